Background: an optimization exercise with open tools, aiming at small area, a short achievable clock period and few clock cycles per item. Do not read the settings as production practice.
At most, simulation tests tie the RTL to the original design; equivalence was not proved.
Runs are listed by start time; runs that overlapped did not see each other's results, and the first one shown may already differ from the original design.
The series may have gaps, and a smaller design here may also do less where the tests do not look.
The RTL of runs 11, 16, 17, 24, 25, 28, 29 and 31 to 33 was laid out without a check of its function.
No driver is modelled on the clock port, so clocking that relies on it looks cheaper here than on a real chip.
Power and IR drop assume default switching activity.

--- design/flow/constraint.sdc ---
create_clock -name core_clock -period 12.5 [get_ports {clk}]
set_input_delay 2.5000 -clock core_clock [delete_from_list [all_inputs] [get_ports {clk}]]
set_output_delay 2.5000 -clock core_clock [all_outputs]
set_load 0.01 [all_outputs]
--- design/flow/config.mk ---
export PLATFORM = sky130hd
export DESIGN_NAME = fastInvSqrt
export DESIGN_NICKNAME = fastInvSqrt
export VERILOG_FILES = /design/flow/design.v
export SDC_FILE = /design/flow/constraint.sdc
export NUM_CORES = 4
export LEC_CHECK = 0
export CAP_MARGIN = 20
export CORE_AREA = 2.5 2.5 61.5 61.5
export DIE_AREA = 0 0 64 64
export SLEW_MARGIN = 20
--- design/flow/run.sh ---
#!/bin/bash
# synth_recipe.tcl (not shown) runs the flow's synth.tcl, then flattens the netlist and writes it again
# the make line also repeats each setting of config.mk as NAME=value (left out here)
make -C /OpenROAD-flow-scripts/flow DESIGN_CONFIG=/design/flow/config.mk WORK_HOME=/design/flow/orfs CLKGATE_MAP_FILE= SYNTH_SCRIPT=/design/flow/synth_recipe.tcl finish
--- design/flow/design.v ---
module fastInvSqrt #(
    parameter INT_WIDTH = 12,       
    parameter FRACT_WIDTH = 4        
    )
    (
    input wire clk,
    input wire rst_n,
    input wire [INT_WIDTH+FRACT_WIDTH-1:0] data_in,
    input wire valid_in,
    output reg ready_in,
    output wire [INT_WIDTH+FRACT_WIDTH-1:0] data_out,
    output reg valid_out,
    input wire ready_out
    );
    localparam WORD_WIDTH = INT_WIDTH + FRACT_WIDTH;
    function automatic [6:0] rsqrt_q4(input [15:0] x);
        begin
            if      (x == 16'd0)     rsqrt_q4 = 7'd0;
            else if (x <  16'd2)     rsqrt_q4 = 7'd93;
            else if (x <  16'd3)     rsqrt_q4 = 7'd45;
            else if (x <  16'd4)     rsqrt_q4 = 7'd44;
            else if (x <  16'd6)     rsqrt_q4 = 7'd32;
            else if (x <  16'd8)     rsqrt_q4 = 7'd26;
            else if (x <  16'd10)    rsqrt_q4 = 7'd23;
            else if (x <  16'd12)    rsqrt_q4 = 7'd20;
            else if (x <  16'd14)    rsqrt_q4 = 7'd18;
            else if (x <  16'd16)    rsqrt_q4 = 7'd17;
            else if (x <  16'd18)    rsqrt_q4 = 7'd16;
            else if (x <  16'd20)    rsqrt_q4 = 7'd15;
            else if (x <  16'd24)    rsqrt_q4 = 7'd14;
            else if (x <  16'd28)    rsqrt_q4 = 7'd13;
            else if (x <  16'd32)    rsqrt_q4 = 7'd12;
            else if (x <  16'd38)    rsqrt_q4 = 7'd11;
            else if (x <  16'd46)    rsqrt_q4 = 7'd10;
            else if (x <  16'd58)    rsqrt_q4 = 7'd9;
            else if (x <  16'd72)    rsqrt_q4 = 7'd8;
            else if (x <  16'd96)    rsqrt_q4 = 7'd7;
            else if (x <  16'd134)   rsqrt_q4 = 7'd6;
            else if (x <  16'd198)   rsqrt_q4 = 7'd5;
            else if (x <  16'd322)   rsqrt_q4 = 7'd4;
            else if (x <  16'd608)   rsqrt_q4 = 7'd3;
            else if (x <  16'd1538)  rsqrt_q4 = 7'd2;
            else if (x <  16'd8194)  rsqrt_q4 = 7'd1;
            else                     rsqrt_q4 = 7'd0;
        end
    endfunction
    reg [6:0] result;    
    wire full_next = valid_in | ~ready_in;   
    always @(posedge clk) begin
        if (!rst_n) begin
            valid_out <= 1'b0;
            ready_in <= 1'b1;
        end else begin
            valid_out <= ready_out & full_next;
            ready_in <= ready_out | ~full_next;
        end
    end
    always @(posedge clk) begin
        if (ready_in) result <= rsqrt_q4(data_in);
    end
    assign data_out = {{(WORD_WIDTH-7){1'b0}}, result};
endmodule
==> run_results.csv, run 1 <==
group,metric,value,unit
sta,hold_viol,0,
cts,clock-sinks,9,
cts,h-tree-depth,1,
logic_synthesis,yosysTopAreaCell,"edfxtp_1",
critical_path,required,12.49,ns
power,pwr-share-seq,44.4,%
sta,tns,0,ns
global_routing,grt_overflow_total,0,
power,p_comb_share,28.3,%
placement,place_ws,7.79,ns
sta,fin_crit_sh,36.2,%
placement,placed_area,1140,um2
logic_synthesis,netlist_instances,107,
power,p_clk_share,27.3,%
sta,fin_ws,7.98,ns
die,die_y,64,um
sta,clock_skew,0.000245,ns
detailed_routing,ant_nets,0,
critical_path,cp.arrival,4.51,ns
cells_and_area,area_delta_synth_final,31.0,%
logic_synthesis,async_flop_share,0,%
detailed_routing,drt-initial-drc-count,22,
cells_and_area,fin_util,34.8,%
power,p_sw,20.5,uW
logic_synthesis,dominantRegCellSynth,"edfxtp_1",
cts,postCtsHoldBufs,0,
placement,place_congestion,0.891,
cts,numCtsBuffers,3,
cts,post_cts_buffers,0,
logic_synthesis,synth_top_cells_by_area,"edfxtp_1, buf_4, o21ai_0, dfxtp_1, nor3_1",
sta,timing.final.crit_period,4.52,ns
cts,cts_tree,"yes",
logic_synthesis,syn-cell-area,887,um2
cells_and_area,nNetsFinal,154,
logic_synthesis,ys_warn_count,1,
global_routing,grt_pass1_wl,3.27,mm
die,die_w,64,um
die,start_util,26.6,%
global_routing,antenna_found_initial,0,
critical_path,start_kind,"input port",
cells_and_area,drive_gt1_share,9.77,%
sta,rsz0062_at_grt,"false",
critical_path,cp_max_fo,11,
power,p_leak,0.000427,uW
die,dieArea,4100,um2
power,vdd_drop_max,0.0000235,V
global_routing,grt_start_max_net_pins,14,
logic_synthesis,synth-seq-cells,9,
power,netSwitchingFraction,26.6,%
sta,maxSlewViolCount,0,
power,p_int,56.8,uW
cells_and_area,final_area,1160,um2
worst_hold_path,hp-class,"reg2reg",
cts,cts_buffer_depth,2,
die,num_rows,21,
logic_synthesis,synth-edff-count,7,
cts,clkSlewWorstSetupHoldPaths,0.06,ns
global_routing,track_usage,9.74,%
detailed_routing,drt-total-wl,1.98,mm
outcome,status,"timing/DRC/antenna clean",
logic_synthesis,synth_top_area_share,23.7,%
cells_and_area,n_antenna_cell,0,
detailed_routing,wire_per_inst,11.1,um
placement,dp_hpwl,1.63,mm
logic_synthesis,seq_area_frac_synth,28.2,%
logic_synthesis,synth.avg_cell_area,8.29,um2
cts,ctsRootBufferMaster,"clkbuf_4",
placement,port_buffers,28,
global_routing,grt_pass1_vias,740,
detailed_routing,vias,864,
detailed_routing,drc,0,
cts,insertion_delay,0.25,ns
sta,finalSetupViolCount,0,
critical_path,critPathKind,"in2reg",
critical_path,crit_path_end_kind,"flip-flop",
detailed_routing,viasPerCell,4.83,
power,pwr_density_cell,66.5,nW/um2
logic_synthesis,synth_cell_types,40,
die,io_pins,38,
job,drv_cap,0,
detailed_routing,dr.pass1.iters,4,
sta,max_freq,221,MHz
cts,ctsResizeCount,0,
die,core-area,3340,um2
flip-flops by register name, summed over array words and instances, names as in the netlist:
| name | count |
|---|---|
| ready_in | 1 |
| result | 7 |
| valid_out | 1 |
layer usage:
metal | vias up | track usage, % | routed length [um]
li1 | 428 | - | -
met1 | 395 | 11.9 | 802
met2 | 39 | 15.9 | 975
met3 | 2 | 2.46 | 187
met4 | 0 | 4.62 | 17
met5 | - | 0 | 0
synthesized netlist by cell type, types with 2 or more instances:
| cell | count |
|---|---|
| a31oi_1 | 4 |
| xnor2_1 | 2 |
| nor3_1 | 8 |
| o31ai_1 | 2 |
| nand2b_1 | 2 |
| nand2_1 | 5 |
| nor2_1 | 9 |
| buf_4 | 11 |
| o21ai_0 | 11 |
| nor3_4 | 2 |
| inv_1 | 5 |
| nor2b_1 | 5 |
| edfxtp_1 | 7 |
| o22ai_1 | 2 |
| a21oi_1 | 3 |
| buf_6 | 2 |
| o21ai_1 | 2 |
| dfxtp_1 | 2 |
| nand3_1 | 2 |
cells by family (layout without fill, tap and decap cells):
family          Yosys count  in the layout  synth area share, %
simple gates             46             46                 32.6
flops                     9              9                 28.2
other cells               1              9                0.423
compound gates           30             30                 21.3
buf+inv                  19             37                 15.5
xor+xnor                  2              2                 1.97
worst paths after layout:
check,startpoint,depth (start not counted),slack [ns],to
max,data_in[2],7,7.98,result[0]$_SDFFCE_PP0P_
min,ready_in$_SDFF_PN1_,0,0.63,result[0]$_SDFFCE_PP0P_
max reg2reg,ready_in$_SDFF_PN1_,3,11.49,ready_in$_SDFF_PN1_
min reg2reg,ready_in$_SDFF_PN1_,0,0.63,result[0]$_SDFFCE_PP0P_
area by class of cell:
cell class                      instances  area, um2
Multi-Input combinational cell         87        529
Timing Repair Buffer                   28        280
Inverter                                5       18.8
Tap cell                               46       57.6
Fill cell                             350       2170
Sequential cell                         9        250
Clock buffer                            4       26.3
power by group through the flow:
stage	registers, uW	logic (uW)	clock network, uW
2_1_floorplan	35.6	12.5	0
3_3_place_gp	34.9	21.6	0
3_5_place_dp	35.1	21.8	0
4_1_cts	34.4	21.8	22.2
5_1_grt	34.6	23.9	23.6
6_report	34.3	21.9	21.1
metrics by stage:
step	power, uW	hold slack, ns	instances
final	77.3	0.633	179
after global routing	82.1	0.674	179
after CTS	78.4	0.638	179
after detailed placement	56.8	0.628	175
after global placement	56.5	0.609	175
after floorplan	48.1	0.604	115
cells in the final DEF (no fill, tap or decap), drive strengths merged, types with 4 or more instances in the layout:
cell type,instances
a31oi,4
clkbuf,4
clkdlybuf4s50,28
conb,9
edfxtp,7
inv,5
nand2,5
nor2,9
nor2b,5
nor3,11
o21ai,13
critical path, cell delays in order:
cell and delay [ns]:
clkdlybuf4s50_1 0.60, nor3_2 0.45, a31oi_1 0.14, nor3_1 0.37, o31ai_1 0.13, a31oi_1 0.26, a2111oi_2 0.06
Testbench counts, summed over its fixed seeds: cycles 1,028, items 1,024.
==> run 2, diff against run 1 <==
==> design/flow/flow/run.sh (new file) <==
#!/bin/bash
# Standard layout, with the port buffers made of buf_2 cells instead of the
# cell buffer_ports picks by default.
set -euo pipefail
bash standard.sh "BUFFER_PORTS_ARGS=-buffer_cell sky130_fd_sc_hd__buf_2" SETUP_SLACK_MARGIN=9.3 finish > standard.log 2>&1
==> design/flow/standard.sh (new file) <==
#!/bin/bash
# synth_recipe.tcl (not shown) runs the flow's synth.tcl, then flattens the netlist and writes it again
# the make line also repeats each setting of config.mk as NAME=value (left out here)
make -C /OpenROAD-flow-scripts/flow DESIGN_CONFIG=/design/flow/config.mk WORK_HOME=/design/flow/orfs CLKGATE_MAP_FILE= SYNTH_SCRIPT=/design/flow/synth_recipe.tcl "${@:-finish}"
removed: design/flow/run.sh
==> run_results.csv, run 2 <==
group,metric,value,unit
worst_hold_path,hp-class,"reg2reg",
sta,max_freq,268,MHz
die,io_pins,38,
cts,clock-sinks,9,
detailed_routing,wire_per_inst,13.1,um
die,die_w,64,um
sta,maxSlewViolCount,0,
die,num_rows,21,
sta,rsz0062_at_grt,"true",
critical_path,start_kind,"input port",
critical_path,critPathKind,"in2reg",
detailed_routing,dr_wl_met3,175,um
cells_and_area,drive_gt1_share,52.3,%
logic_synthesis,ys_warn_count,1,
cts,cts_buffer_depth,2,
cells_and_area,multi_input_area,654,um2
logic_synthesis,synth.avg_cell_area,8.29,um2
critical_path,crit_path_end_kind,"flip-flop",
sta,hold_viol,0,
detailed_routing,wl_met2,1.39,mm
power,pwr_density_cell,59.7,nW/um2
detailed_routing,vias,958,
cells_and_area,area_delta_synth_final,53.7,%
logic_synthesis,synth-seq-cells,9,
critical_path,worstPathCellList,"buf_2 > nor2_2 > and4_4 > buf_4 > or2_2 > a311oi_2 > a2111oi_2",
cells_and_area,layout_common_cells,"buf_2, buf_4, conb_1",
critical_path,cp.arrival,3.73,ns
cells_and_area,final.fill_count,341,
logic_synthesis,synthTopCellsByCount,"buf_4, o21ai_0, nor2_1",
logic_synthesis,seq_area_frac_synth,28.2,%
logic_synthesis,synth-edff-count,7,
critical_path,cp_max_fo,9,
logic_synthesis,yosysTopAreaCell,"edfxtp_1",
die,core-area,3340,um2
sta,finalSetupViolCount,0,
critical_path,crit_family,"simple AND/OR/NAND/NOR gates",
detailed_routing,drt-initial-drc-count,22,
detailed_routing,dr.pass1.iters,4,
global_routing,grt_pass1_wl,4.35,mm
global_routing,grt_pass1_vias,1002,
detailed_routing,highest_layer,"met4",
cells_and_area,largest_reg_flops,7,
sta,timing.final.crit_period,3.73,ns
cts,insertion_delay,0.25,ns
global_routing,track_usage,13.1,%
placement,dp_cells,175,
power,vdd_drop_max,0.0000214,V
sta,fin_crit_sh,29.9,%
critical_path,critical_path_buf_inv_count,2,
cells_and_area,nNetsFinal,172,
cts,h-tree-depth,1,
logic_synthesis,netlist_instances,107,
placement,dp_hpwl,1.72,mm
logic_synthesis,synth_top_area_share,23.7,%
detailed_routing,viasPerCell,4.86,
cells_and_area,regArea,251,um2
power,power,81.4,uW
die,dieArea,4100,um2
detailed_routing,drt-total-wl,2.58,mm
detailed_routing,ant_nets,0,
logic_synthesis,synth_cell_types,40,
cells_and_area,n_antenna_cell,0,
placement,place_congestion,0.865,
logic_synthesis,syn-cell-area,887,um2
critical_path,required,12.50,ns
placement,port_buffers,28,
outcome,status,"timing/DRC/antenna clean",
cells_and_area,top_register,"result",
global_routing,antenna_found_initial,0,
cts,clkSlewWorstSetupHoldPaths,0.06,ns
global_routing,grt_start_max_net_pins,12,
cts,numCtsBuffers,3,
placement,place_ws,8.25,ns
sta,fin_ws,8.77,ns
detailed_routing,met1_length,999,um
power,p_leak,0.000580,uW
die,start_util,26.6,%
critical_path,crit_slowest_cell,"or2_2",
sta,clock_skew,0.00245,ns
detailed_routing,drc,0,
cts,cts_tree,"yes",
global_routing,grt_overflow_total,0,
cts,postCtsHoldBufs,0,
sta,tns,0,ns
cells_and_area,largest_registers,"result x7, ready_in x1, valid_out x1",
job,drv_cap,0,
cts,ctsRootBufferMaster,"clkbuf_4",
cells_and_area,mostFrequentLayoutCell,"buf_2",
die,die_y,64,um
logic_synthesis,dominantRegCellSynth,"edfxtp_1",
logic_synthesis,synth_top_cells_by_area,"edfxtp_1, buf_4, o21ai_0, dfxtp_1, nor3_1",
logic_synthesis,async_flop_share,0,%
critical_path,critPathMaxStageDelay,0.27,ns
cells_and_area,finalNonFillerCells,197,
## run 2: cell counts after synthesis
Identical to the previous run, type by type.
## run 2: worst paths after layout
| kind | from | to | slack, ns | depth (start not counted) |
|---|---|---|---|---|
| min | ready_in$_SDFF_PN1_ | result[5]$_SDFFCE_PP0P_ | 0.56 | 0 |
| max | data_in[5] | result[0]$_SDFFCE_PP0P_ | 8.77 | 7 |
| min reg2reg | ready_in$_SDFF_PN1_ | result[5]$_SDFFCE_PP0P_ | 0.56 | 0 |
| max reg2reg | ready_in$_SDFF_PN1_ | ready_in$_SDFF_PN1_ | 11.58 | 3 |
## run 2: what timing repair did
action | in CTS | in global routing
pin swaps | 18 | 8
buffers inserted | 17 | 1
resized for setup | 40 | 5
endpoints found under the setup margin | 15 | 16
## run 2: layout make-up
class | instances | area share [%]
clock buffer | 4 | 1.93
sequential | 9 | 18.4
timing repair buffer | 46 | 26.1
inverter | 5 | 1.38
multi-input combinational | 87 | 48.0
tap | 46 | 4.22
## run 2: power by group
group	internal, uW	total [uW]	switching (uW)
sequential	33.6	34.3	0.720
combinational	11.7	25.9	14.1
clock	12.2	21.3	9.03
## run 2: cells by family after synthesis
family	after synthesis	synth area share [%]
buffers and inverters	19	15.5
other	1	0.423
DFF	9	28.2
xor gates and xnor gates	2	1.97
and+or+nand+nor	46	32.6
AOI/OAI and AO/OA	30	21.3
## run 2: routing by layer
metal | global-route usage, % | vias to the layer above
li1 | - | 467
met1 | 14.0 | 442
met2 | 25.9 | 47
met3 | 1.94 | 2
met4 | 4.35 | 0
met5 | 0 | -
## run 2: stage by stage
| stage | cell area (um2) | hold slack (ns) | util [%] |
|---|---|---|---|
| 2_1_floorplan | 938 | 0.604 | - |
| 3_3_place_gp | 1020 | 0.608 | 30.5 |
| 3_5_place_dp | 1020 | 0.629 | 30.5 |
| 4_1_cts | 1330 | 0.570 | 39.9 |
| 5_1_grt | 1360 | 0.572 | 40.9 |
| 6_report | 1360 | 0.564 | 40.9 |
==> run 3, diff against run 2 <==
==> design/flow/flow/run.sh (replaced) <==
#!/bin/bash
# Standard layout, with the port buffers made of buf_2 cells instead of the
# cell buffer_ports picks by default.
set -euo pipefail
bash standard.sh "BUFFER_PORTS_ARGS=-buffer_cell sky130_fd_sc_hd__buf_2" finish > standard.log 2>&1
--- a/design/flow/config.mk
+++ b/design/flow/config.mk
@@ -5,6 +5,7 @@
 export SDC_FILE = /design/flow/constraint.sdc
 export NUM_CORES = 4
 export LEC_CHECK = 0
+export ABC_CLOCK_PERIOD_IN_PS = 1000
 export CAP_MARGIN = 20
 export CORE_AREA = 2.5 2.5 61.5 61.5
 export DIE_AREA = 0 0 64 64
==> run_results.csv, run 3 <==
group,metric,value,unit
detailed_routing,ant_nets,0,
cells_and_area,n_antenna_cell,0,
logic_synthesis,synth.avg_cell_area,8.29,um2
logic_synthesis,synth_top_cells_by_area,"edfxtp_1, buf_4, o21ai_0, dfxtp_1, nor3_1",
sta,tns,0,ns
die,num_rows,21,
logic_synthesis,synth-edff-count,7,
power,power,72.8,uW
sta,finalSetupViolCount,0,
detailed_routing,viasPerCell,4.72,
die,die_w,64,um
logic_synthesis,seq_area_frac_synth,28.2,%
cts,insertion_delay,0.25,ns
cts,clkSlewWorstSetupHoldPaths,0.05,ns
detailed_routing,drt-total-wl,2.03,mm
global_routing,antenna_found_initial,0,
placement,placed_area,996,um2
cts,clock-sinks,9,
cells_and_area,mostFrequentLayoutCell,"buf_2",
placement,place_congestion,0.878,
cts,h-tree-depth,1,
critical_path,crit_start,"data_in[12]",
worst_hold_path,hp-class,"reg2reg",
critical_path,required,12.55,ns
job,drv_cap,0,
logic_synthesis,yosysTopAreaCell,"edfxtp_1",
cells_and_area,largest_registers,"result x7, ready_in x1, valid_out x1",
detailed_routing,wire_per_inst,11.3,um
cells_and_area,top_register,"result",
critical_path,start_kind,"input port",
outcome,status,"timing/DRC/antenna clean",
die,die_y,64,um
cells_and_area,drive_gt1_share,30.8,%
logic_synthesis,netlist_instances,107,
critical_path,crit_path_end,"result[0]$_SDFFCE_PP0P_",
logic_synthesis,synth_top_area_share,23.7,%
global_routing,grt_overflow_total,0,
cells_and_area,final.fill_count,360,
critical_path,r2r_setup_slack,11.53,ns
sta,max_freq,256,MHz
placement,port_buffers,28,
cts,postCtsHoldBufs,0,
sta,rsz0062_at_grt,"false",
sta,maxSlewViolCount,0,
critical_path,reg2reg_depth,3,
critical_path,cp_max_fo,6,
power,vdd_drop_max,0.0000213,V
die,dieArea,4100,um2
global_routing,grt_start_max_net_pins,14,
cts,ctsRootBufferMaster,"clkbuf_4",
critical_path,crit_path_end_kind,"flip-flop",
global_routing,grt_pass1_wl,3.33,mm
die,core-area,3340,um2
sta,hold_viol,0,
die,io_pins,38,
sta,timing.final.crit_period,3.90,ns
detailed_routing,dr.pass1.iters,4,
global_routing,grt_pass1_vias,766,
logic_synthesis,ys_warn_count,1,
cells_and_area,area_delta_synth_final,15.2,%
cells_and_area,layout_common_cells,"buf_2, o21ai_0, nor2_1, conb_1, nor3_1",
sta,clock_skew,0.000561,ns
detailed_routing,drc,0,
global_routing,track_usage,10.2,%
logic_synthesis,synth_cell_types,40,
critical_path,critPathMaxStageDelay,0.34,ns
cells_and_area,fin_util,30.6,%
critical_path,worstPathCellList,"buf_2 > nor3_4 > and4_2 > nor3b_1 > o21ai_0 > a311oi_1 > a2111oi_2",
critical_path,rr_startpoint,"ready_in$_SDFF_PN1_",
cells_and_area,largest_reg_flops,7,
placement,dp_hpwl,1.68,mm
cells_and_area,final_area,1020,um2
logic_synthesis,async_flop_share,0,%
power,pwr_density_cell,71.2,nW/um2
logic_synthesis,dominantRegCellSynth,"edfxtp_1",
cts,numCtsBuffers,3,
sta,fin_crit_sh,31.2,%
logic_synthesis,synthTopCellsByCount,"buf_4, o21ai_0, nor2_1",
cells_and_area,nNetsFinal,154,
critical_path,cp.arrival,3.95,ns
critical_path,crit_slowest_cell,"and4_2",
power,p_leak,0.000439,uW
die,start_util,26.6,%
cts,post_cts_buffers,0,
detailed_routing,drt-initial-drc-count,23,
logic_synthesis,synth-seq-cells,9,
cts,ctsResizeCount,0,
cts,cts_tree,"yes",
sta,whs,0.610,ns
logic_synthesis,syn-cell-area,887,um2
detailed_routing,vias,845,
critical_path,r2r-end,"ready_in$_SDFF_PN1_",
cts,cts_buffer_depth,2,
critical_path,critPathKind,"in2reg",
run 3: kinds of logic (layout without fill, tap and decap cells):
| kind of cell | after synthesis | after routing | share of synthesized area (%) |
|---|---|---|---|
| and+or+nand+nor | 46 | 46 | 32.6 |
| AOI/OAI and AO/OA | 30 | 30 | 21.3 |
| buffers and inverters | 19 | 37 | 15.5 |
| DFF | 9 | 9 | 28.2 |
| xor gates and xnor gates | 2 | 2 | 1.97 |
| other | 1 | 9 | 0.423 |
run 3: worst min path at each step:
| stage | cells past startpoint | endpoint | startpoint | slack (ns) |
|---|---|---|---|---|
| after floorplan | 0 | result[0]$_SDFFCE_PP0P_ | ready_in$_SDFF_PN1_ | 0.60 |
| after global placement | 0 | result[5]$_SDFFCE_PP0P_ | ready_in$_SDFF_PN1_ | 0.60 |
| after detailed placement | 0 | result[5]$_SDFFCE_PP0P_ | ready_in$_SDFF_PN1_ | 0.61 |
| after CTS | 0 | result[5]$_SDFFCE_PP0P_ | ready_in$_SDFF_PN1_ | 0.62 |
| after global routing | 0 | result[5]$_SDFFCE_PP0P_ | ready_in$_SDFF_PN1_ | 0.65 |
| final | 0 | result[6]$_SDFFCE_PP0P_ | ready_in$_SDFF_PN1_ | 0.61 |
run 3: final cells by class:
cell class                 instances  area, um2  share of cell area [%]
inverter                           5       18.8                    1.84
clock buffer                       4       26.3                    2.57
multi-input combinational         87        529                    51.8
sequential                         9        250                    24.5
tap                               46       57.6                    5.63
timing repair buffer              28        140                    13.7
run 3: routing by layer:
layer / share of wire (%) / GRT usage [%] / vias up
met4: 0.84 / 5.43 / 0
met5: 0 / 0 / -
met1: 42 / 12.2 / 387
met2: 51 / 17.8 / 26
met3: 5.9 / 1.23 / 2
li1: - / - / 430
run 3: worst max-delay path: cells and delay by family:
family | cells | cell delay, ns
simple gates | 3 | 0.69
buf+inv | 1 | 0.12
compound gates | 3 | 0.64
run 3: report_power, final:
group	switching (uW)	internal [uW]
logic	11.0	6.64
clock network	8.71	12.2
registers	0.660	33.6
total	20.4	52.4
run 3: through the flow:
stage,instances,worst slack [ns]
after floorplan,115,8.66
after global placement,175,8.40
after detailed placement,175,8.31
after CTS,179,8.59
after global routing,179,8.39
final,179,8.60
==> run 4, diff against run 3 <==
--- a/design/flow/config.mk
+++ b/design/flow/config.mk
@@ -5,7 +5,6 @@
 export SDC_FILE = /design/flow/constraint.sdc
 export NUM_CORES = 4
 export LEC_CHECK = 0
-export ABC_CLOCK_PERIOD_IN_PS = 1000
 export CAP_MARGIN = 20
 export CORE_AREA = 2.5 2.5 61.5 61.5
 export DIE_AREA = 0 0 64 64
==> run_results.csv, run 4 <==
group,metric,value,unit
critical_path,crit_family,"simple AND/OR/NAND/NOR gates",
global_routing,grt_overflow_total,0,
die,num_rows,21,
logic_synthesis,netlist_instances,107,
die,dieArea,4100,um2
critical_path,cp_max_fo,6,
die,io_pins,38,
global_routing,track_usage,10.2,%
detailed_routing,drc,0,
placement,placed_area,996,um2
logic_synthesis,dominantRegCellSynth,"edfxtp_1",
sta,timing.final.crit_period,3.90,ns
cells_and_area,layout_common_cells,"buf_2, o21ai_0, nor2_1, conb_1, nor3_1",
detailed_routing,vias,845,
cells_and_area,regArea,250,um2
cts,cts_tree,"yes",
cells_and_area,multi_input_area,529,um2
sta,hold_viol,0,
cells_and_area,n_antenna_cell,0,
logic_synthesis,synthTopCellsByCount,"buf_4, o21ai_0, nor2_1",
cts,ctsResizeCount,0,
cells_and_area,top_register,"result",
cts,clkSlewWorstSetupHoldPaths,0.05,ns
die,start_util,26.6,%
detailed_routing,drt-total-wl,2.03,mm
cts,cts_buffer_depth,2,
critical_path,critPathMaxStageDelay,0.34,ns
detailed_routing,dr.pass1.iters,4,
detailed_routing,drt-initial-drc-count,23,
detailed_routing,ant_nets,0,
logic_synthesis,seq_area_frac_synth,28.2,%
sta,max_freq,256,MHz
sta,finalSetupViolCount,0,
placement,place_congestion,0.878,
cells_and_area,final_area,1020,um2
sta,fin_crit_sh,31.2,%
critical_path,start_kind,"input port",
cells_and_area,drive_gt1_share,30.8,%
die,core-area,3340,um2
critical_path,critPathKind,"in2reg",
detailed_routing,viasPerCell,4.72,
sta,tns,0,ns
critical_path,required,12.55,ns
cts,post_cts_buffers,0,
global_routing,grt_start_max_net_pins,14,
power,pwr_density_cell,71.2,nW/um2
sta,maxSlewViolCount,0,
critical_path,cp.arrival,3.95,ns
sta,clock_skew,0.000561,ns
cts,h-tree-depth,1,
cells_and_area,final.fill_count,360,
cells_and_area,nNetsFinal,154,
placement,place_ws,8.31,ns
power,p_leak,0.000439,uW
logic_synthesis,async_flop_share,0,%
logic_synthesis,synth_top_cells_by_area,"edfxtp_1, buf_4, o21ai_0, dfxtp_1, nor3_1",
cts,postCtsHoldBufs,0,
logic_synthesis,yosysTopAreaCell,"edfxtp_1",
sta,rsz0062_at_grt,"false",
logic_synthesis,syn-cell-area,887,um2
global_routing,grt_pass1_vias,766,
logic_synthesis,synth-seq-cells,9,
cells_and_area,largest_registers,"result x7, ready_in x1, valid_out x1",
critical_path,crit_slowest_cell,"and4_2",
cells_and_area,largest_reg_flops,7,
worst_hold_path,hp-class,"reg2reg",
die,die_w,64,um
logic_synthesis,ys_warn_count,1,
cts,ctsRootBufferMaster,"clkbuf_4",
sta,fin_ws,8.60,ns
global_routing,antenna_found_initial,0,
outcome,status,"timing/DRC/antenna clean",
cts,clock-sinks,9,
logic_synthesis,synth-edff-count,7,
cts,insertion_delay,0.25,ns
detailed_routing,wire_per_inst,11.3,um
cts,numCtsBuffers,3,
power,vdd_drop_max,0.0000213,V
placement,port_buffers,28,
critical_path,crit_path_end_kind,"flip-flop",
logic_synthesis,synth.avg_cell_area,8.29,um2
die,die_y,64,um
logic_synthesis,synth_cell_types,40,
job,drv_cap,0,
cells_and_area,area_delta_synth_final,15.2,%
global_routing,grt_pass1_wl,3.33,mm
critical_path,worstPathCellList,"buf_2 > nor3_4 > and4_2 > nor3b_1 > o21ai_0 > a311oi_1 > a2111oi_2",
placement,dp_hpwl,1.68,mm
cells_and_area,mostFrequentLayoutCell,"buf_2",
logic_synthesis,synth_top_area_share,23.7,%
critical_path,critical_path_buf_inv_count,1,
[run 4: cell counts after synthesis]
No cell type changed its count.
[run 4: cell type report]
cell class,instances,share of cell area (%)
flip-flops and latches,9,24.5
inverters,5,1.84
well taps,46,5.63
repair buffers,28,13.7
clock buffers,4,2.57
multi-input cells,87,51.8
[run 4: final timing paths]
check	startpoint	end	slack, ns	cells after the start
max	data_in[12]	result[0]$_SDFFCE_PP0P_	8.60	7
min	ready_in$_SDFF_PN1_	result[6]$_SDFFCE_PP0P_	0.61	0
max reg2reg	ready_in$_SDFF_PN1_	ready_in$_SDFF_PN1_	11.53	3
min reg2reg	ready_in$_SDFF_PN1_	result[6]$_SDFFCE_PP0P_	0.61	0
[run 4: cells by family after synthesis]
kind of cell / after synthesis / synth area share (%)
and+or+nand+nor: 46 / 32.6
AOI/OAI and AO/OA: 30 / 21.3
buffers and inverters: 19 / 15.5
DFF: 9 / 28.2
xor gates and xnor gates: 2 / 1.97
other: 1 / 0.423
[run 4: per-stage QoR]
stage	util [%]	power [uW]	instances	hold slack, ns
after floorplan	-	48.1	115	0.604
after global placement	29.8	52.1	175	0.605
after global routing	30.6	77.6	179	0.649
after CTS	30.6	74.1	179	0.620
final	30.6	72.8	179	0.610
after detailed placement	29.8	52.4	175	0.607
[run 4: where the power goes]
part           leakage [uW]  switching, uW  internal, uW
registers         0.0000975          0.660          33.6
clock network     0.0000150           8.71          12.2
logic              0.000326           11.0          6.64
[run 4: metal layers]
| layer | share of wire, % | vias to the layer above | track usage [%] | wire (um) |
|---|---|---|---|---|
| met5 | 0 | - | 0 | 0 |
| met4 | 0.84 | 0 | 5.43 | 17 |
| met3 | 5.9 | 2 | 1.23 | 119 |
| met2 | 51 | 26 | 17.8 | 1030 |
| met1 | 42 | 387 | 12.2 | 861 |
| li1 | - | 430 | - | - |
==> run 5, diff against run 4 <==
==> design/flow/flow/run.sh (replaced) <==
#!/bin/bash
# The standard layout, except:
#  - synthesis maps the logic with flow/abc_custom.script instead of ORFS's
#    abc_speed.script (the rest of the synthesis script is the standard flow's own);
#  - port buffers are buf_2 cells;
#  - the constant outputs share one tie cell.
set -euo pipefail
here=$PWD
# A scripts folder that is ORFS's, with abc_speed.script replaced.
mkdir -p scripts_custom
for f in "$FLOW_HOME"/scripts/*; do ln -sf "$f" scripts_custom/; done
rm -f scripts_custom/abc_speed.script
cp flow/abc_custom.script scripts_custom/abc_speed.script
cat > synth_custom.tcl <<EOT
set ::env(SCRIPTS_DIR) $here/scripts_custom
source $here/synth_recipe.tcl
EOT
bash standard.sh SYNTH_SCRIPT=$here/synth_custom.tcl synth > synth.log 2>&1
bash standard.sh "BUFFER_PORTS_ARGS=-buffer_cell sky130_fd_sc_hd__buf_2" SKIP_REPAIR_TIE_FANOUT=1 finish > standard.log 2>&1
==> design/flow/flow/abc_custom.script (new file) <==
strash
dc2
collapse
strash
dc2
dc2
dch
map -B 0.3
topo
stime -c
==> run_results.csv, run 5 <==
group,metric,value,unit
detailed_routing,wire_per_inst,11.3,um
logic_synthesis,yosysTopAreaCell,"edfxtp_1",
sta,tns,0,ns
cts,cts_buffer_depth,2,
critical_path,critPathKind,"in2reg",
cells_and_area,drive_gt1_share,21.2,%
critical_path,required,12.61,ns
sta,maxSlewViolCount,0,
critical_path,critPathMaxStageDelay,0.30,ns
detailed_routing,drc,0,
detailed_routing,drt-initial-drc-count,77,
logic_synthesis,synthTopCellsByCount,"nand2_1, nor2_1, clkinv_1",
critical_path,crit_path_end_kind,"flip-flop",
cells_and_area,top_register,"result",
critical_path,reg2reg_depth,0,
die,start_util,24.7,%
logic_synthesis,dominantRegCellSynth,"edfxtp_1",
die,die_w,64,um
critical_path,r2r-end,"result[3]$_SDFFCE_PP0P_",
logic_synthesis,synth.avg_cell_area,6.45,um2
detailed_routing,dr.pass1.iters,4,
cells_and_area,largest_registers,"result x7, ready_in x1, valid_out x1",
global_routing,track_usage,10.9,%
cells_and_area,nNetsFinal,172,
logic_synthesis,synth-seq-cells,9,
worst_hold_path,min_path_cells,0,
critical_path,start_kind,"input port",
detailed_routing,ant_nets,0,
placement,dp_cells,193,
die,dieArea,4100,um2
logic_synthesis,ys_warn_count,1,
global_routing,grt_pass1_wl,3.58,mm
cells_and_area,layout_common_cells,"buf_2, nand2_1, nor2_1",
cts,post_cts_buffers,0,
cts,cts_tree,"yes",
global_routing,antenna_found_initial,0,
sta,rsz0062_at_grt,"false",
placement,place_congestion,0.945,
critical_path,critical_path_buf_inv_count,1,
job,drv_cap,0,
outcome,status,"timing/DRC/antenna clean",
cts,ctsRootBufferMaster,"clkbuf_4",
worst_hold_path,hp-class,"reg2reg",
critical_path,rr_startpoint,"ready_in$_SDFF_PN1_",
sta,finalSetupViolCount,0,
cts,postCtsHoldBufs,0,
cells_and_area,mostFrequentLayoutCell,"buf_2",
sta,clock_skew,0.00501,ns
detailed_routing,vias,959,
die,die_y,64,um
cells_and_area,fin_util,29.4,%
logic_synthesis,netlist_instances,128,
logic_synthesis,synth_top_cells_by_area,"edfxtp_1, nand2_1, nor2_1, buf_4, clkinv_1",
sta,whs,0.611,ns
critical_path,cp_max_fo,9,
sta,hold_viol,0,
logic_synthesis,synth_cell_types,21,
placement,dp_hpwl,1.75,mm
critical_path,crit_slowest_cell,"a211o_2",
critical_path,crit_family,"simple AND/OR/NAND/NOR gates",
cts,clkSlewWorstSetupHoldPaths,0.06,ns
power,pwr_density_cell,77.7,nW/um2
sta,max_freq,271,MHz
logic_synthesis,seq_area_frac_synth,30.3,%
cells_and_area,final.fill_count,370,
die,core-area,3340,um2
logic_synthesis,async_flop_share,0,%
placement,port_buffers,28,
detailed_routing,viasPerCell,4.87,
cells_and_area,area_delta_synth_final,18.9,%
cells_and_area,finalNonFillerCells,197,
power,p_leak,0.000416,uW
cts,clock-sinks,9,
logic_synthesis,yosysMostFrequentCell,"nand2_1",
cts,h-tree-depth,1,
global_routing,grt_overflow_total,0,
cts,numCtsBuffers,3,
critical_path,r2r_setup_slack,11.65,ns
worst_hold_path,min-delay-start,"ready_in$_SDFF_PN1_",
die,num_rows,21,
cells_and_area,largest_reg_flops,7,
worst_hold_path,hold_end,"result[0]$_SDFFCE_PP0P_",
sta,fin_crit_sh,29.5,%
cts,ctsResizeCount,0,
detailed_routing,drt-total-wl,2.23,mm
power,vdd_drop_max,0.0000194,V
sta,timing.final.crit_period,3.69,ns
cts,insertion_delay,0.25,ns
logic_synthesis,synth_top_area_share,25.5,%
global_routing,grt_pass1_vias,829,
critical_path,cp.arrival,3.79,ns
critical_path,worstPathCellList,"buf_2 > nor2_1 > nand3_1 > nor2_1 > nand3_1 > a211o_2 > a21oi_1",
die,io_pins,38,
logic_synthesis,syn-cell-area,826,um2
logic_synthesis,synth-edff-count,7,
cells_and_area,n_antenna_cell,0,
global_routing,grt_start_max_net_pins,11,
## run 5: cell count changes in the layout (fill, tap and decap cells not counted), moves of 5 or more
cell	delta
clkinv_1	+17
nand3_1	+10
conb_1	-8
nor3_1	-5
nor2b_1	-5
inv_1	-5
nor2_1	+12
nand2_1	+19
## run 5: worst max path at each step
stage          startpoint                 endpoint  slack (ns)  cells after the start
2_1_floorplan  data_in[2]  result[0]$_SDFFCE_PP0P_        8.94                      6
3_3_place_gp   data_in[2]  result[0]$_SDFFCE_PP0P_        8.56                      7
3_5_place_dp   data_in[2]  result[0]$_SDFFCE_PP0P_        8.57                      7
4_1_cts        data_in[2]  result[0]$_SDFFCE_PP0P_        8.84                      7
5_1_grt        data_in[2]  result[0]$_SDFFCE_PP0P_        8.65                      7
6_report       data_in[2]  result[0]$_SDFFCE_PP0P_        8.81                      7
## run 5: power breakdown
part | internal, uW | total, uW | switching [uW]
clock network | 12.2 | 20.8 | 8.56
registers | 33.5 | 34.2 | 0.628
logic | 7.26 | 21.4 | 14.1
## run 5: metal layers
layer	global-route usage (%)	vias to the layer above	wire length [um]
met5	0	-	0
met4	6.25	0	39
met3	1.76	6	196
met2	19.3	57	1130
met1	12.2	420	864
li1	-	476	-
## run 5: per-stage QoR
step,setup WS (ns),instance area (um2),power (uW)
finish,8.81,982,76.3
global route,8.65,982,81.9
CTS,8.84,982,77.1
detailed placement,8.57,956,55.6
global placement,8.56,956,56.5
floorplan,8.94,826,48.6
## run 5: logic make-up (layout without fill, tap and decap cells)
logic type | count (synthesis) | in the layout | share of synthesized area, %
and+or+nand+nor | 63 | 63 | 31.8
AOI/OAI and AO/OA | 29 | 29 | 21.5
buffers and inverters | 26 | 49 | 15.9
DFF | 9 | 9 | 30.3
other | 1 | 1 | 0.454
## run 5: layout make-up
type	instances	area (um2)	area share [%]
clock buffer	4	26.3	2.68
multi-input combinational	93	444	45.2
inverter	17	63.8	6.50
sequential	9	250	25.5
tap	46	57.6	5.86
timing repair buffer	28	140	14.3
==> run 6, diff against run 5 <==
--- a/design/flow/flow/run.sh
+++ b/design/flow/flow/run.sh
@@ -2,7 +2,7 @@
 # The standard layout, except:
 #  - synthesis maps the logic with flow/abc_custom.script instead of ORFS's
 #    abc_speed.script (the rest of the synthesis script is the standard flow's own);
-#  - port buffers are buf_2 cells;
+#  - port buffers are buf_1 cells;
 #  - the constant outputs share one tie cell.
 set -euo pipefail
 here=$PWD
@@ -16,4 +16,4 @@
 source $here/synth_recipe.tcl
 EOT
 bash standard.sh SYNTH_SCRIPT=$here/synth_custom.tcl synth > synth.log 2>&1
-bash standard.sh "BUFFER_PORTS_ARGS=-buffer_cell sky130_fd_sc_hd__buf_2" SKIP_REPAIR_TIE_FANOUT=1 finish > standard.log 2>&1
+bash standard.sh "BUFFER_PORTS_ARGS=-buffer_cell sky130_fd_sc_hd__buf_1" SKIP_REPAIR_TIE_FANOUT=1 finish > standard.log 2>&1
==> run_results.csv, run 6 <==
group,metric,value,unit
outcome,status,"timing/DRC/antenna clean",
critical_path,critPathMaxStageDelay,0.31,ns
cells_and_area,top_register,"result",
sta,fin_crit_sh,30.3,%
cells_and_area,layout_common_cells,"buf_1, nand2_1, nor2_1",
global_routing,track_usage,10.7,%
critical_path,critical_path_buf_inv_count,1,
sta,fin_ws,8.72,ns
sta,finalSetupViolCount,0,
global_routing,antenna_found_initial,0,
die,die_y,64,um
power,p_leak,0.000330,uW
critical_path,crit_family,"simple AND/OR/NAND/NOR gates",
cells_and_area,nNetsFinal,172,
critical_path,cp.depth,7,
logic_synthesis,syn-cell-area,826,um2
sta,clock_skew,0.00246,ns
cells_and_area,mostFrequentLayoutCell,"buf_1",
die,start_util,24.7,%
logic_synthesis,synth-seq-cells,9,
placement,place_ws,8.46,ns
detailed_routing,wire_per_inst,11.0,um
die,dieArea,4100,um2
worst_hold_path,min-delay-start,"ready_in$_SDFF_PN1_",
job,drv_cap,0,
sta,hold_viol,0,
critical_path,cp_max_fo,10,
placement,port_buffers,28,
power,power,75.0,uW
logic_synthesis,yosysMostFrequentCell,"nand2_1",
global_routing,grt_start_max_net_pins,11,
detailed_routing,viasPerCell,4.75,
power,netSwitchingFraction,31.0,%
critical_path,required,12.60,ns
critical_path,crit_slowest_cell,"nor2_1",
power,pwr_density_cell,79.2,nW/um2
power,p_sw,23.3,uW
logic_synthesis,async_flop_share,0,%
die,core-area,3340,um2
critical_path,rr_startpoint,"ready_in$_SDFF_PN1_",
cts,postCtsHoldBufs,0,
sta,max_freq,264,MHz
detailed_routing,ant_nets,0,
power,pwr-share-seq,45.6,%
sta,maxSlewViolCount,0,
cells_and_area,drive_gt1_share,2.65,%
power,vdd_drop_max,0.0000132,V
critical_path,r2r-end,"result[3]$_SDFFCE_PP0P_",
detailed_routing,vias,935,
cts,numCtsBuffers,3,
logic_synthesis,synthTopCellsByCount,"nand2_1, nor2_1, clkinv_1",
logic_synthesis,synth_cell_types,21,
worst_hold_path,min_path_cells,0,
cts,cts_tree,"yes",
cts,clkSlewWorstSetupHoldPaths,0.06,ns
detailed_routing,dr.pass1.iters,4,
critical_path,start_kind,"input port",
critical_path,r2r_setup_slack,11.64,ns
worst_hold_path,hold_end,"result[0]$_SDFFCE_PP0P_",
cts,cts_buffer_depth,2,
detailed_routing,drt-total-wl,2.16,mm
global_routing,grt_pass1_vias,839,
detailed_routing,drt-initial-drc-count,33,
die,die_w,64,um
logic_synthesis,dominantRegCellSynth,"edfxtp_1",
power,p_comb_share,26.6,%
placement,dp_hpwl,1.81,mm
die,num_rows,21,
logic_synthesis,synth-edff-count,7,
critical_path,critPathKind,"in2reg",
critical_path,cp.arrival,3.88,ns
cts,post_cts_buffers,0,
die,io_pins,38,
cells_and_area,largest_registers,"result x7, ready_in x1, valid_out x1",
cells_and_area,fin_util,28.4,%
logic_synthesis,ys_warn_count,1,
placement,place_congestion,0.948,
cts,insertion_delay,0.25,ns
critical_path,worstPathCellList,"buf_1 > nor2_1 > nand3_1 > nor2_1 > nand3_1 > a211o_2 > a21oi_1",
cts,h-tree-depth,1,
sta,rsz0062_at_grt,"false",
power,p_int,51.7,uW
cells_and_area,area_delta_synth_final,14.7,%
cells_and_area,largest_reg_flops,7,
power,p_clk_share,27.9,%
cts,ctsResizeCount,0,
global_routing,grt_pass1_wl,3.44,mm
critical_path,crit_path_end_kind,"flip-flop",
worst_hold_path,hp-class,"reg2reg",
sta,tns,0,ns
logic_synthesis,synth_top_cells_by_area,"edfxtp_1, nand2_1, nor2_1, buf_4, clkinv_1",
logic_synthesis,seq_area_frac_synth,30.3,%
logic_synthesis,synth.avg_cell_area,6.45,um2
detailed_routing,drc,0,
logic_synthesis,synth_top_area_share,25.5,%
cts,ctsRootBufferMaster,"clkbuf_4",
cts,clock-sinks,9,
critical_path,reg2reg_depth,0,
cells_and_area,n_antenna_cell,0,
global_routing,grt_overflow_total,0,
sta,timing.final.crit_period,3.78,ns
logic_synthesis,yosysTopAreaCell,"edfxtp_1",
logic_synthesis,netlist_instances,128,
## run 6: worst max path at each step
stage | startpoint | endpoint | slack (ns)
after detailed placement | data_in[3] | result[0]$_SDFFCE_PP0P_ | 8.46
after floorplan | data_in[2] | result[0]$_SDFFCE_PP0P_ | 8.94
after global placement | data_in[2] | result[0]$_SDFFCE_PP0P_ | 8.45
final | data_in[3] | result[0]$_SDFFCE_PP0P_ | 8.72
after global routing | data_in[3] | result[0]$_SDFFCE_PP0P_ | 8.66
after CTS | data_in[3] | result[0]$_SDFFCE_PP0P_ | 8.74
## run 6: cell families after synthesis
family,synth area share [%]
buffers and inverters,15.9
AND/OR/NAND/NOR,31.8
AO/OA/AOI/OAI,21.5
flip-flops,30.3
other,0.454
## run 6: routing by layer
metal	global-route usage [%]	wire length (um)
met5	0	0
met2	19.8	1120
met1	10.7	858
met3	1.94	124
met4	7.61	62
## run 6: final cells by class
| cell class | count | area, um2 |
|---|---|---|
| inverter | 17 | 63.8 |
| multi-input combinational | 93 | 444 |
| timing repair buffer | 28 | 105 |
| sequential | 9 | 250 |
| tap | 46 | 57.6 |
| fill | 404 | 2390 |
| clock buffer | 4 | 26.3 |
## run 6: per-stage QoR
stage / area, um2 / std cells / hold WS (ns)
2_1_floorplan: 826 / 128 / 0.604
3_3_place_gp: 921 / 193 / 0.621
3_5_place_dp: 921 / 193 / 0.627
4_1_cts: 947 / 197 / 0.640
5_1_grt: 947 / 197 / 0.662
6_report: 947 / 197 / 0.621
## run 6: power by group through the flow
stage	logic, uW	clock network, uW	registers [uW]
finish	19.9	20.9	34.2
global route	22.4	24.2	34.4
CTS	19.7	22.1	34.2
detailed placement	19.7	0	34.9
global placement	20.2	0	34.9
floorplan	13.0	0	35.6
==> run 7, diff against run 6 <==
--- a/design/flow/design.v
+++ b/design/flow/design.v
@@ -55,8 +55,9 @@
             ready_in <= ready_out | ~full_next;
         end
     end
+    wire [6:0] r = rsqrt_q4(data_in);
     always @(posedge clk) begin
-        if (ready_in) result <= rsqrt_q4(data_in);
+        if (ready_in) result <= {r[6:1], r[0] ^ r[1]};
     end
-    assign data_out = {{(WORD_WIDTH-7){1'b0}}, result};
+    assign data_out = {{(WORD_WIDTH-7){1'b0}}, result[6:1], result[0] ^ result[1]};
 endmodule
==> run_results.csv, run 7 <==
group,metric,value,unit
critical_path,required,12.50,ns
sta,finalSetupViolCount,0,
critical_path,cp.arrival,3.68,ns
sta,clock_skew,0.00191,ns
logic_synthesis,synthSimpleGateAreaFrac,27.5,%
logic_synthesis,yosysTopAreaCell,"edfxtp_1",
worst_hold_path,hp-class,"reg2reg",
logic_synthesis,synth_compound_area_share,20.0,%
cells_and_area,largest_registers,"result x7, ready_in x1, valid_out x1",
critical_path,r2r-end,"result[3]$_SDFFCE_PN0P_",
cts,clkSlewWorstSetupHoldPaths,0.05,ns
logic_synthesis,synth-xor-area-share,1.05,%
cells_and_area,drive_gt1_share,2.11,%
die,dieArea,4100,um2
power,power,73.9,uW
detailed_routing,drt-initial-drc-count,20,
logic_synthesis,ys_warn_count,1,
detailed_routing,dr.pass1.iters,4,
power,pwr-share-seq,46.6,%
logic_synthesis,synth-edff-count,7,
power,p_int,51.7,uW
logic_synthesis,synth_mux_area_share,0,%
die,start_util,25.1,%
logic_synthesis,synth_top_cells_by_area,"edfxtp_1, buf_4, nand2_1, clkinv_1, nor2_1",
logic_synthesis,synthTopCellsByCount,"nand2_1, clkinv_1, nor2_1",
logic_synthesis,synth-seq-cells,9,
global_routing,grt_overflow_total,0,
power,pwr_density_cell,80.9,nW/um2
critical_path,start_kind,"input port",
critical_path,crit_top_cell,"nor2_1",
cts,numCtsBuffers,3,
power,p_comb_share,26.0,%
cells_and_area,area_delta_synth_final,9.12,%
cells_and_area,layout_common_cells,"buf_1, nand2_1, clkinv_1",
worst_hold_path,min-delay-start,"ready_in$_SDFF_PN1_",
critical_path,r2r_setup_slack,11.65,ns
die,core-area,3340,um2
sta,max_freq,272,MHz
logic_synthesis,synth_cell_types,23,
logic_synthesis,yosysMostFrequentCell,"nand2_1",
die,die_w,64,um
critical_path,critPathKind,"in2reg",
global_routing,grt_pass1_vias,781,
cts,ctsRootBufferMaster,"clkbuf_4",
sta,maxSlewViolCount,0,
logic_synthesis,dominantRegCellSynth,"edfxtp_1",
cts,cts_buffer_depth,2,
placement,dp_hpwl,1.63,mm
power,p_sw,22.1,uW
critical_path,rr_startpoint,"ready_in$_SDFF_PN1_",
power,p_clk_share,27.4,%
detailed_routing,viasPerCell,4.65,
cells_and_area,top_register,"result",
worst_hold_path,min_path_cells,0,
global_routing,track_usage,10.2,%
logic_synthesis,seq_area_frac_synth,29.9,%
global_routing,grt_pass1_wl,3.35,mm
critical_path,cp_max_fo,9,
logic_synthesis,synth.avg_cell_area,6.70,um2
cts,cts_tree,"yes",
detailed_routing,wire_per_inst,10.6,um
global_routing,grt_start_max_net_pins,11,
detailed_routing,drc,0,
placement,port_buffers,28,
cells_and_area,fin_util,27.4,%
outcome,status,"timing/DRC/antenna clean",
cells_and_area,mostFrequentLayoutCell,"buf_1",
sta,fin_crit_sh,29.4,%
die,die_y,64,um
cts,insertion_delay,0.24,ns
logic_synthesis,synth_top_area_share,25.1,%
cts,h-tree-depth,1,
job,drv_cap,0,
critical_path,worstPathCellList,"buf_1 > nor2_1 > clkinv_1 > nor2_1 > o22ai_1 > nand2_1 > nand3_1 > a21oi_1 > nor3_1",
logic_synthesis,syn-cell-area,837,um2
critical_path,crit_slowest_cell,"nor2_1",
logic_synthesis,netlist_instances,125,
power,netSwitchingFraction,30.0,%
cts,clock-sinks,9,
placement,place_congestion,0.898,
power,p_leak,0.000313,uW
power,vdd_drop_max,0.0000159,V
sta,hold_viol,0,
logic_synthesis,async_flop_share,0,%
sta,rsz0062_at_grt,"false",
sta,timing.final.crit_period,3.68,ns
cts,postCtsHoldBufs,0,
detailed_routing,vias,874,
die,io_pins,38,
detailed_routing,ant_nets,0,
critical_path,reg2reg_depth,0,
cts,post_cts_buffers,0,
cts,ctsResizeCount,0,
sta,tns,0,ns
cells_and_area,largest_reg_flops,7,
cells_and_area,n_antenna_cell,0,
global_routing,antenna_found_initial,0,
cells_and_area,nNetsFinal,163,
logic_synthesis,synth_fa_ha_area_share,0,%
critical_path,critPathMaxStageDelay,0.26,ns
die,num_rows,21,
critical_path,crit_path_end_kind,"flip-flop",
worst_hold_path,hold_end,"result[5]$_SDFFCE_PP0P_",
logic_synthesis,synth_top_family_by_area,"simple AND/OR/NAND/NOR gates",
detailed_routing,drt-total-wl,1.98,mm
==> run 7: changes by cell type after synthesis, sizes merged, moves of 2 or more <==
cell and delta:
a21oi +3, a31oi -2, buf +6, nand3 -6, nor2 -5, nor3 +2, o21a +2, o21ai -4
o21bai -3
==> run 7: cell families (layout without fill, tap and decap cells) <==
family / after synthesis / in the layout
buffers and inverters: 32 / 49
and+or+nand+nor: 55 / 55
other: 1 / 1
xor gates and xnor gates: 1 / 1
DFF: 9 / 9
AOI/OAI and AO/OA: 27 / 27
==> run 7: power by group through the flow <==
stage	logic, uW	clock network [uW]	registers (uW)
after floorplan	14.1	0	35.1
after global placement	19.2	0	35.1
after detailed placement	19.0	0	35.1
after CTS	19.1	21.4	34.4
after global routing	21.9	23.5	34.6
final	19.2	20.2	34.4
==> run 7: final cells by class <==
| class | count | area [um2] |
|---|---|---|
| clock buffer | 4 | 26.3 |
| fill | 386 | 2420 |
| inverter | 17 | 63.8 |
| multi-input combinational | 84 | 410 |
| sequential | 9 | 250 |
| tap | 46 | 57.6 |
| timing repair buffer | 28 | 105 |
==> run 7: worst max path at each step <==
stage,start,to,slack [ns],cells after the start
detailed placement,data_in[4],result[1]$_DFFE_PP_,8.59,9
floorplan,data_in[8],result[1]$_DFFE_PP_,9.00,7
CTS,data_in[4],result[1]$_DFFE_PP_,8.84,9
finish,data_in[4],result[1]$_DFFE_PP_,8.82,9
global placement,data_in[4],result[1]$_DFFE_PP_,8.57,9
global route,data_in[7],result[1]$_DFFE_PP_,8.58,8
==> run 7: critical path: cells and delay by family <==
kind	cells	cell delay, ns
compound gates	2	0.23
simple gates	5	0.66
buf+inv	2	0.28
==> run 7: per-stage QoR <==
step                cells  setup WS, ns  instance area (um2)  hold slack (ns)
global route          188          8.58                  913            0.653
floorplan             125          9.00                  837            0.604
global placement      184          8.57                  887            0.617
finish                188          8.82                  913            0.613
detailed placement    184          8.59                  887            0.608
CTS                   188          8.84                  913            0.622
==> run 7: per-layer routing <==
layer | vias up | global-route usage (%) | share of wire [%]
li1 | 449 | - | -
met1 | 386 | 14.1 | 44
met2 | 37 | 15.4 | 47
met3 | 2 | 0.528 | 6.9
met4 | 0 | 6.52 | 1.4
met5 | - | 0 | 0
Testbench counts for the RTL of run 7, summed over its fixed seeds: cycles 1,028, items 1,024.
==> run 8, diff against run 7 <==
==> design/flow/design.v (replaced) <==
module fastInvSqrt #(
    parameter INT_WIDTH = 12,       
    parameter FRACT_WIDTH = 4        
    )
    (
    input wire clk,
    input wire rst_n,
    input wire [INT_WIDTH+FRACT_WIDTH-1:0] data_in,
    input wire valid_in,
    output reg ready_in,
    output wire [INT_WIDTH+FRACT_WIDTH-1:0] data_out,
    output reg valid_out,
    input wire ready_out
    );
    localparam WORD_WIDTH = INT_WIDTH + FRACT_WIDTH;
    wire [15:0] x = data_in;
    wire [6:0] s;
    wire n24, n25, n26, n27, n28, n29, n30, n31, n32, n33;
    wire n34, n35, n36, n37, n38, n39, n40, n41, n42, n43;
    wire n44, n45, n46, n47, n48, n49, n50, n51, n52, n53;
    wire n54, n55, n56, n57, n58, n59, n60, n61, n62, n63;
    wire n64, n65, n66, n67, n68, n69, n70, n71, n73, n74;
    wire n75, n76, n77, n78, n79, n80, n81, n82, n83, n84;
    wire n85, n86, n87, n88, n89, n90, n91, n92, n94, n95;
    wire n96, n98, n99, n100, n101, n102, n103, n104, n105, n107;
    wire n108, n109, n110, n111, n112, n115;
    assign n24 = x[3] & ~x[1];
    assign n25 = ~x[1] & ~x[0];
    assign n26 = ~x[5] & ~n25;
    assign n27 = ~n24 & ~n26;
    assign n28 = ~x[2] & ~n27;
    assign n29 = ~x[4] & x[3];
    assign n30 = x[2] & x[1];
    assign n31 = ~x[4] & ~n30;
    assign n32 = ~x[3] & ~n31;
    assign n33 = ~n29 & ~n32;
    assign n34 = ~n28 & n33;
    assign n35 = ~x[9] & ~n34;
    assign n36 = ~x[6] & ~n35;
    assign n37 = ~x[3] & ~x[2];
    assign n38 = x[1] & x[0];
    assign n39 = ~x[4] & ~n38;
    assign n40 = n37 & ~n39;
    assign n41 = ~x[2] & n29;
    assign n42 = ~x[6] & ~n41;
    assign n43 = ~n40 & n42;
    assign n44 = ~x[5] & ~n43;
    assign n45 = ~n36 & ~n44;
    assign n46 = ~x[12] & ~x[11];
    assign n47 = ~x[13] & n46;
    assign n48 = ~x[8] & ~x[7];
    assign n49 = ~x[10] & n48;
    assign n50 = n47 & n49;
    assign n51 = ~n45 & n50;
    assign n52 = ~x[6] & n48;
    assign n53 = ~x[5] & ~n24;
    assign n54 = ~x[2] & ~x[1];
    assign n55 = n53 & n54;
    assign n56 = ~x[4] & n55;
    assign n57 = n52 & n56;
    assign n58 = ~x[10] & ~x[9];
    assign n59 = n46 & n58;
    assign n60 = n57 & n59;
    assign n61 = ~x[5] & ~x[4];
    assign n62 = ~x[3] & n61;
    assign n63 = ~n30 & n62;
    assign n64 = x[7] & x[6];
    assign n65 = ~n63 & n64;
    assign n66 = ~x[8] & ~n65;
    assign n67 = n59 & ~n66;
    assign n68 = ~x[13] & ~n67;
    assign n69 = ~n60 & ~n68;
    assign n70 = ~x[15] & ~x[14];
    assign n71 = ~n69 & n70;
    assign s[0] = ~n51 & n71;
    assign n73 = x[6] & ~n56;
    assign n74 = ~x[7] & ~n73;
    assign n75 = x[8] & ~n74;
    assign n76 = x[6] & ~n62;
    assign n77 = x[7] & n63;
    assign n78 = ~n76 & ~n77;
    assign n79 = ~n64 & ~n78;
    assign n80 = n31 & ~n53;
    assign n81 = ~n32 & ~n80;
    assign n82 = x[5] & x[4];
    assign n83 = n52 & ~n82;
    assign n84 = ~n55 & n83;
    assign n85 = ~n81 & n84;
    assign n86 = n58 & ~n85;
    assign n87 = ~n79 & n86;
    assign n88 = ~n75 & n87;
    assign n89 = x[10] & x[9];
    assign n90 = ~n57 & n89;
    assign n91 = n47 & n70;
    assign n92 = ~n90 & n91;
    assign s[1] = ~n88 & n92;
    assign n94 = n58 & n91;
    assign n95 = n52 & n94;
    assign n96 = n35 & n95;
    assign s[6] = n56 & n96;
    assign n98 = ~x[6] & ~x[2];
    assign n99 = ~x[4] & ~n98;
    assign n100 = ~x[5] & ~n99;
    assign n101 = ~n55 & n100;
    assign n102 = n48 & ~n76;
    assign n103 = ~n101 & n102;
    assign n104 = ~s[6] & n103;
    assign n105 = ~n75 & n94;
    assign s[2] = ~n104 & n105;
    assign n107 = ~n36 & n62;
    assign n108 = ~n37 & n61;
    assign n109 = ~n55 & ~n108;
    assign n110 = ~x[6] & n109;
    assign n111 = ~n107 & ~n110;
    assign n112 = n48 & n94;
    assign s[3] = ~n111 & n112;
    assign s[4] = n96 & ~n109;
    assign n115 = ~n54 & n63;
    assign s[5] = n95 & n115;
    reg [6:0] result;    
    wire full_next = valid_in | ~ready_in;   
    always @(posedge clk) begin
        if (!rst_n) begin
            valid_out <= 1'b0;
            ready_in <= 1'b1;
        end else begin
            valid_out <= ready_out & full_next;
            ready_in <= ready_out | ~full_next;
        end
    end
    always @(posedge clk) begin
        if (ready_in) result <= s;
    end
    assign data_out = {{(WORD_WIDTH-7){1'b0}}, result[6:1], result[0] ^ result[1]};
endmodule
--- a/design/flow/flow/run.sh
+++ b/design/flow/flow/run.sh
@@ -1,6 +1,7 @@
 #!/bin/bash
 # The standard layout, except:
-#  - synthesis maps the logic with flow/abc_custom.script instead of ORFS's
+#  - synthesis maps the logic with flow/abc_custom.script, a light mapping
+#    that keeps the RTL's and-inverter graph, instead of ORFS's
 #    abc_speed.script (the rest of the synthesis script is the standard flow's own);
 #  - port buffers are buf_1 cells;
 #  - the constant outputs share one tie cell.
==> design/flow/flow/abc_custom.script (replaced) <==
strash
dch
map -B 0.3
topo
stime -c
==> run_results.csv, run 8 <==
group,metric,value,unit
outcome,status,"timing/DRC/antenna clean",
critical_path,cp_max_fo,5,
worst_hold_path,min-delay-start,"ready_in$_SDFF_PN1_",
sta,rsz0062_at_grt,"false",
cts,h-tree-depth,1,
die,die_w,64,um
logic_synthesis,dominantRegCellSynth,"edfxtp_1",
cts,insertion_delay,0.25,ns
logic_synthesis,synth_cell_types,21,
cells_and_area,layout_common_cells,"buf_1, nand2_1, clkinv_1",
global_routing,grt_pass1_wl,2.69,mm
global_routing,use_met2,13.0,%
critical_path,crit_slowest_cell,"or2_2",
critical_path,critPathMaxStageDelay,0.35,ns
placement,dp_hpwl,1.43,mm
logic_synthesis,yosysTopAreaCell,"edfxtp_1",
logic_synthesis,yosysMostFrequentCell,"nand2_1",
cts,numCtsBuffers,3,
sta,clock_skew,0.00363,ns
detailed_routing,dr.pass1.iters,4,
critical_path,start_kind,"input port",
critical_path,reg2reg_depth,3,
detailed_routing,wire_per_inst,9.74,um
die,io_pins,38,
logic_synthesis,synth-edff-count,7,
placement,placed_area,822,um2
global_routing,antenna_found_initial,0,
logic_synthesis,netlist_instances,113,
detailed_routing,ant_nets,0,
cells_and_area,n_antenna_cell,0,
cells_and_area,area_delta_synth_final,9.89,%
cts,cts_buffer_depth,2,
critical_path,worstPathCellList,"buf_1 > or2_2 > nor2_1 > clkinv_1 > nor2_1 > clkinv_1 > a211oi_1",
die,num_rows,21,
detailed_routing,drc,0,
cts,clock-sinks,9,
sta,tns,0,ns
cts,clkSlewWorstSetupHoldPaths,0.06,ns
logic_synthesis,seq_area_frac_synth,32.4,%
global_routing,grt_pass1_vias,632,
die,dieArea,4100,um2
power,p_leak,0.000300,uW
cells_and_area,largest_reg_flops,7,
critical_path,cp.arrival,3.77,ns
logic_synthesis,synth.avg_cell_area,6.83,um2
cells_and_area,mostFrequentLayoutCell,"buf_1",
sta,hold_viol,0,
critical_path,crit_path_end_kind,"flip-flop",
cts,ctsRootBufferMaster,"clkbuf_4",
logic_synthesis,synth_top_area_share,27.2,%
global_routing,grt_start_max_net_pins,10,
cts,ctsResizeCount,0,
sta,max_freq,271,MHz
critical_path,critPathKind,"in2reg",
placement,place_congestion,0.838,
logic_synthesis,synth_fa_ha_area_share,0,%
detailed_routing,drt-initial-drc-count,27,
detailed_routing,drt-total-wl,1.71,mm
cells_and_area,largest_registers,"result x7, ready_in x1, valid_out x1",
global_routing,track_usage,8.23,%
logic_synthesis,synth_top_cells_by_area,"edfxtp_1, buf_4, nand2_1, clkinv_1, nor2_1",
cells_and_area,finalNonFillerCells,176,
cells_and_area,drive_gt1_share,3.08,%
detailed_routing,viasPerCell,4.32,
critical_path,crit_start,"data_in[8]",
sta,whs,0.624,ns
placement,port_buffers,28,
global_routing,grt_busiest_layer,"met2",
cts,postCtsHoldBufs,0,
cts,post_cts_buffers,0,
worst_hold_path,hp-class,"reg2reg",
detailed_routing,vias,761,
global_routing,grtUsageMet1,10.7,%
logic_synthesis,async_flop_share,0,%
placement,dp_cells,172,
sta,fin_crit_sh,29.6,%
sta,timing.final.crit_period,3.69,ns
cts,cts_tree,"yes",
cells_and_area,nNetsFinal,151,
logic_synthesis,synthSimpleGateAreaFrac,28.2,%
power,pwr_density_cell,84.8,nW/um2
logic_synthesis,synth-seq-cells,9,
logic_synthesis,synthTopCellsByCount,"nand2_1, clkinv_1, buf_4",
global_routing,grtUsageMet3,1.94,%
cells_and_area,final_area,848,um2
logic_synthesis,synth-xor-area-share,1.13,%
logic_synthesis,synth_compound_area_share,15.4,%
die,die_y,64,um
die,core-area,3340,um2
cells_and_area,top_register,"result",
global_routing,grt_overflow_total,0,
worst_hold_path,min_path_cells,0,
sta,maxSlewViolCount,0,
critical_path,required,12.57,ns
logic_synthesis,ys_warn_count,1,
logic_synthesis,synth_mux_area_share,0,%
die,start_util,23.1,%
power,vdd_drop_max,0.0000212,V
job,drv_cap,0,
critical_path,rr_startpoint,"ready_in$_SDFF_PN1_",
logic_synthesis,syn-cell-area,772,um2
logic_synthesis,synth_top_family_by_area,"simple AND/OR/NAND/NOR gates",
sta,finalSetupViolCount,0,
run 8: stage by stage:
step / power [uW] / setup slack, ns / util [%]
floorplan: 47.5 / 8.88 / -
global placement: 50.8 / 8.54 / 24.6
detailed placement: 50.7 / 8.53 / 24.6
CTS: 73.1 / 8.80 / 25.4
global route: 76.7 / 8.67 / 25.4
finish: 71.9 / 8.81 / 25.4
run 8: routing by layer:
layer	vias to the layer above	wire [um]
li1	393	-
met1	325	772
met2	41	749
met3	2	178
met4	0	13
met5	-	0
run 8: path summary, 6_finish.rpt:
path                                to  slack (ns)
setup / recovery   result[5]$_DFFE_PP_        8.81
hold / removal     result[2]$_DFFE_PP_        0.62
setup reg to reg  valid_out$_SDFF_PN0_       11.55
hold reg to reg    result[2]$_DFFE_PP_        0.62
run 8: worst max-delay path: cells and delay by family:
family | cells | cell delay [ns]
AND/OR/NAND/NOR | 3 | 0.76
AO/OA/AOI/OAI | 1 | 0.20
buffers and inverters | 3 | 0.31
run 8: report_power, final:
group	total, uW	switching (uW)	leakage (uW)	internal (uW)
clock	21.8	9.50	0.0000150	12.3
combinational	15.8	10.8	0.000188	5.01
sequential	34.3	0.830	0.0000975	33.5
run 8: logic make-up (layout without fill, tap and decap cells):
group,count (synthesis),count (layout)
DFF,9,9
AOI/OAI and AO/OA,21,21
xor gates and xnor gates,1,1
and+or+nand+nor,50,50
buffers and inverters,31,48
other,1,1
run 8: final cells by class:
| type | count | area [um2] |
|---|---|---|
| repair buffers | 28 | 105 |
| clock buffers | 4 | 26.3 |
| well taps | 46 | 57.6 |
| inverters | 16 | 60.1 |
| multi-input cells | 73 | 349 |
| flip-flops and latches | 9 | 250 |
| fillers | 397 | 2490 |
Testbench counts for the RTL of run 8, summed over its fixed seeds: cycles 1,028, items 1,024.
==> run 9, diff against run 8 <==
--- a/design/flow/flow/run.sh
+++ b/design/flow/flow/run.sh
@@ -17,4 +17,4 @@
 source $here/synth_recipe.tcl
 EOT
 bash standard.sh SYNTH_SCRIPT=$here/synth_custom.tcl synth > synth.log 2>&1
-bash standard.sh "BUFFER_PORTS_ARGS=-buffer_cell sky130_fd_sc_hd__buf_1" SKIP_REPAIR_TIE_FANOUT=1 finish > standard.log 2>&1
+bash standard.sh "BUFFER_PORTS_ARGS=-buffer_cell sky130_fd_sc_hd__buf_1" SKIP_REPAIR_TIE_FANOUT=1 POST_CTS_TCL=$here/flow/post_cts.tcl finish > standard.log 2>&1
==> design/flow/flow/post_cts.tcl (new file) <==
# After clock tree synthesis: upsize and swap pins (no new buffers) on paths
# with less than 9.0 ns of setup slack.
repair_timing -setup -setup_margin 9.0 -sequence "sizeup,swap" -verbose
==> run_results.csv, run 9 <==
group,metric,value,unit
critical_path,rr_startpoint,"ready_in$_SDFF_PN1_",
logic_synthesis,yosysTopAreaCell,"edfxtp_1",
die,num_rows,21,
sta,fin_crit_sh,28.3,%
logic_synthesis,synthTopCellsByCount,"nand2_1, clkinv_1, buf_4",
logic_synthesis,ys_warn_count,1,
die,core-area,3340,um2
critical_path,start_kind,"input port",
critical_path,crit_path_end_kind,"flip-flop",
logic_synthesis,synth-seq-cells,9,
logic_synthesis,dominantRegCellSynth,"edfxtp_1",
critical_path,cp_max_fo,6,
die,dieArea,4100,um2
power,pwr_density_cell,83.4,nW/um2
sta,tns,0,ns
placement,dp_cells,172,
cells_and_area,mostFrequentLayoutCell,"buf_1",
detailed_routing,wire_per_inst,9.78,um
critical_path,crit_family,"compound AO/OA/AOI/OAI gates",
global_routing,track_usage,8.27,%
sta,finalSetupViolCount,0,
critical_path,crit_top_cell,"a21oi_1",
outcome,status,"timing/DRC/antenna clean",
logic_synthesis,synth.avg_cell_area,6.83,um2
cells_and_area,drive_gt1_share,8.46,%
detailed_routing,drt-total-wl,1.72,mm
logic_synthesis,synth_top_cells_by_area,"edfxtp_1, buf_4, nand2_1, clkinv_1, nor2_1",
placement,place_congestion,0.838,
sta,clock_skew,0.00366,ns
cells_and_area,final.fill_count,391,
sta,max_freq,283,MHz
die,die_w,64,um
power,vdd_drop_max,0.0000220,V
power,p_comb_share,22.8,%
detailed_routing,vias,764,
global_routing,antenna_found_initial,0,
detailed_routing,viasPerCell,4.34,
detailed_routing,highest_layer,"met4",
logic_synthesis,synth_cell_types,21,
logic_synthesis,seq_area_frac_synth,32.4,%
die,die_y,64,um
cts,insertion_delay,0.25,ns
detailed_routing,dr_wl_met3,157,um
global_routing,grt_start_max_net_pins,10,
cells_and_area,finalNonFillerCells,176,
detailed_routing,drt-initial-drc-count,30,
sta,rsz0062_at_grt,"false",
placement,dp_hpwl,1.43,mm
cells_and_area,area_delta_synth_final,13.0,%
detailed_routing,met1_length,778,um
logic_synthesis,syn-cell-area,772,um2
detailed_routing,dr.pass1.iters,4,
cells_and_area,top_register,"result",
critical_path,r2r_setup_slack,11.68,ns
cells_and_area,multi_input_area,370,um2
cells_and_area,largest_reg_flops,7,
power,netSwitchingFraction,29.6,%
sta,hold_viol,0,
critical_path,critPathKind,"in2reg",
critical_path,critPathMaxStageDelay,0.23,ns
critical_path,required,12.61,ns
power,p_int,51.2,uW
worst_hold_path,hold_end,"result[2]$_DFFE_PP_",
detailed_routing,wl_met2,772,um
cts,clock-sinks,9,
critical_path,reg2reg_depth,3,
detailed_routing,drc,0,
critical_path,crit_slowest_cell,"buf_1",
worst_hold_path,min_path_cells,0,
power,p_leak,0.000307,uW
cts,clkSlewWorstSetupHoldPaths,0.06,ns
cells_and_area,fin_util,26.1,%
power,p_sw,21.5,uW
global_routing,grt_pass1_wl,2.70,mm
sta,maxSlewViolCount,0,
cells_and_area,nNetsFinal,151,
worst_hold_path,min-delay-start,"ready_in$_SDFF_PN1_",
critical_path,critical_path_buf_inv_count,2,
power,pwr-share-seq,47.3,%
cts,cts_tree,"yes",
logic_synthesis,async_flop_share,0,%
cells_and_area,regArea,251,um2
cells_and_area,n_antenna_cell,0,
placement,port_buffers,28,
global_routing,grt_pass1_vias,639,
cells_and_area,largest_registers,"result x7, ready_in x1, valid_out x1",
logic_synthesis,synth_top_area_share,27.2,%
die,start_util,23.1,%
critical_path,r2r-end,"valid_out$_SDFF_PN0_",
job,drv_cap,0,
sta,timing.final.crit_period,3.54,ns
detailed_routing,ant_nets,0,
die,io_pins,38,
cells_and_area,layout_common_cells,"buf_1, nand2_1, clkinv_1",
critical_path,worstPathCellList,"buf_1 > clkinv_1 > nand2_1 > a21oi_1 > a21oi_2 > o21ai_0 > a21oi_1",
logic_synthesis,netlist_instances,113,
logic_synthesis,synth-edff-count,7,
critical_path,cp.arrival,3.65,ns
worst_hold_path,hp-class,"reg2reg",
global_routing,grt_overflow_total,0,
power,p_clk_share,29.9,%
logic_synthesis,yosysMostFrequentCell,"nand2_1",
==> run 9: cell families after synthesis <==
| family | count (synthesis) | share of synthesized area, % |
|---|---|---|
| AO/OA/AOI/OAI | 21 | 15.4 |
| AND/OR/NAND/NOR | 50 | 28.2 |
| flip-flops | 9 | 32.4 |
| XOR/XNOR | 1 | 1.13 |
| buffers and inverters | 31 | 22.4 |
| other | 1 | 0.486 |
==> run 9: routing by layer <==
layer  GRT usage (%)  up-vias
li1                -      395
met1            10.7      327
met2            13.2       40
met3            1.94        2
met4            3.26        0
met5               0        -
==> run 9: worst max-delay path by stage <==
stage / slack (ns) / end / start / depth (start not counted)
after global routing: 8.77 / result[3]$_DFFE_PP_ / data_in[13] / 7
after floorplan: 8.88 / result[5]$_DFFE_PP_ / data_in[8] / 6
final: 8.96 / result[0]$_DFFE_PP_ / data_in[4] / 7
after detailed placement: 8.53 / result[5]$_DFFE_PP_ / data_in[8] / 7
after global placement: 8.54 / result[5]$_DFFE_PP_ / data_in[8] / 7
==> run 9: per-stage QoR <==
stage	hold slack, ns	total power [uW]	area, um2	setup WS, ns
after global routing	0.576	77.6	872	8.77
after detailed placement	0.622	50.7	822	8.53
after global placement	0.627	50.8	822	8.54
after floorplan	0.607	47.5	772	8.88
final	0.559	72.7	872	8.96
==> run 9: cell type report <==
type | instances | share of cell area, %
Tap cell | 46 | 6.60
Clock buffer | 4 | 3.01
Inverter | 16 | 6.89
Sequential cell | 9 | 28.8
Multi-Input combinational cell | 73 | 42.5
Timing Repair Buffer | 28 | 12.2
==> run 9: power groups by stage <==
stage | Clock, uW | Combinational, uW | Sequential [uW]
finish | 21.8 | 16.6 | 34.4
floorplan | 0 | 12.5 | 35.0
detailed placement | 0 | 15.6 | 35.0
global placement | 0 | 15.8 | 35.1
global route | 24.3 | 18.8 | 34.5
==> run 10, diff against run 9 <==
==> design/flow/flow/post_cts.tcl (replaced) <==
# After clock tree synthesis: upsize and swap pins (no new buffers) on paths
# with less than 9.3 ns of setup slack.
repair_timing -setup -setup_margin 9.3 -sequence "sizeup,swap" -verbose
==> run_results.csv, run 10 <==
group,metric,value,unit
logic_synthesis,yosysTopAreaCell,"edfxtp_1",
global_routing,grt_busiest_layer,"met2",
logic_synthesis,ys_warn_count,1,
sta,timing.final.crit_period,3.44,ns
placement,dp_cells,172,
die,start_util,23.1,%
power,pwr_density_cell,77.3,nW/um2
logic_synthesis,seq_area_frac_synth,32.4,%
global_routing,grt_start_max_net_pins,10,
placement,port_buffers,28,
job,drv_cap,0,
die,core-area,3340,um2
critical_path,cp_max_fo,3,
detailed_routing,wire_per_inst,10.4,um
logic_synthesis,synth-edff-count,7,
die,die_y,64,um
critical_path,worstPathCellList,"buf_1 > nand3b_1 > nor3_2 > nand2_1 > nor2_4 > inv_2 > a211oi_2",
sta,finalSetupViolCount,0,
cts,cts_tree,"yes",
cells_and_area,area_delta_synth_final,28.4,%
placement,placed_area,822,um2
sta,maxSlewViolCount,0,
global_routing,grtUsageMet1,11.2,%
logic_synthesis,synth_top_area_share,27.2,%
placement,dp_hpwl,1.43,mm
sta,whs,0.547,ns
detailed_routing,viasPerCell,4.32,
detailed_routing,drc,0,
global_routing,grt_pass1_wl,2.77,mm
detailed_routing,drt-initial-drc-count,38,
logic_synthesis,dominantRegCellSynth,"edfxtp_1",
cells_and_area,largest_registers,"result x7, ready_in x1, valid_out x1",
logic_synthesis,syn-cell-area,772,um2
global_routing,use_met2,12.8,%
critical_path,crit_slowest_cell,"nor3_2",
sta,tns,0,ns
logic_synthesis,netlist_instances,113,
cts,insertion_delay,0.25,ns
detailed_routing,dr.pass1.iters,5,
global_routing,grtUsageMet3,2.11,%
die,dieArea,4100,um2
critical_path,start_kind,"input port",
critical_path,r2r_setup_slack,11.72,ns
die,die_w,64,um
cells_and_area,mostFrequentLayoutCell,"nand2_1",
sta,clock_skew,0.00329,ns
critical_path,critPathKind,"in2reg",
power,p_leak,0.000373,uW
critical_path,crit_path_end_kind,"flip-flop",
cells_and_area,nNetsFinal,151,
critical_path,required,12.59,ns
global_routing,grt_pass1_vias,650,
cells_and_area,final.fill_count,377,
logic_synthesis,synth_cell_types,21,
logic_synthesis,synth_top_cells_by_area,"edfxtp_1, buf_4, nand2_1, clkinv_1, nor2_1",
outcome,status,"timing/DRC/antenna clean",
logic_synthesis,yosysMostFrequentCell,"nand2_1",
cells_and_area,drive_gt1_share,27.7,%
sta,rsz0062_at_grt,"false",
cells_and_area,n_antenna_cell,0,
logic_synthesis,async_flop_share,0,%
cells_and_area,largest_reg_flops,7,
power,power,76.6,uW
logic_synthesis,synth.avg_cell_area,6.83,um2
die,io_pins,38,
detailed_routing,drt-total-wl,1.83,mm
die,num_rows,21,
power,vdd_drop_max,0.0000212,V
critical_path,critPathMaxStageDelay,0.23,ns
cells_and_area,regArea,254,um2
worst_hold_path,hp-class,"reg2reg",
sta,hold_viol,0,
detailed_routing,ant_nets,0,
critical_path,cp.arrival,3.53,ns
sta,max_freq,291,MHz
logic_synthesis,synthTopCellsByCount,"nand2_1, clkinv_1, buf_4",
cells_and_area,finalNonFillerCells,176,
global_routing,antenna_found_initial,0,
global_routing,grt_overflow_total,0,
cts,clkSlewWorstSetupHoldPaths,0.06,ns
detailed_routing,vias,761,
cells_and_area,top_register,"result",
cts,clock-sinks,9,
sta,fin_crit_sh,27.5,%
cells_and_area,final_area,991,um2
placement,place_congestion,0.838,
global_routing,track_usage,8.42,%
logic_synthesis,synth-seq-cells,9,
cells_and_area,multi_input_area,417,um2
cells_and_area,layout_common_cells,"nand2_1, buf_1, clkinv_1",
## run 10: cell counts after synthesis
Identical to the previous run, type by type.
## run 10: per-layer routing
layer  up-vias  wire length, um  part of all wire, %
li1        396                -                    -
met1       327              799                   44
met2        36              856                   47
met3         2              164                  8.9
met4         0               13                 0.71
met5         -                0                    0
## run 10: where the power goes
part / switching [uW] / internal (uW) / leakage, uW
Sequential: 0.849 / 33.4 / 0.0000975
Combinational: 12.7 / 7.71 / 0.000260
Clock: 9.66 / 12.3 / 0.0000150
Total: 23.3 / 53.4 / 0.000373
## run 10: worst max-delay path, delay by kind of cell
kind / cells / cell delay [ns]
AO/OA/AOI/OAI: 1 / 0.16
buffers and inverters: 2 / 0.14
AND/OR/NAND/NOR: 4 / 0.73
## run 10: final timing paths
check	start	end	cells past startpoint
worst min-delay path	ready_in$_SDFF_PN1_	result[2]$_DFFE_PP_	0
worst max register to register	ready_in$_SDFF_PN1_	valid_out$_SDFF_PN0_	3
worst max-delay path	data_in[13]	result[5]$_DFFE_PP_	7
worst min register to register	ready_in$_SDFF_PN1_	result[2]$_DFFE_PP_	0
## run 10: logic make-up after synthesis
kind of cell,Yosys count,synth area share [%]
DFF,9,32.4
other,1,0.486
AOI/OAI and AO/OA,21,15.4
xor gates and xnor gates,1,1.13
and+or+nand+nor,50,28.2
buffers and inverters,31,22.4
## run 10: area by class of cell
type | count | share of cell area, %
inverter | 16 | 7.83
tap | 46 | 5.81
clock buffer | 4 | 2.65
sequential | 9 | 25.6
multi-input combinational | 73 | 42.0
timing repair buffer | 28 | 16.0
## run 10: stage by stage
stage	setup slack, ns	util [%]
finish	9.06	29.7
global route	8.96	29.7
floorplan	8.88	-
detailed placement	8.53	24.6
global placement	8.54	24.6
==> run 11, diff against run 10 <==
==> design/flow/design.v (replaced) <==
module fastInvSqrt #(
    parameter INT_WIDTH = 12,       
    parameter FRACT_WIDTH = 4        
    )
    (
    input wire clk,
    input wire rst_n,
    input wire [INT_WIDTH+FRACT_WIDTH-1:0] data_in,
    input wire valid_in,
    output reg ready_in,
    output wire [INT_WIDTH+FRACT_WIDTH-1:0] data_out,
    output reg valid_out,
    input wire ready_out
    );
    localparam WORD_WIDTH = INT_WIDTH + FRACT_WIDTH;
    wire [15:0] x = data_in;
    wire [5:0] s;
    wire n23, n24, n25, n26, n27, n28, n29, n30, n31, n32;
    wire n33, n34, n35, n36, n37, n38, n39, n40, n41, n42;
    wire n43, n44, n45, n46, n47, n48, n49, n50, n51, n52;
    wire n53, n54, n55, n56, n57, n58, n59, n60, n61, n62;
    wire n63, n64, n65, n66, n67, n68, n69, n70, n71, n72;
    wire n73, n75, n76, n77, n78, n79, n80, n81, n82, n83;
    wire n84, n85, n86, n87, n88, n89, n90, n91, n92, n93;
    wire n94, n95, n96, n97, n98, n100, n101, n102, n104, n105;
    wire n106, n107, n108, n110, n112;
    assign n23 = ~x[4] & ~x[3];
    assign n24 = ~x[1] & n23;
    assign n25 = ~x[6] & ~n24;
    assign n26 = ~x[4] & x[0];
    assign n27 = ~x[3] & ~x[2];
    assign n28 = ~x[1] & n27;
    assign n29 = ~n26 & n28;
    assign n30 = ~x[4] & x[2];
    assign n31 = ~x[6] & ~x[5];
    assign n32 = ~n30 & n31;
    assign n33 = ~n29 & n32;
    assign n34 = ~n25 & ~n33;
    assign n35 = ~x[4] & ~n27;
    assign n36 = x[4] & ~x[3];
    assign n37 = ~n35 & ~n36;
    assign n38 = ~x[5] & ~n26;
    assign n39 = x[1] & ~n38;
    assign n40 = n37 & n39;
    assign n41 = ~n34 & ~n40;
    assign n42 = ~x[5] & ~x[2];
    assign n43 = ~n37 & n42;
    assign n44 = x[2] & n37;
    assign n45 = ~x[9] & ~n44;
    assign n46 = ~n43 & n45;
    assign n47 = n41 & n46;
    assign n48 = ~x[8] & ~x[7];
    assign n49 = ~x[5] & n23;
    assign n50 = x[2] & x[1];
    assign n51 = n49 & ~n50;
    assign n52 = ~x[9] & x[6];
    assign n53 = ~n51 & n52;
    assign n54 = ~n48 & ~n53;
    assign n55 = ~x[7] & x[6];
    assign n56 = x[5] & n55;
    assign n57 = ~x[12] & ~x[11];
    assign n58 = ~x[10] & n57;
    assign n59 = ~x[13] & n58;
    assign n60 = ~n56 & n59;
    assign n61 = ~n54 & n60;
    assign n62 = ~n47 & n61;
    assign n63 = ~x[15] & ~x[14];
    assign n64 = ~x[13] & n63;
    assign n65 = ~x[9] & n58;
    assign n66 = x[8] & n65;
    assign n67 = n64 & ~n66;
    assign n68 = ~x[6] & n48;
    assign n69 = n24 & n42;
    assign n70 = n68 & n69;
    assign n71 = n63 & n65;
    assign n72 = n70 & n71;
    assign n73 = ~n67 & ~n72;
    assign s[0] = ~n62 & ~n73;
    assign n75 = x[6] & ~n69;
    assign n76 = ~x[7] & ~n75;
    assign n77 = x[8] & ~n76;
    assign n78 = ~x[13] & n71;
    assign n79 = ~n77 & n78;
    assign n80 = x[6] & ~n49;
    assign n81 = ~x[5] & ~x[3];
    assign n82 = ~n28 & n81;
    assign n83 = x[4] & ~n82;
    assign n84 = x[5] & ~x[2];
    assign n85 = x[3] & x[1];
    assign n86 = ~n84 & n85;
    assign n87 = ~x[6] & ~n86;
    assign n88 = ~n83 & n87;
    assign n89 = ~n80 & ~n88;
    assign n90 = ~n48 & ~n51;
    assign n91 = ~x[7] & n51;
    assign n92 = ~n90 & ~n91;
    assign n93 = ~n89 & n92;
    assign n94 = n79 & ~n93;
    assign n95 = x[10] & x[9];
    assign n96 = ~n70 & n95;
    assign n97 = n57 & n64;
    assign n98 = ~n96 & n97;
    assign s[1] = ~n94 & n98;
    assign n100 = n48 & n78;
    assign n101 = ~n80 & n100;
    assign n102 = ~n33 & n101;
    assign s[2] = n79 & ~n102;
    assign n104 = n23 & n41;
    assign n105 = ~n28 & ~n35;
    assign n106 = ~x[5] & ~n105;
    assign n107 = ~x[6] & n106;
    assign n108 = ~n104 & n107;
    assign s[3] = n101 & ~n108;
    assign n110 = ~n34 & n106;
    assign s[4] = n100 & n110;
    assign n112 = n68 & n82;
    assign s[5] = n94 & n112;
    reg [5:0] result;    
    wire full_next = valid_in | ~ready_in;   
    always @(posedge clk) begin
        if (!rst_n) begin
            valid_out <= 1'b0;
            ready_in <= 1'b1;
        end else begin
            valid_out <= ready_out & full_next;
            ready_in <= ready_out | ~full_next;
        end
    end
    always @(posedge clk) begin
        if (ready_in) result <= s;
    end
    assign data_out = {{(WORD_WIDTH-7){1'b0}}, result[4] & result[3] & result[2],
                       result[5:1], result[0] ^ result[1]};
endmodule
--- a/design/flow/flow/run.sh
+++ b/design/flow/flow/run.sh
@@ -17,4 +17,4 @@
 source $here/synth_recipe.tcl
 EOT
 bash standard.sh SYNTH_SCRIPT=$here/synth_custom.tcl synth > synth.log 2>&1
-bash standard.sh "BUFFER_PORTS_ARGS=-buffer_cell sky130_fd_sc_hd__buf_1" SKIP_REPAIR_TIE_FANOUT=1 POST_CTS_TCL=$here/flow/post_cts.tcl finish > standard.log 2>&1
+bash standard.sh "BUFFER_PORTS_ARGS=-buffer_cell sky130_fd_sc_hd__buf_1" SKIP_REPAIR_TIE_FANOUT=1 finish > standard.log 2>&1
removed: design/flow/flow/post_cts.tcl
==> run_results.csv, run 11 <==
group,metric,value,unit
outcome,status,"timing/DRC/antenna clean",
global_routing,grt_start_max_net_pins,10,
critical_path,r2r-end,"valid_out$_SDFF_PN0_",
logic_synthesis,seq_area_frac_synth,29.3,%
sta,finalSetupViolCount,0,
sta,timing.final.crit_period,3.60,ns
logic_synthesis,ys_warn_count,1,
detailed_routing,drc,0,
critical_path,rr_startpoint,"ready_in$_SDFF_PN1_",
cells_and_area,n_antenna_cell,0,
detailed_routing,drt-initial-drc-count,17,
cts,clock-sinks,8,
detailed_routing,dr.pass1.iters,4,
logic_synthesis,synth-edff-count,6,
placement,dp_cells,174,
power,pwr-share-seq,45.5,%
cells_and_area,layout_common_cells,"buf_1, nand2_1, clkinv_1",
logic_synthesis,synth_cell_types,20,
logic_synthesis,yosysMostFrequentCell,"nand2_1",
critical_path,critPathMaxStageDelay,0.31,ns
cells_and_area,largest_registers,"result x6, ready_in x1, valid_out x1",
logic_synthesis,dominantRegCellSynth,"edfxtp_1",
die,die_w,64,um
global_routing,grt_pass1_vias,718,
critical_path,critical_path_buf_inv_count,2,
power,p_comb_share,23.8,%
detailed_routing,drt-total-wl,1.63,mm
critical_path,crit_start,"data_in[3]",
die,num_rows,21,
cells_and_area,largest_reg_flops,6,
power,p_int,47.0,uW
sta,hold_viol,0,
cts,cts_tree,"yes",
power,netSwitchingFraction,30.0,%
power,p_sw,20.2,uW
sta,tns,0,ns
critical_path,cp_max_fo,7,
cells_and_area,mostFrequentLayoutCell,"buf_1",
placement,dp_hpwl,1.36,mm
detailed_routing,ant_nets,0,
cells_and_area,nNetsFinal,153,
die,io_pins,38,
cts,ctsResizeCount,0,
sta,fin_crit_sh,28.8,%
job,drv_cap,0,
detailed_routing,wire_per_inst,9.17,um
cells_and_area,final.fill_count,394,
placement,port_buffers,28,
placement,place_congestion,0.852,
power,p_leak,0.000303,uW
critical_path,required,12.50,ns
die,die_y,64,um
logic_synthesis,yosysTopAreaCell,"edfxtp_1",
cells_and_area,drive_gt1_share,3.03,%
cts,post_cts_buffers,0,
logic_synthesis,synth_top_cells_by_area,"edfxtp_1, buf_4, nand2_1, nand3_1, clkinv_1",
logic_synthesis,syn-cell-area,752,um2
cts,ctsRootBufferMaster,"clkbuf_4",
logic_synthesis,synth-seq-cells,8,
global_routing,grt_pass1_wl,2.96,mm
cts,cts_buffer_depth,2,
power,pwr_density_cell,80.4,nW/um2
critical_path,crit_family,"simple AND/OR/NAND/NOR gates",
sta,rsz0062_at_grt,"false",
critical_path,r2r_setup_slack,11.60,ns
sta,clock_skew,0.00562,ns
power,vdd_drop_max,0.0000146,V
sta,maxSlewViolCount,0,
logic_synthesis,synth.avg_cell_area,6.60,um2
cts,numCtsBuffers,3,
cells_and_area,finalNonFillerCells,178,
die,start_util,22.5,%
cts,h-tree-depth,1,
critical_path,worstPathCellList,"buf_1 > nor2_1 > nand3_1 > o21ai_0 > clkinv_1 > nand2_1 > a21oi_1",
global_routing,grt_overflow_total,0,
logic_synthesis,synth_top_area_share,24.0,%
cts,postCtsHoldBufs,0,
die,dieArea,4100,um2
logic_synthesis,synthTopCellsByCount,"nand2_1, clkinv_1, nand3_1",
cells_and_area,top_register,"result",
detailed_routing,vias,743,
cells_and_area,area_delta_synth_final,11.1,%
power,p_clk_share,30.7,%
critical_path,critPathKind,"in2reg",
sta,max_freq,278,MHz
global_routing,track_usage,8.74,%
logic_synthesis,async_flop_share,0,%
critical_path,crit_path_end_kind,"flip-flop",
critical_path,crit_slowest_cell,"nor2_1",
global_routing,antenna_found_initial,0,
worst_hold_path,hp-class,"reg2reg",
critical_path,crit_path_end,"result[1]$_DFFE_PP_",
cts,clkSlewWorstSetupHoldPaths,0.06,ns
critical_path,reg2reg_depth,3,
critical_path,cp.depth,7,
cts,insertion_delay,0.25,ns
critical_path,cp.arrival,3.59,ns
logic_synthesis,netlist_instances,114,
detailed_routing,viasPerCell,4.17,
die,core-area,3340,um2
critical_path,start_kind,"input port",
## run 11: power groups by stage
| stage | logic [uW] | clock network (uW) | registers, uW |
|---|---|---|---|
| after CTS | 16.0 | 21.5 | 30.7 |
| after floorplan | 12.6 | 0 | 31.1 |
| after detailed placement | 15.9 | 0 | 31.2 |
| final | 16.0 | 20.6 | 30.6 |
| after global placement | 16.1 | 0 | 31.2 |
| after global routing | 18.4 | 23.3 | 30.8 |
## run 11: routing by layer
layer	part of all wire, %	up-vias	global-route usage (%)
li1	-	405	-
met5	0	-	0
met1	45	312	10.5
met3	5.9	0	0.528
met4	0	0	4.89
met2	49	26	15.4
## run 11: per-stage QoR
stage | hold WS, ns | power, uW | util, % | setup WS, ns | area, um2
4_1_cts | 0.615 | 68.2 | 25.0 | 8.91 | 836
3_3_place_gp | 0.604 | 47.3 | 24.3 | 8.68 | 810
6_report | 0.599 | 67.2 | 25.0 | 8.90 | 836
2_1_floorplan | 0.592 | 43.8 | - | 8.95 | 752
5_1_grt | 0.637 | 72.4 | 25.0 | 8.72 | 836
3_5_place_dp | 0.601 | 47.1 | 24.3 | 8.64 | 810
## run 11: worst min path at each step
stage	from	endpoint	slack, ns	depth (start not counted)
global route	ready_in$_SDFF_PN1_	result[3]$_DFFE_PP_	0.64	0
detailed placement	ready_in$_SDFF_PN1_	result[0]$_DFFE_PP_	0.60	0
finish	ready_in$_SDFF_PN1_	result[5]$_DFFE_PP_	0.60	0
floorplan	ready_in$_SDFF_PN1_	result[0]$_DFFE_PP_	0.59	0
CTS	ready_in$_SDFF_PN1_	result[4]$_DFFE_PP_	0.61	0
global placement	ready_in$_SDFF_PN1_	result[0]$_DFFE_PP_	0.60	0
## run 11: final cells by class
cell class / instances / area [um2] / share of cell area (%)
multi-input cells: 76 / 367 / 43.9
flip-flops and latches: 8 / 220 / 26.3
repair buffers: 28 / 105 / 12.6
inverters: 16 / 60.1 / 7.19
well taps: 46 / 57.6 / 6.89
clock buffers: 4 / 26.3 / 3.14
## run 11: cell families (layout without fill, tap and decap cells)
kind of cell              count (synthesis)  after routing  synth area share (%)
AOI/OAI and AO/OA                        18             18                  13.6
xor gates and xnor gates                  1              1                  1.16
buffers and inverters                    30             48                  22.0
DFF                                       8              8                  29.3
other                                     1              1                 0.499
and+or+nand+nor                          56             56                  33.4
==> run 12, diff against run 11 <==
==> design/flow/design.v (replaced) <==
module fastInvSqrt #(
    parameter INT_WIDTH = 12,       
    parameter FRACT_WIDTH = 4        
    )
    (
    input wire clk,
    input wire rst_n,
    input wire [INT_WIDTH+FRACT_WIDTH-1:0] data_in,
    input wire valid_in,
    output reg ready_in,
    output wire [INT_WIDTH+FRACT_WIDTH-1:0] data_out,
    output reg valid_out,
    input wire ready_out
    );
    localparam WORD_WIDTH = INT_WIDTH + FRACT_WIDTH;
    wire [15:0] x = data_in;
    wire [5:0] s;
    wire n23, n24, n25, n26, n27, n28, n29, n30, n31, n32;
    wire n33, n34, n35, n36, n37, n38, n39, n40, n41, n42;
    wire n43, n44, n45, n46, n47, n48, n49, n50, n51, n52;
    wire n53, n54, n55, n56, n57, n58, n59, n60, n61, n62;
    wire n63, n64, n65, n66, n67, n68, n70, n71, n72, n73;
    wire n74, n75, n76, n77, n78, n79, n80, n81, n82, n83;
    wire n84, n85, n86, n87, n88, n89, n90, n91, n92, n93;
    wire n95, n96, n97, n98, n99, n100, n101, n103, n104, n105;
    wire n106, n108, n109, n111, n112;
    assign n23 = ~x[15] & ~x[14];
    assign n24 = ~x[13] & n23;
    assign n25 = ~x[12] & ~x[11];
    assign n26 = ~x[10] & n25;
    assign n27 = ~x[9] & n26;
    assign n28 = x[8] & n27;
    assign n29 = n24 & ~n28;
    assign n30 = ~x[4] & ~x[3];
    assign n31 = ~x[5] & n30;
    assign n32 = ~x[2] & ~x[1];
    assign n33 = n31 & n32;
    assign n34 = ~x[8] & ~x[7];
    assign n35 = ~x[6] & n34;
    assign n36 = n33 & n35;
    assign n37 = n23 & n27;
    assign n38 = n36 & n37;
    assign n39 = ~n29 & ~n38;
    assign n40 = ~x[5] & ~x[2];
    assign n41 = ~n30 & ~n40;
    assign n42 = x[0] & n32;
    assign n43 = ~x[1] & ~n42;
    assign n44 = n30 & ~n43;
    assign n45 = ~x[6] & ~x[5];
    assign n46 = x[1] & x[0];
    assign n47 = n45 & ~n46;
    assign n48 = n44 & n47;
    assign n49 = ~n41 & ~n48;
    assign n50 = x[4] & x[3];
    assign n51 = ~n32 & n50;
    assign n52 = ~n49 & ~n51;
    assign n53 = x[2] & x[1];
    assign n54 = ~n50 & ~n53;
    assign n55 = n49 & ~n54;
    assign n56 = ~x[7] & ~n55;
    assign n57 = ~n52 & n56;
    assign n58 = n31 & ~n53;
    assign n59 = x[6] & ~n58;
    assign n60 = ~x[9] & ~n59;
    assign n61 = ~n57 & n60;
    assign n62 = ~x[13] & n26;
    assign n63 = ~x[7] & x[6];
    assign n64 = x[5] & n63;
    assign n65 = x[9] & ~n34;
    assign n66 = ~n64 & ~n65;
    assign n67 = n62 & n66;
    assign n68 = ~n61 & n67;
    assign s[0] = ~n39 & ~n68;
    assign n70 = x[6] & ~n33;
    assign n71 = ~x[7] & ~n70;
    assign n72 = x[8] & ~n71;
    assign n73 = n24 & n27;
    assign n74 = ~n72 & n73;
    assign n75 = ~n31 & n63;
    assign n76 = x[5] & ~x[2];
    assign n77 = x[1] & ~n76;
    assign n78 = ~x[4] & ~n77;
    assign n79 = x[3] & ~n78;
    assign n80 = ~n34 & ~n58;
    assign n81 = ~x[5] & ~n32;
    assign n82 = x[4] & ~n81;
    assign n83 = ~x[6] & ~n82;
    assign n84 = ~n80 & n83;
    assign n85 = ~n79 & n84;
    assign n86 = ~n75 & ~n85;
    assign n87 = ~x[7] & n58;
    assign n88 = ~n86 & ~n87;
    assign n89 = n74 & ~n88;
    assign n90 = x[10] & x[9];
    assign n91 = ~n36 & n90;
    assign n92 = n24 & n25;
    assign n93 = ~n91 & n92;
    assign s[1] = ~n89 & n93;
    assign n95 = n34 & ~n75;
    assign n96 = ~x[3] & n32;
    assign n97 = ~n44 & n96;
    assign n98 = ~x[4] & x[2];
    assign n99 = n45 & ~n98;
    assign n100 = ~n97 & n99;
    assign n101 = n95 & ~n100;
    assign s[2] = n74 & ~n101;
    assign n103 = n73 & n95;
    assign n104 = x[4] & ~n96;
    assign n105 = n45 & ~n104;
    assign n106 = ~n44 & n105;
    assign s[3] = n103 & ~n106;
    assign n108 = ~n42 & n58;
    assign n109 = n105 & ~n108;
    assign s[4] = n103 & n109;
    assign n111 = ~x[6] & ~n32;
    assign n112 = n58 & n111;
    assign s[5] = n103 & n112;
    reg [5:0] result;    
    wire full_next = valid_in | ~ready_in;   
    always @(posedge clk) begin
        if (!rst_n) begin
            valid_out <= 1'b0;
            ready_in <= 1'b1;
        end else begin
            valid_out <= ready_out & full_next;
            ready_in <= ready_out | ~full_next;
        end
    end
    always @(posedge clk) begin
        if (ready_in) result <= s;
    end
    assign data_out = {{(WORD_WIDTH-7){1'b0}}, result[4] & result[3] & result[2],
                       result[5:1], result[0] ^ result[1]};
endmodule
==> run_results.csv, run 12 <==
group,metric,value,unit
worst_hold_path,hp-class,"reg2reg",
logic_synthesis,synth-seq-cells,8,
sta,max_freq,269,MHz
detailed_routing,drt-total-wl,1.55,mm
die,start_util,21.3,%
global_routing,track_usage,8.14,%
die,die_y,64,um
sta,rsz0062_at_grt,"false",
placement,dp_hpwl,1.33,mm
cts,cts_buffer_depth,2,
cts,h-tree-depth,1,
power,p_int,46.7,uW
die,die_w,64,um
die,io_pins,38,
power,p_comb_share,22.4,%
detailed_routing,ant_nets,0,
cts,ctsResizeCount,0,
cts,numCtsBuffers,3,
power,p_clk_share,31.3,%
critical_path,cp.arrival,3.76,ns
logic_synthesis,synth_fa_ha_area_share,0,%
sta,clock_skew,0.00197,ns
power,p_sw,19.4,uW
logic_synthesis,syn-cell-area,709,um2
global_routing,grt_pass1_vias,688,
cts,post_cts_buffers,0,
logic_synthesis,synth-edff-count,6,
cts,clock-sinks,8,
power,vdd_drop_max,0.0000186,V
cts,postCtsHoldBufs,0,
detailed_routing,vias,713,
cells_and_area,largest_reg_flops,6,
sta,timing.final.crit_period,3.72,ns
logic_synthesis,synth_compound_area_share,16.2,%
logic_synthesis,ys_warn_count,1,
die,num_rows,21,
sta,finalSetupViolCount,0,
cells_and_area,finalNonFillerCells,166,
logic_synthesis,synth_top_cells_by_area,"edfxtp_1, buf_4, clkinv_1, nand3_1, nand2_1",
logic_synthesis,yosysTopAreaCell,"edfxtp_1",
cells_and_area,top_register,"result",
logic_synthesis,synth_top_area_share,25.4,%
sta,tns,0,ns
detailed_routing,viasPerCell,4.30,
critical_path,crit_path_end_kind,"flip-flop",
logic_synthesis,netlist_instances,102,
cells_and_area,mostFrequentLayoutCell,"buf_1",
logic_synthesis,synth_top_family_by_area,"simple AND/OR/NAND/NOR gates",
critical_path,cp_max_fo,4,
global_routing,grt_pass1_wl,2.68,mm
cells_and_area,n_antenna_cell,0,
logic_synthesis,async_flop_share,0,%
placement,place_congestion,0.914,
sta,maxSlewViolCount,0,
cells_and_area,drive_gt1_share,3.33,%
cells_and_area,area_delta_synth_final,11.8,%
sta,fin_crit_sh,29.8,%
cts,cts_tree,"yes",
power,pwr_density_cell,83.3,nW/um2
logic_synthesis,dominantRegCellSynth,"edfxtp_1",
detailed_routing,dr.pass1.iters,4,
logic_synthesis,synth-xor-area-share,1.23,%
cts,ctsRootBufferMaster,"clkbuf_4",
critical_path,required,12.54,ns
job,drv_cap,0,
cells_and_area,final.fill_count,388,
critical_path,critPathKind,"in2reg",
cts,insertion_delay,0.25,ns
cells_and_area,nNetsFinal,141,
critical_path,start_kind,"input port",
sta,hold_viol,0,
logic_synthesis,synth_mux_area_share,0,%
logic_synthesis,synth.avg_cell_area,6.96,um2
global_routing,antenna_found_initial,0,
power,netSwitchingFraction,29.3,%
placement,dp_cells,162,
die,core-area,3340,um2
placement,port_buffers,28,
cells_and_area,layout_common_cells,"buf_1, clkinv_1, nand2_1",
power,p_leak,0.000269,uW
cells_and_area,largest_registers,"result x6, ready_in x1, valid_out x1",
logic_synthesis,seq_area_frac_synth,31.0,%
die,dieArea,4100,um2
outcome,status,"timing/DRC/antenna clean",
detailed_routing,wire_per_inst,9.36,um
detailed_routing,drc,0,
power,pwr-share-seq,46.3,%
detailed_routing,drt-initial-drc-count,24,
logic_synthesis,synth_cell_types,22,
cts,clkSlewWorstSetupHoldPaths,0.05,ns
logic_synthesis,synthTopCellsByCount,"clkinv_1, buf_4, nand2_1",
global_routing,grt_start_max_net_pins,10,
logic_synthesis,yosysMostFrequentCell,"clkinv_1",
global_routing,grt_overflow_total,0,
logic_synthesis,synthSimpleGateAreaFrac,28.2,%
==> run 12: changes by cell type after synthesis, sizes merged, moves of 2 or more <==
cell   before  now
nand3      15    9
nor4        0    3
a21oi       9    7
o21ai       3    6
nor2        8   10
nand2      23   12
==> run 12: metrics by stage <==
| step | setup WS, ns | hold slack (ns) | utilization (%) | total power [uW] | area (um2) |
|---|---|---|---|---|---|
| after floorplan | 8.94 | 0.592 | - | 42.6 | 709 |
| after global placement | 8.48 | 0.600 | 23.0 | 46.0 | 767 |
| after detailed placement | 8.55 | 0.605 | 23.0 | 45.9 | 767 |
| after CTS | 8.81 | 0.620 | 23.8 | 67.3 | 793 |
| after global routing | 8.64 | 0.630 | 23.8 | 70.7 | 793 |
| final | 8.78 | 0.606 | 23.8 | 66.1 | 793 |
==> run 12: path summary, 6_finish.rpt <==
path                       start                   end  slack, ns  cells after the start
max                  data_in[11]   result[5]$_DFFE_PP_       8.78                      6
min          ready_in$_SDFF_PN1_   result[2]$_DFFE_PP_       0.61                      0
max reg2reg  ready_in$_SDFF_PN1_  valid_out$_SDFF_PN0_      11.52                      5
min reg2reg  ready_in$_SDFF_PN1_   result[2]$_DFFE_PP_       0.61                      0
==> run 12: cells by family after synthesis <==
kind of cell    count (synthesis)
other cells                     1
xor+xnor                        1
simple gates                   43
flops                           8
compound gates                 20
buf+inv                        29
==> run 12: area by class of cell <==
type / count / area (um2) / share of cell area [%]
Clock buffer: 4 / 26.3 / 3.31
Inverter: 15 / 56.3 / 7.10
Sequential cell: 8 / 220 / 27.8
Timing Repair Buffer: 28 / 105 / 13.2
Tap cell: 46 / 57.6 / 7.26
Multi-Input combinational cell: 65 / 328 / 41.3
==> run 12: critical path, cell delays in order <==
cell     delay (ns)
buf_1          0.07
nor2_1         0.21
nand3_1        0.13
nor4_1         0.35
nand3_1        0.21
nor4_1         0.29
==> run 12: per-layer routing <==
metal	track usage, %	vias up	share of wire [%]
li1	-	373	-
met1	9.17	315	40
met2	14.7	23	54
met3	1.06	2	5.1
met4	4.35	0	0.64
met5	0	-	0
==> run 12: power groups by stage <==
stage,Sequential [uW],Combinational (uW),Clock [uW]
floorplan,31.1,11.5,0
global placement,31.1,14.9,0
detailed placement,31.2,14.8,0
CTS,30.6,14.9,21.8
global route,30.8,17.0,23.0
finish,30.6,14.8,20.7
Testbench counts for the RTL of run 12, summed over its fixed seeds: cycles 1,028, items 1,024.
==> run 13, diff against run 12 <==
--- a/design/flow/flow/run.sh
+++ b/design/flow/flow/run.sh
@@ -4,7 +4,9 @@
 #    that keeps the RTL's and-inverter graph, instead of ORFS's
 #    abc_speed.script (the rest of the synthesis script is the standard flow's own);
 #  - port buffers are buf_1 cells;
-#  - the constant outputs share one tie cell.
+#  - the constant outputs share one tie cell;
+#  - after clock tree synthesis, cells on the slowest paths are upsized
+#    (flow/post_cts.tcl).
 set -euo pipefail
 here=$PWD
 # A scripts folder that is ORFS's, with abc_speed.script replaced.
@@ -17,4 +19,4 @@
 source $here/synth_recipe.tcl
 EOT
 bash standard.sh SYNTH_SCRIPT=$here/synth_custom.tcl synth > synth.log 2>&1
-bash standard.sh "BUFFER_PORTS_ARGS=-buffer_cell sky130_fd_sc_hd__buf_1" SKIP_REPAIR_TIE_FANOUT=1 finish > standard.log 2>&1
+bash standard.sh "BUFFER_PORTS_ARGS=-buffer_cell sky130_fd_sc_hd__buf_1" SKIP_REPAIR_TIE_FANOUT=1 POST_CTS_TCL=$here/flow/post_cts.tcl finish > standard.log 2>&1
==> design/flow/flow/post_cts.tcl (new file) <==
# After clock tree synthesis: upsize and swap pins (no new buffers) on paths
# with less than 9.0 ns of setup slack, then legalize the placement again.
repair_timing -setup -setup_margin 9.0 -sequence "sizeup,swap" -verbose
detailed_placement
check_placement -verbose
==> run_results.csv, run 13 <==
group,metric,value,unit
outcome,status,"timing/DRC/antenna clean",
cts,clkSlewWorstSetupHoldPaths,0.06,ns
power,p_leak,0.000270,uW
cells_and_area,drive_gt1_share,6.67,%
global_routing,grt_pass1_wl,2.67,mm
critical_path,crit_path_end_kind,"flip-flop",
sta,whs,0.605,ns
global_routing,grt_pass1_vias,687,
placement,dp_hpwl,1.33,mm
logic_synthesis,yosysMostFrequentCell,"clkinv_1",
critical_path,cp_max_fo,4,
logic_synthesis,syn-cell-area,709,um2
logic_synthesis,synthTopCellsByCount,"clkinv_1, buf_4, nand2_1",
sta,tns,0,ns
detailed_routing,drt-total-wl,1.56,mm
cells_and_area,layout_common_cells,"buf_1, clkinv_1, nand2_1",
logic_synthesis,async_flop_share,0,%
die,die_y,64,um
critical_path,cp.arrival,3.58,ns
logic_synthesis,netlist_instances,102,
logic_synthesis,synth_cell_types,22,
logic_synthesis,synth_top_cells_by_area,"edfxtp_1, buf_4, clkinv_1, nand3_1, nand2_1",
logic_synthesis,ys_warn_count,1,
logic_synthesis,synth_top_family_by_area,"simple AND/OR/NAND/NOR gates",
worst_hold_path,hp-class,"reg2reg",
cells_and_area,top_register,"result",
placement,placed_area,767,um2
sta,timing.final.crit_period,3.58,ns
sta,maxSlewViolCount,0,
placement,port_buffers,28,
critical_path,critPathKind,"in2reg",
critical_path,required,12.50,ns
power,vdd_drop_max,0.0000186,V
logic_synthesis,synth_mux_area_share,0,%
die,num_rows,21,
critical_path,crit_start,"data_in[11]",
cells_and_area,final.fill_count,385,
logic_synthesis,synth_top_area_share,25.4,%
detailed_routing,drt-initial-drc-count,20,
logic_synthesis,seq_area_frac_synth,31.0,%
detailed_routing,ant_nets,0,
cells_and_area,mostFrequentLayoutCell,"buf_1",
sta,fin_ws,8.92,ns
cts,cts_tree,"yes",
job,drv_cap,0,
cells_and_area,largest_registers,"result x6, ready_in x1, valid_out x1",
die,die_w,64,um
die,core-area,3340,um2
logic_synthesis,dominantRegCellSynth,"edfxtp_1",
critical_path,start_kind,"input port",
die,dieArea,4100,um2
sta,finalSetupViolCount,0,
global_routing,grtUsageMet3,1.06,%
global_routing,grtUsageMet1,9.17,%
detailed_routing,vias,716,
cells_and_area,nNetsFinal,141,
logic_synthesis,synth_compound_area_share,16.2,%
logic_synthesis,synth-xor-area-share,1.23,%
sta,clock_skew,0.00259,ns
detailed_routing,drc,0,
global_routing,use_met2,14.7,%
cells_and_area,area_delta_synth_final,14.6,%
die,start_util,21.3,%
logic_synthesis,synth_fa_ha_area_share,0,%
logic_synthesis,synthSimpleGateAreaFrac,28.2,%
cells_and_area,final_area,813,um2
global_routing,grt_overflow_total,0,
global_routing,grt_busiest_layer,"met2",
placement,place_ws,8.55,ns
cts,insertion_delay,0.25,ns
critical_path,rr_startpoint,"ready_in$_SDFF_PN1_",
logic_synthesis,yosysTopAreaCell,"edfxtp_1",
cells_and_area,multi_input_area,348,um2
sta,max_freq,280,MHz
cts,clock-sinks,8,
global_routing,antenna_found_initial,0,
placement,place_congestion,0.914,
sta,hold_viol,0,
logic_synthesis,synth-edff-count,6,
sta,fin_crit_sh,28.6,%
sta,rsz0062_at_grt,"false",
die,io_pins,38,
global_routing,track_usage,8.14,%
cells_and_area,largest_reg_flops,6,
power,pwr_density_cell,81.8,nW/um2
cells_and_area,regArea,220,um2
logic_synthesis,synth-seq-cells,8,
detailed_routing,viasPerCell,4.31,
worst_hold_path,min-delay-start,"ready_in$_SDFF_PN1_",
logic_synthesis,synth.avg_cell_area,6.96,um2
detailed_routing,dr.pass1.iters,4,
global_routing,grt_start_max_net_pins,10,
cells_and_area,n_antenna_cell,0,
detailed_routing,wire_per_inst,9.42,um
## run 13: cell counts after synthesis
No cell type changed its count.
## run 13: path summary, 6_finish.rpt
check / end / slack (ns) / depth (start not counted)
worst max-delay path: result[1]$_DFFE_PP_ / 8.92 / 7
worst max register to register: valid_out$_SDFF_PN0_ / 11.52 / 5
worst min register to register: result[2]$_DFFE_PP_ / 0.60 / 0
worst min-delay path: result[2]$_DFFE_PP_ / 0.60 / 0
## run 13: area by class of cell
class                      instances  area share, %
multi-input combinational         65           42.8
sequential                         8           27.1
timing repair buffer              28           12.9
tap                               46           7.08
inverter                          15           6.92
clock buffer                       4           3.23
## run 13: worst max-delay path, cell delays in order
cell	delay, ns
buf_1	0.07
nor2_1	0.21
nand3_1	0.15
nor4_2	0.24
o21ai_0	0.19
a21oi_1	0.16
nor2_1	0.06
## run 13: logic make-up after synthesis
group | count (synthesis)
buffers and inverters | 29
AO/OA/AOI/OAI | 20
XOR/XNOR | 1
other | 1
flip-flops | 8
AND/OR/NAND/NOR | 43
## run 13: where the power goes
part	internal (uW)	total (uW)	switching, uW	leakage [uW]
logic	4.85	15.2	10.4	0.000170
clock network	12.2	20.7	8.55	0.0000150
registers	29.8	30.6	0.823	0.0000859
## run 13: routing by layer
metal | vias up | routed length [um]
met4 | 0 | 10
met5 | - | 0
met3 | 2 | 84
met1 | 316 | 619
li1 | 375 | -
met2 | 23 | 850
## run 13: metrics by stage
stage               power, uW  utilization [%]  std cells
floorplan                42.6                -        102
global placement         46.0             23.0        162
detailed placement       45.9             23.0        162
global route             71.1             24.4        166
finish                   66.6             24.4        166
==> run 14, diff against run 13 <==
==> design/flow/flow/post_cts.tcl (replaced) <==
# After clock tree synthesis: upsize and swap pins (no new buffers) on paths
# with less than 9.15 ns of setup slack, then legalize the placement again.
repair_timing -setup -setup_margin 9.15 -sequence "sizeup,swap" -verbose
detailed_placement
check_placement -verbose
==> run_results.csv, run 14 <==
group,metric,value,unit
outcome,status,"timing/DRC/antenna clean",
critical_path,rr_startpoint,"ready_in$_SDFF_PN1_",
global_routing,grt_pass1_wl,2.79,mm
detailed_routing,wire_per_inst,9.57,um
logic_synthesis,yosysTopAreaCell,"edfxtp_1",
die,die_y,64,um
cts,cts_tree,"yes",
power,pwr_density_cell,77.1,nW/um2
logic_synthesis,async_flop_share,0,%
worst_hold_path,hold_end,"result[2]$_DFFE_PP_",
cells_and_area,mostFrequentLayoutCell,"buf_1",
cells_and_area,drive_gt1_share,19.2,%
critical_path,reg2reg_depth,5,
detailed_routing,drt-initial-drc-count,25,
critical_path,cp_max_fo,4,
critical_path,start_kind,"input port",
cts,clock-sinks,8,
die,die_w,64,um
global_routing,track_usage,8.44,%
critical_path,critPathKind,"in2reg",
cells_and_area,top_register,"result",
cts,insertion_delay,0.25,ns
sta,hold_viol,0,
detailed_routing,drc,0,
cells_and_area,nNetsFinal,141,
logic_synthesis,yosysMostFrequentCell,"clkinv_1",
cells_and_area,layout_common_cells,"buf_1, clkinv_1, nand2_1",
detailed_routing,vias,723,
sta,whs,0.550,ns
sta,clock_skew,0.00240,ns
detailed_routing,ant_nets,0,
sta,max_freq,282,MHz
detailed_routing,viasPerCell,4.36,
critical_path,r2r-end,"valid_out$_SDFF_PN0_",
cts,clkSlewWorstSetupHoldPaths,0.05,ns
logic_synthesis,synthTopCellsByCount,"clkinv_1, buf_4, nand2_1",
sta,rsz0062_at_grt,"false",
critical_path,crit_path_end_kind,"flip-flop",
global_routing,grt_overflow_total,0,
placement,place_congestion,0.914,
logic_synthesis,seq_area_frac_synth,31.0,%
cells_and_area,n_antenna_cell,0,
placement,port_buffers,28,
cells_and_area,largest_reg_flops,6,
worst_hold_path,hp-class,"reg2reg",
sta,fin_ws,8.95,ns
job,drv_cap,0,
die,num_rows,21,
global_routing,grt_pass1_vias,707,
logic_synthesis,synth_top_area_share,25.4,%
logic_synthesis,ys_warn_count,1,
sta,maxSlewViolCount,0,
critical_path,cp.arrival,3.55,ns
power,p_leak,0.000309,uW
critical_path,r2r_setup_slack,11.64,ns
critical_path,required,12.50,ns
global_routing,antenna_found_initial,0,
sta,finalSetupViolCount,0,
sta,fin_crit_sh,28.4,%
cells_and_area,area_delta_synth_final,26.5,%
logic_synthesis,synth-seq-cells,8,
worst_hold_path,min_path_cells,0,
logic_synthesis,synth_top_cells_by_area,"edfxtp_1, buf_4, clkinv_1, nand3_1, nand2_1",
logic_synthesis,synth.avg_cell_area,6.96,um2
logic_synthesis,syn-cell-area,709,um2
die,dieArea,4100,um2
sta,timing.final.crit_period,3.55,ns
logic_synthesis,netlist_instances,102,
placement,dp_hpwl,1.33,mm
global_routing,grt_start_max_net_pins,10,
placement,place_ws,8.55,ns
logic_synthesis,dominantRegCellSynth,"edfxtp_1",
cells_and_area,largest_registers,"result x6, ready_in x1, valid_out x1",
placement,dp_cells,162,
die,start_util,21.3,%
power,power,69.2,uW
detailed_routing,drt-total-wl,1.59,mm
logic_synthesis,synth-edff-count,6,
detailed_routing,dr.pass1.iters,4,
die,io_pins,38,
die,core-area,3340,um2
sta,tns,0,ns
power,vdd_drop_max,0.0000184,V
logic_synthesis,synth_cell_types,22,
cells_and_area,finalNonFillerCells,166,
worst_hold_path,min-delay-start,"ready_in$_SDFF_PN1_",
-- run 14: worst max path at each step --
stage | cells after the start | start | to
3_3_place_gp | 7 | data_in[11] | result[1]$_DFFE_PP_
5_1_grt | 7 | data_in[12] | result[1]$_DFFE_PP_
3_5_place_dp | 7 | data_in[11] | result[1]$_DFFE_PP_
2_1_floorplan | 6 | data_in[11] | result[1]$_DFFE_PP_
6_report | 7 | data_in[12] | result[1]$_DFFE_PP_
-- run 14: logic make-up after synthesis --
kind of cell	synth area share, %
AOI/OAI and AO/OA	16.2
xor gates and xnor gates	1.23
buffers and inverters	22.8
DFF	31.0
other	0.529
and+or+nand+nor	28.2
-- run 14: per-layer routing --
layer,track usage [%],up-vias,wire length [um]
met5,0,-,0
met2,15.4,27,862
li1,-,371,-
met1,9.40,323,629
met3,1.06,2,86
met4,4.62,0,10
-- run 14: final cells by class --
class,count,area (um2)
Multi-Input combinational cell,65,390
Timing Repair Buffer,28,145
Inverter,15,56.3
Fill cell,372,2440
Tap cell,46,57.6
Clock buffer,4,26.3
Sequential cell,8,221
-- run 14: per-stage QoR --
stage | util (%) | area [um2]
2_1_floorplan | - | 709
3_3_place_gp | 23.0 | 767
3_5_place_dp | 23.0 | 767
5_1_grt | 26.9 | 897
6_report | 26.9 | 897
-- run 14: power by group --
group	switching, uW	internal, uW
clock	8.54	12.2
combinational	11.3	6.50
sequential	0.864	29.8
total	20.7	48.5
-- run 14: critical path: stages --
cell     delay (ns)
buf_1          0.08
nor2_2         0.18
nand3_2        0.12
nor4_4         0.32
o21ai_1        0.14
a21oi_1        0.15
nor2_1         0.06
==> run 15, diff against run 14 <==
--- a/design/flow/flow/run.sh
+++ b/design/flow/flow/run.sh
@@ -5,8 +5,6 @@
 #    abc_speed.script (the rest of the synthesis script is the standard flow's own);
 #  - port buffers are buf_1 cells;
 #  - the constant outputs share one tie cell;
-#  - after clock tree synthesis, cells on the slowest paths are upsized
-#    (flow/post_cts.tcl).
 set -euo pipefail
 here=$PWD
 # A scripts folder that is ORFS's, with abc_speed.script replaced.
==> design/flow/flow/post_cts.tcl (replaced) <==
source [file join [file dirname [info script]] sizeopt.tcl]
size_for_area_period $::env(FLOW_PERIOD_NS)
detailed_placement
check_placement -verbose
==> design/flow/flow/sizeopt.tcl (new file) <==
proc so_eval {} {
  estimate_parasitics -placement
  set ends [find_timing_paths -path_delay max -group_path_count $::so_k -endpoint_path_count 1]
  set ws [get_property [lindex $ends 0] slack]
  set sum 0.0
  foreach e $ends { set sum [expr {$sum + [get_property $e slack]}] }
  return [list [expr {[rsz::design_area] * 1e12 * ($::so_period - $ws)}] $sum]
}
proc so_better {a b} {
  lassign $a m1 s1
  lassign $b m2 s2
  if {$m1 < $m2 - 1e-6} { return 1 }
  if {$m1 <= $m2 + 1e-9 && $s1 > $s2 + 1e-6} { return 1 }
  return 0
}
proc so_family {inst} {
  set m [get_name [get_property $inst liberty_cell]]
  if {![regexp {^(sky130_fd_sc_hd__[a-z0-9]+)_(\d+)$} $m -> base drive]} { return {} }
  set out {}
  foreach lc [get_lib_cells ${base}_*] {
    set n [get_name $lc]
    if {[regexp "^${base}_\\d+\$" $n] && $n ne $m} { lappend out $n }
  }
  return $out
}
proc so_skip {inst} {
  set lc [get_property $inst liberty_cell]
  if {$lc eq "" || $lc eq "NULL"} { return 1 }
  return [regexp {df|clkbuf_|conb|tap|fill} [get_name $lc]]
}
proc so_try {inst best} {
  set orig [get_name [get_property $inst liberty_cell]]
  set bestcell $orig
  foreach c [so_family $inst] {
    replace_cell $inst $c
    set v [so_eval]
    if {[so_better $v $best]} { set best $v; set bestcell $c }
  }
  replace_cell $inst $bestcell
  return [list $best [expr {$bestcell ne $orig}] $bestcell]
}
proc size_for_area_period {period {k 8}} {
  set ::so_period $period
  set ::so_k $k
  set best [so_eval]
  puts "sizeopt: start $best"
  for {set pass 0} {$pass < 40} {incr pass} {
    set changed 0
    set insts {}
    foreach e [find_timing_paths -path_delay max -group_path_count $k -endpoint_path_count 1] {
      foreach pt [get_property $e points] {
        if {[catch {set inst [get_cells -of_objects [get_property $pt pin]]}] || $inst eq ""} { continue }
        if {[lsearch -exact $insts [get_name $inst]] < 0} { lappend insts [get_name $inst] }
      }
    }
    foreach name $insts {
      set inst [get_cells $name]
      if {[so_skip $inst]} { continue }
      lassign [so_try $inst $best] best ch cell
      if {$ch} { incr changed; puts "sizeopt: $name -> $cell $best" }
    }
    if {!$changed} { break }
  }
  foreach inst [get_cells *] {
    if {[so_skip $inst]} { continue }
    lassign [so_try $inst $best] best ch cell
    if {$ch} { puts "sizeopt: [get_name $inst] -> $cell $best" }
  }
  puts "sizeopt: end $best"
}
==> run_results.csv, run 15 <==
group,metric,value,unit
sta,maxSlewViolCount,0,
critical_path,required,12.54,ns
power,p_leak,0.000270,uW
cells_and_area,area_delta_synth_final,12.7,%
critical_path,crit_slowest_cell,"nor4_1",
detailed_routing,drt-total-wl,1.56,mm
critical_path,critPathKind,"in2reg",
cells_and_area,top_register,"result",
job,drv_cap,0,
power,p_clk_share,31.2,%
critical_path,critPathMaxStageDelay,0.34,ns
die,dieArea,4100,um2
power,pwr_density_cell,83.0,nW/um2
sta,finalSetupViolCount,0,
cells_and_area,largest_reg_flops,6,
logic_synthesis,seq_area_frac_synth,31.0,%
cells_and_area,final.fill_count,385,
sta,rsz0062_at_grt,"false",
die,die_w,64,um
logic_synthesis,synthTopCellsByCount,"clkinv_1, buf_4, nand2_1",
critical_path,critical_path_buf_inv_count,1,
global_routing,track_usage,8.21,%
placement,place_ws,8.55,ns
detailed_routing,drc,0,
cts,cts_tree,"yes",
logic_synthesis,synth-edff-count,6,
logic_synthesis,syn-cell-area,709,um2
power,p_comb_share,22.8,%
sta,fin_ws,8.87,ns
cts,clkSlewWorstSetupHoldPaths,0.05,ns
logic_synthesis,ys_warn_count,1,
global_routing,grt_start_max_net_pins,10,
critical_path,crit_family,"simple AND/OR/NAND/NOR gates",
detailed_routing,dr.pass1.iters,4,
logic_synthesis,async_flop_share,0,%
global_routing,grtUsageMet3,1.06,%
worst_hold_path,hp-class,"reg2reg",
power,p_sw,19.6,uW
global_routing,grt_pass1_wl,2.70,mm
power,netSwitchingFraction,29.5,%
sta,clock_skew,0.00196,ns
logic_synthesis,synth_top_family_by_area,"simple AND/OR/NAND/NOR gates",
cells_and_area,n_antenna_cell,0,
critical_path,start_kind,"input port",
logic_synthesis,synth_fa_ha_area_share,0,%
global_routing,grtUsageMet1,9.28,%
sta,whs,0.606,ns
outcome,status,"timing/DRC/antenna clean",
global_routing,use_met2,14.8,%
placement,dp_hpwl,1.33,mm
cells_and_area,largest_registers,"result x6, ready_in x1, valid_out x1",
cells_and_area,layout_common_cells,"buf_1, clkinv_1, nand2_1",
detailed_routing,ant_nets,0,
cts,clock-sinks,8,
logic_synthesis,netlist_instances,102,
logic_synthesis,synth.avg_cell_area,6.96,um2
sta,tns,0,ns
logic_synthesis,synth_mux_area_share,0,%
logic_synthesis,synth_top_area_share,25.4,%
die,die_y,64,um
global_routing,grt_pass1_vias,687,
logic_synthesis,yosysTopAreaCell,"edfxtp_1",
detailed_routing,wire_per_inst,9.40,um
power,pwr-share-seq,46.0,%
cts,insertion_delay,0.25,ns
die,start_util,21.3,%
global_routing,grt_overflow_total,0,
placement,place_congestion,0.914,
cells_and_area,drive_gt1_share,3.33,%
placement,dp_cells,162,
cells_and_area,regArea,220,um2
detailed_routing,drt-initial-drc-count,21,
die,io_pins,38,
sta,max_freq,275,MHz
die,num_rows,21,
cells_and_area,multi_input_area,334,um2
logic_synthesis,synthSimpleGateAreaFrac,28.2,%
logic_synthesis,yosysMostFrequentCell,"clkinv_1",
logic_synthesis,dominantRegCellSynth,"edfxtp_1",
logic_synthesis,synth_compound_area_share,16.2,%
critical_path,worstPathCellList,"buf_1 > nor2_4 > nand3_1 > nor4_1 > nand3_1 > nor4_1",
critical_path,cp.arrival,3.67,ns
sta,fin_crit_sh,29.0,%
logic_synthesis,synth_cell_types,22,
cells_and_area,finalNonFillerCells,166,
critical_path,cp_max_fo,4,
power,vdd_drop_max,0.0000186,V
global_routing,antenna_found_initial,0,
cells_and_area,fin_util,24.0,%
logic_synthesis,synth_top_cells_by_area,"edfxtp_1, buf_4, clkinv_1, nand3_1, nand2_1",
sta,timing.final.crit_period,3.63,ns
die,core-area,3340,um2
sta,hold_viol,0,
placement,port_buffers,28,
cells_and_area,mostFrequentLayoutCell,"buf_1",
detailed_routing,viasPerCell,4.28,
global_routing,grt_busiest_layer,"met2",
critical_path,crit_path_end_kind,"flip-flop",
logic_synthesis,synth-seq-cells,8,
detailed_routing,vias,711,
cells_and_area,nNetsFinal,141,
power,p_int,46.8,uW
logic_synthesis,synth-xor-area-share,1.23,%
## run 15: cell counts after synthesis
No cell type changed its count.
## run 15: metrics by stage
| stage | power, uW | cell area [um2] |
|---|---|---|
| after global placement | 46.0 | 767 |
| final | 66.4 | 800 |
| after global routing | 71.1 | 800 |
| after detailed placement | 45.9 | 767 |
| after floorplan | 42.6 | 709 |
## run 15: power groups by stage
stage / sequential (uW) / combinational [uW] / clock, uW
6_report: 30.6 / 15.1 / 20.7
5_1_grt: 30.8 / 17.3 / 23.0
3_5_place_dp: 31.2 / 14.8 / 0
3_3_place_gp: 31.1 / 14.9 / 0
2_1_floorplan: 31.1 / 11.5 / 0
## run 15: final cells by class
| type | count | area share [%] |
|---|---|---|
| well taps | 46 | 7.20 |
| inverters | 15 | 7.04 |
| flip-flops and latches | 8 | 27.5 |
| multi-input cells | 65 | 41.8 |
| repair buffers | 28 | 13.1 |
| clock buffers | 4 | 3.29 |
## run 15: logic make-up after synthesis
group,after synthesis
other,1
flip-flops,8
AND/OR/NAND/NOR,43
AO/OA/AOI/OAI,20
buffers and inverters,29
XOR/XNOR,1
## run 15: per-layer routing
layer  up-vias  routed length [um]
li1        374                   -
met1       314                 629
met2        21                 844
met3         2                  76
met4         0                  10
met5         -                   0
## run 15: final timing paths
check	slack [ns]	to	cells after the start	start
worst max-delay path	8.87	result[5]$_DFFE_PP_	6	data_in[11]
worst min-delay path	0.61	result[2]$_DFFE_PP_	0	ready_in$_SDFF_PN1_
worst max register to register	11.52	valid_out$_SDFF_PN0_	5	ready_in$_SDFF_PN1_
worst min register to register	0.61	result[2]$_DFFE_PP_	0	ready_in$_SDFF_PN1_
==> run 16, diff against run 15 <==
==> design/flow/design.v (replaced) <==
module fastInvSqrt #(
    parameter INT_WIDTH = 12,       
    parameter FRACT_WIDTH = 4        
    )
    (
    input wire clk,
    input wire rst_n,
    input wire [INT_WIDTH+FRACT_WIDTH-1:0] data_in,
    input wire valid_in,
    output reg ready_in,
    output wire [INT_WIDTH+FRACT_WIDTH-1:0] data_out,
    output reg valid_out,
    input wire ready_out
    );
    localparam WORD_WIDTH = INT_WIDTH + FRACT_WIDTH;
    wire [15:0] x = data_in;
    wire [5:0] s;
    wire n23, n24, n25, n26, n27, n28, n29, n30, n31, n32;
    wire n33, n34, n35, n36, n37, n38, n39, n40, n41, n42;
    wire n43, n44, n45, n46, n47, n48, n49, n50, n51, n52;
    wire n53, n54, n55, n56, n57, n58, n59, n60, n61, n62;
    wire n63, n64, n65, n66, n67, n68, n69, n71, n72, n73;
    wire n74, n75, n76, n77, n78, n79, n80, n81, n82, n83;
    wire n84, n85, n86, n87, n88, n89, n90, n91, n92, n94;
    wire n95, n96, n97, n98, n99, n101, n102, n103, n104, n105;
    wire n106, n107, n109, n110, n112;
    assign n23 = ~x[15] & ~x[14];
    assign n24 = ~x[13] & n23;
    assign n25 = ~x[12] & ~x[11];
    assign n26 = ~x[10] & n25;
    assign n27 = ~x[9] & n26;
    assign n28 = x[8] & n27;
    assign n29 = n24 & ~n28;
    assign n30 = ~x[4] & ~x[3];
    assign n31 = x[2] & x[1];
    assign n32 = n30 & ~n31;
    assign n33 = ~x[5] & n32;
    assign n34 = ~x[2] & ~x[1];
    assign n35 = n33 & n34;
    assign n36 = ~x[8] & ~x[7];
    assign n37 = ~x[6] & n36;
    assign n38 = n35 & n37;
    assign n39 = n23 & n27;
    assign n40 = n38 & n39;
    assign n41 = ~n29 & ~n40;
    assign n42 = ~x[3] & n34;
    assign n43 = ~x[5] & ~x[2];
    assign n44 = ~x[5] & x[4];
    assign n45 = ~n43 & ~n44;
    assign n46 = ~n42 & ~n45;
    assign n47 = x[0] & n35;
    assign n48 = ~n46 & ~n47;
    assign n49 = n32 & n48;
    assign n50 = x[4] & x[3];
    assign n51 = ~n34 & ~n43;
    assign n52 = n50 & n51;
    assign n53 = ~x[9] & ~n52;
    assign n54 = ~n49 & n53;
    assign n55 = n37 & ~n54;
    assign n56 = ~x[5] & n36;
    assign n57 = x[7] & ~n33;
    assign n58 = ~x[9] & n57;
    assign n59 = ~n56 & ~n58;
    assign n60 = n36 & ~n50;
    assign n61 = x[1] & x[0];
    assign n62 = n30 & ~n61;
    assign n63 = ~x[2] & ~n62;
    assign n64 = n60 & n63;
    assign n65 = ~x[6] & ~n64;
    assign n66 = ~n59 & ~n65;
    assign n67 = ~n55 & ~n66;
    assign n68 = ~x[13] & n26;
    assign n69 = ~n67 & n68;
    assign s[0] = ~n41 & ~n69;
    assign n71 = x[6] & ~n35;
    assign n72 = ~x[7] & ~n71;
    assign n73 = x[6] & n30;
    assign n74 = ~n57 & ~n73;
    assign n75 = ~x[8] & ~n74;
    assign n76 = ~n72 & ~n75;
    assign n77 = x[5] & ~x[2];
    assign n78 = x[3] & x[1];
    assign n79 = ~n77 & n78;
    assign n80 = x[6] & ~x[5];
    assign n81 = n60 & ~n80;
    assign n82 = ~n79 & n81;
    assign n83 = ~x[5] & ~n34;
    assign n84 = x[4] & ~n83;
    assign n85 = ~n33 & ~n84;
    assign n86 = n82 & n85;
    assign n87 = n27 & ~n86;
    assign n88 = ~n76 & n87;
    assign n89 = x[10] & x[9];
    assign n90 = ~n38 & n89;
    assign n91 = n24 & n25;
    assign n92 = ~n90 & n91;
    assign s[1] = ~n88 & n92;
    assign n94 = x[8] & ~n72;
    assign n95 = n37 & n48;
    assign n96 = n56 & n73;
    assign n97 = n24 & n27;
    assign n98 = ~n96 & n97;
    assign n99 = ~n95 & n98;
    assign s[2] = ~n94 & n99;
    assign n101 = ~x[4] & x[3];
    assign n102 = n46 & ~n101;
    assign n103 = ~x[5] & ~n102;
    assign n104 = n30 & ~n49;
    assign n105 = n103 & ~n104;
    assign n106 = n37 & ~n105;
    assign n107 = ~n96 & ~n106;
    assign s[3] = n97 & ~n107;
    assign n109 = n37 & n97;
    assign n110 = n103 & n109;
    assign s[4] = n54 & n110;
    assign n112 = n33 & ~n34;
    assign s[5] = n109 & n112;
    reg [5:0] result;    
    wire full_next = valid_in | ~ready_in;   
    always @(posedge clk) begin
        if (!rst_n) begin
            valid_out <= 1'b0;
            ready_in <= 1'b1;
        end else begin
            valid_out <= ready_out & full_next;
            ready_in <= ready_out | ~full_next;
        end
    end
    always @(posedge clk) begin
        if (ready_in) result <= s;
    end
    assign data_out = {{(WORD_WIDTH-7){1'b0}}, result[4] & result[3] & result[2],
                       result[5:1], result[0] ^ result[1]};
endmodule
==> run_results.csv, run 16 <==
group,metric,value,unit
logic_synthesis,synthSimpleGateAreaFrac,23.9,%
cells_and_area,drive_gt1_share,5.83,%
global_routing,grt_pass1_wl,2.66,mm
cells_and_area,largest_registers,"result x6, ready_in x1, valid_out x1",
logic_synthesis,yosysTopAreaCell,"edfxtp_1",
cells_and_area,nNetsFinal,141,
sta,finalSetupViolCount,0,
sta,fin_ws,8.92,ns
critical_path,cp.arrival,3.64,ns
critical_path,crit_slowest_cell,"nor3b_1",
placement,place_congestion,0.854,
global_routing,grt_overflow_total,0,
cts,insertion_delay,0.25,ns
cts,clock-sinks,8,
critical_path,crit_path_end_kind,"flip-flop",
detailed_routing,drt-total-wl,1.62,mm
cells_and_area,n_antenna_cell,0,
sta,fin_crit_sh,28.7,%
logic_synthesis,synthTopCellsByCount,"nand2_1, clkinv_1, buf_4",
sta,maxSlewViolCount,0,
power,pwr_density_cell,82.2,nW/um2
critical_path,worstPathCellList,"buf_2 > nor2_2 > nand4_1 > o211ai_2 > nand2_1 > nor3b_1",
detailed_routing,wire_per_inst,9.78,um
critical_path,required,12.56,ns
power,p_sw,19.3,uW
placement,placed_area,771,um2
critical_path,cp_max_fo,5,
sta,hold_viol,0,
logic_synthesis,synth_fa_ha_area_share,0,%
power,p_int,46.9,uW
logic_synthesis,synth_top_cells_by_area,"edfxtp_1, buf_4, nand2_1, clkinv_1, dfxtp_1",
cells_and_area,layout_common_cells,"buf_1, nand2_1, clkinv_1",
logic_synthesis,ys_warn_count,1,
power,p_leak,0.000282,uW
power,pwr-share-seq,46.2,%
logic_synthesis,synth-seq-cells,8,
critical_path,critPathKind,"in2reg",
die,num_rows,21,
sta,clock_skew,0.00855,ns
detailed_routing,ant_nets,0,
logic_synthesis,netlist_instances,102,
logic_synthesis,synth_compound_area_share,20.4,%
placement,dp_hpwl,1.39,mm
logic_synthesis,synth-edff-count,6,
logic_synthesis,async_flop_share,0,%
logic_synthesis,synth_top_family_by_area,"simple AND/OR/NAND/NOR gates",
logic_synthesis,synth_top_area_share,25.3,%
cells_and_area,mostFrequentLayoutCell,"buf_1",
global_routing,grt_start_max_net_pins,10,
placement,place_ws,8.56,ns
sta,rsz0062_at_grt,"false",
cells_and_area,final_area,806,um2
global_routing,track_usage,8.36,%
cells_and_area,largest_reg_flops,6,
sta,timing.final.crit_period,3.58,ns
logic_synthesis,yosysMostFrequentCell,"nand2_1",
job,drv_cap,0,
critical_path,r2r_setup_slack,11.50,ns
die,core-area,3340,um2
die,start_util,21.4,%
detailed_routing,vias,726,
detailed_routing,drt-initial-drc-count,15,
logic_synthesis,dominantRegCellSynth,"edfxtp_1",
detailed_routing,drc,0,
die,die_y,64,um
detailed_routing,dr.pass1.iters,4,
outcome,status,"timing/DRC/antenna clean",
power,p_comb_share,23.1,%
logic_synthesis,synth.avg_cell_area,6.99,um2
sta,max_freq,279,MHz
logic_synthesis,synth-xor-area-share,1.23,%
logic_synthesis,seq_area_frac_synth,30.9,%
power,netSwitchingFraction,29.1,%
placement,port_buffers,28,
cts,clkSlewWorstSetupHoldPaths,0.06,ns
logic_synthesis,syn-cell-area,713,um2
die,die_w,64,um
sta,tns,0,ns
global_routing,grt_pass1_vias,647,
cts,cts_tree,"yes",
cells_and_area,top_register,"result",
power,p_clk_share,30.7,%
critical_path,start_kind,"input port",
detailed_routing,viasPerCell,4.37,
logic_synthesis,synth_mux_area_share,0,%
die,dieArea,4100,um2
global_routing,antenna_found_initial,0,
power,vdd_drop_max,0.0000192,V
critical_path,critPathMaxStageDelay,0.26,ns
worst_hold_path,hp-class,"reg2reg",
logic_synthesis,synth_cell_types,22,
die,io_pins,38,
cells_and_area,area_delta_synth_final,13.0,%
==> run 16: cell count changes after synthesis, moves of 2 or more <==
cell      change
a31oi_1       +2
nand2_1       +7
nand3_1       -6
nor2_1        -4
nor4_1        -2
o211ai_1      +4
==> run 16: cell families (layout without fill, tap and decap cells) <==
logic type      after synthesis  after routing
simple gates                 38             38
other cells                   1              1
buf+inv                      30             48
xor+xnor                      1              1
compound gates               24             24
flops                         8              8
==> run 16: metal layers <==
metal | track usage, % | up-vias | share of wire, %
li1 | - | 376 | -
met1 | 10.2 | 327 | 44
met2 | 13.8 | 21 | 48
met3 | 1.76 | 2 | 7.8
met4 | 4.08 | 0 | 0.68
met5 | 0 | - | 0
==> run 16: path summary, 6_finish.rpt <==
| check | start | end | cells after the start |
|---|---|---|---|
| max reg2reg | ready_in$_SDFF_PN1_ | valid_out$_SDFF_PN0_ | 5 |
| min | ready_in$_SDFF_PN1_ | result[3]$_DFFE_PP_ | 0 |
| min reg2reg | ready_in$_SDFF_PN1_ | result[3]$_DFFE_PP_ | 0 |
| max | data_in[4] | result[4]$_DFFE_PP_ | 6 |
==> run 16: metrics by stage <==
stage / total power (uW) / hold WS (ns) / std cells / util [%]
floorplan: 42.8 / 0.592 / 102 / -
detailed placement: 45.9 / 0.603 / 162 / 23.1
finish: 66.2 / 0.595 / 166 / 24.1
global route: 70.4 / 0.629 / 166 / 24.1
global placement: 45.9 / 0.605 / 162 / 23.1
==> run 16: final cells by class <==
cell class / count / area [um2]
flip-flops and latches: 8 / 220
inverters: 16 / 60.1
clock buffers: 4 / 26.3
multi-input cells: 64 / 334
fillers: 390 / 2530
repair buffers: 28 / 108
well taps: 46 / 57.6
==> run 16: power by group through the flow <==
stage	registers [uW]	logic [uW]	clock network, uW
2_1_floorplan	31.1	11.6	0
3_3_place_gp	31.2	14.8	0
3_5_place_dp	31.2	14.7	0
5_1_grt	30.8	17.4	22.2
6_report	30.6	15.3	20.4
==> run 16: critical path, delay by kind of cell <==
kind / cells / cell delay (ns)
and+or+nand+nor: 4 / 0.79
AOI/OAI and AO/OA: 1 / 0.22
buffers and inverters: 1 / 0.13
==> run 17, diff against run 16 <==
==> design/flow/design.v (replaced) <==
module fastInvSqrt #(
    parameter INT_WIDTH = 12,       
    parameter FRACT_WIDTH = 4        
    )
    (
    input wire clk,
    input wire rst_n,
    input wire [INT_WIDTH+FRACT_WIDTH-1:0] data_in,
    input wire valid_in,
    output reg ready_in,
    output wire [INT_WIDTH+FRACT_WIDTH-1:0] data_out,
    output reg valid_out,
    input wire ready_out
    );
    localparam WORD_WIDTH = INT_WIDTH + FRACT_WIDTH;
    wire [15:0] x = data_in;
    wire [5:0] s;
    wire n23, n24, n25, n26, n27, n28, n29, n30, n31, n32;
    wire n33, n34, n35, n36, n37, n38, n39, n40, n41, n42;
    wire n43, n44, n45, n46, n47, n48, n49, n50, n51, n52;
    wire n53, n54, n55, n56, n57, n58, n59, n60, n61, n62;
    wire n63, n64, n66, n67, n68, n69, n70, n71, n72, n73;
    wire n74, n75, n76, n77, n78, n79, n80, n81, n82, n83;
    wire n84, n85, n86, n87, n88, n89, n90, n92, n93, n94;
    wire n95, n96, n97, n99, n100, n101, n102, n103, n104, n106;
    wire n107, n108, n109, n111;
    assign n23 = ~x[12] & ~x[11];
    assign n24 = ~x[10] & n23;
    assign n25 = x[2] & x[1];
    assign n26 = ~x[4] & ~x[3];
    assign n27 = ~n25 & n26;
    assign n28 = ~x[5] & n27;
    assign n29 = ~x[7] & n28;
    assign n30 = x[7] & ~n28;
    assign n31 = ~n29 & ~n30;
    assign n32 = x[6] & ~n31;
    assign n33 = ~x[8] & ~n32;
    assign n34 = ~x[9] & ~n33;
    assign n35 = ~x[5] & ~x[2];
    assign n36 = x[4] & x[3];
    assign n37 = x[1] & x[0];
    assign n38 = n26 & ~n37;
    assign n39 = ~n36 & ~n38;
    assign n40 = n35 & ~n39;
    assign n41 = ~x[2] & ~x[1];
    assign n42 = n36 & ~n41;
    assign n43 = ~n27 & ~n35;
    assign n44 = ~n42 & n43;
    assign n45 = ~n40 & ~n44;
    assign n46 = ~x[1] & ~x[0];
    assign n47 = n26 & n46;
    assign n48 = ~x[6] & ~n47;
    assign n49 = ~x[9] & n48;
    assign n50 = ~n45 & n49;
    assign n51 = ~x[8] & ~x[7];
    assign n52 = x[6] & x[5];
    assign n53 = ~x[13] & ~n52;
    assign n54 = n51 & n53;
    assign n55 = ~n50 & n54;
    assign n56 = ~n34 & ~n55;
    assign n57 = n24 & ~n56;
    assign n58 = ~x[15] & ~x[14];
    assign n59 = ~x[13] & n58;
    assign n60 = n29 & n41;
    assign n61 = ~x[9] & n58;
    assign n62 = n24 & n61;
    assign n63 = n60 & n62;
    assign n64 = ~n59 & ~n63;
    assign s[0] = ~n57 & ~n64;
    assign n66 = ~x[5] & n26;
    assign n67 = ~x[8] & ~x[5];
    assign n68 = ~x[3] & ~n41;
    assign n69 = n67 & n68;
    assign n70 = ~x[6] & ~n69;
    assign n71 = ~n66 & ~n70;
    assign n72 = x[5] & ~x[2];
    assign n73 = x[3] & x[1];
    assign n74 = ~n72 & n73;
    assign n75 = ~x[8] & ~x[6];
    assign n76 = ~x[4] & n75;
    assign n77 = ~n74 & n76;
    assign n78 = ~n71 & ~n77;
    assign n79 = n31 & ~n78;
    assign n80 = ~x[13] & n62;
    assign n81 = ~x[7] & ~x[6];
    assign n82 = x[8] & ~n81;
    assign n83 = ~n60 & n82;
    assign n84 = n80 & ~n83;
    assign n85 = ~n79 & n84;
    assign n86 = n60 & n75;
    assign n87 = x[10] & x[9];
    assign n88 = ~n86 & n87;
    assign n89 = n23 & n59;
    assign n90 = ~n88 & n89;
    assign s[1] = ~n85 & n90;
    assign n92 = ~x[4] & ~x[2];
    assign n93 = ~n36 & ~n92;
    assign n94 = ~x[5] & ~n93;
    assign n95 = n48 & n94;
    assign n96 = n51 & ~n95;
    assign n97 = ~n71 & n96;
    assign s[2] = n84 & ~n97;
    assign n99 = x[3] & x[2];
    assign n100 = ~x[3] & ~n25;
    assign n101 = ~x[4] & ~n100;
    assign n102 = ~n99 & n101;
    assign n103 = n67 & n81;
    assign n104 = ~n102 & n103;
    assign s[3] = n84 & ~n104;
    assign n106 = n80 & n103;
    assign n107 = ~x[3] & n41;
    assign n108 = ~n47 & n107;
    assign n109 = ~n101 & ~n108;
    assign s[4] = n106 & ~n109;
    assign n111 = n27 & ~n41;
    assign s[5] = n106 & n111;
    reg [5:0] result;    
    wire full_next = valid_in | ~ready_in;   
    always @(posedge clk) begin
        if (!rst_n) begin
            valid_out <= 1'b0;
            ready_in <= 1'b1;
        end else begin
            valid_out <= ready_out & full_next;
            ready_in <= ready_out | ~full_next;
        end
    end
    always @(posedge clk) begin
        if (ready_in) result <= s;
    end
    assign data_out = {{(WORD_WIDTH-7){1'b0}}, result[4] & ~result[3] & result[2],
                       result[5:4], result[3] ^ result[2], result[2:1], result[0] ^ result[1]};
endmodule
==> run_results.csv, run 17 <==
group,metric,value,unit
outcome,status,"timing/DRC/antenna clean",
critical_path,start_kind,"input port",
critical_path,critPathKind,"in2reg",
detailed_routing,vias,699,
die,die_w,64,um
power,power,67.0,uW
cts,clkSlewWorstSetupHoldPaths,0.06,ns
global_routing,grt_pass1_vias,667,
sta,tns,0,ns
logic_synthesis,netlist_instances,102,
cells_and_area,top_register,"result",
detailed_routing,wire_per_inst,9.32,um
cells_and_area,drive_gt1_share,4.13,%
global_routing,track_usage,8.62,%
logic_synthesis,synth-edff-count,6,
cells_and_area,nNetsFinal,143,
placement,placed_area,777,um2
cells_and_area,final_area,805,um2
placement,place_congestion,0.823,
critical_path,cp_max_fo,7,
die,start_util,21.3,%
logic_synthesis,yosysMostFrequentCell,"nor2_1",
die,die_y,64,um
cts,insertion_delay,0.26,ns
detailed_routing,ant_nets,0,
logic_synthesis,synth-seq-cells,8,
critical_path,worstPathCellList,"buf_1 > nand2_1 > nand2_1 > clkinv_1 > ha_1 > clkinv_1 > a21oi_1 > o22ai_1 > a21oi_1",
global_routing,grt_overflow_total,0,
die,num_rows,21,
die,core-area,3340,um2
placement,port_buffers,28,
cells_and_area,layout_common_cells,"buf_1, nor2_1, clkinv_1",
sta,rsz0062_at_grt,"false",
cells_and_area,n_antenna_cell,0,
sta,hold_viol,0,
cells_and_area,area_delta_synth_final,13.0,%
global_routing,grt_pass1_wl,2.77,mm
logic_synthesis,synth.avg_cell_area,6.98,um2
cts,cts_tree,"yes",
power,p_leak,0.000280,uW
die,dieArea,4100,um2
logic_synthesis,dominantRegCellSynth,"edfxtp_1",
logic_synthesis,synth_top_cells_by_area,"edfxtp_1, buf_4, nor2_1, clkinv_1, nand2_1",
cells_and_area,fin_util,24.1,%
logic_synthesis,yosysTopAreaCell,"edfxtp_1",
worst_hold_path,hp-class,"reg2reg",
global_routing,antenna_found_initial,0,
logic_synthesis,synthTopCellsByCount,"nor2_1, clkinv_1, buf_4, nand2_1",
critical_path,crit_slowest_cell,"ha_1",
logic_synthesis,seq_area_frac_synth,30.9,%
sta,max_freq,273,MHz
cells_and_area,largest_registers,"result x6, ready_in x1, valid_out x1",
critical_path,cp.arrival,3.75,ns
power,vdd_drop_max,0.0000163,V
placement,dp_cells,163,
detailed_routing,drt-total-wl,1.56,mm
job,drv_cap,0,
logic_synthesis,synth_top_area_share,25.3,%
critical_path,crit_path_end_kind,"flip-flop",
cells_and_area,finalNonFillerCells,167,
logic_synthesis,synth_cell_types,22,
logic_synthesis,async_flop_share,0,%
die,io_pins,38,
cells_and_area,mostFrequentLayoutCell,"buf_1",
logic_synthesis,ys_warn_count,1,
detailed_routing,drt-initial-drc-count,21,
placement,dp_hpwl,1.35,mm
sta,clock_skew,0.00545,ns
detailed_routing,drc,0,
sta,fin_crit_sh,29.3,%
detailed_routing,viasPerCell,4.19,
global_routing,grt_start_max_net_pins,10,
cells_and_area,largest_reg_flops,6,
sta,maxSlewViolCount,0,
sta,timing.final.crit_period,3.66,ns
critical_path,critPathMaxStageDelay,0.27,ns
sta,finalSetupViolCount,0,
cts,clock-sinks,8,
critical_path,required,12.59,ns
logic_synthesis,syn-cell-area,712,um2
detailed_routing,dr.pass1.iters,4,
power,pwr_density_cell,83.3,nW/um2
[run 17: changes by cell type after synthesis, sizes merged, moves of 2 or more]
| cell | delta |
|---|---|
| clkinv | -2 |
| nand2 | -6 |
| nand3 | +2 |
| nor2 | +10 |
| nor3 | +2 |
| o211ai | -3 |
| o21ai | -2 |
[run 17: critical path, delay by kind of cell]
kind            cells  cell delay (ns)
compound gates      3             0.40
buf+inv             3             0.35
fa+ha+maj           1             0.27
simple gates        2             0.23
[run 17: cell type report]
| class | count | area (um2) |
|---|---|---|
| clock buffer | 4 | 26.3 |
| fill | 393 | 2530 |
| inverter | 14 | 52.6 |
| multi-input combinational | 67 | 342 |
| sequential | 8 | 220 |
| tap | 46 | 57.6 |
| timing repair buffer | 28 | 106 |
[run 17: logic make-up (layout without fill, tap and decap cells)]
logic type,Yosys count,in the layout,share of synthesized area (%)
AO/OA/AOI/OAI,19,19,16.3
AND/OR/NAND/NOR,44,44,26.9
flip-flops,8,8,30.9
other,1,1,0.527
buffers and inverters,27,46,21.1
adder cells (fa/ha/maj),1,1,1.76
XOR/XNOR,2,2,2.46
[run 17: worst paths after layout]
kind,slack (ns),cells after the start,startpoint,to
worst max register to register,11.49,5,ready_in$_SDFF_PN1_,valid_out$_SDFF_PN0_
worst max-delay path,8.84,9,data_in[2],result[0]$_DFFE_PP_
worst min register to register,0.61,0,ready_in$_SDFF_PN1_,result[2]$_DFFE_PP_
worst min-delay path,0.61,0,ready_in$_SDFF_PN1_,result[2]$_DFFE_PP_
[run 17: stage by stage]
step	hold WS, ns	setup WS [ns]
2_1_floorplan	0.592	8.85
5_1_grt	0.649	8.66
3_3_place_gp	0.609	8.60
3_5_place_dp	0.611	8.58
6_report	0.610	8.84
[run 17: routing by layer]
metal	vias up	global-route usage, %	wire, um
met5	-	0	0
met4	0	5.71	23
met3	4	2.82	161
met2	28	12.9	677
met1	296	10.5	695
li1	371	-	-
[run 17: power breakdown]
group | total (uW) | switching [uW] | internal [uW] | leakage [uW]
Sequential | 30.7 | 0.921 | 29.8 | 0.0000859
Clock | 21.1 | 8.87 | 12.2 | 0.0000150
Combinational | 15.3 | 10.2 | 5.07 | 0.000179
Total | 67.0 | 20.0 | 47.1 | 0.000280
==> run 18, diff against run 17 <==
==> design/flow/design.v: back to that of run 12 <==
==> design/flow/flow/abc_custom.script (replaced) <==
strash
map -B 0.3
topo
stime -c
==> run_results.csv, run 18 <==
group,metric,value,unit
outcome,status,"timing/DRC/antenna clean",
cells_and_area,drive_gt1_share,3.25,%
logic_synthesis,yosysMostFrequentCell,"nand2_1",
global_routing,grt_pass1_wl,2.44,mm
die,num_rows,21,
critical_path,critPathMaxStageDelay,0.38,ns
detailed_routing,drc,0,
logic_synthesis,synth-edff-count,6,
critical_path,cp_max_fo,5,
logic_synthesis,synth_top_area_share,24.9,%
placement,dp_hpwl,1.29,mm
global_routing,grt_overflow_total,0,
detailed_routing,ant_nets,0,
global_routing,grt_start_max_net_pins,10,
power,p_comb_share,22.9,%
power,p_int,47.0,uW
power,p_sw,19.2,uW
logic_synthesis,synthTopCellsByCount,"nand2_1, buf_4, clkinv_1",
power,netSwitchingFraction,29.0,%
logic_synthesis,netlist_instances,105,
logic_synthesis,yosysTopAreaCell,"edfxtp_1",
cells_and_area,area_delta_synth_final,11.6,%
cells_and_area,layout_common_cells,"buf_1, nand2_1, clkinv_1",
critical_path,critPathKind,"in2reg",
sta,finalSetupViolCount,0,
logic_synthesis,async_flop_share,0,%
power,p_leak,0.000287,uW
logic_synthesis,synthSimpleGateAreaFrac,27.9,%
detailed_routing,vias,710,
cells_and_area,largest_registers,"result x6, ready_in x1, valid_out x1",
logic_synthesis,synth-xor-area-share,1.21,%
sta,hold_viol,0,
logic_synthesis,synth_top_family_by_area,"simple AND/OR/NAND/NOR gates",
placement,place_congestion,0.817,
detailed_routing,wire_per_inst,8.97,um
cells_and_area,n_antenna_cell,0,
placement,port_buffers,28,
logic_synthesis,synth.avg_cell_area,6.89,um2
die,start_util,21.7,%
sta,maxSlewViolCount,0,
logic_synthesis,synth_compound_area_share,18.2,%
critical_path,critical_path_buf_inv_count,2,
cts,clkSlewWorstSetupHoldPaths,0.05,ns
power,vdd_drop_max,0.0000157,V
logic_synthesis,synth_top_cells_by_area,"edfxtp_1, buf_4, nand2_1, clkinv_1, nor2_1",
power,pwr_density_cell,82.1,nW/um2
placement,placed_area,781,um2
logic_synthesis,seq_area_frac_synth,30.4,%
die,die_w,64,um
sta,tns,0,ns
sta,max_freq,279,MHz
global_routing,antenna_found_initial,0,
critical_path,crit_path_end_kind,"flip-flop",
power,p_clk_share,31.0,%
detailed_routing,dr.pass1.iters,4,
worst_hold_path,hp-class,"reg2reg",
cells_and_area,largest_reg_flops,6,
cts,clock-sinks,8,
sta,clock_skew,0.00414,ns
logic_synthesis,synth_mux_area_share,0,%
critical_path,start_kind,"input port",
critical_path,crit_slowest_cell,"nor3_1",
logic_synthesis,syn-cell-area,723,um2
detailed_routing,drt-initial-drc-count,20,
logic_synthesis,dominantRegCellSynth,"edfxtp_1",
die,die_y,64,um
logic_synthesis,synth_cell_types,23,
cells_and_area,nNetsFinal,144,
critical_path,cp.arrival,3.66,ns
placement,dp_cells,165,
logic_synthesis,synth-seq-cells,8,
logic_synthesis,synth_fa_ha_area_share,0,%
critical_path,required,12.57,ns
global_routing,grt_pass1_vias,606,
die,core-area,3340,um2
critical_path,crit_family,"simple AND/OR/NAND/NOR gates",
critical_path,reg2reg_depth,2,
logic_synthesis,ys_warn_count,1,
cts,insertion_delay,0.25,ns
cells_and_area,finalNonFillerCells,169,
cts,cts_tree,"yes",
die,io_pins,38,
sta,timing.final.crit_period,3.59,ns
critical_path,cp.depth,6,
cells_and_area,final_area,807,um2
power,power,66.3,uW
cells_and_area,top_register,"result",
critical_path,worstPathCellList,"buf_2 > nor3_1 > clkinv_1 > a31oi_1 > nand2_1 > nor4_1",
cells_and_area,fin_util,24.2,%
job,drv_cap,0,
global_routing,track_usage,7.32,%
cells_and_area,mostFrequentLayoutCell,"buf_1",
detailed_routing,viasPerCell,4.20,
worst_hold_path,min_path_cells,0,
power,pwr-share-seq,46.1,%
sta,rsz0062_at_grt,"false",
sta,fin_crit_sh,28.7,%
detailed_routing,drt-total-wl,1.52,mm
die,dieArea,4100,um2
-- run 18: layout make-up --
class,instances,area (um2)
inverter,14,52.6
clock buffer,4,26.3
timing repair buffer,28,106
multi-input combinational,69,344
tap,46,57.6
fill,380,2530
sequential,8,220
-- run 18: path summary, 6_finish.rpt --
check	slack (ns)	endpoint	startpoint
setup reg to reg	11.54	valid_out$_SDFF_PN0_	ready_in$_SDFF_PN1_
setup / recovery	8.91	result[5]$_DFFE_PP_	data_in[3]
hold / removal	0.59	result[2]$_DFFE_PP_	ready_in$_SDFF_PN1_
hold reg to reg	0.59	result[2]$_DFFE_PP_	ready_in$_SDFF_PN1_
-- run 18: logic make-up after synthesis --
kind of cell,Yosys count
AND/OR/NAND/NOR,45
buffers and inverters,28
AO/OA/AOI/OAI,22
other,1
XOR/XNOR,1
flip-flops,8
-- run 18: per-layer routing --
layer / global-route usage, % / share of wire (%) / up-vias
li1: - / - / 378
met4: 3.26 / 0.99 / 0
met3: 1.06 / 6.7 / 4
met2: 14.3 / 53 / 20
met5: 0 / 0 / -
met1: 7.53 / 39 / 308
-- run 18: stage by stage --
step	hold slack [ns]	worst slack (ns)
final	0.595	8.91
after global routing	0.632	8.74
after detailed placement	0.599	8.62
after global placement	0.604	8.59
after floorplan	0.592	8.96
-- run 18: worst register-to-register path, cell delays in order, from the launching register on --
cell	delay (ns)
dfxtp_1	0.50
clkinv_1	0.14
o211a_1	0.22
-- run 18: power groups by stage --
stage	Clock, uW	Sequential [uW]	Combinational, uW
global route	22.9	30.7	17.2
finish	20.5	30.6	15.2
global placement	0	31.1	15.2
detailed placement	0	31.1	15.1
floorplan	0	31.1	11.8
Testbench counts for the RTL of run 18, summed over its fixed seeds: cycles 1,028, items 1,024.
==> run 19, diff against run 18 <==
==> design/flow/flow/abc_custom.script (replaced) <==
strash
dch
map -B 0.2
topo
stime -c
==> run_results.csv, run 19 <==
group,metric,value,unit
cells_and_area,nNetsFinal,141,
critical_path,rr_startpoint,"ready_in$_SDFF_PN1_",
cells_and_area,layout_common_cells,"buf_1, clkinv_1, nand2_1",
detailed_routing,vias,709,
critical_path,r2r_setup_slack,11.51,ns
die,die_w,64,um
logic_synthesis,synth-seq-cells,8,
logic_synthesis,syn-cell-area,709,um2
placement,place_congestion,0.853,
cts,clkSlewWorstSetupHoldPaths,0.05,ns
power,pwr_density_cell,82.4,nW/um2
power,p_leak,0.000268,uW
critical_path,start_kind,"input port",
logic_synthesis,synth_top_area_share,25.4,%
critical_path,crit_path_end_kind,"flip-flop",
cells_and_area,largest_reg_flops,6,
sta,fin_crit_sh,28.4,%
sta,tns,0,ns
sta,hold_viol,0,
die,io_pins,38,
cells_and_area,area_delta_synth_final,10.9,%
sta,maxSlewViolCount,0,
placement,port_buffers,28,
logic_synthesis,netlist_instances,102,
detailed_routing,ant_nets,0,
detailed_routing,wire_per_inst,9.55,um
power,p_sw,19.2,uW
die,num_rows,21,
power,p_int,45.6,uW
critical_path,crit_family,"simple AND/OR/NAND/NOR gates",
logic_synthesis,async_flop_share,0,%
detailed_routing,highest_layer,"met4",
cts,clock-sinks,8,
critical_path,critPathMaxStageDelay,0.35,ns
critical_path,crit_start,"data_in[4]",
logic_synthesis,synth-edff-count,6,
logic_synthesis,synth_cell_types,23,
power,p_clk_share,29.4,%
cells_and_area,drive_gt1_share,3.36,%
cells_and_area,mostFrequentLayoutCell,"buf_1",
cts,insertion_delay,0.25,ns
power,p_comb_share,23.4,%
critical_path,required,12.60,ns
die,die_y,64,um
sta,clock_skew,0.000575,ns
detailed_routing,wl_met2,830,um
detailed_routing,drc,0,
job,drv_cap,0,
placement,dp_hpwl,1.30,mm
detailed_routing,dr_wl_met3,117,um
detailed_routing,dr.pass1.iters,4,
sta,timing.final.crit_period,3.54,ns
cells_and_area,largest_registers,"result x6, ready_in x1, valid_out x1",
cells_and_area,n_antenna_cell,0,
critical_path,cp.depth,7,
global_routing,grt_overflow_total,0,
cells_and_area,top_register,"result",
logic_synthesis,ys_warn_count,1,
die,core-area,3340,um2
global_routing,grt_pass1_vias,669,
logic_synthesis,synth.avg_cell_area,6.96,um2
critical_path,reg2reg_depth,5,
sta,whs,0.601,ns
critical_path,r2r-end,"valid_out$_SDFF_PN0_",
critical_path,crit_slowest_cell,"nor3_1",
cts,cts_tree,"yes",
sta,finalSetupViolCount,0,
logic_synthesis,dominantRegCellSynth,"edfxtp_1",
detailed_routing,met1_length,591,um
worst_hold_path,hp-class,"reg2reg",
critical_path,cp_max_fo,7,
critical_path,critical_path_buf_inv_count,2,
detailed_routing,viasPerCell,4.30,
die,start_util,21.3,%
power,pwr-share-seq,47.2,%
global_routing,antenna_found_initial,0,
critical_path,crit_path_end,"result[0]$_DFFE_PP_",
outcome,status,"timing/DRC/antenna clean",
global_routing,track_usage,7.85,%
logic_synthesis,synth_top_cells_by_area,"edfxtp_1, buf_4, clkinv_1, nand2_1, dfxtp_1",
global_routing,grt_start_max_net_pins,10,
power,vdd_drop_max,0.0000156,V
die,dieArea,4100,um2
logic_synthesis,yosysTopAreaCell,"edfxtp_1",
critical_path,critPathKind,"in2reg",
sta,rsz0062_at_grt,"false",
critical_path,worstPathCellList,"buf_1 > nor3_1 > nand2_1 > clkinv_1 > o21ai_1 > o21bai_1 > a21oi_1",
detailed_routing,drt-initial-drc-count,31,
global_routing,grt_pass1_wl,2.51,mm
sta,max_freq,282,MHz
detailed_routing,drt-total-wl,1.58,mm
critical_path,cp.arrival,3.64,ns
logic_synthesis,seq_area_frac_synth,31.0,%
power,netSwitchingFraction,29.6,%
logic_synthesis,synthTopCellsByCount,"clkinv_1, nand2_1, buf_4",
[run 19: kinds of logic (layout without fill, tap and decap cells)]
logic type,count (synthesis),after routing,synth area share [%]
and+or+nand+nor,43,43,27.3
AOI/OAI and AO/OA,20,20,17.1
xor gates and xnor gates,1,1,1.23
other,1,1,0.529
buffers and inverters,29,46,22.8
DFF,8,8,31.0
[run 19: metal layers]
layer,global-route usage (%),up-vias
li1,-,370
met1,7.25,307
met2,14.2,28
met3,1.94,4
met4,6.79,0
met5,0,-
[run 19: worst min path at each step]
stage,from,end,depth (start not counted)
6_report,ready_in$_SDFF_PN1_,result[5]$_DFFE_PP_,0
5_1_grt,ready_in$_SDFF_PN1_,result[5]$_DFFE_PP_,0
3_5_place_dp,ready_in$_SDFF_PN1_,result[5]$_DFFE_PP_,0
3_3_place_gp,ready_in$_SDFF_PN1_,result[1]$_DFFE_PP_,0
2_1_floorplan,ready_in$_SDFF_PN1_,result[0]$_DFFE_PP_,0
[run 19: final cells by class]
class,instances,area [um2]
multi-input combinational,65,325
fill,376,2550
sequential,8,220
clock buffer,3,22.5
tap,46,57.6
timing repair buffer,28,105
inverter,15,56.3
[run 19: power by group through the flow]
stage	Sequential [uW]	Combinational, uW	Clock (uW)
global placement	31.1	15.1	0
detailed placement	31.1	14.9	0
global route	30.7	17.2	22.2
finish	30.6	15.2	19.1
floorplan	31.1	11.7	0
[run 19: through the flow]
stage / cells / instance area [um2] / util [%] / power (uW) / setup WS (ns)
after floorplan: 102 / 709 / - / 42.8 / 8.89
after global placement: 162 / 767 / 23.0 / 46.3 / 8.70
after detailed placement: 162 / 767 / 23.0 / 46.1 / 8.69
after global routing: 165 / 787 / 23.6 / 70.0 / 8.76
final: 165 / 787 / 23.6 / 64.8 / 8.96
==> run 20, diff against run 19 <==
==> design/flow/flow/abc_custom.script (replaced) <==
strash
dch
map -B 0.5
topo
stime -c
==> run_results.csv, run 20 <==
group,metric,value,unit
worst_hold_path,min-delay-start,"ready_in$_SDFF_PN1_",
logic_synthesis,synth-seq-cells,8,
detailed_routing,drt-initial-drc-count,15,
detailed_routing,drt-total-wl,1.49,mm
logic_synthesis,yosysTopAreaCell,"edfxtp_1",
logic_synthesis,dominantRegCellSynth,"edfxtp_1",
cells_and_area,final.fill_count,388,
sta,fin_crit_sh,28.0,%
sta,timing.final.crit_period,3.50,ns
logic_synthesis,seq_area_frac_synth,30.9,%
global_routing,grt_pass1_vias,631,
sta,rsz0062_at_grt,"false",
critical_path,critPathKind,"in2reg",
logic_synthesis,netlist_instances,105,
logic_synthesis,ys_warn_count,1,
critical_path,crit_path_end_kind,"flip-flop",
critical_path,start_kind,"input port",
sta,fin_ws,9.00,ns
critical_path,r2r-end,"valid_out$_SDFF_PN0_",
detailed_routing,dr.pass1.iters,4,
cells_and_area,area_delta_synth_final,12.8,%
detailed_routing,wire_per_inst,8.81,um
global_routing,track_usage,7.10,%
logic_synthesis,synth-edff-count,6,
power,p_leak,0.000284,uW
sta,finalSetupViolCount,0,
logic_synthesis,synth_cell_types,21,
die,start_util,21.4,%
job,drv_cap,0,
detailed_routing,ant_nets,0,
cells_and_area,top_register,"result",
global_routing,grt_overflow_total,0,
sta,tns,0,ns
critical_path,cp.arrival,3.60,ns
critical_path,critPathMaxStageDelay,0.24,ns
logic_synthesis,synth_top_area_share,25.3,%
cells_and_area,nNetsFinal,144,
logic_synthesis,synth_top_cells_by_area,"edfxtp_1, buf_4, nand2_1, nand3_1, clkinv_1",
cells_and_area,regArea,220,um2
power,pwr_density_cell,81.9,nW/um2
logic_synthesis,synthTopCellsByCount,"nand2_1, buf_4, clkinv_1",
critical_path,crit_slowest_cell,"nor2_1",
critical_path,r2r_setup_slack,11.64,ns
cells_and_area,multi_input_area,350,um2
die,num_rows,21,
global_routing,grt_pass1_wl,2.35,mm
critical_path,crit_top_cell,"nor2_1",
critical_path,crit_family,"simple AND/OR/NAND/NOR gates",
cts,insertion_delay,0.25,ns
logic_synthesis,syn-cell-area,713,um2
sta,clock_skew,0.00200,ns
critical_path,cp_max_fo,4,
cts,clkSlewWorstSetupHoldPaths,0.05,ns
global_routing,grt_start_max_net_pins,10,
cells_and_area,largest_reg_flops,6,
die,die_y,64,um
global_routing,antenna_found_initial,0,
die,die_w,64,um
worst_hold_path,hp-class,"reg2reg",
outcome,status,"timing/DRC/antenna clean",
placement,port_buffers,28,
cells_and_area,layout_common_cells,"buf_1, nand2_1, clkinv_1",
worst_hold_path,min_path_cells,0,
critical_path,critical_path_buf_inv_count,2,
logic_synthesis,synth.avg_cell_area,6.79,um2
sta,maxSlewViolCount,0,
critical_path,reg2reg_depth,3,
cts,clock-sinks,8,
die,dieArea,4100,um2
critical_path,required,12.60,ns
die,io_pins,38,
critical_path,rr_startpoint,"ready_in$_SDFF_PN1_",
cells_and_area,drive_gt1_share,4.88,%
cells_and_area,fin_util,24.1,%
logic_synthesis,async_flop_share,0,%
critical_path,worstPathCellList,"buf_1 > nor2_1 > clkinv_1 > nor2_1 > nand3_1 > nor4_1 > nor2_1 > a21oi_1",
detailed_routing,vias,704,
cells_and_area,mostFrequentLayoutCell,"buf_1",
worst_hold_path,hold_end,"result[5]$_DFFE_PP_",
cells_and_area,largest_registers,"result x6, ready_in x1, valid_out x1",
sta,hold_viol,0,
logic_synthesis,yosysMostFrequentCell,"nand2_1",
placement,place_ws,8.60,ns
die,core-area,3340,um2
placement,place_congestion,0.792,
detailed_routing,drc,0,
sta,max_freq,286,MHz
cells_and_area,n_antenna_cell,0,
power,vdd_drop_max,0.0000140,V
placement,dp_hpwl,1.30,mm
cts,cts_tree,"yes",
detailed_routing,viasPerCell,4.17,
==> run 20: changes by cell type after synthesis <==
cell	change
nor4_1	-1
nor2_1	+1
a31o_2	-1
nand2_1	+4
and2_2	+1
nand4_1	-1
o31ai_1	-1
nand3b_1	+2
a21oi_1	+1
o21bai_1	-2
nand3_1	+4
clkinv_1	-3
o211ai_1	-1
==> run 20: layout make-up <==
type                       instances  share of cell area (%)
inverter                          12                    5.60
clock buffer                       4                    3.27
sequential                         8                    27.4
timing repair buffer              28                    13.1
tap                               46                    7.15
multi-input combinational         71                    43.5
==> run 20: cell families (layout without fill, tap and decap cells) <==
kind of cell,after synthesis,in the layout,synth area share (%)
simple gates,53,53,34.0
buf+inv,26,44,21.1
compound gates,16,16,12.3
flops,8,8,30.9
other cells,1,1,0.526
xor+xnor,1,1,1.23
==> run 20: power by group <==
group          switching (uW)  internal (uW)  leakage (uW)  total (uW)
logic                    10.0           4.84      0.000183        14.9
registers               0.781           29.8     0.0000859        30.5
clock network            8.33           12.2     0.0000150        20.5
total                    19.1           46.8      0.000284        65.9
==> run 20: per-stage QoR <==
step | instances | instance area [um2] | hold WS, ns | total power, uW
floorplan | 105 | 713 | 0.588 | 42.6
detailed placement | 165 | 771 | 0.598 | 45.8
global placement | 165 | 771 | 0.595 | 46.0
finish | 169 | 805 | 0.600 | 65.9
global route | 169 | 805 | 0.637 | 71.0
==> run 20: worst max path at each step <==
stage                 from  slack (ns)                   to  cells after the start
3_5_place_dp   data_in[14]        8.60  result[1]$_DFFE_PP_                      6
2_1_floorplan  data_in[14]        8.84  result[1]$_DFFE_PP_                      5
6_report        data_in[7]        9.00  result[0]$_DFFE_PP_                      8
5_1_grt         data_in[7]        8.73  result[0]$_DFFE_PP_                      8
3_3_place_gp    data_in[3]        8.60  result[1]$_DFFE_PP_                      7
==> run 20: metal layers <==
| metal | vias up | GRT usage, % | share of wire, % |
|---|---|---|---|
| met5 | - | 0 | 0 |
| met2 | 19 | 13.3 | 49 |
| li1 | 379 | - | - |
| met3 | 2 | 1.58 | 8.2 |
| met4 | 0 | 3.26 | 0.47 |
| met1 | 304 | 7.43 | 42 |
==> run 21, diff against run 20 <==
==> design/flow/flow/abc_custom.script (replaced) <==
strash
dch
map -B 0.1
topo
stime -c
==> run_results.csv, run 21 <==
group,metric,value,unit
critical_path,critPathKind,"in2reg",
sta,maxSlewViolCount,0,
power,p_leak,0.000274,uW
cells_and_area,layout_common_cells,"buf_1, nand2_1, clkinv_1",
die,die_y,64,um
power,p_sw,19.0,uW
cts,cts_tree,"yes",
global_routing,grt_busiest_layer,"met2",
die,dieArea,4100,um2
logic_synthesis,syn-cell-area,706,um2
worst_hold_path,hp-class,"reg2reg",
cells_and_area,mostFrequentLayoutCell,"buf_1",
detailed_routing,drc,0,
global_routing,use_met2,15.4,%
placement,dp_hpwl,1.30,mm
power,netSwitchingFraction,28.8,%
global_routing,grt_overflow_total,0,
critical_path,cp_max_fo,5,
power,pwr-share-seq,46.3,%
die,die_w,64,um
power,power,66.0,uW
sta,max_freq,286,MHz
cells_and_area,n_antenna_cell,0,
cells_and_area,largest_registers,"result x6, ready_in x1, valid_out x1",
logic_synthesis,synth-edff-count,6,
logic_synthesis,dominantRegCellSynth,"edfxtp_1",
detailed_routing,drt-total-wl,1.50,mm
die,num_rows,21,
die,core-area,3340,um2
logic_synthesis,synth_cell_types,24,
detailed_routing,dr.pass1.iters,4,
placement,port_buffers,28,
global_routing,antenna_found_initial,0,
cells_and_area,final_area,796,um2
logic_synthesis,netlist_instances,99,
cells_and_area,final.fill_count,388,
sta,rsz0062_at_grt,"false",
placement,place_ws,8.58,ns
cts,insertion_delay,0.24,ns
global_routing,grtUsageMet3,1.23,%
placement,dp_cells,159,
detailed_routing,vias,715,
die,start_util,21.1,%
sta,hold_viol,0,
outcome,status,"timing/DRC/antenna clean",
global_routing,grtUsageMet1,7.42,%
critical_path,start_kind,"input port",
sta,tns,0,ns
critical_path,required,12.49,ns
logic_synthesis,synth.avg_cell_area,7.13,um2
global_routing,grt_pass1_wl,2.54,mm
power,p_clk_share,30.6,%
cts,clkSlewWorstSetupHoldPaths,0.05,ns
power,p_comb_share,23.0,%
power,vdd_drop_max,0.0000162,V
cells_and_area,top_register,"result",
sta,finalSetupViolCount,0,
logic_synthesis,synth_top_area_share,25.5,%
placement,placed_area,763,um2
global_routing,track_usage,7.61,%
cells_and_area,largest_reg_flops,6,
detailed_routing,ant_nets,0,
logic_synthesis,ys_warn_count,1,
sta,clock_skew,0.00218,ns
critical_path,crit_path_end_kind,"flip-flop",
logic_synthesis,synthTopCellsByCount,"buf_4, nand2_1, clkinv_1",
detailed_routing,viasPerCell,4.39,
sta,timing.final.crit_period,3.50,ns
cells_and_area,finalNonFillerCells,163,
cts,clock-sinks,8,
detailed_routing,drt-initial-drc-count,26,
power,p_int,47.0,uW
job,drv_cap,0,
logic_synthesis,synth_top_cells_by_area,"edfxtp_1, buf_4, nand2_1, clkinv_1, dfxtp_1",
logic_synthesis,synth-seq-cells,8,
critical_path,cp.arrival,3.49,ns
logic_synthesis,async_flop_share,0,%
power,pwr_density_cell,82.9,nW/um2
sta,fin_crit_sh,28.0,%
cells_and_area,nNetsFinal,138,
cells_and_area,area_delta_synth_final,12.8,%
global_routing,grt_pass1_vias,660,
placement,place_congestion,0.880,
die,io_pins,38,
cells_and_area,drive_gt1_share,5.98,%
logic_synthesis,seq_area_frac_synth,31.2,%
detailed_routing,wire_per_inst,9.23,um
logic_synthesis,yosysTopAreaCell,"edfxtp_1",
sta,fin_ws,9.00,ns
global_routing,grt_start_max_net_pins,10,
## run 21: layout make-up
type                            instances  area [um2]  share of cell area, %
Inverter                               13        48.8                   6.13
Timing Repair Buffer                   28         106                   13.4
Multi-Input combinational cell         64         337                   42.3
Clock buffer                            4        26.3                   3.30
Sequential cell                         8         220                   27.7
Tap cell                               46        57.6                   7.23
## run 21: cell families after synthesis
| kind of cell | count (synthesis) | share of synthesized area, % |
|---|---|---|
| compound gates | 22 | 20.0 |
| other cells | 1 | 0.531 |
| xor+xnor | 1 | 1.24 |
| flops | 8 | 31.2 |
| simple gates | 40 | 25.2 |
| buf+inv | 27 | 21.8 |
## run 21: final timing paths
path / cells past startpoint / slack [ns] / start / end
hold / removal: 0 / 0.60 / ready_in$_SDFF_PN1_ / result[2]$_DFFE_PP_
setup reg to reg: 5 / 11.51 / ready_in$_SDFF_PN1_ / valid_out$_SDFF_PN0_
hold reg to reg: 0 / 0.60 / ready_in$_SDFF_PN1_ / result[2]$_DFFE_PP_
setup / recovery: 7 / 9.00 / data_in[1] / result[1]$_DFFE_PP_
## run 21: metal layers
layer,share of wire (%),wire [um]
met1,37,551
met2,56,843
met3,7.3,110
met4,0,0
met5,0,0
## run 21: through the flow
stage,util [%],hold slack (ns)
floorplan,-,0.592
global placement,22.9,0.595
detailed placement,22.9,0.601
global route,23.8,0.635
finish,23.8,0.601
## run 21: worst max-delay path: stages
cell      delay, ns
buf_1          0.12
nor2_2         0.22
clkinv_1       0.13
nor2_1         0.18
o21ai_1        0.08
a21boi_1       0.15
a21oi_1        0.09
## run 21: power by group through the flow
stage                     sequential (uW)  combinational [uW]  clock, uW
after floorplan                      31.1                11.8          0
after global placement               31.1                14.9          0
after detailed placement             31.2                14.9          0
after global routing                 30.7                17.4       24.0
final                                30.6                15.2       20.2
==> run 22, diff against run 21 <==
==> design/flow/flow/abc_custom.script (replaced) <==
strash
dch
map -B 0.15
topo
stime -c
==> run_results.csv, run 22 <==
group,metric,value,unit
die,start_util,21.3,%
logic_synthesis,ys_warn_count,1,
power,vdd_drop_max,0.0000201,V
placement,place_congestion,0.860,
logic_synthesis,synthTopCellsByCount,"clkinv_1, nand2_1, buf_4",
cells_and_area,layout_common_cells,"buf_1, clkinv_1, nand2_1",
die,io_pins,38,
logic_synthesis,synth-seq-cells,8,
die,core-area,3340,um2
cells_and_area,drive_gt1_share,3.31,%
placement,dp_hpwl,1.33,mm
cells_and_area,fin_util,23.8,%
global_routing,grt_pass1_vias,642,
placement,port_buffers,28,
critical_path,cp.arrival,3.59,ns
sta,rsz0062_at_grt,"false",
detailed_routing,drc,0,
sta,timing.final.crit_period,3.60,ns
power,p_sw,19.5,uW
power,pwr-share-seq,46.0,%
placement,place_ws,8.67,ns
cells_and_area,nNetsFinal,142,
sta,clock_skew,0.00358,ns
job,drv_cap,0,
detailed_routing,drt-initial-drc-count,11,
sta,finalSetupViolCount,0,
critical_path,crit_path_end_kind,"flip-flop",
logic_synthesis,synth_cell_types,22,
cells_and_area,mostFrequentLayoutCell,"buf_1",
critical_path,critPathMaxStageDelay,0.43,ns
cells_and_area,multi_input_area,328,um2
detailed_routing,drt-total-wl,1.51,mm
detailed_routing,dr.pass1.iters,4,
sta,max_freq,277,MHz
cts,insertion_delay,0.25,ns
logic_synthesis,seq_area_frac_synth,30.9,%
critical_path,worstPathCellList,"buf_1 > nor2_1 > clkinv_1 > a2111oi_0 > a21oi_1",
detailed_routing,vias,721,
global_routing,antenna_found_initial,0,
logic_synthesis,dominantRegCellSynth,"edfxtp_1",
logic_synthesis,netlist_instances,103,
detailed_routing,wire_per_inst,9.05,um
global_routing,grt_pass1_wl,2.56,mm
power,p_leak,0.000272,uW
power,pwr_density_cell,83.7,nW/um2
power,p_int,46.8,uW
die,dieArea,4100,um2
cells_and_area,n_antenna_cell,0,
logic_synthesis,synth_top_area_share,25.3,%
cts,clkSlewWorstSetupHoldPaths,0.06,ns
power,p_comb_share,22.5,%
global_routing,grt_overflow_total,0,
critical_path,cp_max_fo,4,
sta,tns,0,ns
detailed_routing,ant_nets,0,
sta,fin_crit_sh,28.8,%
die,die_w,64,um
cells_and_area,area_delta_synth_final,11.4,%
cells_and_area,top_register,"result",
cells_and_area,final.fill_count,387,
logic_synthesis,synth-edff-count,6,
sta,maxSlewViolCount,0,
worst_hold_path,hp-class,"reg2reg",
critical_path,required,12.49,ns
cells_and_area,largest_reg_flops,6,
sta,fin_ws,8.90,ns
critical_path,start_kind,"input port",
global_routing,grt_start_max_net_pins,10,
detailed_routing,viasPerCell,4.32,
cts,clock-sinks,8,
sta,hold_viol,0,
outcome,status,"timing/DRC/antenna clean",
critical_path,critPathKind,"in2reg",
die,num_rows,21,
cells_and_area,regArea,220,um2
power,p_clk_share,31.5,%
die,die_y,64,um
logic_synthesis,syn-cell-area,712,um2
logic_synthesis,yosysTopAreaCell,"edfxtp_1",
power,netSwitchingFraction,29.4,%
logic_synthesis,synth.avg_cell_area,6.91,um2
cells_and_area,largest_registers,"result x6, ready_in x1, valid_out x1",
cts,cts_tree,"yes",
critical_path,crit_slowest_cell,"a2111oi_0",
global_routing,track_usage,7.69,%
logic_synthesis,synth_top_cells_by_area,"edfxtp_1, buf_4, clkinv_1, nand2_1, dfxtp_1",
logic_synthesis,async_flop_share,0,%
==> run 22: cell families after synthesis <==
group | after synthesis | synth area share [%]
AO/OA/AOI/OAI | 20 | 16.7
XOR/XNOR | 1 | 1.23
buffers and inverters | 29 | 22.7
flip-flops | 8 | 30.9
other | 1 | 0.527
AND/OR/NAND/NOR | 44 | 27.9
==> run 22: power groups by stage <==
stage / Sequential (uW) / Clock, uW / Combinational, uW
2_1_floorplan: 31.1 / 0 / 11.6
3_3_place_gp: 31.1 / 0 / 15.0
3_5_place_dp: 31.1 / 0 / 14.9
5_1_grt: 30.8 / 22.7 / 17.1
6_report: 30.5 / 20.9 / 14.9
==> run 22: final timing paths <==
kind / startpoint / end / slack (ns) / cells after the start
setup / recovery: data_in[7] / result[0]$_DFFE_PP_ / 8.90 / 5
hold / removal: ready_in$_SDFF_PN1_ / result[4]$_DFFE_PP_ / 0.60 / 0
setup reg to reg: ready_in$_SDFF_PN1_ / valid_out$_SDFF_PN0_ / 11.52 / 5
hold reg to reg: ready_in$_SDFF_PN1_ / result[4]$_DFFE_PP_ / 0.60 / 0
==> run 22: layout make-up <==
type                       instances  share of cell area, %
tap                               46                   7.26
inverter                          15                   7.10
sequential                         8                   27.8
clock buffer                       4                   3.31
timing repair buffer              28                   13.2
multi-input combinational         66                   41.3
==> run 22: stage by stage <==
| stage | total power (uW) | instances | cell area, um2 | hold WS (ns) |
|---|---|---|---|---|
| 2_1_floorplan | 42.7 | 103 | 712 | 0.592 |
| 3_3_place_gp | 46.1 | 163 | 769 | 0.603 |
| 6_report | 66.4 | 167 | 793 | 0.600 |
| 3_5_place_dp | 46.0 | 163 | 769 | 0.599 |
| 5_1_grt | 70.6 | 167 | 793 | 0.627 |
==> run 22: worst max-delay path: cells and delay by family <==
kind / cells / cell delay (ns)
AOI/OAI and AO/OA: 2 / 0.55
buffers and inverters: 2 / 0.28
and+or+nand+nor: 1 / 0.26
==> run 22: routing by layer <==
metal / vias to the layer above / global-route usage [%] / share of wire, %
li1: 374 / - / -
met1: 325 / 8.08 / 40
met3: 2 / 1.41 / 7.1
met5: - / 0 / 0
met2: 20 / 13.9 / 52
met4: 0 / 4.89 / 1.3
==> run 23, diff against run 22 <==
==> design/flow/flow/abc_custom.script (replaced) <==
strash
dch
map
topo
stime -c
==> run_results.csv, run 23 <==
group,metric,value,unit
logic_synthesis,synth.avg_cell_area,6.89,um2
power,p_leak,0.000278,uW
detailed_routing,drt-initial-drc-count,24,
cells_and_area,nNetsFinal,141,
critical_path,cp_max_fo,5,
critical_path,crit_start,"data_in[2]",
cts,clkSlewWorstSetupHoldPaths,0.05,ns
critical_path,crit_path_end_kind,"flip-flop",
worst_hold_path,hp-class,"reg2reg",
die,die_w,64,um
global_routing,grt_start_max_net_pins,10,
sta,hold_viol,0,
detailed_routing,wl_met2,850,um
sta,maxSlewViolCount,0,
global_routing,grt_pass1_vias,693,
critical_path,reg2reg_depth,5,
logic_synthesis,ys_warn_count,1,
placement,placed_area,761,um2
die,io_pins,38,
sta,rsz0062_at_grt,"false",
cells_and_area,largest_registers,"result x6, ready_in x1, valid_out x1",
cells_and_area,layout_common_cells,"buf_1, nand2_1, clkinv_1",
cells_and_area,area_delta_synth_final,12.6,%
cts,clock-sinks,8,
cells_and_area,top_register,"result",
detailed_routing,ant_nets,0,
detailed_routing,vias,745,
logic_synthesis,async_flop_share,0,%
cells_and_area,final_area,792,um2
logic_synthesis,yosysTopAreaCell,"edfxtp_1",
critical_path,rr_startpoint,"ready_in$_SDFF_PN1_",
critical_path,required,12.59,ns
sta,clock_skew,0.000849,ns
critical_path,critPathKind,"in2reg",
placement,place_congestion,0.919,
placement,dp_hpwl,1.35,mm
critical_path,r2r-end,"valid_out$_SDFF_PN0_",
detailed_routing,drt-total-wl,1.60,mm
cells_and_area,mostFrequentLayoutCell,"buf_1",
logic_synthesis,seq_area_frac_synth,31.3,%
logic_synthesis,synth_top_cells_by_area,"edfxtp_1, buf_4, nand2_1, nand3_1, clkinv_1",
critical_path,crit_path_end,"result[1]$_DFFE_PP_",
logic_synthesis,dominantRegCellSynth,"edfxtp_1",
placement,port_buffers,28,
logic_synthesis,syn-cell-area,703,um2
cells_and_area,drive_gt1_share,5.83,%
detailed_routing,highest_layer,"met4",
cells_and_area,final.fill_count,386,
job,drv_cap,0,
global_routing,track_usage,7.98,%
logic_synthesis,synth_cell_types,21,
sta,whs,0.602,ns
detailed_routing,wire_per_inst,9.64,um
logic_synthesis,synth-seq-cells,8,
logic_synthesis,synth-edff-count,6,
global_routing,antenna_found_initial,0,
sta,fin_crit_sh,27.9,%
detailed_routing,viasPerCell,4.49,
die,start_util,21.1,%
critical_path,cp.arrival,3.58,ns
die,die_y,64,um
die,core-area,3340,um2
sta,timing.final.crit_period,3.49,ns
sta,max_freq,286,MHz
detailed_routing,met1_length,592,um
logic_synthesis,netlist_instances,102,
die,num_rows,21,
logic_synthesis,synth_top_area_share,25.6,%
global_routing,grt_overflow_total,0,
detailed_routing,dr_wl_met3,153,um
cells_and_area,n_antenna_cell,0,
detailed_routing,dr.pass1.iters,4,
outcome,status,"timing/DRC/antenna clean",
detailed_routing,drc,0,
cts,cts_tree,"yes",
cts,insertion_delay,0.25,ns
global_routing,grt_pass1_wl,2.69,mm
power,vdd_drop_max,0.0000158,V
sta,finalSetupViolCount,0,
cells_and_area,fin_util,23.7,%
power,pwr_density_cell,84.1,nW/um2
sta,tns,0,ns
die,dieArea,4100,um2
critical_path,start_kind,"input port",
cells_and_area,largest_reg_flops,6,
critical_path,r2r_setup_slack,11.51,ns
logic_synthesis,yosysMostFrequentCell,"nand2_1",
logic_synthesis,synthTopCellsByCount,"nand2_1, buf_4, clkinv_1, nor2_1, nand3_1",
run 23: cell count changes after synthesis, moves of 2 or more:
cell,before,now
a211oi_1,0,2
nand3_1,6,10
a31oi_1,2,0
clkinv_1,15,13
a21oi_1,6,8
nor3_1,7,2
nor2_1,10,13
run 23: how the worst min path moves through the flow:
stage,from,endpoint,cells past startpoint
6_report,ready_in$_SDFF_PN1_,result[5]$_DFFE_PP_,0
5_1_grt,ready_in$_SDFF_PN1_,result[1]$_DFFE_PP_,0
3_5_place_dp,ready_in$_SDFF_PN1_,result[2]$_DFFE_PP_,0
3_3_place_gp,ready_in$_SDFF_PN1_,result[2]$_DFFE_PP_,0
2_1_floorplan,ready_in$_SDFF_PN1_,result[0]$_DFFE_PP_,0
run 23: layer usage:
layer,vias to the layer above,track usage (%)
met5,-,0
met1,333,8.49
li1,373,-
met4,0,3.53
met2,37,15.2
met3,2,1.23
run 23: stage by stage:
| stage | cells | power, uW | setup slack, ns |
|---|---|---|---|
| after floorplan | 102 | 42.8 | 8.98 |
| after global placement | 162 | 46.2 | 8.61 |
| after detailed placement | 162 | 46.0 | 8.62 |
| after global routing | 166 | 71.3 | 8.85 |
| final | 166 | 66.6 | 9.01 |
run 23: cell families after synthesis:
group | share of synthesized area (%)
AND/OR/NAND/NOR | 26.3
buffers and inverters | 21.9
AO/OA/AOI/OAI | 18.7
flip-flops | 31.3
XOR/XNOR | 1.25
other | 0.533
run 23: report_power, final:
part / switching, uW / internal [uW]
clock network: 8.36 / 12.2
registers: 0.818 / 29.8
logic: 10.4 / 5.06
run 23: critical path, stage by stage:
cell      delay, ns
buf_1          0.14
nor2_2         0.20
clkinv_1       0.15
nor2_1         0.16
nand3_1        0.12
nand3_1        0.09
nand3_1        0.07
a21oi_1        0.16
run 23: layout make-up:
| type | instances | area, um2 | area share [%] |
|---|---|---|---|
| well taps | 46 | 57.6 | 7.27 |
| repair buffers | 28 | 108 | 13.6 |
| multi-input cells | 67 | 332 | 41.9 |
| clock buffers | 4 | 26.3 | 3.32 |
| inverters | 13 | 48.8 | 6.16 |
| flip-flops and latches | 8 | 220 | 27.8 |
==> run 24, diff against run 23 <==
==> design/flow/design.v: back to that of run 16 <==
==> run_results.csv, run 24 <==
group,metric,value,unit
critical_path,cp.arrival,3.67,ns
critical_path,r2r-end,"valid_out$_SDFF_PN0_",
sta,maxSlewViolCount,0,
cells_and_area,mostFrequentLayoutCell,"buf_1",
critical_path,r2r_setup_slack,11.53,ns
power,vdd_drop_max,0.0000190,V
critical_path,crit_path_end_kind,"flip-flop",
placement,dp_cells,157,
outcome,status,"timing/DRC/antenna clean",
cells_and_area,n_antenna_cell,0,
power,p_leak,0.000261,uW
detailed_routing,wire_per_inst,9.48,um
logic_synthesis,synth_top_cells_by_area,"edfxtp_1, buf_4, clkinv_1, nand2_1, dfxtp_1",
cts,clock-sinks,8,
die,dieArea,4100,um2
placement,place_congestion,0.855,
power,pwr_density_cell,84.7,nW/um2
global_routing,grt_start_max_net_pins,10,
detailed_routing,wl_met2,667,um
sta,clock_skew,0.00206,ns
logic_synthesis,async_flop_share,0,%
critical_path,critPathKind,"in2reg",
die,start_util,21.0,%
detailed_routing,vias,705,
job,drv_cap,0,
sta,whs,0.598,ns
detailed_routing,drc,0,
global_routing,grt_overflow_total,0,
worst_hold_path,min-delay-start,"ready_in$_SDFF_PN1_",
logic_synthesis,synth.avg_cell_area,7.21,um2
detailed_routing,dr_wl_met3,128,um
logic_synthesis,synthTopCellsByCount,"buf_4, clkinv_1, nand2_1",
sta,worst_pin_slew,0.517,ns
cts,clkSlewWorstSetupHoldPaths,0.06,ns
detailed_routing,drt-initial-drc-count,30,
cells_and_area,final.fill_count,390,
cts,insertion_delay,0.25,ns
global_routing,track_usage,8.14,%
sta,fin_ws,8.81,ns
sta,timing.final.crit_period,3.69,ns
worst_hold_path,min_path_cells,0,
critical_path,start_kind,"input port",
sta,slew_headroom,65.2,%
logic_synthesis,synth-edff-count,6,
sta,finalSetupViolCount,0,
worst_hold_path,hp-class,"reg2reg",
sta,max_freq,271,MHz
sta,hold_viol,0,
cells_and_area,nNetsFinal,136,
power,power,66.4,uW
detailed_routing,ant_nets,0,
logic_synthesis,ys_warn_count,1,
placement,place_ws,8.54,ns
cells_and_area,drive_gt1_share,4.35,%
logic_synthesis,synth_top_area_share,25.8,%
logic_synthesis,yosysTopAreaCell,"edfxtp_1",
logic_synthesis,dominantRegCellSynth,"edfxtp_1",
critical_path,cp_max_fo,6,
cells_and_area,largest_registers,"result x6, ready_in x1, valid_out x1",
logic_synthesis,syn-cell-area,699,um2
global_routing,grt_pass1_vias,630,
cells_and_area,finalNonFillerCells,161,
critical_path,reg2reg_depth,5,
logic_synthesis,yosysMostFrequentCell,"buf_4",
cells_and_area,layout_common_cells,"buf_1, clkinv_1, nand2_1",
logic_synthesis,seq_area_frac_synth,31.5,%
placement,port_buffers,28,
cells_and_area,area_delta_synth_final,12.2,%
die,die_w,64,um
sta,tns,0,ns
die,num_rows,21,
detailed_routing,drt-total-wl,1.53,mm
cells_and_area,largest_reg_flops,6,
detailed_routing,viasPerCell,4.38,
logic_synthesis,netlist_instances,97,
cts,cts_tree,"yes",
die,io_pins,38,
sta,rsz0062_at_grt,"false",
sta,fin_crit_sh,29.5,%
logic_synthesis,synth_cell_types,23,
detailed_routing,dr.pass1.iters,4,
die,core-area,3340,um2
placement,dp_hpwl,1.33,mm
critical_path,rr_startpoint,"ready_in$_SDFF_PN1_",
cells_and_area,top_register,"result",
critical_path,required,12.48,ns
logic_synthesis,synth-seq-cells,8,
die,die_y,64,um
global_routing,antenna_found_initial,0,
worst_hold_path,hold_end,"result[4]$_DFFE_PP_",
detailed_routing,highest_layer,"met4",
detailed_routing,met1_length,720,um
global_routing,grt_pass1_wl,2.62,mm
==> run 24: metrics by stage <==
| step | instance area (um2) | utilization, % |
|---|---|---|
| 3_3_place_gp | 757 | 22.7 |
| 2_1_floorplan | 699 | - |
| 5_1_grt | 785 | 23.5 |
| 6_report | 785 | 23.5 |
| 3_5_place_dp | 757 | 22.7 |
==> run 24: worst max-delay path by stage <==
stage,endpoint,from
final,result[1]$_DFFE_PP_,data_in[4]
after detailed placement,result[1]$_DFFE_PP_,data_in[4]
after global routing,result[2]$_DFFE_PP_,data_in[11]
after floorplan,result[2]$_DFFE_PP_,data_in[11]
after global placement,result[5]$_DFFE_PP_,data_in[11]
==> run 24: layout make-up <==
type	instances	area, um2	share of cell area [%]
multi-input combinational	63	329	41.9
sequential	8	220	28.1
timing repair buffer	28	106	13.6
tap	46	57.6	7.34
inverter	12	45.0	5.74
clock buffer	4	26.3	3.35
==> run 24: kinds of logic after synthesis <==
family,Yosys count,share of synthesized area (%)
buffers and inverters,26,21.5
AO/OA/AOI/OAI,24,20.6
flip-flops,8,31.5
AND/OR/NAND/NOR,37,24.7
other,1,0.536
XOR/XNOR,1,1.25
==> run 24: metal layers <==
metal	vias up	track usage (%)
met4	0	4.89
li1	364	-
met2	38	12.6
met3	2	1.23
met5	-	0
met1	301	10.6
==> run 24: critical path: stages <==
cell,delay [ns]
buf_2,0.13
nor2_1,0.19
nand3_1,0.20
nor3_1,0.34
o21bai_1,0.13
o21ai_1,0.10
a31oi_1,0.09
==> run 24: where the power goes <==
part / total, uW / switching (uW) / internal [uW]
Combinational: 14.9 / 9.97 / 4.96
Clock: 20.9 / 8.74 / 12.2
Sequential: 30.5 / 0.803 / 29.7
==> run 25, diff against run 24 <==
==> design/flow/design.v (replaced) <==
module fastInvSqrt #(
    parameter INT_WIDTH = 12,       
    parameter FRACT_WIDTH = 4        
    )
    (
    input wire clk,
    input wire rst_n,
    input wire [INT_WIDTH+FRACT_WIDTH-1:0] data_in,
    input wire valid_in,
    output reg ready_in,
    output wire [INT_WIDTH+FRACT_WIDTH-1:0] data_out,
    output reg valid_out,
    input wire ready_out
    );
    localparam WORD_WIDTH = INT_WIDTH + FRACT_WIDTH;
    wire [15:0] x = data_in;
    wire [5:0] s;
    wire n23, n24, n25, n26, n27, n28, n29, n30, n31, n32;
    wire n33, n34, n35, n36, n37, n38, n39, n40, n41, n42;
    wire n43, n44, n45, n46, n47, n48, n49, n50, n51, n52;
    wire n53, n54, n55, n56, n57, n58, n59, n60, n61, n62;
    wire n63, n64, n65, n67, n68, n69, n70, n71, n72, n73;
    wire n74, n75, n76, n77, n78, n79, n80, n81, n82, n83;
    wire n84, n85, n86, n87, n88, n89, n90, n91, n93, n94;
    wire n95, n96, n97, n98, n99, n100, n101, n102, n103, n105;
    wire n107, n109;
    assign n23 = x[4] & x[3];
    assign n24 = ~x[4] & ~x[3];
    assign n25 = ~x[2] & ~n24;
    assign n26 = ~n23 & n25;
    assign n27 = ~x[6] & ~n26;
    assign n28 = ~x[5] & ~n27;
    assign n29 = ~x[2] & ~x[1];
    assign n30 = x[0] & ~n29;
    assign n31 = ~x[1] & ~x[0];
    assign n32 = ~x[5] & ~n31;
    assign n33 = ~n30 & n32;
    assign n34 = x[2] & x[1];
    assign n35 = n24 & ~n34;
    assign n36 = ~n33 & n35;
    assign n37 = x[5] & x[1];
    assign n38 = ~x[2] & ~n37;
    assign n39 = n23 & ~n38;
    assign n40 = ~x[9] & ~n39;
    assign n41 = ~n36 & n40;
    assign n42 = ~x[13] & ~x[6];
    assign n43 = ~n41 & n42;
    assign n44 = ~n28 & ~n43;
    assign n45 = ~x[12] & ~x[11];
    assign n46 = ~x[10] & n45;
    assign n47 = ~x[8] & ~x[7];
    assign n48 = n46 & n47;
    assign n49 = ~n44 & n48;
    assign n50 = ~x[5] & n24;
    assign n51 = ~n34 & n50;
    assign n52 = x[7] & ~n51;
    assign n53 = ~x[7] & n51;
    assign n54 = ~x[8] & ~n53;
    assign n55 = ~n52 & n54;
    assign n56 = ~x[9] & n46;
    assign n57 = ~x[8] & ~x[6];
    assign n58 = n56 & ~n57;
    assign n59 = ~n55 & n58;
    assign n60 = ~x[15] & ~x[14];
    assign n61 = n29 & n53;
    assign n62 = n56 & n61;
    assign n63 = x[13] & ~n62;
    assign n64 = n60 & ~n63;
    assign n65 = ~n59 & n64;
    assign s[0] = ~n49 & n65;
    assign n67 = ~x[13] & n60;
    assign n68 = n56 & n67;
    assign n69 = ~x[7] & ~x[6];
    assign n70 = x[8] & ~n69;
    assign n71 = ~n61 & n70;
    assign n72 = n68 & ~n71;
    assign n73 = ~x[6] & ~x[5];
    assign n74 = x[3] & x[1];
    assign n75 = n73 & n74;
    assign n76 = x[2] & n74;
    assign n77 = ~x[6] & ~x[4];
    assign n78 = ~n76 & n77;
    assign n79 = x[6] & ~n50;
    assign n80 = ~x[3] & ~n29;
    assign n81 = n73 & n80;
    assign n82 = ~n79 & ~n81;
    assign n83 = ~n78 & n82;
    assign n84 = ~n75 & ~n83;
    assign n85 = n55 & n84;
    assign n86 = n72 & ~n85;
    assign n87 = n57 & n61;
    assign n88 = x[10] & x[9];
    assign n89 = ~n87 & n88;
    assign n90 = n45 & n67;
    assign n91 = ~n89 & n90;
    assign s[1] = ~n86 & n91;
    assign n93 = n47 & ~n79;
    assign n94 = n24 & ~n36;
    assign n95 = ~x[4] & x[2];
    assign n96 = n80 & ~n95;
    assign n97 = ~n23 & n73;
    assign n98 = ~n96 & n97;
    assign n99 = ~n94 & n98;
    assign n100 = ~x[3] & n99;
    assign n101 = n73 & ~n95;
    assign n102 = ~n100 & n101;
    assign n103 = n93 & ~n102;
    assign s[2] = n72 & ~n103;
    assign n105 = n68 & n93;
    assign s[3] = ~n99 & n105;
    assign n107 = ~n36 & n98;
    assign s[4] = n105 & n107;
    assign n109 = n47 & n81;
    assign s[5] = n86 & n109;
    reg [5:0] result;    
    wire full_next = valid_in | ~ready_in;   
    always @(posedge clk) begin
        if (!rst_n) begin
            valid_out <= 1'b0;
            ready_in <= 1'b1;
        end else begin
            valid_out <= ready_out & full_next;
            ready_in <= ready_out | ~full_next;
        end
    end
    always @(posedge clk) begin
        if (ready_in) result <= s;
    end
    assign data_out = {{(WORD_WIDTH-7){1'b0}}, result[4] & result[3] & result[2],
                       result[5:1], result[0] ^ result[1]};
endmodule
==> run_results.csv, run 25 <==
group,metric,value,unit
outcome,status,"timing/DRC/antenna clean",
power,pwr_density_cell,81.4,nW/um2
detailed_routing,dr.pass1.iters,3,
critical_path,critPathMaxStageDelay,0.28,ns
logic_synthesis,synth.avg_cell_area,6.92,um2
cells_and_area,largest_reg_flops,6,
logic_synthesis,netlist_instances,106,
logic_synthesis,seq_area_frac_synth,30.0,%
die,core-area,3340,um2
detailed_routing,viasPerCell,4.25,
global_routing,track_usage,7.62,%
logic_synthesis,synth-xor-area-share,1.19,%
logic_synthesis,synth-edff-count,6,
global_routing,grt_start_max_net_pins,10,
detailed_routing,ant_nets,0,
detailed_routing,wire_per_inst,9.04,um
sta,timing.final.crit_period,3.60,ns
power,power,67.1,uW
die,die_w,64,um
die,io_pins,38,
placement,place_congestion,0.825,
critical_path,crit_slowest_cell,"nor3b_1",
cells_and_area,fin_util,24.7,%
job,drv_cap,0,
critical_path,critPathKind,"in2reg",
global_routing,grt_busiest_layer,"met2",
logic_synthesis,synth_cell_types,24,
cts,clock-sinks,8,
placement,placed_area,791,um2
detailed_routing,vias,722,
detailed_routing,drc,0,
placement,port_buffers,28,
cts,clkSlewWorstSetupHoldPaths,0.05,ns
sta,rsz0062_at_grt,"false",
worst_hold_path,min_path_cells,0,
critical_path,cp_max_fo,9,
logic_synthesis,yosysTopAreaCell,"edfxtp_1",
critical_path,crit_top_cell,"nand3_1",
cells_and_area,largest_registers,"result x6, ready_in x1, valid_out x1",
cells_and_area,final_area,823,um2
critical_path,reg2reg_depth,5,
cells_and_area,regArea,220,um2
sta,max_freq,278,MHz
global_routing,grtUsageMet1,8.41,%
sta,hold_viol,0,
cells_and_area,nNetsFinal,145,
critical_path,crit_path_end_kind,"flip-flop",
critical_path,start_kind,"input port",
logic_synthesis,synth_top_area_share,24.6,%
detailed_routing,drt-initial-drc-count,13,
logic_synthesis,synth_mux_area_share,0,%
die,dieArea,4100,um2
logic_synthesis,synthSimpleGateAreaFrac,27.0,%
global_routing,grt_pass1_wl,2.50,mm
cells_and_area,n_antenna_cell,0,
die,die_y,64,um
cells_and_area,top_register,"result",
logic_synthesis,synth_fa_ha_area_share,0,%
power,p_leak,0.000285,uW
die,num_rows,21,
global_routing,antenna_found_initial,0,
cts,cts_tree,"yes",
logic_synthesis,synthTopCellsByCount,"clkinv_1, buf_4, nand2_1, nor2_1, a21oi_1",
cells_and_area,mostFrequentLayoutCell,"buf_1",
sta,whs,0.594,ns
critical_path,critical_path_buf_inv_count,1,
global_routing,grt_pass1_vias,625,
cells_and_area,drive_gt1_share,4.03,%
cells_and_area,multi_input_area,354,um2
critical_path,required,12.51,ns
power,vdd_drop_max,0.0000198,V
detailed_routing,drt-total-wl,1.54,mm
cts,insertion_delay,0.25,ns
global_routing,grt_overflow_total,0,
cells_and_area,area_delta_synth_final,12.3,%
critical_path,cp.arrival,3.61,ns
critical_path,worstPathCellList,"buf_1 > nand2_1 > nand3_1 > nor3b_1 > nand3_1 > and3_1",
cells_and_area,final.fill_count,385,
sta,clock_skew,0.00529,ns
logic_synthesis,async_flop_share,0,%
worst_hold_path,hp-class,"reg2reg",
die,start_util,22.0,%
logic_synthesis,synth-seq-cells,8,
critical_path,crit_family,"simple AND/OR/NAND/NOR gates",
cells_and_area,layout_common_cells,"buf_1, clkinv_1, nor2_1, nand2_1, a21oi_1",
logic_synthesis,synth_top_cells_by_area,"edfxtp_1, buf_4, clkinv_1, nand2_1, nor2_1",
global_routing,grtUsageMet3,3.17,%
sta,tns,0,ns
critical_path,cp.depth,6,
logic_synthesis,dominantRegCellSynth,"edfxtp_1",
sta,finalSetupViolCount,0,
logic_synthesis,synth_compound_area_share,19.3,%
logic_synthesis,ys_warn_count,1,
sta,maxSlewViolCount,0,
logic_synthesis,synth_top_family_by_area,"simple AND/OR/NAND/NOR gates",
logic_synthesis,syn-cell-area,733,um2
global_routing,use_met2,13.2,%
sta,fin_crit_sh,28.8,%
placement,dp_hpwl,1.34,mm
logic_synthesis,yosysMostFrequentCell,"clkinv_1",
-- run 25: cell types whose count changed after synthesis, moves of 3 or more --
cell	before	now
a21oi_1	6	9
nor2_1	9	14
clkinv_1	12	15
o21ai_0	5	2
nor3_1	6	2
nand3_1	3	8
a31oi_1	6	1
-- run 25: cell type report --
cell class                      count  area share [%]
Multi-Input combinational cell     69            43.0
Sequential cell                     8            26.7
Timing Repair Buffer               28            13.2
Tap cell                           46            6.99
Inverter                           15            6.84
Clock buffer                        4            3.19
-- run 25: power breakdown --
group / internal (uW) / total, uW / switching [uW]
logic: 5.43 / 15.9 / 10.4
registers: 29.8 / 30.6 / 0.805
clock network: 12.2 / 20.6 / 8.42
total: 47.4 / 67.1 / 19.7
-- run 25: final timing paths --
kind                        from              endpoint  slack, ns
max                   data_in[2]   result[5]$_DFFE_PP_       8.90
min          ready_in$_SDFF_PN1_   result[2]$_DFFE_PP_       0.59
max reg2reg  ready_in$_SDFF_PN1_  valid_out$_SDFF_PN0_      11.49
min reg2reg  ready_in$_SDFF_PN1_   result[2]$_DFFE_PP_       0.59
-- run 25: kinds of logic after synthesis --
kind of cell | Yosys count
xor gates and xnor gates | 1
and+or+nand+nor | 44
DFF | 8
buffers and inverters | 29
other | 1
AOI/OAI and AO/OA | 23
-- run 25: metrics by stage --
stage          setup slack, ns  std cells
6_report                  8.90        170
5_1_grt                   8.72        170
3_5_place_dp              8.43        166
3_3_place_gp              8.51        166
2_1_floorplan             8.83        106
-- run 25: metal layers --
| metal | routed length (um) | vias up |
|---|---|---|
| li1 | - | 383 |
| met1 | 674 | 309 |
| met2 | 715 | 28 |
| met3 | 140 | 2 |
| met4 | 6 | 0 |
| met5 | 0 | - |
==> run 26, diff against run 25 <==
==> design/flow/design.v: back to that of run 12 <==
==> design/flow/flow/abc_custom.script (replaced) <==
strash
dch -f
map
topo
stime -c
==> run_results.csv, run 26 <==
group,metric,value,unit
outcome,status,"timing/DRC/antenna clean",
logic_synthesis,synth_top_cells_by_area,"edfxtp_1, buf_4, nand2_1, nor2_1, nand3_1",
die,io_pins,38,
sta,max_freq,279,MHz
die,num_rows,21,
critical_path,critical_path_buf_inv_count,2,
sta,fin_crit_sh,28.7,%
cells_and_area,n_antenna_cell,0,
critical_path,cp.depth,5,
cts,cts_tree,"yes",
global_routing,antenna_found_initial,0,
critical_path,r2r-end,"valid_out$_SDFF_PN0_",
cells_and_area,drive_gt1_share,3.36,%
critical_path,start_kind,"input port",
detailed_routing,wire_per_inst,9.47,um
detailed_routing,vias,721,
sta,maxSlewViolCount,0,
cells_and_area,largest_reg_flops,6,
critical_path,critPathKind,"in2reg",
critical_path,critPathMaxStageDelay,0.42,ns
critical_path,crit_family,"compound AO/OA/AOI/OAI gates",
logic_synthesis,synth_cell_types,21,
die,dieArea,4100,um2
cts,clkSlewWorstSetupHoldPaths,0.05,ns
placement,dp_cells,161,
logic_synthesis,synth_top_area_share,25.8,%
critical_path,rr_startpoint,"ready_in$_SDFF_PN1_",
logic_synthesis,seq_area_frac_synth,31.5,%
cells_and_area,area_delta_synth_final,12.0,%
placement,port_buffers,28,
logic_synthesis,yosysMostFrequentCell,"nand2_1",
cts,insertion_delay,0.25,ns
cells_and_area,finalNonFillerCells,165,
cells_and_area,top_register,"result",
critical_path,crit_start,"data_in[7]",
sta,finalSetupViolCount,0,
placement,dp_hpwl,1.33,mm
detailed_routing,dr.pass1.iters,4,
power,vdd_drop_max,0.0000148,V
logic_synthesis,synth.avg_cell_area,6.91,um2
cells_and_area,final.fill_count,390,
die,die_y,64,um
logic_synthesis,synthTopCellsByCount,"nand2_1, buf_4, nor2_1",
critical_path,crit_path_end,"result[0]$_DFFE_PP_",
sta,hold_viol,0,
critical_path,cp.arrival,3.57,ns
worst_hold_path,hp-class,"reg2reg",
detailed_routing,drt-total-wl,1.56,mm
cells_and_area,mostFrequentLayoutCell,"buf_1",
cells_and_area,multi_input_area,332,um2
logic_synthesis,syn-cell-area,698,um2
cells_and_area,regArea,220,um2
logic_synthesis,netlist_instances,101,
die,die_w,64,um
critical_path,crit_slowest_cell,"a2111oi_0",
global_routing,track_usage,8.50,%
global_routing,grt_overflow_total,0,
detailed_routing,drc,0,
placement,place_congestion,0.950,
global_routing,grt_pass1_vias,667,
logic_synthesis,synth-edff-count,6,
logic_synthesis,ys_warn_count,1,
sta,rsz0062_at_grt,"false",
job,drv_cap,0,
global_routing,grt_pass1_wl,2.86,mm
detailed_routing,viasPerCell,4.37,
logic_synthesis,dominantRegCellSynth,"edfxtp_1",
logic_synthesis,synth-seq-cells,8,
sta,whs,0.598,ns
cells_and_area,nNetsFinal,140,
sta,clock_skew,0.00315,ns
detailed_routing,ant_nets,0,
detailed_routing,drt-initial-drc-count,13,
logic_synthesis,async_flop_share,0,%
critical_path,r2r_setup_slack,11.60,ns
critical_path,crit_path_end_kind,"flip-flop",
sta,tns,0,ns
critical_path,required,12.48,ns
logic_synthesis,yosysTopAreaCell,"edfxtp_1",
power,power,66.1,uW
power,pwr_density_cell,84.5,nW/um2
critical_path,reg2reg_depth,3,
global_routing,grt_start_max_net_pins,10,
cts,clock-sinks,8,
die,core-area,3340,um2
cells_and_area,layout_common_cells,"buf_1, nand2_1, nor2_1",
power,p_leak,0.000270,uW
die,start_util,20.9,%
cells_and_area,largest_registers,"result x6, ready_in x1, valid_out x1",
placement,place_ws,8.66,ns
sta,fin_ws,8.91,ns
critical_path,cp_max_fo,4,
sta,timing.final.crit_period,3.59,ns
critical_path,worstPathCellList,"buf_1 > nor2_1 > clkinv_1 > a2111oi_0 > a21oi_1",
run 26: worst min path at each step:
stage | startpoint | endpoint | slack [ns] | depth (start not counted)
final | ready_in$_SDFF_PN1_ | result[4]$_DFFE_PP_ | 0.60 | 0
after floorplan | ready_in$_SDFF_PN1_ | result[0]$_DFFE_PP_ | 0.59 | 0
after global routing | ready_in$_SDFF_PN1_ | result[1]$_DFFE_PP_ | 0.65 | 0
after global placement | ready_in$_SDFF_PN1_ | result[0]$_DFFE_PP_ | 0.60 | 0
after detailed placement | ready_in$_SDFF_PN1_ | result[1]$_DFFE_PP_ | 0.60 | 0
run 26: power breakdown:
group / internal (uW) / switching (uW) / leakage, uW
registers: 29.8 / 0.826 / 0.0000859
clock network: 12.2 / 8.31 / 0.0000150
logic: 4.84 / 10.2 / 0.000169
total: 46.8 / 19.3 / 0.000270
run 26: metrics by stage:
stage / utilization (%) / instance area (um2)
floorplan: - / 698
global placement: 22.6 / 756
detailed placement: 22.6 / 756
global route: 23.4 / 782
finish: 23.4 / 782
run 26: cells by family after synthesis:
kind of cell | count (synthesis) | synth area share, %
AO/OA/AOI/OAI | 22 | 18.8
XOR/XNOR | 1 | 1.25
buffers and inverters | 25 | 21.0
flip-flops | 8 | 31.5
other | 1 | 0.537
AND/OR/NAND/NOR | 44 | 26.9
run 26: cell type report:
class	count	area share (%)
inverter	11	5.28
timing repair buffer	28	13.4
multi-input combinational	68	42.4
sequential	8	28.2
clock buffer	4	3.36
tap	46	7.36
run 26: worst register-to-register path, cell delays in order (launching register included):
cell and delay [ns]:
dfxtp_1 0.50, clkinv_1 0.11, nor2_1 0.14, nor2_1 0.05
run 26: routing by layer:
metal | GRT usage, % | vias up | wire (um)
met2 | 15.8 | 16 | 838
met3 | 1.06 | 2 | 96
met1 | 9.47 | 336 | 618
li1 | - | 367 | -
met5 | 0 | - | 0
met4 | 4.08 | 0 | 8
Testbench counts for the RTL of run 26, summed over its fixed seeds: cycles 1,028, items 1,024.
==> run 27, diff against run 26 <==
==> design/flow/flow/abc_custom.script (replaced) <==
strash
map
topo
stime -c
==> run_results.csv, run 27 <==
group,metric,value,unit
die,num_rows,21,
cells_and_area,layout_common_cells,"buf_1, nand2_1, clkinv_1",
logic_synthesis,seq_area_frac_synth,30.8,%
die,start_util,21.4,%
worst_hold_path,min_path_cells,0,
logic_synthesis,syn-cell-area,716,um2
die,die_w,64,um
global_routing,antenna_found_initial,0,
critical_path,crit_path_end_kind,"flip-flop",
job,drv_cap,0,
detailed_routing,highest_layer,"met4",
logic_synthesis,yosysMostFrequentCell,"nand2_1",
worst_hold_path,min-delay-start,"ready_in$_SDFF_PN1_",
cells_and_area,drive_gt1_share,5.88,%
placement,place_congestion,0.871,
sta,rsz0062_at_grt,"false",
detailed_routing,drc,0,
cts,clkSlewWorstSetupHoldPaths,0.05,ns
logic_synthesis,synth-edff-count,6,
critical_path,start_kind,"input port",
cells_and_area,largest_reg_flops,6,
sta,tns,0,ns
critical_path,required,12.60,ns
logic_synthesis,synth.avg_cell_area,7.09,um2
sta,fin_ws,8.99,ns
die,die_y,64,um
logic_synthesis,synth_cell_types,25,
logic_synthesis,ys_warn_count,1,
detailed_routing,vias,699,
logic_synthesis,netlist_instances,101,
global_routing,track_usage,8.03,%
detailed_routing,met1_length,659,um
logic_synthesis,yosysTopAreaCell,"edfxtp_1",
logic_synthesis,dominantRegCellSynth,"edfxtp_1",
logic_synthesis,synth_top_cells_by_area,"edfxtp_1, buf_4, nand2_1, clkinv_1, a21oi_1",
sta,finalSetupViolCount,0,
placement,dp_hpwl,1.36,mm
sta,whs,0.598,ns
power,power,65.8,uW
power,p_leak,0.000286,uW
die,dieArea,4100,um2
global_routing,grt_overflow_total,0,
critical_path,reg2reg_depth,2,
critical_path,cp_max_fo,6,
critical_path,crit_start,"data_in[1]",
cts,clock-sinks,8,
detailed_routing,wl_met2,765,um
placement,place_ws,8.67,ns
detailed_routing,drt-total-wl,1.59,mm
cells_and_area,n_antenna_cell,0,
worst_hold_path,hp-class,"reg2reg",
sta,fin_crit_sh,28.1,%
sta,timing.final.crit_period,3.51,ns
cts,insertion_delay,0.24,ns
cells_and_area,mostFrequentLayoutCell,"buf_1",
cts,cts_tree,"yes",
logic_synthesis,synthTopCellsByCount,"nand2_1, buf_4, clkinv_1",
detailed_routing,ant_nets,0,
cells_and_area,finalNonFillerCells,165,
critical_path,worstPathCellList,"buf_2 > nor2_1 > clkinv_1 > a32oi_1 > o21bai_1 > a21oi_1",
cells_and_area,top_register,"result",
global_routing,grt_pass1_wl,2.64,mm
detailed_routing,dr.pass1.iters,4,
power,vdd_drop_max,0.0000165,V
sta,hold_viol,0,
critical_path,rr_startpoint,"ready_in$_SDFF_PN1_",
detailed_routing,dr_wl_met3,124,um
critical_path,critPathMaxStageDelay,0.28,ns
cells_and_area,area_delta_synth_final,12.6,%
detailed_routing,viasPerCell,4.24,
sta,maxSlewViolCount,0,
critical_path,critPathKind,"in2reg",
global_routing,grt_pass1_vias,648,
critical_path,crit_slowest_cell,"nor2_1",
placement,dp_cells,161,
outcome,status,"timing/DRC/antenna clean",
logic_synthesis,synth_top_area_share,25.2,%
critical_path,cp.arrival,3.61,ns
power,pwr_density_cell,81.7,nW/um2
detailed_routing,wire_per_inst,9.64,um
detailed_routing,drt-initial-drc-count,12,
logic_synthesis,synth-seq-cells,8,
die,core-area,3340,um2
sta,clock_skew,0.00303,ns
logic_synthesis,async_flop_share,0,%
cells_and_area,nNetsFinal,140,
placement,port_buffers,28,
die,io_pins,38,
sta,max_freq,285,MHz
cells_and_area,largest_registers,"result x6, ready_in x1, valid_out x1",
global_routing,grt_start_max_net_pins,10,
==> run 27: critical path, delay by kind of cell <==
family	cells	cell delay, ns
AOI/OAI and AO/OA	3	0.54
buffers and inverters	2	0.28
and+or+nand+nor	1	0.28
==> run 27: layer usage <==
layer | vias up | track usage, %
li1 | 373 | -
met1 | 298 | 9.07
met2 | 24 | 13.3
met3 | 4 | 1.58
met4 | 0 | 5.98
met5 | - | 0
==> run 27: layout make-up <==
| cell class | count | area, um2 |
|---|---|---|
| Fill cell | 391 | 2530 |
| Multi-Input combinational cell | 67 | 349 |
| Sequential cell | 8 | 220 |
| Timing Repair Buffer | 28 | 108 |
| Tap cell | 46 | 57.6 |
| Inverter | 12 | 45.0 |
| Clock buffer | 4 | 26.3 |
==> run 27: per-stage QoR <==
step	util (%)	cell area, um2
floorplan	-	716
global placement	23.2	773
detailed placement	23.2	773
global route	24.1	806
finish	24.1	806
==> run 27: path summary, 6_finish.rpt <==
path                               end  slack, ns
setup / recovery   result[0]$_DFFE_PP_       8.99
hold / removal     result[5]$_DFFE_PP_       0.60
setup reg to reg  valid_out$_SDFF_PN0_      11.54
hold reg to reg    result[5]$_DFFE_PP_       0.60
==> run 27: report_power, final <==
group	switching [uW]	internal, uW
combinational	10.3	5.05
sequential	0.808	29.8
clock	7.68	12.1
==> run 27: kinds of logic (layout without fill, tap and decap cells) <==
group           after synthesis  after routing  synth area share, %
flops                         8              8                 30.8
compound gates               27             27                 23.8
xor+xnor                      1              1                 1.22
simple gates                 38             38                 22.7
buf+inv                      26             44                 21.0
other cells                   1              1                0.524
==> run 28, diff against run 27 <==
==> design/flow/design.v: back to that of run 11 <==
==> design/flow/flow/abc_custom.script (replaced) <==
strash
dch
map
topo
stime -c
==> run_results.csv, run 28 <==
group,metric,value,unit
outcome,status,"timing/DRC/antenna clean",
global_routing,track_usage,7.95,%
die,die_w,64,um
logic_synthesis,netlist_instances,109,
cells_and_area,largest_reg_flops,6,
detailed_routing,viasPerCell,4.31,
detailed_routing,drt-initial-drc-count,26,
die,dieArea,4100,um2
power,p_leak,0.000287,uW
cells_and_area,n_antenna_cell,0,
cells_and_area,mostFrequentLayoutCell,"buf_1",
cts,clkSlewWorstSetupHoldPaths,0.05,ns
power,power,66.6,uW
critical_path,cp_max_fo,9,
cts,clock-sinks,8,
detailed_routing,vias,746,
die,num_rows,21,
global_routing,grt_pass1_wl,2.69,mm
logic_synthesis,synth_cell_types,22,
global_routing,grt_start_max_net_pins,10,
die,core-area,3340,um2
critical_path,cp.arrival,3.53,ns
placement,place_congestion,0.891,
sta,finalSetupViolCount,0,
placement,dp_hpwl,1.39,mm
power,pwr_density_cell,79.7,nW/um2
critical_path,r2r_setup_slack,11.59,ns
logic_synthesis,seq_area_frac_synth,29.4,%
worst_hold_path,hp-class,"reg2reg",
logic_synthesis,dominantRegCellSynth,"edfxtp_1",
sta,tns,0,ns
critical_path,critPathKind,"in2reg",
logic_synthesis,synth-edff-count,6,
critical_path,reg2reg_depth,3,
logic_synthesis,synth-seq-cells,8,
logic_synthesis,synth.avg_cell_area,6.88,um2
cells_and_area,top_register,"result",
detailed_routing,ant_nets,0,
cells_and_area,largest_registers,"result x6, ready_in x1, valid_out x1",
logic_synthesis,yosysTopAreaCell,"edfxtp_1",
detailed_routing,drc,0,
critical_path,required,12.58,ns
sta,clock_skew,0.00293,ns
power,vdd_drop_max,0.0000191,V
cells_and_area,area_delta_synth_final,11.5,%
sta,hold_viol,0,
detailed_routing,wire_per_inst,9.47,um
die,io_pins,38,
job,drv_cap,0,
global_routing,grt_pass1_vias,662,
sta,maxSlewViolCount,0,
cells_and_area,layout_common_cells,"buf_1, nand2_1, clkinv_1",
logic_synthesis,synth_top_cells_by_area,"edfxtp_1, buf_4, nand3_1, nand2_1, clkinv_1",
cts,insertion_delay,0.24,ns
cts,cts_tree,"yes",
critical_path,crit_path_end_kind,"flip-flop",
global_routing,grt_overflow_total,0,
logic_synthesis,syn-cell-area,749,um2
cells_and_area,drive_gt1_share,5.51,%
logic_synthesis,synth_top_area_share,24.0,%
die,die_y,64,um
cells_and_area,final.fill_count,397,
detailed_routing,drt-total-wl,1.64,mm
detailed_routing,dr.pass1.iters,4,
logic_synthesis,ys_warn_count,1,
global_routing,antenna_found_initial,0,
sta,rsz0062_at_grt,"false",
logic_synthesis,async_flop_share,0,%
placement,port_buffers,28,
sta,max_freq,289,MHz
logic_synthesis,synthTopCellsByCount,"nand2_1, buf_4, clkinv_1",
worst_hold_path,min_path_cells,0,
critical_path,start_kind,"input port",
sta,fin_crit_sh,27.6,%
cells_and_area,nNetsFinal,148,
die,start_util,22.5,%
logic_synthesis,yosysMostFrequentCell,"nand2_1",
sta,timing.final.crit_period,3.46,ns
run 28: cell count changes after synthesis, moves of 2 or more:
cell / before / now
nand3_1: 3 / 12
o2bb2ai_1: 0 / 2
a21boi_0: 2 / 0
clkinv_1: 12 / 14
nor3_1: 3 / 6
o22ai_1: 3 / 0
o211ai_1: 0 / 2
nand3b_1: 0 / 2
a32oi_1: 2 / 0
nand2_1: 18 / 15
run 28: cell families after synthesis:
kind of cell / count (synthesis) / share of synthesized area (%)
other: 1 / 0.500
DFF: 8 / 29.4
AOI/OAI and AO/OA: 22 / 17.7
and+or+nand+nor: 49 / 30.2
buffers and inverters: 28 / 21.0
xor gates and xnor gates: 1 / 1.17
run 28: path summary, 6_finish.rpt:
path                        from                   end
max                   data_in[3]   result[5]$_DFFE_PP_
min          ready_in$_SDFF_PN1_   result[5]$_DFFE_PP_
min reg2reg  ready_in$_SDFF_PN1_   result[5]$_DFFE_PP_
max reg2reg  ready_in$_SDFF_PN1_  valid_out$_SDFF_PN0_
run 28: power breakdown:
| group | total (uW) | switching (uW) | internal (uW) |
|---|---|---|---|
| sequential | 30.6 | 0.805 | 29.8 |
| combinational | 16.3 | 10.9 | 5.35 |
| clock | 19.8 | 7.63 | 12.1 |
run 28: critical path: stages:
cell	delay, ns
buf_2	0.15
nor3_1	0.33
nand2_1	0.17
nand2_1	0.09
o21ai_1	0.07
a211oi_1	0.22
run 28: cell type report:
class | count | area [um2] | area share, %
multi-input cells | 73 | 370 | 44.3
flip-flops and latches | 8 | 220 | 26.3
repair buffers | 28 | 109 | 13.0
well taps | 46 | 57.6 | 6.89
inverters | 14 | 52.6 | 6.29
clock buffers | 4 | 26.3 | 3.14
run 28: stage by stage:
stage / util, % / instance area (um2) / std cells / hold slack (ns) / setup WS, ns
finish: 25.0 / 836 / 173 / 0.601 / 9.04
detailed placement: 24.2 / 807 / 169 / 0.592 / 8.65
global placement: 24.2 / 807 / 169 / 0.600 / 8.64
floorplan: - / 749 / 109 / 0.592 / 9.06
global route: 25.0 / 836 / 173 / 0.629 / 8.82
run 28: layer usage:
| layer | up-vias | wire length (um) | GRT usage [%] |
|---|---|---|---|
| met4 | 0 | 40 | 3.80 |
| met3 | 4 | 112 | 1.23 |
| met1 | 320 | 712 | 9.71 |
| met2 | 25 | 773 | 13.5 |
| li1 | 397 | - | - |
| met5 | - | 0 | 0 |
==> run 29, diff against run 28 <==
==> design/flow/design.v (replaced) <==
module fastInvSqrt #(
    parameter INT_WIDTH = 12,       
    parameter FRACT_WIDTH = 4        
    )
    (
    input wire clk,
    input wire rst_n,
    input wire [INT_WIDTH+FRACT_WIDTH-1:0] data_in,
    input wire valid_in,
    output reg ready_in,
    output wire [INT_WIDTH+FRACT_WIDTH-1:0] data_out,
    output reg valid_out,
    input wire ready_out
    );
    localparam WORD_WIDTH = INT_WIDTH + FRACT_WIDTH;
    wire [15:0] x = data_in;
    wire [5:0] s;
    wire n23, n24, n25, n26, n27, n28, n29, n30, n31, n32;
    wire n33, n34, n35, n36, n37, n38, n39, n40, n41, n42;
    wire n43, n44, n45, n46, n47, n48, n49, n50, n51, n52;
    wire n53, n54, n55, n56, n57, n58, n59, n60, n61, n62;
    wire n63, n64, n65, n66, n67, n68, n69, n71, n72, n73;
    wire n74, n75, n76, n77, n78, n79, n80, n81, n82, n83;
    wire n84, n85, n86, n87, n88, n89, n90, n92, n93, n94;
    wire n95, n96, n97, n99, n100, n101, n102, n104, n105, n107;
    assign n23 = ~x[8] & ~x[7];
    assign n24 = ~x[6] & n23;
    assign n25 = ~x[2] & ~x[1];
    assign n26 = x[4] & x[3];
    assign n27 = ~n25 & n26;
    assign n28 = ~x[5] & ~x[3];
    assign n29 = n25 & n28;
    assign n30 = ~x[4] & n29;
    assign n31 = x[0] & n30;
    assign n32 = ~x[4] & ~x[3];
    assign n33 = x[2] & x[1];
    assign n34 = n32 & ~n33;
    assign n35 = ~n31 & n34;
    assign n36 = ~n27 & ~n35;
    assign n37 = ~x[5] & ~n29;
    assign n38 = ~x[2] & n37;
    assign n39 = ~n36 & ~n38;
    assign n40 = ~x[9] & ~n39;
    assign n41 = n24 & ~n40;
    assign n42 = x[1] & x[0];
    assign n43 = n32 & ~n42;
    assign n44 = ~x[2] & ~n26;
    assign n45 = ~n43 & n44;
    assign n46 = ~x[6] & ~n45;
    assign n47 = ~x[5] & n23;
    assign n48 = ~n46 & n47;
    assign n49 = ~x[4] & n28;
    assign n50 = ~n33 & n49;
    assign n51 = ~n23 & ~n50;
    assign n52 = ~x[7] & n50;
    assign n53 = ~n51 & ~n52;
    assign n54 = x[6] & ~n53;
    assign n55 = ~x[8] & ~n54;
    assign n56 = ~x[9] & ~n55;
    assign n57 = ~n48 & ~n56;
    assign n58 = ~n41 & n57;
    assign n59 = ~x[12] & ~x[11];
    assign n60 = ~x[13] & n59;
    assign n61 = ~x[10] & n60;
    assign n62 = ~n58 & n61;
    assign n63 = ~x[15] & ~x[14];
    assign n64 = n24 & n30;
    assign n65 = ~x[10] & ~x[9];
    assign n66 = n59 & n65;
    assign n67 = n64 & n66;
    assign n68 = x[13] & ~n67;
    assign n69 = n63 & ~n68;
    assign s[0] = ~n62 & n69;
    assign n71 = n60 & n63;
    assign n72 = n65 & n71;
    assign n73 = x[6] & ~n30;
    assign n74 = ~x[7] & ~n73;
    assign n75 = x[8] & ~n74;
    assign n76 = n72 & ~n75;
    assign n77 = x[6] & ~n49;
    assign n78 = ~n25 & n28;
    assign n79 = x[4] & ~n78;
    assign n80 = x[5] & ~x[2];
    assign n81 = x[3] & x[1];
    assign n82 = ~n80 & n81;
    assign n83 = ~x[6] & ~n82;
    assign n84 = ~n79 & n83;
    assign n85 = ~n77 & ~n84;
    assign n86 = n53 & ~n85;
    assign n87 = n76 & ~n86;
    assign n88 = x[10] & x[9];
    assign n89 = ~n64 & n88;
    assign n90 = n71 & ~n89;
    assign s[1] = ~n87 & n90;
    assign n92 = ~n31 & ~n38;
    assign n93 = ~x[6] & ~n92;
    assign n94 = x[4] & n37;
    assign n95 = n23 & ~n77;
    assign n96 = ~n94 & n95;
    assign n97 = ~n93 & n96;
    assign s[2] = n76 & ~n97;
    assign n99 = ~x[5] & ~n94;
    assign n100 = ~n41 & n49;
    assign n101 = n99 & ~n100;
    assign n102 = n72 & n95;
    assign s[3] = ~n101 & n102;
    assign n104 = n24 & n72;
    assign n105 = ~n35 & n99;
    assign s[4] = n104 & n105;
    assign n107 = ~n25 & n50;
    assign s[5] = n104 & n107;
    reg [5:0] result;    
    wire full_next = valid_in | ~ready_in;   
    always @(posedge clk) begin
        if (!rst_n) begin
            valid_out <= 1'b0;
            ready_in <= 1'b1;
        end else begin
            valid_out <= ready_out & full_next;
            ready_in <= ready_out | ~full_next;
        end
    end
    always @(posedge clk) begin
        if (ready_in) result <= s;
    end
    assign data_out = {{(WORD_WIDTH-7){1'b0}}, result[4] & result[3] & result[2],
                       result[5:1], result[0] ^ result[1]};
endmodule
==> run_results.csv, run 29 <==
group,metric,value,unit
critical_path,crit_family,"simple AND/OR/NAND/NOR gates",
global_routing,grt_start_max_net_pins,10,
cells_and_area,largest_reg_flops,6,
cells_and_area,top_register,"result",
worst_hold_path,hp-class,"reg2reg",
logic_synthesis,synth_compound_area_share,15.7,%
logic_synthesis,synth-xor-area-share,1.23,%
global_routing,antenna_found_initial,0,
logic_synthesis,seq_area_frac_synth,31.0,%
critical_path,critPathKind,"in2reg",
sta,maxSlewViolCount,0,
logic_synthesis,netlist_instances,104,
logic_synthesis,synthTopCellsByCount,"nand2_1, buf_4, nor2_1",
placement,placed_area,768,um2
placement,place_ws,8.63,ns
cts,insertion_delay,0.25,ns
die,dieArea,4100,um2
placement,port_buffers,28,
logic_synthesis,yosysTopAreaCell,"edfxtp_1",
sta,rsz0062_at_grt,"false",
critical_path,crit_slowest_cell,"clkinv_1",
critical_path,required,12.60,ns
cts,clkSlewWorstSetupHoldPaths,0.05,ns
global_routing,track_usage,7.66,%
detailed_routing,vias,723,
detailed_routing,wire_per_inst,9.38,um
cells_and_area,final_area,802,um2
sta,fin_ws,9.00,ns
logic_synthesis,synth_top_cells_by_area,"edfxtp_1, buf_4, nand2_1, nor2_1, a21oi_1",
critical_path,critical_path_buf_inv_count,2,
cells_and_area,layout_common_cells,"buf_1, nand2_1, nor2_1",
critical_path,cp_max_fo,5,
cells_and_area,n_antenna_cell,0,
die,die_w,64,um
sta,fin_crit_sh,28.0,%
detailed_routing,drt-initial-drc-count,27,
critical_path,critPathMaxStageDelay,0.19,ns
sta,timing.final.crit_period,3.50,ns
cts,cts_tree,"yes",
critical_path,rr_startpoint,"ready_in$_SDFF_PN1_",
cells_and_area,area_delta_synth_final,12.9,%
job,drv_cap,0,
detailed_routing,viasPerCell,4.33,
power,power,65.3,uW
logic_synthesis,synth_top_family_by_area,"simple AND/OR/NAND/NOR gates",
critical_path,crit_start,"data_in[5]",
cells_and_area,largest_registers,"result x6, ready_in x1, valid_out x1",
placement,place_congestion,0.861,
critical_path,crit_path_end_kind,"flip-flop",
logic_synthesis,synthSimpleGateAreaFrac,31.5,%
logic_synthesis,synth_mux_area_share,0,%
logic_synthesis,syn-cell-area,711,um2
global_routing,grt_pass1_wl,2.55,mm
logic_synthesis,dominantRegCellSynth,"edfxtp_1",
critical_path,worstPathCellList,"buf_1 > clkinv_1 > nand3_1 > nand2_1 > nand3_1 > nand2_1 > a21oi_1 > nand2_1 > a21oi_1",
worst_hold_path,min-delay-start,"ready_in$_SDFF_PN1_",
logic_synthesis,synth-edff-count,6,
logic_synthesis,synth.avg_cell_area,6.83,um2
die,start_util,21.3,%
logic_synthesis,synth_top_area_share,25.4,%
logic_synthesis,synth-seq-cells,8,
detailed_routing,dr.pass1.iters,4,
critical_path,cp.arrival,3.60,ns
power,vdd_drop_max,0.0000167,V
sta,clock_skew,0.00139,ns
outcome,status,"timing/DRC/antenna clean",
logic_synthesis,ys_warn_count,1,
critical_path,crit_top_cell,"nand2_1",
critical_path,start_kind,"input port",
die,io_pins,38,
detailed_routing,drt-total-wl,1.57,mm
cells_and_area,mostFrequentLayoutCell,"buf_1",
die,core-area,3340,um2
cells_and_area,drive_gt1_share,7.44,%
placement,dp_hpwl,1.32,mm
cts,clock-sinks,8,
sta,max_freq,285,MHz
die,die_y,64,um
cells_and_area,nNetsFinal,143,
detailed_routing,drc,0,
die,num_rows,21,
global_routing,grt_pass1_vias,677,
power,pwr_density_cell,81.5,nW/um2
logic_synthesis,synth_fa_ha_area_share,0,%
logic_synthesis,async_flop_share,0,%
global_routing,grt_overflow_total,0,
sta,hold_viol,0,
logic_synthesis,yosysMostFrequentCell,"nand2_1",
sta,finalSetupViolCount,0,
sta,tns,0,ns
logic_synthesis,synth_cell_types,22,
detailed_routing,ant_nets,0,
power,p_leak,0.000286,uW
## run 29: cell types whose count changed in the layout (fill, tap and decap cells not counted), sizes merged, moves of 2 or more
cell	change
nand2	+8
o21a	+2
nand3b	-2
o21ai	-4
nand3	-4
o2bb2ai	-2
clkinv	-4
## run 29: where the power goes
| group | total (uW) | internal (uW) | switching (uW) |
|---|---|---|---|
| clock | 19.3 | 11.0 | 8.32 |
| combinational | 15.5 | 5.16 | 10.3 |
| sequential | 30.6 | 29.8 | 0.803 |
## run 29: worst paths after layout
check | end | slack, ns | depth (start not counted)
min | result[3]$_DFFE_PP_ | 0.61 | 0
max | result[0]$_DFFE_PP_ | 9.00 | 9
min reg2reg | result[3]$_DFFE_PP_ | 0.61 | 0
max reg2reg | valid_out$_SDFF_PN0_ | 11.59 | 3
## run 29: cells by family after synthesis
kind of cell / after synthesis
buffers and inverters: 24
XOR/XNOR: 1
other: 1
flip-flops: 8
AO/OA/AOI/OAI: 18
AND/OR/NAND/NOR: 52
## run 29: final cells by class
type	count	area [um2]
fill	376	2530
multi-input combinational	72	355
sequential	8	220
inverter	10	37.5
tap	46	57.6
clock buffer	3	22.5
timing repair buffer	28	109
## run 29: worst reg2reg max path: cells and delay by family (launching register included)
kind / cells / cell delay, ns
AND/OR/NAND/NOR: 2 / 0.19
flip-flops: 1 / 0.51
buffers and inverters: 1 / 0.10
## run 29: stage by stage
step / util, % / hold WS [ns] / instances
6_report: 24.0 / 0.607 / 167
5_1_grt: 24.0 / 0.636 / 167
3_5_place_dp: 23.0 / 0.598 / 164
3_3_place_gp: 23.0 / 0.596 / 164
2_1_floorplan: - / 0.592 / 104
## run 29: metal layers
layer | vias to the layer above | GRT usage (%) | wire length (um)
met1 | 322 | 8.94 | 677
li1 | 371 | - | -
met5 | - | 0 | 0
met2 | 28 | 12.5 | 735
met4 | 0 | 4.62 | 19
met3 | 2 | 1.94 | 133
==> run 30, diff against run 29 <==
==> design/flow/design.v: back to that of run 12 <==
--- a/design/flow/flow/sizeopt.tcl
+++ b/design/flow/flow/sizeopt.tcl
@@ -26,7 +26,7 @@
 proc so_skip {inst} {
   set lc [get_property $inst liberty_cell]
   if {$lc eq "" || $lc eq "NULL"} { return 1 }
-  return [regexp {df|clkbuf_|conb|tap|fill} [get_name $lc]]
+  return [regexp {clkbuf_|clkinv|conb|tap|fill} [get_name $lc]]
 }
 proc so_try {inst best} {
   set orig [get_name [get_property $inst liberty_cell]]
==> run_results.csv, run 30 <==
group,metric,value,unit
outcome,status,"timing/DRC/antenna clean",
power,p_clk_share,30.9,%
sta,tns,0,ns
power,netSwitchingFraction,29.4,%
detailed_routing,drc,0,
critical_path,cp_max_fo,5,
worst_hold_path,hp-class,"reg2reg",
global_routing,grtUsageMet1,8.49,%
cells_and_area,largest_registers,"result x6, ready_in x1, valid_out x1",
power,pwr_density_cell,84.1,nW/um2
detailed_routing,ant_nets,0,
logic_synthesis,synth_top_cells_by_area,"edfxtp_1, buf_4, nand2_1, nand3_1, clkinv_1",
logic_synthesis,async_flop_share,0,%
sta,clock_skew,0.000849,ns
power,p_int,47.0,uW
critical_path,required,12.59,ns
global_routing,track_usage,7.98,%
cts,clkSlewWorstSetupHoldPaths,0.05,ns
power,vdd_drop_max,0.0000158,V
die,die_w,64,um
critical_path,cp.arrival,3.58,ns
detailed_routing,vias,745,
placement,dp_hpwl,1.35,mm
worst_hold_path,min-delay-start,"ready_in$_SDFF_PN1_",
cells_and_area,final.fill_count,386,
die,dieArea,4100,um2
logic_synthesis,synth_top_area_share,25.6,%
cts,cts_tree,"yes",
global_routing,grt_start_max_net_pins,10,
detailed_routing,wire_per_inst,9.64,um
cells_and_area,nNetsFinal,141,
global_routing,grtUsageMet3,1.23,%
cells_and_area,mostFrequentLayoutCell,"buf_1",
power,p_sw,19.6,uW
logic_synthesis,dominantRegCellSynth,"edfxtp_1",
die,io_pins,38,
die,num_rows,21,
sta,maxSlewViolCount,0,
sta,rsz0062_at_grt,"false",
critical_path,rr_startpoint,"ready_in$_SDFF_PN1_",
logic_synthesis,ys_warn_count,1,
cts,insertion_delay,0.25,ns
placement,port_buffers,28,
global_routing,grt_overflow_total,0,
logic_synthesis,yosysMostFrequentCell,"nand2_1",
placement,place_ws,8.62,ns
sta,fin_ws,9.01,ns
critical_path,critPathKind,"in2reg",
power,p_comb_share,23.2,%
sta,finalSetupViolCount,0,
cells_and_area,area_delta_synth_final,12.6,%
cells_and_area,layout_common_cells,"buf_1, nand2_1, clkinv_1",
placement,place_congestion,0.919,
cells_and_area,drive_gt1_share,5.83,%
logic_synthesis,synth-edff-count,6,
sta,hold_viol,0,
logic_synthesis,synth.avg_cell_area,6.89,um2
sta,fin_crit_sh,27.9,%
logic_synthesis,synth-seq-cells,8,
cells_and_area,n_antenna_cell,0,
logic_synthesis,yosysTopAreaCell,"edfxtp_1",
power,p_leak,0.000278,uW
sta,max_freq,286,MHz
job,drv_cap,0,
detailed_routing,viasPerCell,4.49,
logic_synthesis,synthTopCellsByCount,"nand2_1, buf_4, clkinv_1, nor2_1, nand3_1",
cells_and_area,top_register,"result",
die,start_util,21.1,%
critical_path,start_kind,"input port",
global_routing,grt_pass1_wl,2.69,mm
logic_synthesis,syn-cell-area,703,um2
critical_path,crit_path_end_kind,"flip-flop",
detailed_routing,dr.pass1.iters,4,
cts,clock-sinks,8,
logic_synthesis,synth_cell_types,21,
detailed_routing,drt-total-wl,1.60,mm
sta,timing.final.crit_period,3.49,ns
die,core-area,3340,um2
power,pwr-share-seq,45.9,%
global_routing,use_met2,15.2,%
global_routing,grt_busiest_layer,"met2",
critical_path,crit_start,"data_in[2]",
cells_and_area,largest_reg_flops,6,
detailed_routing,drt-initial-drc-count,24,
global_routing,antenna_found_initial,0,
logic_synthesis,seq_area_frac_synth,31.3,%
die,die_y,64,um
global_routing,grt_pass1_vias,693,
logic_synthesis,netlist_instances,102,
[run 30: cell count changes in the layout (fill, tap and decap cells not counted), sizes merged, moves of 2 or more]
cell	before	now
o22ai	0	2
nor2	11	13
nand2	23	15
o21a	2	0
o21ai	1	6
nand3	8	10
nor3	6	2
clkinv	10	13
[run 30: logic make-up after synthesis]
| group | after synthesis | synth area share (%) |
|---|---|---|
| and+or+nand+nor | 43 | 26.3 |
| buffers and inverters | 27 | 21.9 |
| AOI/OAI and AO/OA | 22 | 18.7 |
| DFF | 8 | 31.3 |
| xor gates and xnor gates | 1 | 1.25 |
| other | 1 | 0.533 |
[run 30: worst max-delay path, cell delays in order]
cell	delay [ns]
buf_1	0.14
nor2_2	0.20
clkinv_1	0.15
nor2_1	0.16
nand3_1	0.12
nand3_1	0.09
nand3_1	0.07
a21oi_1	0.16
[run 30: area by class of cell]
type	instances	area [um2]	share of cell area [%]
Clock buffer	4	26.3	3.32
Inverter	13	48.8	6.16
Multi-Input combinational cell	67	332	41.9
Sequential cell	8	220	27.8
Tap cell	46	57.6	7.27
Timing Repair Buffer	28	108	13.6
[run 30: final timing paths]
check | end | slack, ns | depth (start not counted)
hold / removal | result[5]$_DFFE_PP_ | 0.60 | 0
setup / recovery | result[1]$_DFFE_PP_ | 9.01 | 8
setup reg to reg | valid_out$_SDFF_PN0_ | 11.51 | 5
hold reg to reg | result[5]$_DFFE_PP_ | 0.60 | 0
[run 30: power by group through the flow]
stage	Combinational [uW]	Sequential (uW)	Clock (uW)
after floorplan	11.7	31.1	0
after global placement	15.1	31.1	0
after detailed placement	14.9	31.2	0
after global routing	17.4	30.8	23.0
final	15.5	30.6	20.5
[run 30: layer usage]
| metal | vias to the layer above | wire length, um |
|---|---|---|
| met5 | - | 0 |
| met4 | 0 | 6 |
| met3 | 2 | 153 |
| met2 | 37 | 850 |
| met1 | 333 | 592 |
| li1 | 373 | - |
[run 30: metrics by stage]
| step | total power (uW) | area [um2] | util, % | hold WS (ns) | std cells |
|---|---|---|---|---|---|
| after floorplan | 42.8 | 703 | - | 0.592 | 102 |
| after global placement | 46.2 | 761 | 22.8 | 0.596 | 162 |
| after detailed placement | 46.0 | 761 | 22.8 | 0.601 | 162 |
| after global routing | 71.3 | 792 | 23.7 | 0.635 | 166 |
| final | 66.6 | 792 | 23.7 | 0.602 | 166 |
Testbench counts for the RTL of run 30, summed over its fixed seeds: cycles 1,028, items 1,024.
==> run 31, diff against run 30 <==
==> design/flow/design.v: back to that of run 17 <==
--- a/design/flow/flow/sizeopt.tcl
+++ b/design/flow/flow/sizeopt.tcl
@@ -26,7 +26,7 @@
 proc so_skip {inst} {
   set lc [get_property $inst liberty_cell]
   if {$lc eq "" || $lc eq "NULL"} { return 1 }
-  return [regexp {clkbuf_|clkinv|conb|tap|fill} [get_name $lc]]
+  return [regexp {df|clkbuf_|conb|tap|fill} [get_name $lc]]
 }
 proc so_try {inst best} {
   set orig [get_name [get_property $inst liberty_cell]]
==> run_results.csv, run 31 <==
group,metric,value,unit
global_routing,track_usage,8.46,%
critical_path,start_kind,"input port",
detailed_routing,viasPerCell,4.31,
detailed_routing,ant_nets,0,
power,p_sw,19.5,uW
detailed_routing,drt-total-wl,1.54,mm
global_routing,grt_pass1_wl,2.80,mm
cells_and_area,nNetsFinal,136,
die,core-area,3340,um2
global_routing,grt_overflow_total,0,
outcome,status,"timing/DRC/antenna clean",
sta,max_freq,278,MHz
die,die_y,64,um
die,die_w,64,um
critical_path,crit_slowest_cell,"nor3_1",
cts,clock-sinks,8,
job,drv_cap,0,
placement,place_congestion,0.809,
logic_synthesis,netlist_instances,95,
sta,fin_crit_sh,28.8,%
detailed_routing,vias,689,
cells_and_area,n_antenna_cell,0,
sta,rsz0062_at_grt,"false",
sta,clock_skew,0.00107,ns
power,p_int,46.9,uW
power,pwr-share-seq,46.2,%
logic_synthesis,syn-cell-area,696,um2
placement,port_buffers,28,
cells_and_area,top_register,"result",
critical_path,critPathKind,"in2reg",
critical_path,crit_family,"simple AND/OR/NAND/NOR gates",
logic_synthesis,yosysTopAreaCell,"edfxtp_1",
critical_path,critical_path_buf_inv_count,1,
power,power,66.4,uW
cts,cts_tree,"yes",
cells_and_area,regArea,220,um2
critical_path,critPathMaxStageDelay,0.37,ns
power,p_comb_share,22.4,%
sta,timing.final.crit_period,3.60,ns
cells_and_area,multi_input_area,330,um2
critical_path,cp_max_fo,4,
placement,dp_hpwl,1.28,mm
cts,insertion_delay,0.25,ns
placement,place_ws,8.59,ns
cells_and_area,area_delta_synth_final,13.8,%
power,netSwitchingFraction,29.4,%
sta,tns,0,ns
logic_synthesis,ys_warn_count,1,
critical_path,worstPathCellList,"buf_1 > nor3_1 > nand4_1 > a31oi_1 > a21oi_1",
die,num_rows,21,
cells_and_area,largest_reg_flops,6,
logic_synthesis,synth-seq-cells,8,
worst_hold_path,hp-class,"reg2reg",
power,pwr_density_cell,83.8,nW/um2
cells_and_area,fin_util,23.7,%
detailed_routing,drt-initial-drc-count,3,
detailed_routing,dr.pass1.iters,4,
logic_synthesis,synth_top_cells_by_area,"edfxtp_1, buf_4, nand2_1, clkinv_1, dfxtp_1",
global_routing,antenna_found_initial,0,
die,start_util,20.8,%
cells_and_area,largest_registers,"result x6, ready_in x1, valid_out x1",
logic_synthesis,dominantRegCellSynth,"edfxtp_1",
sta,finalSetupViolCount,0,
power,p_leak,0.000286,uW
sta,hold_viol,0,
logic_synthesis,synthTopCellsByCount,"nand2_1, buf_4, clkinv_1",
cells_and_area,mostFrequentLayoutCell,"buf_1",
cells_and_area,drive_gt1_share,6.14,%
logic_synthesis,synth_cell_types,23,
logic_synthesis,synth_top_area_share,25.9,%
cells_and_area,final.fill_count,404,
detailed_routing,drc,0,
logic_synthesis,async_flop_share,0,%
critical_path,required,12.49,ns
cts,clkSlewWorstSetupHoldPaths,0.05,ns
die,io_pins,38,
logic_synthesis,yosysMostFrequentCell,"nand2_1",
detailed_routing,wire_per_inst,9.64,um
sta,maxSlewViolCount,0,
logic_synthesis,synth-edff-count,6,
die,dieArea,4100,um2
global_routing,grt_start_max_net_pins,10,
cells_and_area,layout_common_cells,"buf_1, nand2_1, clkinv_1",
global_routing,grt_pass1_vias,722,
critical_path,crit_path_end_kind,"flip-flop",
logic_synthesis,seq_area_frac_synth,31.7,%
sta,fin_ws,8.90,ns
critical_path,cp.arrival,3.59,ns
power,p_clk_share,31.3,%
logic_synthesis,synth.avg_cell_area,7.32,um2
power,vdd_drop_max,0.0000154,V
## run 31: cell count changes after synthesis, sizes merged, moves of 2 or more
| cell | change |
|---|---|
| a21oi | -3 |
| o211ai | +2 |
| nor2 | -5 |
| o22ai | -2 |
| o21a | +2 |
| nand3 | -6 |
| nand4 | +2 |
| a31oi | +3 |
## run 31: power by group through the flow
stage               Sequential (uW)  Combinational [uW]  Clock, uW
global route                   30.9                17.2       23.5
detailed placement             31.2                14.6          0
finish                         30.7                14.9       20.8
global placement               31.2                14.7          0
floorplan                      31.2                11.1          0
## run 31: cell type report
type                    count  share of cell area [%]
inverters                  13                    6.16
clock buffers               4                    3.32
multi-input cells          61                    41.7
well taps                  46                    7.27
flip-flops and latches      8                    27.8
repair buffers             28                    13.7
## run 31: cells by family (layout without fill, tap and decap cells)
family | Yosys count | after routing | share of synthesized area, %
AND/OR/NAND/NOR | 35 | 35 | 22.5
buffers and inverters | 26 | 45 | 21.0
other | 1 | 1 | 0.539
AO/OA/AOI/OAI | 22 | 22 | 20.0
XOR/XNOR | 2 | 2 | 2.52
flip-flops | 8 | 8 | 31.7
adder cells (fa/ha/maj) | 1 | 1 | 1.80
## run 31: per-stage QoR
stage	hold WS, ns	instance area, um2	instances
2_1_floorplan	0.588	696	95
3_3_place_gp	0.592	761	156
3_5_place_dp	0.598	761	156
5_1_grt	0.632	792	160
6_report	0.606	792	160
## run 31: path summary, 6_finish.rpt
check	start	to	slack [ns]	depth (start not counted)
max reg2reg	ready_in$_SDFF_PN1_	result[0]$_DFFE_PP_	11.67	0
min reg2reg	ready_in$_SDFF_PN1_	result[2]$_DFFE_PP_	0.61	0
min	ready_in$_SDFF_PN1_	result[2]$_DFFE_PP_	0.61	0
max	data_in[11]	result[1]$_DFFE_PP_	8.90	5
## run 31: layer usage
| layer | vias up | global-route usage [%] | share of wire (%) |
|---|---|---|---|
| met4 | 0 | 4.89 | 0.91 |
| met3 | 4 | 1.41 | 7.0 |
| met2 | 24 | 16.3 | 55 |
| met5 | - | 0 | 0 |
| met1 | 307 | 8.39 | 37 |
| li1 | 354 | - | - |
==> run 32, diff against run 31 <==
==> design/flow/design.v (replaced) <==
module fastInvSqrt #(
    parameter INT_WIDTH = 12,       
    parameter FRACT_WIDTH = 4        
    )
    (
    input wire clk,
    input wire rst_n,
    input wire [INT_WIDTH+FRACT_WIDTH-1:0] data_in,
    input wire valid_in,
    output reg ready_in,
    output wire [INT_WIDTH+FRACT_WIDTH-1:0] data_out,
    output reg valid_out,
    input wire ready_out
    );
    localparam WORD_WIDTH = INT_WIDTH + FRACT_WIDTH;
    wire [15:0] x = data_in;
    wire [5:0] s;
    wire n23, n24, n25, n26, n27, n28, n29, n30, n31, n32;
    wire n33, n34, n35, n36, n37, n38, n39, n40, n41, n42;
    wire n43, n44, n45, n46, n47, n48, n49, n50, n51, n52;
    wire n53, n54, n55, n56, n57, n58, n59, n60, n61, n62;
    wire n63, n64, n65, n66, n68, n69, n70, n71, n72, n73;
    wire n74, n75, n76, n77, n78, n79, n80, n81, n82, n83;
    wire n84, n85, n86, n87, n89, n90, n91, n92, n93, n94;
    wire n95, n96, n97, n98, n100, n101, n102, n103, n105, n107;
    assign n23 = ~x[12] & ~x[11];
    assign n24 = ~x[10] & n23;
    assign n25 = ~x[8] & ~x[7];
    assign n26 = n24 & n25;
    assign n27 = ~x[4] & ~x[3];
    assign n28 = x[5] & ~x[2];
    assign n29 = x[1] & ~n28;
    assign n30 = n27 & ~n29;
    assign n31 = ~x[2] & ~x[1];
    assign n32 = x[4] & x[3];
    assign n33 = ~n31 & n32;
    assign n34 = ~n30 & ~n33;
    assign n35 = ~x[0] & n27;
    assign n36 = ~x[2] & ~n35;
    assign n37 = ~x[5] & n36;
    assign n38 = ~n34 & ~n37;
    assign n39 = ~x[13] & n38;
    assign n40 = ~x[9] & ~n39;
    assign n41 = ~x[6] & ~n40;
    assign n42 = ~x[5] & n27;
    assign n43 = n31 & n42;
    assign n44 = ~n32 & n36;
    assign n45 = ~n43 & n44;
    assign n46 = ~x[6] & ~n45;
    assign n47 = ~x[5] & ~n46;
    assign n48 = ~n41 & ~n47;
    assign n49 = n26 & ~n48;
    assign n50 = x[2] & x[1];
    assign n51 = n42 & ~n50;
    assign n52 = x[7] & ~n51;
    assign n53 = ~x[7] & n51;
    assign n54 = ~n52 & ~n53;
    assign n55 = ~x[8] & n54;
    assign n56 = ~x[15] & ~x[14];
    assign n57 = ~x[13] & n56;
    assign n58 = ~x[9] & n24;
    assign n59 = n57 & n58;
    assign n60 = ~x[8] & ~x[6];
    assign n61 = n59 & ~n60;
    assign n62 = ~n55 & n61;
    assign n63 = n26 & n43;
    assign n64 = x[13] & ~n63;
    assign n65 = n56 & ~n64;
    assign n66 = ~n62 & n65;
    assign s[0] = ~n49 & n66;
    assign n68 = x[6] & ~n43;
    assign n69 = ~x[7] & ~n68;
    assign n70 = x[8] & ~n69;
    assign n71 = n59 & ~n70;
    assign n72 = x[6] & ~n42;
    assign n73 = ~x[5] & ~x[3];
    assign n74 = ~n31 & n73;
    assign n75 = x[4] & ~n74;
    assign n76 = x[3] & n29;
    assign n77 = n60 & ~n76;
    assign n78 = ~n75 & n77;
    assign n79 = ~n72 & ~n78;
    assign n80 = n54 & ~n79;
    assign n81 = n71 & ~n80;
    assign n82 = ~x[7] & n60;
    assign n83 = n43 & n82;
    assign n84 = x[10] & x[9];
    assign n85 = ~n83 & n84;
    assign n86 = n23 & n57;
    assign n87 = ~n85 & n86;
    assign s[1] = ~n81 & n87;
    assign n89 = n25 & ~n72;
    assign n90 = ~x[4] & n36;
    assign n91 = ~x[3] & ~x[2];
    assign n92 = ~x[4] & ~n91;
    assign n93 = ~x[3] & n31;
    assign n94 = ~n92 & ~n93;
    assign n95 = ~n90 & ~n94;
    assign n96 = ~x[6] & ~x[5];
    assign n97 = ~n95 & n96;
    assign n98 = n89 & ~n97;
    assign s[2] = n71 & ~n98;
    assign n100 = n59 & n89;
    assign n101 = ~n94 & n96;
    assign n102 = ~x[3] & ~n49;
    assign n103 = n101 & ~n102;
    assign s[3] = n100 & ~n103;
    assign n105 = ~n38 & n101;
    assign s[4] = n100 & n105;
    assign n107 = n74 & n82;
    assign s[5] = n81 & n107;
    reg [5:0] result;    
    wire full_next = valid_in | ~ready_in;   
    always @(posedge clk) begin
        if (!rst_n) begin
            valid_out <= 1'b0;
            ready_in <= 1'b1;
        end else begin
            valid_out <= ready_out & full_next;
            ready_in <= ready_out | ~full_next;
        end
    end
    always @(posedge clk) begin
        if (ready_in) result <= s;
    end
    assign data_out = {{(WORD_WIDTH-7){1'b0}}, result[4] & result[3] & result[2],
                       result[5:1], result[0] ^ result[1]};
endmodule
==> run_results.csv, run 32 <==
group,metric,value,unit
outcome,status,"timing/DRC/antenna clean",
sta,hold_viol,0,
global_routing,grt_busiest_layer,"met2",
power,power,65.5,uW
power,vdd_drop_max,0.0000204,V
logic_synthesis,synth_top_area_share,25.2,%
logic_synthesis,syn-cell-area,714,um2
detailed_routing,dr.pass1.iters,4,
critical_path,critPathKind,"in2reg",
critical_path,critical_path_buf_inv_count,1,
detailed_routing,vias,678,
cells_and_area,largest_reg_flops,6,
logic_synthesis,dominantRegCellSynth,"edfxtp_1",
placement,dp_hpwl,1.39,mm
detailed_routing,viasPerCell,4.08,
job,drv_cap,0,
cells_and_area,area_delta_synth_final,14.7,%
logic_synthesis,netlist_instances,103,
logic_synthesis,async_flop_share,0,%
critical_path,required,12.59,ns
cts,clkSlewWorstSetupHoldPaths,0.05,ns
cells_and_area,finalNonFillerCells,166,
power,p_leak,0.000296,uW
global_routing,grt_pass1_vias,584,
global_routing,grt_start_max_net_pins,10,
critical_path,worstPathCellList,"buf_1 > nor3_2 > nand3_1 > nand2_1 > nand2_1 > nand2_1 > nand2_1 > a21oi_1 > nor3b_2",
logic_synthesis,synth_cell_types,22,
cells_and_area,top_register,"result",
sta,fin_crit_sh,28.6,%
cells_and_area,mostFrequentLayoutCell,"buf_1",
detailed_routing,ant_nets,0,
die,dieArea,4100,um2
global_routing,grt_overflow_total,0,
die,die_y,64,um
placement,dp_cells,163,
detailed_routing,wire_per_inst,9.89,um
cells_and_area,largest_registers,"result x6, ready_in x1, valid_out x1",
die,num_rows,21,
critical_path,cp.arrival,3.66,ns
sta,max_freq,280,MHz
logic_synthesis,synth.avg_cell_area,6.94,um2
cts,clock-sinks,8,
detailed_routing,drc,0,
logic_synthesis,synth_top_cells_by_area,"edfxtp_1, buf_4, nand2_1, clkinv_1, nand3_1",
logic_synthesis,synthTopCellsByCount,"nand2_1, clkinv_1, buf_4",
power,pwr_density_cell,79.9,nW/um2
cells_and_area,drive_gt1_share,7.50,%
cells_and_area,n_antenna_cell,0,
critical_path,critPathMaxStageDelay,0.24,ns
die,io_pins,38,
sta,timing.final.crit_period,3.58,ns
placement,port_buffers,28,
global_routing,grtUsageMet1,10.8,%
global_routing,track_usage,8.33,%
global_routing,use_met2,12.8,%
sta,finalSetupViolCount,0,
sta,clock_skew,0.00420,ns
detailed_routing,drt-total-wl,1.64,mm
global_routing,antenna_found_initial,0,
placement,place_congestion,0.854,
global_routing,grt_pass1_wl,2.66,mm
critical_path,cp_max_fo,4,
cts,cts_tree,"yes",
placement,placed_area,772,um2
cells_and_area,nNetsFinal,142,
critical_path,crit_path_end_kind,"flip-flop",
detailed_routing,drt-initial-drc-count,27,
logic_synthesis,ys_warn_count,1,
cts,insertion_delay,0.25,ns
critical_path,crit_family,"simple AND/OR/NAND/NOR gates",
die,start_util,21.4,%
sta,fin_ws,8.92,ns
logic_synthesis,seq_area_frac_synth,30.8,%
critical_path,start_kind,"input port",
global_routing,grtUsageMet3,2.64,%
logic_synthesis,synth-seq-cells,8,
worst_hold_path,hp-class,"reg2reg",
cells_and_area,final_area,820,um2
die,core-area,3340,um2
logic_synthesis,synth-edff-count,6,
placement,place_ws,8.36,ns
logic_synthesis,yosysMostFrequentCell,"nand2_1",
sta,maxSlewViolCount,0,
cells_and_area,layout_common_cells,"buf_1, nand2_1, clkinv_1",
logic_synthesis,yosysTopAreaCell,"edfxtp_1",
sta,rsz0062_at_grt,"false",
sta,tns,0,ns
die,die_w,64,um
critical_path,crit_top_cell,"nand2_1",
cells_and_area,final.fill_count,379,
critical_path,crit_slowest_cell,"nor3_2",
run 32: logic make-up after synthesis:
logic type	Yosys count	synth area share, %
compound gates	16	13.3
xor+xnor	2	2.45
buf+inv	30	23.1
flops	8	30.8
other cells	1	0.525
simple gates	46	29.8
run 32: final timing paths:
kind	startpoint	end	cells after the start	slack, ns
setup / recovery	data_in[5]	result[5]$_DFFE_PP_	9	8.92
hold / removal	ready_in$_SDFF_PN1_	result[0]$_DFFE_PP_	0	0.61
setup reg to reg	ready_in$_SDFF_PN1_	valid_out$_SDFF_PN0_	5	11.51
hold reg to reg	ready_in$_SDFF_PN1_	result[0]$_DFFE_PP_	0	0.61
run 32: power breakdown:
group,switching (uW),internal [uW]
Sequential,0.880,29.8
Clock,8.09,10.9
Combinational,10.6,5.13
Total,19.6,45.8
run 32: cell type report:
type / count / area (um2) / share of cell area [%]
well taps: 46 / 57.6 / 7.02
clock buffers: 3 / 22.5 / 2.75
flip-flops and latches: 8 / 220 / 26.9
inverters: 16 / 60.1 / 7.33
multi-input cells: 65 / 353 / 43.1
repair buffers: 28 / 106 / 13.0
run 32: metal layers:
metal	wire (um)	part of all wire [%]	up-vias
li1	-	-	370
met1	772	47	287
met2	743	45	21
met3	126	7.7	0
met4	0	0	0
met5	0	0	-
run 32: stage by stage:
stage               hold slack [ns]  utilization (%)
finish                        0.609             24.6
global route                  0.636             24.6
detailed placement            0.600             23.1
global placement              0.607             23.1
floorplan                     0.592                -
==> run 33, diff against run 32 <==
==> design/flow/design.v (replaced) <==
module fastInvSqrt #(
    parameter INT_WIDTH = 12,       
    parameter FRACT_WIDTH = 4        
    )
    (
    input wire clk,
    input wire rst_n,
    input wire [INT_WIDTH+FRACT_WIDTH-1:0] data_in,
    input wire valid_in,
    output reg ready_in,
    output wire [INT_WIDTH+FRACT_WIDTH-1:0] data_out,
    output reg valid_out,
    input wire ready_out
    );
    localparam WORD_WIDTH = INT_WIDTH + FRACT_WIDTH;
    wire [15:0] x = data_in;
    wire [5:0] s;
    wire n23, n24, n25, n26, n27, n28, n29, n30, n31, n32;
    wire n33, n34, n35, n36, n37, n38, n39, n40, n41, n42;
    wire n43, n44, n45, n46, n47, n48, n49, n50, n51, n52;
    wire n53, n54, n55, n56, n57, n58, n59, n60, n61, n62;
    wire n63, n64, n66, n67, n68, n69, n70, n71, n72, n73;
    wire n74, n75, n76, n77, n78, n79, n80, n81, n82, n83;
    wire n84, n85, n86, n87, n88, n89, n91, n92, n93, n94;
    wire n95, n96, n97, n98, n99, n100, n101, n103, n104, n105;
    wire n107, n109;
    assign n23 = x[2] & x[1];
    assign n24 = ~x[4] & ~x[3];
    assign n25 = ~n23 & n24;
    assign n26 = ~x[5] & n25;
    assign n27 = x[7] & n26;
    assign n28 = ~x[7] & x[5];
    assign n29 = x[6] & ~n28;
    assign n30 = ~n27 & n29;
    assign n31 = ~x[8] & ~n30;
    assign n32 = x[5] & ~n24;
    assign n33 = ~x[2] & ~n32;
    assign n34 = ~x[2] & ~x[1];
    assign n35 = x[4] & x[3];
    assign n36 = ~n34 & n35;
    assign n37 = ~n33 & n36;
    assign n38 = ~x[9] & ~n37;
    assign n39 = ~x[5] & n24;
    assign n40 = ~n35 & ~n39;
    assign n41 = n33 & n40;
    assign n42 = x[0] & n34;
    assign n43 = n25 & ~n42;
    assign n44 = x[1] & ~x[0];
    assign n45 = n43 & ~n44;
    assign n46 = ~n41 & ~n45;
    assign n47 = n38 & n46;
    assign n48 = ~x[7] & ~x[6];
    assign n49 = ~x[13] & n48;
    assign n50 = ~n47 & n49;
    assign n51 = n31 & ~n50;
    assign n52 = ~x[12] & ~x[11];
    assign n53 = ~x[10] & n52;
    assign n54 = ~x[8] & ~x[7];
    assign n55 = x[9] & ~n54;
    assign n56 = n53 & ~n55;
    assign n57 = ~n51 & n56;
    assign n58 = ~x[15] & ~x[14];
    assign n59 = ~x[9] & n53;
    assign n60 = ~x[7] & n34;
    assign n61 = n39 & n60;
    assign n62 = n59 & n61;
    assign n63 = x[13] & ~n62;
    assign n64 = n58 & ~n63;
    assign s[0] = ~n57 & n64;
    assign n66 = n31 & n61;
    assign n67 = x[10] & x[9];
    assign n68 = ~n66 & n67;
    assign n69 = ~n26 & n54;
    assign n70 = ~n27 & ~n69;
    assign n71 = x[6] & ~n39;
    assign n72 = ~x[5] & ~n34;
    assign n73 = x[4] & ~n72;
    assign n74 = x[5] & ~x[2];
    assign n75 = x[3] & x[1];
    assign n76 = ~n74 & n75;
    assign n77 = ~x[6] & ~n35;
    assign n78 = ~n76 & n77;
    assign n79 = ~n73 & n78;
    assign n80 = ~n71 & ~n79;
    assign n81 = ~n70 & ~n80;
    assign n82 = ~x[13] & n58;
    assign n83 = n59 & n82;
    assign n84 = x[8] & ~n48;
    assign n85 = ~n61 & n84;
    assign n86 = n83 & ~n85;
    assign n87 = ~n81 & n86;
    assign n88 = n52 & n82;
    assign n89 = ~n87 & n88;
    assign s[1] = ~n68 & n89;
    assign n91 = n54 & n83;
    assign n92 = ~n71 & n91;
    assign n93 = ~x[1] & ~n42;
    assign n94 = n24 & ~n93;
    assign n95 = ~x[3] & n34;
    assign n96 = ~n94 & n95;
    assign n97 = ~x[6] & ~x[5];
    assign n98 = ~x[4] & x[2];
    assign n99 = n97 & ~n98;
    assign n100 = ~n96 & n99;
    assign n101 = n92 & ~n100;
    assign s[2] = n86 & ~n101;
    assign n103 = x[4] & ~n95;
    assign n104 = n97 & ~n103;
    assign n105 = ~n94 & n104;
    assign s[3] = n92 & ~n105;
    assign n107 = n91 & n104;
    assign s[4] = ~n43 & n107;
    assign n109 = n25 & ~n34;
    assign s[5] = n107 & n109;
    reg [5:0] result;    
    wire full_next = valid_in | ~ready_in;   
    always @(posedge clk) begin
        if (!rst_n) begin
            valid_out <= 1'b0;
            ready_in <= 1'b1;
        end else begin
            valid_out <= ready_out & full_next;
            ready_in <= ready_out | ~full_next;
        end
    end
    always @(posedge clk) begin
        if (ready_in) result <= s;
    end
    assign data_out = {{(WORD_WIDTH-7){1'b0}}, result[4] & result[3] & result[2],
                       result[5:1], result[0] ^ result[1]};
endmodule
==> run_results.csv, run 33 <==
group,metric,value,unit
cells_and_area,layout_common_cells,"buf_1, nand2_1, clkinv_1",
critical_path,required,12.50,ns
cts,cts_tree,"yes",
cts,clock-sinks,8,
die,die_y,64,um
logic_synthesis,synth.avg_cell_area,6.96,um2
critical_path,critPathKind,"in2reg",
sta,maxSlewViolCount,0,
sta,hold_viol,0,
power,p_int,46.8,uW
die,num_rows,21,
logic_synthesis,synth-seq-cells,8,
logic_synthesis,async_flop_share,0,%
cells_and_area,largest_registers,"result x6, ready_in x1, valid_out x1",
die,die_w,64,um
sta,fin_ws,8.96,ns
sta,fin_crit_sh,28.3,%
sta,finalSetupViolCount,0,
sta,rsz0062_at_grt,"false",
worst_hold_path,min_path_cells,0,
outcome,status,"timing/DRC/antenna clean",
sta,timing.final.crit_period,3.54,ns
power,pwr_density_cell,82.9,nW/um2
logic_synthesis,synthTopCellsByCount,"nand2_1, buf_4, clkinv_1",
global_routing,antenna_found_initial,0,
critical_path,start_kind,"input port",
placement,place_congestion,0.911,
logic_synthesis,syn-cell-area,703,um2
die,dieArea,4100,um2
critical_path,r2r-end,"valid_out$_SDFF_PN0_",
logic_synthesis,synth_top_area_share,25.6,%
power,p_sw,19.4,uW
logic_synthesis,ys_warn_count,1,
critical_path,rr_startpoint,"ready_in$_SDFF_PN1_",
sta,tns,0,ns
critical_path,cp.arrival,3.54,ns
critical_path,reg2reg_depth,3,
worst_hold_path,hp-class,"reg2reg",
cells_and_area,top_register,"result",
power,p_leak,0.000281,uW
logic_synthesis,dominantRegCellSynth,"edfxtp_1",
logic_synthesis,yosysMostFrequentCell,"nand2_1",
power,vdd_drop_max,0.0000191,V
logic_synthesis,netlist_instances,101,
cells_and_area,n_antenna_cell,0,
placement,placed_area,761,um2
cells_and_area,fin_util,23.9,%
cells_and_area,largest_reg_flops,6,
power,pwr-share-seq,46.1,%
cells_and_area,nNetsFinal,140,
global_routing,grt_pass1_vias,627,
detailed_routing,wire_per_inst,9.28,um
cells_and_area,area_delta_synth_final,13.5,%
critical_path,r2r_setup_slack,11.59,ns
global_routing,grt_start_max_net_pins,10,
cells_and_area,drive_gt1_share,5.88,%
cells_and_area,mostFrequentLayoutCell,"buf_1",
global_routing,grt_overflow_total,0,
cells_and_area,final.fill_count,391,
detailed_routing,dr.pass1.iters,4,
die,start_util,21.1,%
placement,port_buffers,28,
job,drv_cap,0,
power,p_comb_share,23.0,%
logic_synthesis,synth_cell_types,21,
placement,dp_hpwl,1.32,mm
cells_and_area,final_area,798,um2
logic_synthesis,synth-edff-count,6,
logic_synthesis,synth_top_cells_by_area,"edfxtp_1, buf_4, nand2_1, clkinv_1, nor2_1",
critical_path,cp_max_fo,8,
cts,clkSlewWorstSetupHoldPaths,0.05,ns
sta,clock_skew,0.00106,ns
detailed_routing,drt-initial-drc-count,8,
power,netSwitchingFraction,29.3,%
detailed_routing,vias,706,
sta,whs,0.601,ns
worst_hold_path,hold_end,"result[0]$_DFFE_PP_",
die,core-area,3340,um2
power,p_clk_share,30.9,%
cts,insertion_delay,0.25,ns
detailed_routing,viasPerCell,4.28,
detailed_routing,drt-total-wl,1.53,mm
detailed_routing,drc,0,
logic_synthesis,yosysTopAreaCell,"edfxtp_1",
detailed_routing,ant_nets,0,
sta,max_freq,283,MHz
global_routing,track_usage,7.58,%
global_routing,grt_pass1_wl,2.50,mm
placement,place_ws,8.49,ns
logic_synthesis,seq_area_frac_synth,31.3,%
die,io_pins,38,
critical_path,crit_path_end_kind,"flip-flop",
worst_hold_path,min-delay-start,"ready_in$_SDFF_PN1_",
==> run 33: changes by cell type after synthesis, moves of 2 or more <==
| cell | before | now |
|---|---|---|
| a21oi_1 | 7 | 3 |
| clkinv_1 | 16 | 12 |
| nand3_1 | 9 | 5 |
| nor3_1 | 2 | 6 |
| nand2_1 | 19 | 22 |
| nand4_1 | 1 | 4 |
| nor2_1 | 8 | 11 |
| nor4_1 | 2 | 0 |
| o2111ai_1 | 0 | 2 |
==> run 33: power by group through the flow <==
stage / Clock [uW] / Combinational (uW) / Sequential [uW]
2_1_floorplan: 0 / 11.5 / 31.1
3_3_place_gp: 0 / 14.8 / 31.1
3_5_place_dp: 0 / 14.7 / 31.1
5_1_grt: 22.7 / 17.2 / 30.7
6_report: 20.5 / 15.2 / 30.5
==> run 33: layout make-up <==
type / instances / area [um2] / area share (%)
well taps: 46 / 57.6 / 7.21
clock buffers: 4 / 26.3 / 3.29
multi-input cells: 67 / 342 / 42.8
inverters: 12 / 45.0 / 5.64
repair buffers: 28 / 108 / 13.5
flip-flops and latches: 8 / 220 / 27.6
==> run 33: logic make-up (layout without fill, tap and decap cells) <==
family | after synthesis | after routing | share of synthesized area (%)
flip-flops | 8 | 8 | 31.3
other | 1 | 1 | 0.533
AO/OA/AOI/OAI | 16 | 16 | 15.5
buffers and inverters | 26 | 44 | 21.4
XOR/XNOR | 1 | 1 | 1.25
AND/OR/NAND/NOR | 49 | 49 | 30.1
==> run 33: metrics by stage <==
stage	cells	power, uW
final	165	66.2
after global routing	165	70.7
after detailed placement	161	45.8
after global placement	161	45.9
after floorplan	101	42.6
==> run 33: routing by layer <==
metal / GRT usage [%] / vias to the layer above / wire length, um
li1: - / 374 / -
met3: 2.11 / 0 / 133
met1: 8.31 / 312 / 646
met5: 0 / - / 0
met4: 4.08 / 0 / 0
met2: 13.2 / 20 / 750
==> run 33: worst max-delay path: stages <==
cell	delay, ns
buf_2	0.15
nor2_4	0.15
nand2_1	0.09
nor3_1	0.28
o21ai_1	0.12
o211a_1	0.24
==> run 33: worst max-delay path by stage <==
stage                          start             endpoint  slack (ns)
after floorplan           data_in[3]  result[1]$_DFFE_PP_        8.85
after global placement    data_in[3]  result[1]$_DFFE_PP_        8.54
after detailed placement  data_in[3]  result[1]$_DFFE_PP_        8.49
after global routing      data_in[3]  result[1]$_DFFE_PP_        8.86
final                     data_in[3]  result[1]$_DFFE_PP_        8.96

==> port drivers added, routing unchanged <==
The results above use ideal ports. As a check the final layouts listed here were re-extracted and re-timed, cells and wires unchanged. Step 1: set_driving_cell puts a clkbuf_16 on clk and a buf_2 on each other input, an assumption about the parent block. Step 2, shift: input delay + t, output delay - t, t = (earliest + latest rising clock arrival at the registers) / 2. This alone moves slack from input paths to output paths. Three values: ideal ports, drivers, drivers and shift; two values: the first two.
| run | t (ns) | slack for setup (ns) | cell pins on the clock port's net |
|---|---|---|---|
| run 1 | 0.267 | 7.979 / 7.975 / 7.709 | 1 |
| run 2 | 0.266 | 8.766 / 8.754 / 8.488 | 1 |
| run 3 | 0.269 | 8.599 / 8.597 / 8.329 | 1 |
| run 4 | 0.269 | 8.599 / 8.597 / 8.329 | 1 |
| run 5 | 0.267 | 8.815 / 8.811 / 8.544 | 1 |
| run 6 | 0.268 | 8.716 / 8.715 / 8.448 | 1 |
| run 7 | 0.262 | 8.820 / 8.818 / 8.556 | 1 |
| run 8 | 0.271 | 8.806 / 8.804 / 8.533 | 1 |
| run 9 | 0.271 | 8.962 / 8.957 / 8.686 | 1 |
| run 10 | 0.272 | 9.060 / 9.047 / 8.787 | 1 |
| run 11 | 0.263 | 8.904 / 8.898 / 8.635 | 1 |
| run 12 | 0.265 | 8.780 / 8.777 / 8.512 | 1 |
| run 13 | 0.266 | 8.924 / 8.922 / 8.656 | 1 |
| run 14 | 0.266 | 8.952 / 8.947 / 8.682 | 1 |
| run 15 | 0.265 | 8.870 / 8.867 / 8.602 | 1 |
| run 16 | 0.266 | 8.916 / 8.917 / 8.651 | 1 |
| run 17 | 0.269 | 8.842 / 8.828 / 8.559 | 1 |
| run 18 | 0.265 | 8.911 / 8.908 / 8.643 | 1 |
| run 19 | 0.268 | 8.956 / 8.953 / 8.686 | 1 |
| run 20 | 0.263 | 9.000 / 8.989 / 8.726 | 1 |
| run 21 | 0.259 | 9.001 / 8.995 / 8.736 | 1 |
| run 22 | 0.264 | 8.896 / 8.893 / 8.629 | 1 |
| run 23 | 0.264 | 9.008 / 9.005 / 8.741 | 1 |
| run 24 | 0.268 | 8.808 / 8.808 / 8.540 | 1 |
| run 25 | 0.269 | 8.902 / 8.898 / 8.630 | 1 |
| run 26 | 0.265 | 8.913 / 8.900 / 8.635 | 1 |
| run 27 | 0.262 | 8.990 / 8.990 / 8.729 | 1 |
| run 28 | 0.258 | 9.044 / 9.036 / 8.785 | 1 |
| run 29 | 0.267 | 8.997 / 8.993 / 8.727 | 1 |
| run 30 | 0.264 | 9.008 / 9.005 / 8.741 | 1 |
| run 31 | 0.266 | 8.902 / 8.896 / 8.630 | 1 |
| run 32 | 0.263 | 8.923 / 8.914 / 8.651 | 1 |
| run 33 | 0.262 | 8.965 / 8.961 / 8.699 | 1 |
After both steps setup and hold are still met in every run listed. For run 17, which loses most, drivers alone change the setup slack by -0.014 ns; drivers and shift together by -0.283 ns.
